Context: an optimization exercise on an open-source flow, tuned for small area, a short achievable clock period and few clock cycles. The choices shown serve that exercise and are no tape-out recipe. Where RTL was checked, it was by simulation tests only, not by an equivalence proof against the original. The runs stand in the order in which they began. Some may have run side by side, so a run need not build on the results above it, and the first need not be the original design. Not every run is shown, and edits may drop behaviour that the tests do not exercise. For runs 5 to 7, only the layout was checked, not whether the RTL still works. No activity file was given, so power comes from the tool's default toggle rates.

**flow/config.mk**
```make
export PLATFORM = sky130hd
export DESIGN_NAME = divider
export DESIGN_NICKNAME = divider
export VERILOG_FILES = /design/flow/design.v
export SDC_FILE = /design/flow/constraint.sdc
export NUM_CORES = 4
export LEC_CHECK = 0
export CAP_MARGIN = 20
export CORE_MARGIN = 2
export CORE_UTILIZATION = 40
export SLEW_MARGIN = 20
```
**flow/constraint.sdc**
```tcl
create_clock -name core_clock -period 10.0 [get_ports {clk}]
set_input_delay 2.0000 -clock core_clock [delete_from_list [all_inputs] [get_ports {clk}]]
set_output_delay 2.0000 -clock core_clock [all_outputs]
set_load 0.01 [all_outputs]
```
**flow/design.v**
```verilog
module divider
(
	input  wire        clk         ,
	input  wire        rst         ,
	input  wire [63:0] divisor     , 
	input  wire [63:0] dividend    , 
	input  wire [9 :0] inst_op_f3  , 
	input  wire        div_ready   , 
	output wire [63:0] div_rem_data, 
	output wire        div_finish  , 
	output reg         busy_o       
);
	parameter DIV   = 10'b0110011_100;
	parameter DIVU  = 10'b0110011_101;
	parameter REM   = 10'b0110011_110;
	parameter REMU  = 10'b0110011_111;
	parameter DIVW  = 10'b0111011_100;
	parameter DIVUW = 10'b0111011_101;
	parameter REMW  = 10'b0111011_110;
	parameter REMUW = 10'b0111011_111;
	reg [6 :0] counter   ;
	reg        sign      ; 
	reg        sign_y    ; 
	reg [63:0] dividend_t; 
	reg [63:0] divider_t ; 
	reg  [127:0] temp_a   ; 
	reg  [127:0] temp_b   ; 
	reg          finish   ; 
	wire         sign_inst; 
	assign sign_inst = (inst_op_f3 == DIV) || (inst_op_f3 == DIVW) || (inst_op_f3 == REM) || (inst_op_f3 == REMW);
	wire         div_by_zero = inst_op_f3[9:3] == 7'b0111011 ? (divisor[31:0] == 32'd0) : (divisor == 64'd0);
	reg [63:0] yushu;
	reg [63:0] shang;
	always @(posedge clk)
		begin
			if(rst == 1'b1) begin
				counter    = 7'b0  ;
				dividend_t = 64'b0 ;
				divider_t  = 64'b0 ;
				temp_a     = 128'b0;
				temp_b     = 128'b0;
				finish     = 1'b0  ;
				sign       = 1'b0  ;
				sign_y     = 1'b0  ;
				busy_o     = 1'b0  ;
			end
			else begin
				case(counter)
					0:begin
						if(div_ready) begin 
							counter = counter + 1;
							finish  = 1'b0       ;
							busy_o  = 1'b1       ;
                            if((inst_op_f3 == DIV) | (inst_op_f3 == DIVU) | (inst_op_f3 == REM) |(inst_op_f3 == REMU)) begin
    							if(sign_inst && dividend[63] && divisor[63]) begin 
    								dividend_t = ~dividend + 1; 
    								divider_t  = ~divisor + 1 ; 
    								sign       = 1'b0         ; 
    								sign_y     = 1'b1         ; 
    							end
    							else if(sign_inst && dividend[63]) begin 
    								dividend_t = ~dividend + 1; 
    								divider_t  = divisor      ; 
    								sign       = 1'b1         ; 
    								sign_y     = 1'b1         ; 
    							end
    							else if(sign_inst && divisor[63]) begin 
    								divider_t  = ~divisor + 1; 
    								dividend_t = dividend    ; 
    								sign       = 1'b1        ; 
    								sign_y     = 1'b0        ; 
    							end
							    else begin 
							    	divider_t  = divisor ; 
							    	dividend_t = dividend; 
							    	sign       = 1'b0    ; 
							    	sign_y     = 1'b0    ; 
							    end
                            end
                            else begin 
    							if(sign_inst && dividend[31] && divisor[31]) begin 
    								dividend_t = {{32{1'b0}},~dividend[31:0] + 1}; 
    								divider_t  = {{32{1'b0}},~divisor[31:0] + 1}; 
    								sign       = 1'b0         ; 
    								sign_y     = 1'b1         ; 
    							end
    							else if(sign_inst && dividend[31]) begin 
    								dividend_t = {{32{1'b0}},~dividend[31:0] + 1}; 
    								divider_t  = {{32{1'b0}},divisor[31:0]}; 
    								sign       = 1'b1         ; 
    								sign_y     = 1'b1         ; 
    							end
    							else if(sign_inst && divisor[31]) begin 
    								divider_t  = {{32{1'b0}},~divisor[31:0] + 1};; 
    								dividend_t = {{32{1'b0}},dividend[31:0]}; 
    								sign       = 1'b1        ; 
    								sign_y     = 1'b0        ; 
    							end
							    else begin 
							    	divider_t  = {{32{1'b0}},divisor[31:0]} ; 
							    	dividend_t = {{32{1'b0}},dividend[31:0]}; 
							    	sign       = 1'b0    ; 
							    	sign_y     = 1'b0    ; 
							    end
                            end
						end
					end
					1:begin
						temp_a  = {64'b0, dividend_t};
						temp_b  = {divider_t, 64'b0 };
						counter = counter + 1        ;
						busy_o  = 1'b1               ;
					end
					66:begin
						finish  = 1'b1       ;
						counter = counter + 1;
						busy_o  = 1'b0       ;
					end
					67:begin
						counter = 7'b0;
						finish  = 1'b0;
						busy_o  = 1'b0;
					end
					default:begin
						counter = counter + 1;
						temp_a  = {temp_a[126:0], 1'b0};
						if(temp_a >= temp_b) begin
							temp_a = temp_a - temp_b + 1'b1; 
						end
						else begin
							temp_a = temp_a;
						end
					end
				endcase
			end
		end
	always @(*)
		begin
			if(rst == 1'b1) begin
				yushu = 64'b0;
				shang = 64'b0;
			end
			else if(div_by_zero) begin 
				shang = 64'hffff_ffff_ffff_ffff;
				yushu = dividend               ;
			end
			else if(finish) begin
				if(sign && (!sign_y)) begin 
					yushu = temp_a[127:64]     ;
					shang = ~temp_a[63 : 0] + 1;
				end
				else if(sign && sign_y) begin
					yushu = ~temp_a[127:64] + 1;
					shang = ~temp_a[63 : 0] + 1;
				end
				else if((!sign) && (sign_y)) begin
					yushu = ~temp_a[127:64] + 1;
					shang = temp_a[63 : 0]     ;
				end
				else begin
					yushu = temp_a[127:64];
					shang = temp_a[63 : 0];
				end
			end
			else begin
				yushu = temp_a[127:64];
				shang = temp_a[63 : 0];
			end
		end
	assign div_finish = finish;
	assign div_rem_data = ((inst_op_f3 == DIV) || (inst_op_f3 == DIVU)) ? shang :
						  ((inst_op_f3 == DIVUW) || (inst_op_f3 == DIVW)) ? {{32{shang[31]}}, shang[31:0]} :
	                      ((inst_op_f3 == REM) || (inst_op_f3 == REMU)) ? yushu : 
						  ((inst_op_f3 == REMUW) || (inst_op_f3 == REMW)) ? {{32{yushu[31]}}, yushu[31:0]} : 64'b0;
	reg [9 :0] current_instr_type; 
	reg [9 :0] next_instr_type;
	always@(*)begin
		case(current_instr_type)
			DIV:next_instr_type = (inst_op_f3 == DIV)   ? DIV 	: 
							 	  (inst_op_f3 == DIVU)  ? DIVU 	:
							 	  (inst_op_f3 == REM)	? REM	:
							 	  (inst_op_f3 == REMU) 	? REMU  :
							 	  (inst_op_f3 == DIVW)  ? DIVW 	: 
								  (inst_op_f3 == DIVUW) ? DIVUW	:
								  (inst_op_f3 == REMW)	? REMW	:
							 	  (inst_op_f3 == REMUW) ? REMUW :1'b0;
		   DIVU:next_instr_type = (inst_op_f3 == DIV)   ? DIV 	: 
							 	  (inst_op_f3 == DIVU)  ? DIVU 	:
							 	  (inst_op_f3 == REM)	? REM	:
							 	  (inst_op_f3 == REMU) 	? REMU  :
							 	  (inst_op_f3 == DIVW)  ? DIVW 	: 
								  (inst_op_f3 == DIVUW) ? DIVUW	:
								  (inst_op_f3 == REMW)	? REMW	:
							 	  (inst_op_f3 == REMUW) ? REMUW :1'b0;
		    REM:next_instr_type = (inst_op_f3 == DIV)   ? DIV 	: 
							 	  (inst_op_f3 == DIVU)  ? DIVU 	:
							 	  (inst_op_f3 == REM)	? REM	:
							 	  (inst_op_f3 == REMU) 	? REMU  :
							 	  (inst_op_f3 == DIVW)  ? DIVW 	: 
								  (inst_op_f3 == DIVUW) ? DIVUW	:
								  (inst_op_f3 == REMW)	? REMW	:
							 	  (inst_op_f3 == REMUW) ? REMUW :1'b0;
		   REMU:next_instr_type = (inst_op_f3 == DIV)   ? DIV 	: 
							 	  (inst_op_f3 == DIVU)  ? DIVU 	:
							 	  (inst_op_f3 == REM)	? REM	:
							 	  (inst_op_f3 == REMU) 	? REMU  :
							 	  (inst_op_f3 == DIVW)  ? DIVW 	: 
								  (inst_op_f3 == DIVUW) ? DIVUW	:
								  (inst_op_f3 == REMW)	? REMW	:
							 	  (inst_op_f3 == REMUW) ? REMUW :1'b0;
		   DIVW:next_instr_type = (inst_op_f3 == DIV)   ? DIV 	: 
							 	  (inst_op_f3 == DIVU)  ? DIVU 	:
							 	  (inst_op_f3 == REM)	? REM	:
							 	  (inst_op_f3 == REMU) 	? REMU  :
							 	  (inst_op_f3 == DIVW)  ? DIVW 	: 
								  (inst_op_f3 == DIVUW) ? DIVUW	:
								  (inst_op_f3 == REMW)	? REMW	:
							 	  (inst_op_f3 == REMUW) ? REMUW :1'b0;
		  DIVUW:next_instr_type = (inst_op_f3 == DIV)   ? DIV 	: 
							 	  (inst_op_f3 == DIVU)  ? DIVU 	:
							 	  (inst_op_f3 == REM)	? REM	:
							 	  (inst_op_f3 == REMU) 	? REMU  :
							 	  (inst_op_f3 == DIVW)  ? DIVW 	: 
								  (inst_op_f3 == DIVUW) ? DIVUW	:
								  (inst_op_f3 == REMW)	? REMW	:
							 	  (inst_op_f3 == REMUW) ? REMUW :1'b0;
		   REMW:next_instr_type = (inst_op_f3 == DIV)   ? DIV 	: 
							 	  (inst_op_f3 == DIVU)  ? DIVU 	:
							 	  (inst_op_f3 == REM)	? REM	:
							 	  (inst_op_f3 == REMU) 	? REMU  :
							 	  (inst_op_f3 == DIVW)  ? DIVW 	: 
								  (inst_op_f3 == DIVUW) ? DIVUW	:
								  (inst_op_f3 == REMW)	? REMW	:
							 	  (inst_op_f3 == REMUW) ? REMUW :1'b0;
		   REMUW:next_instr_type = (inst_op_f3 == DIV)   ? DIV 	: 
							 	  (inst_op_f3 == DIVU)  ? DIVU 	:
							 	  (inst_op_f3 == REM)	? REM	:
							 	  (inst_op_f3 == REMU) 	? REMU  :
							 	  (inst_op_f3 == DIVW)  ? DIVW 	: 
								  (inst_op_f3 == DIVUW) ? DIVUW	:
								  (inst_op_f3 == REMW)	? REMW	:
							 	  (inst_op_f3 == REMUW) ? REMUW :1'b0;								  
		   1'b0:next_instr_type = (inst_op_f3 == DIV)   ? DIV 	: 
							 	  (inst_op_f3 == DIVU)  ? DIVU 	:
							 	  (inst_op_f3 == REM)	? REM	:
							 	  (inst_op_f3 == REMU) 	? REMU  :
							 	  (inst_op_f3 == DIVW)  ? DIVW 	: 
								  (inst_op_f3 == DIVUW) ? DIVUW	:
								  (inst_op_f3 == REMW)	? REMW	:
							 	  (inst_op_f3 == REMUW) ? REMUW :1'b0;
			default:next_instr_type = 1'b0;
		endcase
	end
	always@(posedge clk)begin
		current_instr_type <= next_instr_type;
	end
endmodule
```
**flow/run.sh**
```bash
#!/bin/bash
# synth_recipe.tcl (not shown) runs the flow's synth.tcl, then flattens the netlist and writes it again
# the make line also repeats each setting of config.mk as NAME=value (left out here)
make -C /OpenROAD-flow-scripts/flow DESIGN_CONFIG=/design/flow/config.mk WORK_HOME=/design/flow/orfs CLKGATE_MAP_FILE= SYNTH_SCRIPT=/design/flow/synth_recipe.tcl finish
```
==> out/results.tsv, run 1 <==
metric	value	unit
status	timing/DRC/antenna clean	
Arrival @ worst endpoint	7.19	ns
Synth Area in Simple Gates	20.41	%
Die X-Extent	282.9	um
most frequent cells in the layout	nand2_1, a21oi_1, nor2_1, dfxtp_1, inv_1	
antenna cells	0	
Synth Flop Type	dfxtp_1	
Yosys warning total	1	
max cap viols	0	
Clock Latency Late Sink	0.62	ns
xor and xnor area share after synthesis	9.823	%
I/O pin cnt	207	
Slew Viols, Final	0	
post-synthesis cell area	0.03112	sq mm
RSZ-0062 raised after global routing	false	
Cell variety after synth	90	
layout cells sized above 1	3.769	%
share of the synthesized area in the top cell type	21.30	%
Pwr Density	318.0	mW/mm^2
Antenna Violating Nets Remaining	0	
Via density	6.034	
Worst-Margin Slew	1.218	ns
vias in the first global route	31290	
WL/cell	24.23	um
peak supply drop	0.0002327	V
Layout area overhead	13.81	%
synthesized flop and latch total	331	
initial core utilization	40.30	%
Fmax	0.1088	GHz
main combinational cell family by area after synthesis	compound AO/OA/AOI/OAI gates	
CTS root buf	clkbuf_16	
largest net degree at the start of global routing	142	
post-CTS setup buffer count	0	
compound-cell area share of the yosys netlist	28.42	%
critical path type	input pin to output port	
Critical Path, Cell by Cell	clkdlybuf4s50_1, or3_1, or4_1, or3_1, nor3_2, nand4_1, o32ai_1, and3_2, nor2_1, o21ai_1, o2111ai_4, o2111ai_1, clkdlybuf4s50_1	
NumNets Final	4803	
die footprint	0.08004	sq mm
post-synthesis adder-cell area fraction	12.45	%
relative slew slack	18.08	%
mux contribution to synthesized area	0.6233	%
Post-Route WL	131.9	mm
min Tclk post-route	9.194	ns
Post-route DRC	0	
via count	32850	
TritonCTS clock tree	yes	
CTS max path bufs	3	
# hold bufs at CTS	0	
First-pass DRT Iterations	6	
Critical Path Fanout Max	32	
critical path's largest stage delay	0.64	ns
CTS resizes	0	
Fillers	8059	
syn avg cell area	7.189	sq um
Crit path required time	8.00	ns
cell taking the most area after synthesis	dfxtp_1	
Placer Congestion	0.9783	
HP Class	register to register	
Post-Syn Nets	4760	
Port Buffer Count	206	
Post-synth ARST share	0	%
core area	0.07721	sq mm
final setup TNS	0	ns
Die Y	282.9	um
DRT iter0 DRCs	3426	
clock transition at the registers of the reported paths	0.06	ns
GRT Total Usage	31.85	%
top area cells in the synthesized netlist	dfxtp_1, ha_1, xnor2_1	
Sink Count	331	
clk_skew	0.03046	ns
most common cell after layout, fill and taps aside	nand2_1	
CP Capture Type	output port	
Worst setup SP type	input pin	
Hold Vio Cnt, Final	0	
design area	0.03541	sq mm
grt total ovfl	0	
Slowest cell on crit path	and3_2	
dpl hpwl	103.6	mm
Gate Count Post-Synth	4328	
cell family with most CP delay	simple AND/OR/NAND/NOR gates	
fin crit share	91.94	%
DP Area	0.03394	sq mm
final setup fails	0	
critical path buffer and inverter count	2	
htree depth	2	
Num CTS Buffers	44	
initial antenna violation count	10	
first-pass GRT wire length	197.8	mm
post-synthesis sequential area ratio	21.30	%
Row Count	102	
Pleak	13.28	nW
EDFF count, synth	0	
[Yosys cell counts, drive strengths merged (37+ instances only)]
cell type,instances
nor2b,39
a211oi,98
a31oi,49
a22oi,38
a21oi,443
o31ai,82
clkbuf,228
o21bai,41
or3,37
nor2,350
nand2,530
nor4,63
ha,260
o21ai,317
nor3,77
inv,313
xnor2,258
xor2,91
nand3,103
a221oi,62
o211ai,80
dfxtp,331
[worst paths after layout]
path | cells after the start | endpoint | startpoint | slack (ns)
setup / recovery | 13 | div_rem_data[61] | divisor[32] | 0.81
hold / removal | 2 | temp_b[118] | divider_t[54] | 0.45
setup reg to reg | 17 | temp_a[27] | temp_a[1] | 3.91
hold reg to reg | 2 | temp_b[118] | divider_t[54] | 0.45
[tightest hold or removal path, cell delays in order (launching register included)]
cell	delay (ns)
dfxtp_1	0.31
nand2_1	0.05
a21oi_1	0.05
[through the flow]
stage	hold slack [ns]	power (mW)	instances	utilization, %	setup WS [ns]
2_1_floorplan	0.4249	7.172	4328	-	3.092
3_5_place_dp	0.4430	9.418	5365	43.96	0.8959
4_1_cts	0.4501	11.09	5444	45.86	0.9018
6_report	0.4514	11.26	5444	45.86	0.8060
3_3_place_gp	0.4376	9.436	5365	43.96	1.000
5_1_grt	0.4607	11.99	5444	45.86	0.5519
[registers in the layout, indices dropped and copies added, names as in the netlist]
register,flops
sign,1
divider_t,64
sign_y,1
temp_a,128
dividend_t,64
finish,1
busy_o,1
temp_b,64
counter,7
[layer usage]
layer | vias to the layer above | track usage [%] | wire length (um)
met5 | - | 0 | 95
met4 | 12 | 12.11 | 5425
met3 | 254 | 5.081 | 10200
met2 | 1312 | 52.59 | 60440
met1 | 15740 | 41.58 | 55730
li1 | 15530 | - | -
[logic make-up after synthesis]
family          count (synthesis)
fa+ha+maj                     291
flops                         331
mux                            19
compound gates               1396
simple gates                 1376
xor+xnor                      349
buf+inv                       566
[area by class of cell]
| type | count | area (sq um) | area share (%) |
|---|---|---|---|
| multi-input combinational | 3431 | 22420 | 63.31 |
| sequential | 331 | 6626 | 18.71 |
| timing repair buffer | 250 | 2416 | 6.823 |
| tap | 1040 | 1301 | 3.675 |
| clock buffer | 59 | 1227 | 3.466 |
| inverter | 313 | 1175 | 3.318 |
| clock inverter | 20 | 246.5 | 0.6960 |
[power by group]
part | internal [mW] | switching [mW]
registers | 1.54 | 0.233
clock network | 0.926 | 0.700
logic | 2.70 | 5.17
total | 5.16 | 6.10
Testbench counts, summed over its fixed seeds: cycles 163,200.
==> run 2, diff against run 1 <==
==> flow/design.v (replaced) <==
module divider
(
	input  wire        clk         ,
	input  wire        rst         ,
	input  wire [63:0] divisor     ,
	input  wire [63:0] dividend    ,
	input  wire [9 :0] inst_op_f3  ,
	input  wire        div_ready   ,
	output wire [63:0] div_rem_data,
	output wire        div_finish  ,
	output wire        busy_o
);
	localparam S_IDLE = 2'd0, S_NORM = 2'd1, S_ITER = 2'd2, S_DONE = 2'd3;
	reg [1:0]  state;
	reg [63:0] rem_r;    
	reg [64:0] dsr_r;    
	reg [63:0] quo_r;    
	reg [4:0]  cnt_r;    
	reg        w_r;      
	reg        rem_op_r; 
	reg        neg_q_r;  
	reg        neg_r_r;  
	reg        dz_r;     
	wire op_w      = inst_op_f3[6];
	wire op_signed = ~inst_op_f3[0];
	wire [63:0] xa = op_w ? {{32{op_signed & dividend[31]}}, dividend[31:0]} : dividend;
	wire [63:0] xb = op_w ? {{32{op_signed & divisor[31]}},  divisor[31:0]}  : divisor;
	wire a_neg = op_signed & xa[63];
	wire b_neg = op_signed & xb[63];
	wire [63:0] abs_a = a_neg ? (~xa + 64'd1) : xa;
	wire [63:0] abs_b = b_neg ? (~xb + 64'd1) : xb;
	wire b_zero = op_w ? (divisor[31:0] == 32'd0) : (divisor == 64'd0);
	function [5:0] lzc64;
		input [63:0] x;
		integer i;
		reg [31:0] v1; reg [31:0] c1;
		reg [15:0] v2; reg [31:0] c2;
		reg [7:0]  v3; reg [23:0] c3;
		reg [3:0]  v4; reg [15:0] c4;
		reg [1:0]  v5; reg [9:0]  c5;
		begin
			for (i = 0; i < 32; i = i + 1) begin
				v1[i] = x[2*i+1] | x[2*i];
				c1[i] = ~x[2*i+1];
			end
			for (i = 0; i < 16; i = i + 1) begin
				v2[i] = v1[2*i+1] | v1[2*i];
				c2[2*i+:2] = v1[2*i+1] ? {1'b0, c1[2*i+1]} : {1'b1, c1[2*i]};
			end
			for (i = 0; i < 8; i = i + 1) begin
				v3[i] = v2[2*i+1] | v2[2*i];
				c3[3*i+:3] = v2[2*i+1] ? {1'b0, c2[2*(2*i+1)+:2]} : {1'b1, c2[2*(2*i)+:2]};
			end
			for (i = 0; i < 4; i = i + 1) begin
				v4[i] = v3[2*i+1] | v3[2*i];
				c4[4*i+:4] = v3[2*i+1] ? {1'b0, c3[3*(2*i+1)+:3]} : {1'b1, c3[3*(2*i)+:3]};
			end
			for (i = 0; i < 2; i = i + 1) begin
				v5[i] = v4[2*i+1] | v4[2*i];
				c5[5*i+:5] = v4[2*i+1] ? {1'b0, c4[4*(2*i+1)+:4]} : {1'b1, c4[4*(2*i)+:4]};
			end
			lzc64 = v5[1] ? {1'b0, c5[9:5]} : {1'b1, c5[4:0]};
		end
	endfunction
	wire [5:0] lz_a = lzc64(rem_r);
	wire [5:0] lz_b = lzc64(dsr_r[63:0]);
	wire [5:0] sh   = lz_b[5:0] - lz_a[5:0];
	wire [64:0] dsr_aligned = {dsr_r[63:0], 1'b0} << {sh[5:1], 1'b0};
	wire zero_quo = dz_r | (rem_r < dsr_r[63:0]);
	wire [65:0] t1 = {2'b0, rem_r} - {1'b0, dsr_r};
	wire        q1 = ~t1[65];
	wire [63:0] r1 = q1 ? t1[63:0] : rem_r;
	wire [64:0] d1 = {1'b0, dsr_r[64:1]};
	wire [65:0] t2 = {2'b0, r1} - {1'b0, d1};
	wire        q2 = ~t2[65];
	wire [63:0] r2 = q2 ? t2[63:0] : r1;
	always @(posedge clk) begin
		if (rst) begin
			state <= S_IDLE;
		end else begin
			case (state)
				S_IDLE: if (div_ready) begin
					state    <= S_NORM;
					rem_r    <= abs_a;
					dsr_r    <= {1'b0, abs_b};
					quo_r    <= {64{b_zero}};
					w_r      <= op_w;
					rem_op_r <= inst_op_f3[1];
					neg_q_r  <= (a_neg ^ b_neg) & ~b_zero;
					neg_r_r  <= a_neg;
					dz_r     <= b_zero;
				end
				S_NORM: begin
					if (zero_quo) begin
						state <= S_IDLE;
					end else begin
						state <= S_ITER;
						dsr_r <= dsr_aligned;
						cnt_r <= sh[5:1];
					end
				end
				S_ITER: begin
					rem_r <= r2;
					dsr_r <= {2'b0, dsr_r[64:2]};
					quo_r <= {quo_r[61:0], q1, q2};
					cnt_r <= cnt_r - 5'd1;
					if (cnt_r == 5'd0)
						state <= S_DONE;
				end
				S_DONE: state <= S_IDLE;
			endcase
		end
	end
	wire [63:0] res_mag = rem_op_r ? rem_r : quo_r;
	wire        res_neg = rem_op_r ? neg_r_r : neg_q_r;
	wire [63:0] res     = res_neg ? (~res_mag + 64'd1) : res_mag;
	assign div_rem_data = w_r ? {{32{res[31]}}, res[31:0]} : res;
	assign div_finish   = (state == S_DONE) | ((state == S_NORM) & zero_quo);
	assign busy_o       = (state == S_ITER);
endmodule
==> out/results.tsv, run 2 <==
metric	value	unit
Slew Viols, Final	0	
TritonCTS clock tree	yes	
First-pass DRT Iterations	6	
Fillers	7020	
I/O pin cnt	207	
layout cells sized above 1	5.766	%
initial antenna violation count	3	
htree depth	1	
grt total ovfl	0	
syn avg cell area	7.693	sq um
count leader, synth	a21oi_1	
FF/Latch Area	0.006136	sq mm
Port Buffer Count	199	
RSZ-0062 raised after global routing	false	
antenna cells	0	
HP Class	register to register	
first-pass GRT wire length	159.2	mm
status	timing/DRC/antenna clean	
Fmax	0.1190	GHz
Worst setup SP type	register	
final setup TNS	0	ns
post-route non-filler standard cell count	4625	
final worst setup slack	1.596	ns
Cell variety after synth	95	
Clock Latency Late Sink	0.58	ns
Pleak	12.24	nW
Post-Syn Nets	3916	
Synth top cells by count	a21oi_1, nor2_1, nand2_1	
Row Count	96	
post-synthesis sequential area ratio	21.97	%
Placer Congestion	0.9467	
Hold Vio Cnt, Final	0	
Synth Flop Type	edfxtp_1	
Die X-Extent	268.3	um
most common cell after layout, fill and taps aside	a21oi_1	
biggest regs	dsr_r x65, quo_r x64, rem_r x64	
CTS max path bufs	3	
min Tclk post-route	8.404	ns
post-CTS setup buffer count	0	
Largest register FFs	65	
dpl hpwl	83.87	mm
vias in the first global route	26580	
EDFF count, synth	203	
clk_skew	0.01989	ns
initial core utilization	40.59	%
NumNets Final	3960	
Critical Path Fanout Max	7	
Yosys warning total	1	
Crit path required time	10.32	ns
most frequent cells in the layout	a21oi_1, nor2_1, nand2_1, o21ai_0, edfxtp_1	
GRT Total Usage	28.39	%
Via density	6.160	
fin crit share	84.04	%
Sink Count	205	
Worst-Margin Slew	1.054	ns
Post-Route WL	105.5	mm
placed insts	4577	
share of the synthesized area in the top cell type	21.82	%
critical path type	register to register	
final setup fails	0	
Layout area overhead	12.76	%
relative slew slack	29.51	%
# hold bufs at CTS	0	
Antenna Violating Nets Remaining	0	
post-synthesis cell area	0.02793	sq mm
die footprint	0.07197	sq mm
WL/cell	22.80	um
cell taking the most area after synthesis	edfxtp_1	
Pwr Density	190.8	mW/mm^2
area of the multi-input gates	0.02053	sq mm
total power	6.011	mW
peak supply drop	0.0001323	V
Num CTS Buffers	26	
synthesized flop and latch total	205	
Gate Count Post-Synth	3631	
CTS resizes	0	
top area cells in the synthesized netlist	edfxtp_1, a21oi_1, ha_1	
core area	0.06883	sq mm
largest net degree at the start of global routing	74	
Post-synth ARST share	0	%
Post-route DRC	0	
worst slack, placed	1.753	ns
Arrival @ worst endpoint	8.72	ns
clock transition at the registers of the reported paths	0.06	ns
DRT iter0 DRCs	3014	
via count	28490	
max cap viols	0	
CTS root buf	clkbuf_16	
CP Capture Type	register	
Die Y	268.3	um
run 2: changes by cell type after synthesis, moves of 107 or more:
cell,previous run,this run
inv_1,313,137
dfxtp_1,331,2
edfxtp_1,0,203
ha_1,260,141
nand2_1,530,294
a21o_1,31,138
mux2i_1,16,171
run 2: worst max-delay path, cell delays in order, from the launching register on:
cell	delay, ns
edfxtp_1	0.49
inv_1	0.15
ha_1	0.36
o211ai_1	0.18
a21oi_1	0.10
a2111oi_0	0.47
buf_4	0.22
o21ai_1	0.07
buf_4	0.17
o211ai_1	0.36
a21oi_1	0.22
nor2_1	0.65
o41a_1	0.53
mux2_2	0.43
ha_1	0.27
nor2b_1	0.14
o31ai_1	0.39
o2bb2ai_1	0.29
o31a_1	0.27
o311ai_0	0.26
a31oi_1	0.49
o31a_1	0.36
o21ai_0	0.21
a311oi_1	0.43
mux2_2	0.39
a211o_1	0.22
run 2: cells by family after synthesis:
| family | Yosys count | share of synthesized area, % |
|---|---|---|
| flops | 205 | 21.97 |
| simple gates | 1102 | 18.74 |
| buf+inv | 360 | 5.048 |
| xor+xnor | 276 | 8.654 |
| compound gates | 1297 | 29.51 |
| fa+ha+maj | 144 | 6.531 |
| mux | 247 | 9.554 |
run 2: worst paths after layout:
check,start,endpoint,slack (ns),depth (start not counted)
min reg2reg,register,register,0.53,2
min,register,register,0.53,2
max reg2reg,dsr_r[2],rem_r[63],1.60,25
max,dsr_r[2],rem_r[63],1.60,25
run 2: cell type report:
type / instances / share of cell area, %
tap: 931 / 3.698
clock buffer: 31 / 2.193
inverter: 138 / 1.644
sequential: 205 / 19.48
clock inverter: 16 / 0.4330
timing repair buffer: 238 / 7.380
multi-input combinational: 3066 / 65.17
run 2: per-stage QoR:
stage          util [%]  hold WS (ns)  instance area (sq um)
5_1_grt           45.77        0.5619                  31500
2_1_floorplan         -        0.4631                  27930
6_report          45.77        0.5306                  31500
3_3_place_gp      44.52        0.5194                  30640
4_1_cts           45.73        0.5413                  31470
3_5_place_dp      44.52        0.5341                  30640
run 2: layer usage:
layer / part of all wire [%] / track usage, % / vias up
met2: 43 / 43.82 / 1191
met5: 0.032 / 0 / -
met1: 46 / 40.79 / 13390
met3: 7.7 / 3.620 / 173
li1: - / - / 13730
met4: 3.5 / 9.361 / 6
run 2: power breakdown:
| group | internal [mW] | switching, mW | total (mW) |
|---|---|---|---|
| logic | 1.46 | 2.39 | 3.85 |
| clock network | 0.542 | 0.403 | 0.946 |
| registers | 1.08 | 0.137 | 1.22 |
| total | 3.08 | 2.93 | 6.01 |
Testbench counts for the RTL of run 2, summed over its fixed seeds: cycles 14,195.
==> run 3, diff against run 2 <==
--- a/flow/config.mk
+++ b/flow/config.mk
@@ -10,2 +10,3 @@
 export CORE_UTILIZATION = 40
+export SETUP_SLACK_MARGIN = 4
 export SLEW_MARGIN = 20
==> out/results.tsv, run 3 <==
metric	value	unit
biggest regs	dsr_r x65, quo_r x64, rem_r x64	
worst hold slack	0.5445	ns
Die X-Extent	268.3	um
Synth top cells by count	a21oi_1, nor2_1, nand2_1	
Die Y	268.3	um
count leader, synth	a21oi_1	
most common cell after layout, fill and taps aside	a21oi_1	
largest net degree at the start of global routing	73	
cell taking the most area after synthesis	edfxtp_1	
initial antenna violation count	5	
RSZ-0062 raised after global routing	true	
EDFF count, synth	203	
first-pass GRT wire length	168.8	mm
cell family with most CP delay	compound AO/OA/AOI/OAI gates	
Via density	6.301	
Largest register FFs	65	
Row Count	96	
max cap viols	0	
Post-Route WL	117.3	mm
Port Buffer Count	199	
Critical Path Fanout Max	7	
Placer Congestion	0.9665	
DRT iter0 DRCs	3257	
post-synthesis sequential area ratio	21.97	%
relative slew slack	14.45	%
via count	30820	
min Tclk post-route	6.458	ns
syn avg cell area	7.693	sq um
HP Class	register to register	
top area cells in the synthesized netlist	edfxtp_1, a21oi_1, ha_1	
vias in the first global route	27970	
CTS max path bufs	3	
critical path's largest stage delay	0.43	ns
grt total ovfl	0	
Cell variety after synth	95	
Fmax	0.1548	GHz
Synth Flop Type	edfxtp_1	
First-pass DRT Iterations	6	
dpl hpwl	82.79	mm
synthesized flop and latch total	205	
Crit path required time	10.28	ns
Num CTS Buffers	27	
Post-route DRC	0	
post-route non-filler standard cell count	4892	
final setup fails	0	
clk_skew	0.01563	ns
Pwr Density	196.3	mW/mm^2
Yosys warning total	1	
Slowest cell on crit path	edfxtp_1	
worst slack, placed	1.652	ns
die footprint	0.07197	sq mm
Fillers	6414	
most frequent cells in the layout	a21oi_1, nor2_1, nand2_1, buf_4, edfxtp_1	
final setup TNS	0	ns
clock transition at the registers of the reported paths	0.07	ns
Antenna Violating Nets Remaining	0	
status	timing/DRC/antenna clean	
GRT Total Usage	30.24	%
Slew Viols, Final	0	
share of the synthesized area in the top cell type	21.82	%
htree depth	1	
critical path type	register to register	
placed insts	4574	
critical path buffer and inverter count	11	
Worst setup SP type	register	
post-layout util	53.72	%
# hold bufs at CTS	0	
CTS root buf	clkbuf_16	
Arrival @ worst endpoint	6.74	ns
I/O pin cnt	207	
Clock Latency Late Sink	0.59	ns
peak supply drop	0.0001688	V
WL/cell	23.98	um
core area	0.06883	sq mm
Post-synth ARST share	0	%
Hold Vio Cnt, Final	0	
initial core utilization	40.59	%
CP Capture Type	register	
Gate Count Post-Synth	3631	
Sink Count	205	
NumNets Final	4223	
Post-Syn Nets	3916	
cell mode on critical path	buf_4	
Pleak	14.18	nW
Layout area overhead	32.36	%
TritonCTS clock tree	yes	
post-synthesis cell area	0.02793	sq mm
fin crit share	64.58	%
final worst setup slack	3.542	ns
Worst-Margin Slew	1.283	ns
layout cells sized above 1	21.95	%
## run 3: changes by cell type in the layout (fill, tap and decap cells not counted), moves of 23 or more
cell,before,now
a21oi_1,437,389
a21oi_2,2,39
buf_4,36,228
buf_6,0,29
clkdlybuf4s50_1,198,172
ha_1,139,48
ha_4,1,77
inv_1,136,101
inv_2,1,27
nand2_1,294,271
nor2_1,367,341
o21ai_0,225,180
o21ai_1,28,52
## run 3: cell type report
| type | count | area, sq um | share of cell area, % |
|---|---|---|---|
| multi-input cells | 3067 | 23330 | 63.11 |
| flip-flops and latches | 205 | 6136 | 16.60 |
| repair buffers | 499 | 4923 | 13.32 |
| well taps | 931 | 1165 | 3.151 |
| clock buffers | 32 | 694.4 | 1.878 |
| inverters | 138 | 545.5 | 1.475 |
| clock inverters | 18 | 170.2 | 0.4602 |
| diodes | 2 | 5.005 | 0.01354 |
## run 3: per-stage QoR
| stage | cell area, sq um | power [mW] |
|---|---|---|
| 6_report | 36970 | 7.259 |
| 3_5_place_dp | 30720 | 4.964 |
| 5_1_grt | 36970 | 7.576 |
| 2_1_floorplan | 28200 | 3.864 |
| 3_3_place_gp | 30720 | 4.965 |
| 4_1_cts | 34240 | 6.496 |
## run 3: final timing paths
kind	startpoint	end	slack [ns]	cells after the start
worst min-delay path	register	register	0.54	2
worst min register to register	register	register	0.54	2
worst max-delay path	rem_r[5]	rem_r[41]	3.54	30
worst max register to register	rem_r[5]	rem_r[41]	3.54	30
## run 3: worst register-to-register path: cells and delay by family (launching register included)
family,cells,cell delay (ns)
flip-flops,1,0.43
multiplexers,1,0.35
buffers and inverters,11,1.80
AO/OA/AOI/OAI,10,1.86
adder cells (fa/ha/maj),2,0.57
AND/OR/NAND/NOR,6,1.14
## run 3: logic make-up (layout without fill, tap and decap cells)
| logic type | count (synthesis) | in the layout | synth area share, % |
|---|---|---|---|
| AOI/OAI and AO/OA | 1297 | 1297 | 29.51 |
| and+or+nand+nor | 1102 | 1103 | 18.74 |
| buffers and inverters | 360 | 687 | 5.048 |
| xor gates and xnor gates | 276 | 276 | 8.654 |
| muxes | 247 | 247 | 9.554 |
| DFF | 205 | 205 | 21.97 |
| adders and majority gates | 144 | 144 | 6.531 |
| other | 0 | 2 | 0 |
## run 3: what timing repair did
action,in CTS,in global routing
buffers inserted,101,142
pin swaps,59,145
cloned,11,11
gates resized for setup,357,370
endpoints found under the setup margin,154,144
## run 3: power breakdown
part / internal, mW / switching [mW] / leakage [nW]
sequential: 1.08 / 0.125 / 1.93
clock: 0.552 / 0.432 / 0.403
combinational: 2.14 / 2.93 / 11.9
total: 3.77 / 3.49 / 14.2
## run 3: routing by layer
metal  up-vias  track usage (%)  wire (um)
li1      14280                -          -
met2      1596            46.23      50450
met1     14640            42.47      49210
met5         -                0         26
met4         4            12.83       6275
met3       309            4.279      11350
==> run 4, diff against run 3 <==
--- a/flow/design.v
+++ b/flow/design.v
@@ -15,5 +15,5 @@
 	reg [63:0] rem_r;    
-	reg [64:0] dsr_r;    
+	reg [63:0] dsr_r;    
 	reg [63:0] quo_r;    
-	reg [4:0]  cnt_r;    
+	reg [5:0]  cnt_r;    
 	reg        w_r;      
@@ -65,13 +65,8 @@
 	wire [5:0] lz_a = lzc64(rem_r);
-	wire [5:0] lz_b = lzc64(dsr_r[63:0]);
-	wire [5:0] sh   = lz_b[5:0] - lz_a[5:0];
-	wire [64:0] dsr_aligned = {dsr_r[63:0], 1'b0} << {sh[5:1], 1'b0};
-	wire zero_quo = dz_r | (rem_r < dsr_r[63:0]);
-	wire [65:0] t1 = {2'b0, rem_r} - {1'b0, dsr_r};
-	wire        q1 = ~t1[65];
+	wire [5:0] lz_b = lzc64(dsr_r);
+	wire [5:0] sh   = lz_b - lz_a;
+	wire [64:0] t1 = {1'b0, rem_r} - {1'b0, dsr_r};
+	wire        q1 = ~t1[64];
 	wire [63:0] r1 = q1 ? t1[63:0] : rem_r;
-	wire [64:0] d1 = {1'b0, dsr_r[64:1]};
-	wire [65:0] t2 = {2'b0, r1} - {1'b0, d1};
-	wire        q2 = ~t2[65];
-	wire [63:0] r2 = q2 ? t2[63:0] : r1;
+	wire zero_quo = dz_r | ~q1;
 	always @(posedge clk) begin
@@ -84,3 +79,3 @@
 					rem_r    <= abs_a;
-					dsr_r    <= {1'b0, abs_b};
+					dsr_r    <= abs_b;
 					quo_r    <= {64{b_zero}};
@@ -97,4 +92,4 @@
 						state <= S_ITER;
-						dsr_r <= dsr_aligned;
-						cnt_r <= sh[5:1];
+						dsr_r <= dsr_r << sh;
+						cnt_r <= sh;
 					end
@@ -102,7 +97,7 @@
 				S_ITER: begin
-					rem_r <= r2;
-					dsr_r <= {2'b0, dsr_r[64:2]};
-					quo_r <= {quo_r[61:0], q1, q2};
-					cnt_r <= cnt_r - 5'd1;
-					if (cnt_r == 5'd0)
+					rem_r <= r1;
+					dsr_r <= {1'b0, dsr_r[63:1]};
+					quo_r <= {quo_r[62:0], q1};
+					cnt_r <= cnt_r - 6'd1;
+					if (cnt_r == 6'd0)
 						state <= S_DONE;
--- a/flow/config.mk
+++ b/flow/config.mk
@@ -10,3 +10,2 @@
 export CORE_UTILIZATION = 40
-export SETUP_SLACK_MARGIN = 4
 export SLEW_MARGIN = 20
==> out/results.tsv, run 4 <==
metric	value	unit
RSZ-0062 raised after global routing	false	
Antenna Violating Nets Remaining	0	
relative slew slack	26.80	%
via count	25620	
syn avg cell area	7.754	sq um
Comb power frac	48.8	%
Arrival @ worst endpoint	5.99	ns
top area cells in the synthesized netlist	edfxtp_1, mux2i_1, nand2_1	
htree depth	1	
final setup TNS	0	ns
final setup fails	0	
Seq pwr share	27.2	%
fin crit share	79.91	%
design area	0.02793	sq mm
HP Start	quo_r[42]	
critical path type	register to output port	
Fillers	5926	
Clock power frac	24.0	%
count leader, synth	nand2_1	
sw frac	43.72	%
CTS max path bufs	3	
Fmax	0.1251	GHz
core area	0.06047	sq mm
worst slack, placed	2.767	ns
TritonCTS clock tree	yes	
max cap viols	0	
Critical Path, Cell by Cell	buf_4, buf_4, mux2i_1, o21ai_0, or2_2, nor2_1, nand2_1, nor2_1, a31oi_1, xor2_1, o21ai_0, clkdlybuf4s50_1	
critical path buffer and inverter count	3	
Hold Vio Cnt, Final	0	
Post-Syn Nets	3378	
area of the multi-input gates	0.01718	sq mm
DRT iter0 DRCs	3172	
Num CTS Buffers	28	
final worst setup slack	2.009	ns
post-layout util	46.19	%
grt total ovfl	0	
Gate Count Post-Synth	3157	
Row Count	90	
Worst setup SP type	register	
first-pass GRT wire length	149.8	mm
cell taking the most area after synthesis	edfxtp_1	
Pleak	10.61	nW
most frequent cells in the layout	nand2_1, nor2_1, a21oi_1, o21ai_0, edfxtp_1	
clock transition at the registers of the reported paths	0.07	ns
largest net degree at the start of global routing	93	
EDFF count, synth	203	
Pwr Density	157.0	mW/mm^2
Slowest cell on crit path	edfxtp_1	
internal power	2.467	mW
initial antenna violation count	0	
antenna cells	0	
crit path from	rem_op_r	
status	timing/DRC/antenna clean	
DP Area	0.02698	sq mm
total power	4.384	mW
Slew Viols, Final	0	
Worst-Margin Slew	1.098	ns
vias in the first global route	23500	
clk_skew	0.03812	ns
Clock Latency Late Sink	0.61	ns
Critical Path Fanout Max	78	
initial core utilization	40.48	%
Post-Route WL	100.4	mm
CP Capture Type	output port	
WL/cell	25.01	um
cell family with most CP delay	buffers and inverters	
post-synthesis cell area	0.02448	sq mm
FF/Latch Area	0.006136	sq mm
CTS resizes	0	
die footprint	0.06319	sq mm
Yosys warning total	1	
NumNets Final	3431	
critical path's largest stage delay	0.97	ns
biggest regs	dsr_r x64, quo_r x64, rem_r x64	
r2r startpoint	dsr_r[50]	
Sink Count	205	
Port Buffer Count	199	
HP Class	register to register	
I/O pin cnt	207	
Placer Congestion	1.003	
most common cell after layout, fill and taps aside	nand2_1	
# hold bufs at CTS	0	
First-pass DRT Iterations	6	
share of the synthesized area in the top cell type	24.90	%
GRT Total Usage	30.79	%
post-synthesis sequential area ratio	25.07	%
peak supply drop	0.0001424	V
sw power	1.917	mW
dpl hpwl	77.52	mm
min Tclk post-route	7.991	ns
Post-route DRC	0	
Via density	6.384	
synthesized flop and latch total	205	
CTS root buf	clkbuf_16	
Die Y	251.4	um
Die X-Extent	251.4	um
Cell variety after synth	86	
Synth Flop Type	edfxtp_1	
layout cells sized above 1	6.685	%
Crit path required time	8.00	ns
Post-synth ARST share	0	%
Synth top cells by count	nand2_1, nor2_1, a21oi_1	
Layout area overhead	14.09	%
post-CTS setup buffer count	0	
[run 4: final cells by class]
cell class	count	area share [%]
tap	782	3.503
sequential	205	21.97
multi-input combinational	2622	61.52
clock inverter	21	0.8467
clock buffer	30	2.536
timing repair buffer	232	8.001
inverter	121	1.626
[run 4: per-stage QoR]
stage / hold slack [ns] / cells
finish: 0.5400 / 4013
global route: 0.5870 / 4013
CTS: 0.5410 / 4013
detailed placement: 0.5332 / 3962
global placement: 0.5126 / 3962
floorplan: 0.4899 / 3157
[run 4: tightest hold or removal path, cell delays in order (launching register included)]
cell and delay (ns):
edfxtp_1 0.34, nand2_1 0.05, nand2_1 0.05
[run 4: cells by family after synthesis]
kind of cell / synth area share [%]
AND/OR/NAND/NOR: 22.41
AO/OA/AOI/OAI: 22.79
buffers and inverters: 5.367
XOR/XNOR: 8.229
multiplexers: 11.99
flip-flops: 25.07
adder cells (fa/ha/maj): 4.150
[run 4: final timing paths]
| kind | end | slack [ns] | depth (start not counted) |
|---|---|---|---|
| worst max register to register | dsr_r[57] | 2.88 | 15 |
| worst max-delay path | div_rem_data[63] | 2.01 | 12 |
| worst min-delay path | quo_r[43] | 0.54 | 2 |
| worst min register to register | quo_r[43] | 0.54 | 2 |
[run 4: routing by layer]
metal	share of wire (%)	track usage [%]	wire length, um	vias up
met5	0	0	0	-
met4	3.1	9.422	3106	0
met3	11	7.238	11470	140
met2	41	44.22	41440	1468
met1	44	45.34	44350	12280
li1	-	-	-	11740
[run 4: power groups by stage]
stage	logic, mW	registers, mW	clock network, mW
6_report	2.14	1.19	1.05
5_1_grt	2.29	1.19	1.10
4_1_cts	2.08	1.18	1.07
3_5_place_dp	2.07	1.20	0
3_3_place_gp	2.06	1.20	0
2_1_floorplan	1.41	1.12	0
Testbench counts for the RTL of run 4, summed over its fixed seeds: cycles 22,072.
==> run 5, diff against run 4 <==
==> flow/design.v (replaced) <==
module divider
(
	input  wire        clk         ,
	input  wire        rst         ,
	input  wire [63:0] divisor     ,
	input  wire [63:0] dividend    ,
	input  wire [9 :0] inst_op_f3  ,
	input  wire        div_ready   ,
	output wire [63:0] div_rem_data,
	output wire        div_finish  ,
	output wire        busy_o
);
	localparam S_IDLE = 3'd0, S_NORM = 3'd1, S_ITER = 3'd2, S_NEG = 3'd3, S_DONE = 3'd4;
	reg [2:0]  state;
	reg [63:0] rem_r;    
	reg [63:0] dsr_r;    
	reg [63:0] res_r;    
	reg [5:0]  cnt_r;    
	reg [6:0]  lza_r;    
	reg [6:0]  lzb_r;    
	reg        w_r;      
	reg        rem_op_r; 
	reg        a_neg_r;  
	reg        b_neg_r;  
	reg        neg_r;    
	reg        dz_r;     
	reg        one_r;    
	reg        fneg_r;   
	function [5:0] lzc64;
		input [63:0] x;
		integer i;
		reg [31:0] v1; reg [31:0] c1;
		reg [15:0] v2; reg [31:0] c2;
		reg [7:0]  v3; reg [23:0] c3;
		reg [3:0]  v4; reg [15:0] c4;
		reg [1:0]  v5; reg [9:0]  c5;
		begin
			for (i = 0; i < 32; i = i + 1) begin
				v1[i] = x[2*i+1] | x[2*i];
				c1[i] = ~x[2*i+1];
			end
			for (i = 0; i < 16; i = i + 1) begin
				v2[i] = v1[2*i+1] | v1[2*i];
				c2[2*i+:2] = v1[2*i+1] ? {1'b0, c1[2*i+1]} : {1'b1, c1[2*i]};
			end
			for (i = 0; i < 8; i = i + 1) begin
				v3[i] = v2[2*i+1] | v2[2*i];
				c3[3*i+:3] = v2[2*i+1] ? {1'b0, c2[2*(2*i+1)+:2]} : {1'b1, c2[2*(2*i)+:2]};
			end
			for (i = 0; i < 4; i = i + 1) begin
				v4[i] = v3[2*i+1] | v3[2*i];
				c4[4*i+:4] = v3[2*i+1] ? {1'b0, c3[3*(2*i+1)+:3]} : {1'b1, c3[3*(2*i)+:3]};
			end
			for (i = 0; i < 2; i = i + 1) begin
				v5[i] = v4[2*i+1] | v4[2*i];
				c5[5*i+:5] = v4[2*i+1] ? {1'b0, c4[4*(2*i+1)+:4]} : {1'b1, c4[4*(2*i)+:4]};
			end
			lzc64 = v5[1] ? {1'b0, c5[9:5]} : {1'b1, c5[4:0]};
		end
	endfunction
	function [6:0] lz_mag;
		input [63:0] x;
		input        sgn;    
		input        w;      
		reg [5:0] c64, c32;
		reg       p64, p32;
		reg [6:0] v64;
		reg [5:0] v32;
		begin
			c64 = lzc64({x[63:1] ^ x[62:0], 1'b1});
			c32 = lzc64({x[31:1] ^ x[30:0], 1'b1, 32'd0});
			p64 = (x[62:0] & ~x[63:1]) == 63'd0;
			p32 = (x[30:0] & ~x[31:1]) == 31'd0;
			v64 = (x[63] & ~sgn) ? 7'd0 : ({1'b0, c64} + {6'd0, ~(x[63] & p64)});
			v32 = (x[31] & ~sgn) ? 6'd0 : ({1'b0, c32[4:0]} + {5'd0, ~(x[31] & p32)});
			lz_mag = w ? {1'b0, v32} + 7'd32 : v64;
		end
	endfunction
	function [63:0] inc64;
		input [63:0] x;
		input cin;
		integer i, l;
		reg [63:0] pp;
		begin
			pp = x;
			for (l = 0; l < 6; l = l + 1)
				for (i = 63; i >= 0; i = i - 1)
					if ((i >> l) & 1)
						pp[i] = pp[i] & pp[((i >> l) << l) - 1];
			inc64[0] = x[0] ^ cin;
			for (i = 1; i < 64; i = i + 1) inc64[i] = x[i] ^ (pp[i-1] & cin);
		end
	endfunction
	function [64:0] add64;
		input [63:0] x, y;
		input cin;
		integer i, l;
		reg [63:0] g, p, gg, pp;
		begin
			g = x & y; p = x ^ y;
			gg = g; pp = p;
			gg[0] = g[0] | (p[0] & cin);
			for (l = 0; l < 6; l = l + 1)
				for (i = 0; i < 64; i = i + 1)
					if ((i >> l) & 1) begin
						gg[i] = gg[i] | (pp[i] & gg[((i >> l) << l) - 1]);
						pp[i] = pp[i] & pp[((i >> l) << l) - 1];
					end
			add64[0] = p[0] ^ cin;
			for (i = 1; i < 64; i = i + 1) add64[i] = p[i] ^ gg[i-1];
			add64[64] = gg[63];
		end
	endfunction
	wire op_w      = inst_op_f3[6];
	wire op_signed = ~inst_op_f3[0];
	wire op_rem    = inst_op_f3[1];
	wire [63:0] xa = op_w ? {{32{op_signed & dividend[31]}}, dividend[31:0]} : dividend;
	wire [63:0] xb = op_w ? {{32{op_signed & divisor[31]}},  divisor[31:0]}  : divisor;
	wire a_neg  = op_signed & (op_w ? dividend[31] : dividend[63]);
	wire b_neg  = op_signed & (op_w ? divisor[31]  : divisor[63]);
	wire b_zero = (divisor[31:0] == 32'd0) & (op_w | (divisor[63:32] == 32'd0));
	wire b_one  = (xb == 64'd1) | (op_signed & (xb == {64{1'b1}}));
	wire [6:0]  sh      = lzb_r - lza_r;
	wire        early   = dz_r | one_r | (lza_r > lzb_r);
	wire [63:0] neg_in  = (state == S_NEG) ? res_r : rem_r;
	wire [63:0] neg_out = inc64(~neg_in, 1'b1);
	wire [63:0] abs_b   = b_neg_r ? inc64(~dsr_r, 1'b1) : dsr_r;
	wire [64:0] t1 = add64(rem_r, ~dsr_r, 1'b1);
	wire        q1 = t1[64];    
	wire [63:0] r1 = q1 ? t1[63:0] : rem_r;
	wire        last = (cnt_r == 6'd0);
	always @(posedge clk) begin
		if (rst) begin
			state <= S_IDLE;
		end else begin
			case (state)
				S_IDLE: if (div_ready) begin
					state    <= S_NORM;
					rem_r    <= xa;
					dsr_r    <= xb;
					res_r    <= op_rem ? (b_one ? 64'd0 : xa) : (b_one ? xa : {64{b_zero}});
					lza_r    <= lz_mag(dividend, op_signed, op_w);
					lzb_r    <= lz_mag(divisor, op_signed, op_w);
					w_r      <= op_w;
					rem_op_r <= op_rem;
					a_neg_r  <= a_neg;
					b_neg_r  <= b_neg;
					neg_r    <= op_rem ? a_neg : (a_neg ^ b_neg);
					dz_r     <= b_zero;
					one_r    <= b_one;
					fneg_r   <= ~op_rem & b_one & b_neg;
				end
				S_NORM: begin
					if (early) begin
						state <= fneg_r ? S_NEG : S_IDLE;
					end else begin
						state <= S_ITER;
						if (a_neg_r)
							rem_r <= neg_out;
						dsr_r <= abs_b << sh[5:0];
						cnt_r <= sh[5:0];
						if (!rem_op_r)
							res_r <= 64'd0;
					end
				end
				S_ITER: begin
					rem_r <= r1;
					dsr_r <= {1'b0, dsr_r[63:1]};
					res_r <= (last & rem_op_r) ? r1 : {res_r[62:0], q1};
					cnt_r <= cnt_r - 6'd1;
					if (last)
						state <= neg_r ? S_NEG : S_DONE;
				end
				S_NEG: begin
					res_r <= neg_out;
					state <= S_DONE;
				end
				default: state <= S_IDLE;
			endcase
		end
	end
	assign div_rem_data = w_r ? {{32{res_r[31]}}, res_r[31:0]} : res_r;
	assign div_finish   = (state == S_DONE) | ((state == S_NORM) & early & ~fneg_r);
	assign busy_o       = (state == S_ITER) | (state == S_NEG);
endmodule
--- a/flow/config.mk
+++ b/flow/config.mk
@@ -10,2 +10,3 @@
 export CORE_UTILIZATION = 40
+export SETUP_SLACK_MARGIN = 4
 export SLEW_MARGIN = 20
==> out/results.tsv, run 5 <==
metric	value	unit
status	timing/DRC/antenna clean	
Post-route DRC	0	
clk_skew	0.08239	ns
via count	34150	
dpl hpwl	101.5	mm
CP Capture Type	output port	
relative slew slack	23.32	%
synthesized flop and latch total	223	
TritonCTS clock tree	yes	
largest net degree at the start of global routing	99	
top area cells in the synthesized netlist	edfxtp_1, o21ai_0, ha_1	
Sink Count	223	
post-route non-filler standard cell count	4961	
worst slack, placed	3.486	ns
biggest regs	dsr_r x64, rem_r x64, res_r x64	
worst hold slack	0.5570	ns
Synth top cells by count	o21ai_0, a21oi_1, nand2_1	
DP Area	0.03256	sq mm
NumNets Final	4263	
Fmax	0.1720	GHz
clock transition at the registers of the reported paths	0.06	ns
Post-Route WL	138.9	mm
first-pass GRT wire length	202.9	mm
core area	0.07432	sq mm
Via density	6.883	
Post-Syn Nets	4279	
Critical Path Fanout Max	6	
Num CTS Buffers	30	
Placer Congestion	0.9757	
post-synthesis cell area	0.02996	sq mm
syn avg cell area	7.525	sq um
final setup fails	0	
Hold Vio Cnt, Final	0	
Row Count	100	
CTS max path bufs	3	
post-layout util	45.11	%
Slew Viols, Final	0	
Gate Count Post-Synth	3982	
I/O pin cnt	207	
peak supply drop	0.0001541	V
Pleak	12.28	nW
First-pass DRT Iterations	7	
Crit path required time	8.00	ns
Pwr Density	164.1	mW/mm^2
Post-synth ARST share	0	%
Port Buffer Count	199	
layout cells sized above 1	6.140	%
FF/Latch Area	0.006669	sq mm
Die X-Extent	277.7	um
Arrival @ worst endpoint	3.81	ns
Layout area overhead	11.90	%
Cell variety after synth	106	
cell taking the most area after synthesis	edfxtp_1	
htree depth	1	
most common cell after layout, fill and taps aside	o21ai_0	
Synth Flop Type	edfxtp_1	
design area	0.03353	sq mm
post-synthesis sequential area ratio	22.25	%
min Tclk post-route	5.814	ns
initial antenna violation count	5	
DRT iter0 DRCs	5489	
area of the multi-input gates	0.02113	sq mm
Worst setup SP type	register	
EDFF count, synth	220	
HP Class	register to register	
count leader, synth	o21ai_0	
most frequent cells in the layout	o21ai_0, a21oi_1, nand2_1, nor2_1, inv_1	
max cap viols	0	
final setup TNS	0	ns
Antenna Violating Nets Remaining	0	
post-CTS setup buffer count	0	
total power	5.501	mW
Yosys warning total	1	
share of the synthesized area in the top cell type	22.05	%
Clock Latency Late Sink	0.66	ns
final worst setup slack	4.186	ns
CTS root buf	clkbuf_16	
Worst-Margin Slew	1.150	ns
placed insts	4902	
grt total ovfl	0	
initial core utilization	40.32	%
Die Y	277.7	um
GRT Total Usage	34.39	%
critical path type	register to output port	
Fillers	7612	
WL/cell	28.00	um
vias in the first global route	30760	
fin crit share	58.14	%
die footprint	0.07711	sq mm
RSZ-0062 raised after global routing	false	
-- run 5: cell types whose count changed after synthesis, sizes merged, moves of 41 or more --
cell	change
a211oi	+44
a21oi	+50
a22oi	+48
clkbuf	+79
ha	+71
inv	+148
mux2i	-94
nand2	-156
nand3	+44
o21ai	+177
o22ai	+68
xor2	-41
-- run 5: cell families after synthesis --
logic type                 count (synthesis)  synth area share (%)
xor gates and xnor gates                 201                 5.875
and+or+nand+nor                         1172                 19.57
adders and majority gates                156                 6.689
buffers and inverters                    593                 7.938
AOI/OAI and AO/OA                       1528                 33.20
DFF                                      223                 22.25
muxes                                    109                 4.476
-- run 5: layout make-up --
class / count / area share, %
multi-input cells: 3166 / 63.03
flip-flops and latches: 223 / 19.89
repair buffers: 274 / 7.605
well taps: 969 / 3.616
inverters: 271 / 3.038
clock buffers: 37 / 2.317
clock inverters: 19 / 0.4851
diodes: 2 / 0.01493
-- run 5: final timing paths --
path	from	end	slack, ns	depth (start not counted)
min	fneg_r	state[0]	0.56	2
max reg2reg	dsr_r[0]	rem_r[55]	4.43	14
max	lzb_r[2]	div_finish	4.19	12
min reg2reg	fneg_r	state[0]	0.56	2
-- run 5: timing repair --
action | in CTS | in global routing
gates resized for setup | 0 | 3
hold buffers | 0 | 0
setup endpoints to repair | 0 | 4
-- run 5: layer usage --
metal  vias up  global-route usage (%)  part of all wire (%)
li1      15100                       -                     -
met5         -                       0                 0.019
met2      2386                   49.96                    41
met4         4                   14.28                   4.7
met3       308                   7.462                    13
met1     16350                   48.90                    41
-- run 5: where the power goes --
part | total, mW | switching, mW | internal [mW]
clock network | 1.10 | 0.497 | 0.601
registers | 1.43 | 0.209 | 1.22
logic | 2.97 | 1.94 | 1.03
-- run 5: worst max-delay path, cell delays in order (launching register included) --
cell and delay, ns:
edfxtp_1 0.40, ha_1 0.52, o21a_1 0.18, o21a_1 0.10
o21a_1 0.09, o21ai_0 0.06, nand2b_1 0.07, a21oi_1 0.09
o21ai_0 0.20, buf_4 0.19, nand3b_1 0.09, a21oi_1 0.49
clkdlybuf4s50_1 0.65
==> run 6, diff against run 5 <==
--- a/flow/config.mk
+++ b/flow/config.mk
@@ -10,3 +10,2 @@
 export CORE_UTILIZATION = 40
-export SETUP_SLACK_MARGIN = 4
 export SLEW_MARGIN = 20
==> out/results.tsv, run 6 <==
metric	value	unit
worst slack, placed	3.542	ns
relative slew slack	15.53	%
WL/cell	27.79	um
most frequent cells in the layout	o21ai_0, a21oi_1, nand2_1, nor2_1, inv_1	
status	timing/DRC/antenna clean	
Gate Count Post-Synth	3982	
antenna cells	0	
Post-Route WL	137.7	mm
Worst-Margin Slew	1.254	ns
HP Class	register to register	
Worst setup SP type	input pin	
Die Y	277.7	um
top area cells in the synthesized netlist	edfxtp_1, o21ai_0, ha_1	
final setup fails	0	
EDFF count, synth	220	
grt total ovfl	0	
Pwr Density	166.2	mW/mm^2
most common cell after layout, fill and taps aside	o21ai_0	
Crit path required time	10.45	ns
Fmax	0.1691	GHz
GRT Total Usage	34.04	%
Num CTS Buffers	30	
Cell variety after synth	106	
cell taking the most area after synthesis	edfxtp_1	
Post-Syn Nets	4279	
critical path type	input pin to register	
first-pass GRT wire length	202.2	mm
Port Buffer Count	199	
Synth Flop Type	edfxtp_1	
largest net degree at the start of global routing	87	
htree depth	1	
final worst setup slack	4.087	ns
NumNets Final	4260	
CTS resizes	0	
initial antenna violation count	0	
First-pass DRT Iterations	8	
syn avg cell area	7.525	sq um
die footprint	0.07711	sq mm
vias in the first global route	30710	
Layout area overhead	12.14	%
peak supply drop	0.0001689	V
TritonCTS clock tree	yes	
Slew Viols, Final	0	
worst hold slack	0.5298	ns
# hold bufs at CTS	0	
CP Capture Type	register	
Clock Latency Late Sink	0.64	ns
post-synthesis cell area	0.02996	sq mm
post-CTS setup buffer count	0	
count leader, synth	o21ai_0	
Arrival @ worst endpoint	6.36	ns
RSZ-0062 raised after global routing	false	
Post-route DRC	0	
Via density	6.854	
via count	33960	
Die X-Extent	277.7	um
Pleak	12.30	nW
Placer Congestion	0.9826	
Synth top cells by count	o21ai_0, a21oi_1, nand2_1	
clock transition at the registers of the reported paths	0.06	ns
clk_skew	0.03801	ns
Sink Count	223	
CTS max path bufs	3	
CTS root buf	clkbuf_16	
initial core utilization	40.32	%
Hold Vio Cnt, Final	0	
synthesized flop and latch total	223	
DRT iter0 DRCs	5252	
share of the synthesized area in the top cell type	22.05	%
post-synthesis sequential area ratio	22.25	%
Post-synth ARST share	0	%
Row Count	100	
final setup TNS	0	ns
core area	0.07432	sq mm
Antenna Violating Nets Remaining	0	
I/O pin cnt	207	
max cap viols	0	
min Tclk post-route	5.913	ns
dpl hpwl	100.8	mm
fin crit share	59.13	%
Critical Path Fanout Max	64	
Yosys warning total	1	
biggest regs	dsr_r x64, rem_r x64, res_r x64	
layout cells sized above 1	6.248	%
run 6: cell counts after synthesis:
Identical to the previous run, type by type.
run 6: routing by layer:
metal / wire length [um] / GRT usage, % / up-vias
met3: 18740 / 9.130 / 367
met2: 56910 / 49.43 / 2404
met5: 0 / 0 / -
met1: 55520 / 47.45 / 16080
li1: - / - / 15100
met4: 6497 / 13.89 / 0
run 6: final timing paths:
path               endpoint  slack, ns  depth (start not counted)   startpoint
hold / removal     state[0]       0.53                          2       fneg_r
setup / recovery  res_r[44]       4.09                         11  divisor[49]
setup reg to reg  res_r[49]       4.34                         14     state[0]
hold reg to reg    state[0]       0.53                          2       fneg_r
run 6: per-stage QoR:
step | cells | area, sq um | power [mW] | utilization [%]
detailed placement | 4899 | 32540 | 4.269 | 43.78
CTS | 4953 | 33570 | 5.460 | 45.17
global route | 4954 | 33600 | 5.800 | 45.21
global placement | 4898 | 32530 | 4.256 | 43.77
finish | 4954 | 33600 | 5.586 | 45.21
floorplan | 3982 | 29960 | 3.259 | -
run 6: power breakdown:
group | switching [mW] | total, mW | internal, mW
Sequential | 0.216 | 1.44 | 1.22
Clock | 0.513 | 1.19 | 0.680
Combinational | 1.93 | 2.95 | 1.02
Total | 2.66 | 5.59 | 2.93
run 6: worst max-delay path, cell delays in order:
cell             delay (ns)
clkdlybuf4s50_1        0.63
inv_1                  0.12
or3_1                  0.42
nor4_1                 0.58
a21boi_0               0.23
o21ai_1                0.75
xor2_4                 0.16
buf_4                  0.70
a21oi_1                0.17
or2_0                  0.24
a211oi_1               0.24
run 6: cell type report:
class	count	area, sq um
Clock buffer	33	762.0
Sequential cell	223	6669
Fill cell	7511	40720
Inverter	271	1018
Clock inverter	21	269.0
Multi-Input combinational cell	3166	21120
Tap cell	969	1212
Timing Repair Buffer	271	2547
run 6: logic make-up after synthesis:
logic type	share of synthesized area [%]
AO/OA/AOI/OAI	33.20
XOR/XNOR	5.875
adder cells (fa/ha/maj)	6.689
buffers and inverters	7.938
flip-flops	22.25
multiplexers	4.476
AND/OR/NAND/NOR	19.57
==> run 7, diff against run 6 <==
--- a/flow/design.v
+++ b/flow/design.v
@@ -15,3 +15,3 @@
 	reg [63:0] rem_r;    
-	reg [63:0] dsr_r;    
+	reg [64:0] dsr_r;    
 	reg [63:0] res_r;    
@@ -21,3 +21,3 @@
 	reg        w_r;      
-	reg        rem_op_r; 
+	reg        out_rem_r; 
 	reg        a_neg_r;  
@@ -28,3 +28,3 @@
 	reg        fneg_r;   
-	function [5:0] lzc64;
+	function [10:0] lzc64;
 		input [63:0] x;
@@ -57,3 +57,3 @@
 			end
-			lzc64 = v5[1] ? {1'b0, c5[9:5]} : {1'b1, c5[4:0]};
+			lzc64 = {c5[4:0], v5[1] ? {1'b0, c5[9:5]} : {1'b1, c5[4:0]}};
 		end
@@ -64,2 +64,3 @@
 		input        w;      
+		reg [10:0] c;
 		reg [5:0] c64, c32;
@@ -69,4 +70,5 @@
 		begin
-			c64 = lzc64({x[63:1] ^ x[62:0], 1'b1});
-			c32 = lzc64({x[31:1] ^ x[30:0], 1'b1, 32'd0});
+			c   = lzc64({x[63:1] ^ x[62:0], 1'b1});
+			c64 = c[5:0];
+			c32 = {1'b0, c[10:6]};
 			p64 = (x[62:0] & ~x[63:1]) == 63'd0;
@@ -93,7 +95,7 @@
 	endfunction
-	function [64:0] add64;
-		input [63:0] x, y;
+	function [65:0] add65;
+		input [64:0] x, y;
 		input cin;
 		integer i, l;
-		reg [63:0] g, p, gg, pp;
+		reg [64:0] g, p, gg, pp;
 		begin
@@ -102,4 +104,4 @@
 			gg[0] = g[0] | (p[0] & cin);
-			for (l = 0; l < 6; l = l + 1)
-				for (i = 0; i < 64; i = i + 1)
+			for (l = 0; l < 7; l = l + 1)
+				for (i = 0; i < 65; i = i + 1)
 					if ((i >> l) & 1) begin
@@ -108,5 +110,5 @@
 					end
-			add64[0] = p[0] ^ cin;
-			for (i = 1; i < 64; i = i + 1) add64[i] = p[i] ^ gg[i-1];
-			add64[64] = gg[63];
+			add65[0] = p[0] ^ cin;
+			for (i = 1; i < 65; i = i + 1) add65[i] = p[i] ^ gg[i-1];
+			add65[65] = gg[64];
 		end
@@ -124,7 +126,7 @@
 	wire        early   = dz_r | one_r | (lza_r > lzb_r);
-	wire [63:0] neg_in  = (state == S_NEG) ? res_r : rem_r;
+	wire [63:0] neg_in  = (state == S_NEG && !out_rem_r) ? res_r : rem_r;
 	wire [63:0] neg_out = inc64(~neg_in, 1'b1);
-	wire [63:0] abs_b   = b_neg_r ? inc64(~dsr_r, 1'b1) : dsr_r;
-	wire [64:0] t1 = add64(rem_r, ~dsr_r, 1'b1);
-	wire        q1 = t1[64];    
+	wire [64:0] dsr_sh  = dsr_r << sh[5:0];
+	wire [65:0] t1 = add65({1'b0, rem_r}, dsr_r, ~b_neg_r);
+	wire        q1 = ~t1[64];   
 	wire [63:0] r1 = q1 ? t1[63:0] : rem_r;
@@ -139,4 +141,4 @@
 					rem_r    <= xa;
-					dsr_r    <= xb;
-					res_r    <= op_rem ? (b_one ? 64'd0 : xa) : (b_one ? xa : {64{b_zero}});
+					dsr_r    <= {b_neg, xb};
+					res_r    <= b_one ? (op_rem ? 64'd0 : xa) : {64{b_zero}};
 					lza_r    <= lz_mag(dividend, op_signed, op_w);
@@ -144,3 +146,3 @@
 					w_r      <= op_w;
-					rem_op_r <= op_rem;
+					out_rem_r <= op_rem & ~b_one;
 					a_neg_r  <= a_neg;
@@ -159,6 +161,5 @@
 							rem_r <= neg_out;
-						dsr_r <= abs_b << sh[5:0];
+						dsr_r <= b_neg_r ? dsr_sh : ~dsr_sh;
 						cnt_r <= sh[5:0];
-						if (!rem_op_r)
-							res_r <= 64'd0;
+						res_r <= 64'd0;
 					end
@@ -167,4 +168,4 @@
 					rem_r <= r1;
-					dsr_r <= {1'b0, dsr_r[63:1]};
-					res_r <= (last & rem_op_r) ? r1 : {res_r[62:0], q1};
+					dsr_r <= {1'b1, dsr_r[64:1]};
+					res_r <= {res_r[62:0], q1};
 					cnt_r <= cnt_r - 6'd1;
@@ -174,3 +175,6 @@
 				S_NEG: begin
-					res_r <= neg_out;
+					if (out_rem_r)
+						rem_r <= neg_out;
+					else
+						res_r <= neg_out;
 					state <= S_DONE;
@@ -181,3 +185,4 @@
 	end
-	assign div_rem_data = w_r ? {{32{res_r[31]}}, res_r[31:0]} : res_r;
+	wire [63:0] res = out_rem_r ? rem_r : res_r;
+	assign div_rem_data = w_r ? {{32{res[31]}}, res[31:0]} : res;
 	assign div_finish   = (state == S_DONE) | ((state == S_NORM) & early & ~fneg_r);
--- a/flow/config.mk
+++ b/flow/config.mk
@@ -10,2 +10,3 @@
 export CORE_UTILIZATION = 40
+export SETUP_SLACK_MARGIN = 5
 export SLEW_MARGIN = 20
==> out/results.tsv, run 7 <==
metric	value	unit
Slew Viols, Final	0	
share of the synthesized area in the top cell type	24.78	%
min Tclk post-route	5.077	ns
final setup fails	0	
Port Buffer Count	199	
Pwr Density	218.1	mW/mm^2
initial core utilization	40.58	%
Seq pwr share	24.8	%
Sink Count	224	
Gate Count Post-Synth	3134	
Synth Flop Type	edfxtp_1	
cell count of the worst reg-to-reg path	11	
dpl hpwl	80.59	mm
Post-synth ARST share	0	%
Row Count	94	
Cell variety after synth	88	
Die X-Extent	262.7	um
r2r startpoint	out_rem_r	
status	timing/DRC/antenna clean	
fin crit share	50.77	%
R2R Setup Slk	5.12	ns
synthesized flop and latch total	224	
layout cells sized above 1	10.54	%
Worst setup SP type	input pin	
Slowest cell on crit path	clkdlybuf4s50_1	
Post-Syn Nets	3426	
CP Capture Type	register	
hold endpoint	state[2]	
clk_skew	0.02984	ns
biggest regs	dsr_r x65, rem_r x64, res_r x64	
Post-route DRC	0	
Synth top cells by count	nand2_1, o21ai_0, mux2i_1	
top area cells in the synthesized netlist	edfxtp_1, mux2i_1, ha_1	
Critical Path Fanout Max	30	
critical path's largest stage delay	0.64	ns
via count	27500	
htree depth	1	
CTS max path bufs	3	
peak supply drop	0.0001467	V
post-synthesis sequential area ratio	25.01	%
antenna cells	0	
Largest register FFs	65	
Pleak	12.32	nW
clock transition at the registers of the reported paths	0.06	ns
CTS root buf	clkbuf_16	
HP Class	register to register	
core area	0.06598	sq mm
Clock Latency Late Sink	0.62	ns
GRT Total Usage	31.13	%
WL/cell	27.55	um
count leader, synth	nand2_1	
worst hold slack	0.5440	ns
internal power	3.625	mW
cell taking the most area after synthesis	edfxtp_1	
Antenna Violating Nets Remaining	0	
first-pass GRT wire length	167.2	mm
Fmax	0.1970	GHz
die footprint	0.06903	sq mm
grt total ovfl	0	
sw power	3.236	mW
Clock power frac	16.6	%
HP Start	neg_r	
Comb power frac	58.6	%
Arrival @ worst endpoint	5.42	ns
I/O pin cnt	207	
Post-Route WL	113.7	mm
initial antenna violation count	0	
EDFF count, synth	221	
largest net degree at the start of global routing	74	
final setup TNS	0	ns
RR Endpoint	res_r[61]	
syn avg cell area	8.544	sq um
most frequent cells in the layout	nand2_1, o21ai_0, mux2i_1, edfxtp_1, a21oi_1	
NumNets Final	3532	
First-pass DRT Iterations	6	
most common cell after layout, fill and taps aside	nand2_1	
DRT iter0 DRCs	3121	
Hold Crit Depth	1	
Hold Vio Cnt, Final	0	
RSZ-0062 raised after global routing	true	
Placer Congestion	0.9579	
Critical Path, Cell by Cell	clkdlybuf4s50_1, nand4_1, nor4_2, a31oi_2, o41ai_1, buf_4, or3_4, o211ai_1, a21oi_1, nand3_1	
Worst-Margin Slew	1.139	ns
post-synthesis cell area	0.02678	sq mm
post-layout util	47.67	%
Die Y	262.7	um
Layout area overhead	17.47	%
critical path type	input pin to register	
sw frac	47.16	%
Num CTS Buffers	30	
Via density	6.664	
Crit path required time	10.34	ns
relative slew slack	23.80	%
Yosys warning total	1	
vias in the first global route	26540	
TritonCTS clock tree	yes	
max cap viols	0	
[run 7: changes by cell type in the layout (fill, tap and decap cells not counted), moves of 61 or more]
| cell | before | now |
|---|---|---|
| mux2i_1 | 71 | 239 |
| inv_1 | 266 | 154 |
| o21ai_0 | 378 | 242 |
| nor2_1 | 271 | 204 |
| clkdlybuf4s50_1 | 198 | 137 |
| a21oi_1 | 366 | 205 |
[run 7: how the worst max path moves through the flow]
stage,startpoint,end,slack (ns),cells past startpoint
6_report,divisor[33],res_r[0],4.92,10
4_1_cts,divisor[53],lzb_r[4],5.00,13
3_3_place_gp,dividend[31],lza_r[4],3.41,13
2_1_floorplan,divisor[63],lzb_r[4],5.00,13
3_5_place_dp,dividend[31],lza_r[4],3.29,13
5_1_grt,divisor[47],lzb_r[4],4.88,13
[run 7: what timing repair did]
action                                  4_1_cts  5_1_grt
hold buffers                                  0        0
pin swaps                                     8       12
cloned                                        3        4
endpoints found under the setup margin      225      139
buffers inserted                             16       10
resized for setup                           100       66
[run 7: area by class of cell]
type                    instances  area (sq um)
clock buffers                  41         852.1
multi-input cells            2550         19240
repair buffers                276          2834
well taps                     864          1081
fillers                      6264         34530
inverters                     158         594.3
clock inverters                14         158.9
flip-flops and latches        224          6698
[run 7: kinds of logic (layout without fill, tap and decap cells)]
group           Yosys count  in the layout  share of synthesized area [%]
fa+ha+maj               151            151                          7.280
compound gates          907            907                          22.11
mux                     351            351                          16.25
buf+inv                 360            489                          5.233
flops                   224            224                          25.01
xor+xnor                218            218                          7.131
simple gates            923            923                          16.99
[run 7: power by group through the flow]
stage	clock network [mW]	logic [mW]	registers (mW)
after CTS	1.15	3.91	1.68
after floorplan	0	2.67	1.53
after detailed placement	0	3.83	1.69
final	1.14	4.02	1.70
after global routing	1.18	4.30	1.71
after global placement	0	3.79	1.69
[run 7: per-stage QoR]
stage / power, mW / std cells / setup slack (ns) / instance area, sq um
6_report: 6.861 / 4127 / 4.923 / 31450
5_1_grt: 7.191 / 4127 / 4.877 / 31450
4_1_cts: 6.735 / 4113 / 5.004 / 31110
3_5_place_dp: 5.529 / 4039 / 3.291 / 29540
3_3_place_gp: 5.473 / 4039 / 3.412 / 29540
2_1_floorplan: 4.195 / 3134 / 5.000 / 26810
[run 7: per-layer routing]
layer  global-route usage [%]  wire, um  vias up
met5                        0         0        -
met4                    15.52      5960        0
met3                    4.723     10520      305
met2                    48.61     50520     1664
met1                    41.91     46680    13410
li1                         -         -    12120
[run 7: critical path: cells and delay by family]
| family | cells | cell delay, ns |
|---|---|---|
| simple gates | 4 | 1.36 |
| buf+inv | 2 | 0.88 |
| compound gates | 4 | 1.15 |
==> run 8, diff against run 7 <==
--- a/flow/design.v
+++ b/flow/design.v
@@ -156,3 +156,5 @@
 					if (early) begin
-						state <= fneg_r ? S_NEG : S_IDLE;
+						if (fneg_r)
+							res_r <= neg_out;
+						state <= fneg_r ? S_DONE : S_IDLE;
 					end else begin
==> out/results.tsv, run 8 <==
metric	value	unit
Die Y	261.3	um
Num CTS Buffers	30	
Hold Vio Cnt, Final	0	
RSZ-0062 raised after global routing	false	
initial core utilization	40.34	%
critical path's largest stage delay	0.63	ns
syn avg cell area	8.240	sq um
Layout area overhead	16.13	%
peak supply drop	0.0001380	V
final setup fails	0	
TritonCTS clock tree	yes	
Largest register FFs	65	
Clock Latency Late Sink	0.62	ns
Crit path required time	8.00	ns
Post-synth ARST share	0	%
critical path type	register to output port	
Critical Path Fanout Max	38	
Row Count	94	
grt total ovfl	0	
max cap viols	0	
post-synthesis sequential area ratio	25.29	%
via count	27310	
dpl hpwl	78.94	mm
CTS max path bufs	3	
die footprint	0.06826	sq mm
layout cells sized above 1	9.928	%
Critical Path, Cell by Cell	buf_6, buf_8, mux2i_1, a21oi_1, clkdlybuf4s50_1	
NumNets Final	3582	
first-pass GRT wire length	161.3	mm
cell family with most CP delay	buffers and inverters	
DRT iter0 DRCs	4019	
Slew Viols, Final	0	
total power	5.448	mW
vias in the first global route	24660	
htree depth	1	
relative slew slack	14.55	%
share of the synthesized area in the top cell type	25.07	%
Via density	6.533	
I/O pin cnt	207	
count leader, synth	o21ai_0	
clk_skew	0.03136	ns
Antenna Violating Nets Remaining	0	
Die X-Extent	261.3	um
WL/cell	26.69	um
sw power	2.424	mW
Post-Route WL	111.6	mm
Yosys warning total	1	
min Tclk post-route	5.028	ns
Post-Syn Nets	3505	
CTS root buf	clkbuf_16	
Slowest cell on crit path	mux2i_1	
Fmax	0.1989	GHz
# hold bufs at CTS	0	
Seq pwr share	27.3	%
EDFF count, synth	221	
most common cell after layout, fill and taps aside	o21ai_0	
Placer Congestion	0.9472	
post-layout util	46.84	%
Worst-Margin Slew	1.268	ns
Synth Flop Type	edfxtp_1	
final setup TNS	0	ns
largest net degree at the start of global routing	74	
most frequent cells in the layout	o21ai_0, a21oi_1, nand2_1, edfxtp_1, nor2_1	
critical path buffer and inverter count	3	
post-synthesis cell area	0.02647	sq mm
core area	0.06563	sq mm
Post-route DRC	0	
sw frac	44.49	%
Cell variety after synth	95	
status	timing/DRC/antenna clean	
Clock power frac	21.4	%
Port Buffer Count	199	
HP Class	register to register	
Worst setup SP type	register	
Comb power frac	51.4	%
Sink Count	224	
CP Capture Type	output port	
internal power	3.024	mW
initial antenna violation count	9	
synthesized flop and latch total	224	
cell taking the most area after synthesis	edfxtp_1	
top area cells in the synthesized netlist	edfxtp_1, ha_1, mux2i_1	
fin crit share	50.28	%
Gate Count Post-Synth	3213	
Pwr Density	177.2	mW/mm^2
biggest regs	dsr_r x65, rem_r x64, res_r x64	
GRT Total Usage	31.26	%
First-pass DRT Iterations	6	
Arrival @ worst endpoint	3.03	ns
Pleak	11.87	nW
clock transition at the registers of the reported paths	0.07	ns
Synth top cells by count	o21ai_0, a21oi_1, nand2_1	
run 8: cell types whose count changed after synthesis, moves of 14 or more:
cell / change
nor3_1: +19
mux2i_1: -71
o21ai_0: +91
a22oi_1: +19
a221oi_1: -20
clkbuf_1: +16
nand3_1: -33
o221ai_1: -17
o211ai_1: -14
a21oi_1: +94
inv_1: +15
o22ai_1: +21
run 8: final timing paths:
check             from          endpoint  slack, ns  depth (start not counted)
max reg2reg    b_neg_r         rem_r[45]       5.20                         14
max          out_rem_r  div_rem_data[62]       4.97                          5
min reg2reg      neg_r          state[0]       0.56                          2
min              neg_r          state[0]       0.56                          2
run 8: repair_timing:
| item | CTS | global route |
|---|---|---|
| buffers inserted | 2 | 13 |
| gates resized for setup | 80 | 117 |
| cloned | 2 | 4 |
| setup endpoints to repair | 178 | 103 |
| pin swaps | 3 | 10 |
run 8: worst reg2reg max path, delay by kind of cell (launching register included):
family	cells	cell delay [ns]
flip-flops	1	0.39
buffers and inverters	2	0.56
AND/OR/NAND/NOR	3	0.77
AO/OA/AOI/OAI	7	1.83
adder cells (fa/ha/maj)	2	0.87
run 8: stage by stage:
stage	hold WS (ns)	cells	cell area, sq um	setup slack, ns
after floorplan	0.5010	3213	26530	5.037
after global placement	0.5410	4098	29240	3.674
after detailed placement	0.5392	4098	29240	3.653
after CTS	0.5522	4158	30390	4.990
after global routing	0.6027	4180	30740	4.962
final	0.5555	4180	30740	4.972
run 8: layout make-up:
cell class                 instances  area [sq um]
multi-input combinational       2602         18770
sequential                       224          6698
inverter                         173         661.9
clock inverter                    25         274.0
clock buffer                      31         754.5
fill                            6501         34880
timing repair buffer             259          2496
tap                              864          1081
antenna                            2         5.005
run 8: cells by family (layout without fill, tap and decap cells):
logic type	after synthesis	in the layout	share of synthesized area [%]
AND/OR/NAND/NOR	892	896	16.57
flip-flops	224	224	25.29
adder cells (fa/ha/maj)	151	151	7.363
other	0	2	0
XOR/XNOR	207	207	6.848
multiplexers	271	271	13.24
AO/OA/AOI/OAI	1077	1077	24.95
buffers and inverters	391	488	5.737
run 8: power by group through the flow:
stage          sequential [mW]  combinational (mW)  clock [mW]
5_1_grt                   1.49                3.00        1.20
2_1_floorplan             1.37                1.86           0
4_1_cts                   1.47                2.69        1.17
3_3_place_gp              1.49                2.65           0
6_report                  1.48                2.80        1.16
3_5_place_dp              1.49                2.67           0
run 8: per-layer routing:
layer  track usage [%]  up-vias  wire length, um
li1                  -    12270                -
met1             44.39    13160            46140
met2             44.97     1632            46830
met3             7.269      249            13270
met4             13.83        2             5300
met5                 0        -               18
Testbench counts for the RTL of run 8, summed over its fixed seeds: cycles 13,401.
==> run 9, diff against run 8 <==
--- a/flow/config.mk
+++ b/flow/config.mk
@@ -9,3 +9,3 @@
 export CORE_MARGIN = 2
-export CORE_UTILIZATION = 40
+export CORE_UTILIZATION = 65
 export SETUP_SLACK_MARGIN = 5
==> out/results.tsv, run 9 <==
metric	value	unit
clk_skew	0.03563	ns
cell taking the most area after synthesis	edfxtp_1	
Hold Vio Cnt, Final	0	
RSZ-0062 raised after global routing	true	
DRT iter0 DRCs	5772	
Pwr Density	176.2	mW/mm^2
max cap viols	0	
peak supply drop	0.0001307	V
core area	0.04001	sq mm
Crit path required time	10.27	ns
Arrival @ worst endpoint	5.38	ns
Cell variety after synth	95	
htree depth	1	
Placer Congestion	1.026	
sw power	2.425	mW
CP Capture Type	register	
largest net degree at the start of global routing	91	
share of the synthesized area in the top cell type	25.07	%
layout cells sized above 1	10.56	%
Die Y	205.8	um
final setup fails	0	
internal power	2.927	mW
clock transition at the registers of the reported paths	0.06	ns
final worst setup slack	4.885	ns
Pleak	11.86	nW
EDFF count, synth	221	
biggest regs	dsr_r x65, rem_r x64, res_r x64	
Synth Flop Type	edfxtp_1	
Antenna Violating Nets Remaining	0	
GRT Total Usage	48.09	%
vias in the first global route	26960	
Port Buffer Count	199	
CTS max path bufs	3	
Post-synth ARST share	0	%
count leader, synth	o21ai_0	
I/O pin cnt	207	
First-pass DRT Iterations	9	
status	timing/DRC/antenna clean	
Largest register FFs	65	
# hold bufs at CTS	0	
Worst setup SP type	register	
sw frac	45.32	%
Num CTS Buffers	27	
Clock power frac	19.2	%
via count	29030	
Post-route DRC	0	
critical path type	register to register	
final setup TNS	0	ns
NumNets Final	3577	
CTS root buf	clkbuf_16	
WL/cell	27.66	um
Seq pwr share	27.7	%
Via density	7.578	
relative slew slack	21.25	%
dpl hpwl	73.94	mm
TritonCTS clock tree	yes	
Critical Path Fanout Max	54	
Fmax	0.1955	GHz
die footprint	0.04236	sq mm
syn avg cell area	8.240	sq um
Yosys warning total	1	
Fillers	2831	
initial antenna violation count	1	
Post-Syn Nets	3505	
min Tclk post-route	5.115	ns
HP Class	register to register	
grt total ovfl	0	
Clock Latency Late Sink	0.60	ns
first-pass GRT wire length	156.6	mm
Worst-Margin Slew	1.169	ns
Sink Count	224	
post-synthesis sequential area ratio	25.29	%
Comb power frac	53.1	%
Gate Count Post-Synth	3213	
most frequent cells in the layout	o21ai_0, a21oi_1, nand2_1, edfxtp_1, nor2_1	
Die X-Extent	205.8	um
Synth top cells by count	o21ai_0, a21oi_1, nand2_1	
most common cell after layout, fill and taps aside	o21ai_0	
Layout area overhead	14.71	%
Slew Viols, Final	0	
Row Count	73	
Post-Route WL	106.0	mm
fin crit share	51.15	%
post-synthesis cell area	0.02647	sq mm
synthesized flop and latch total	224	
top area cells in the synthesized netlist	edfxtp_1, ha_1, mux2i_1	
initial core utilization	66.18	%
antenna cells	0	
worst slack, placed	3.136	ns
-- run 9: cell counts after synthesis --
No cell type changed its count.
-- run 9: cell families after synthesis --
| family | share of synthesized area (%) |
|---|---|
| AND/OR/NAND/NOR | 16.57 |
| flip-flops | 25.29 |
| multiplexers | 13.24 |
| adder cells (fa/ha/maj) | 7.363 |
| buffers and inverters | 5.737 |
| XOR/XNOR | 6.848 |
| AO/OA/AOI/OAI | 24.95 |
-- run 9: layout make-up --
type,instances,area [sq um],share of cell area [%]
repair buffers,259,2524,8.310
inverters,173,663.1,2.184
well taps,525,656.9,2.163
flip-flops and latches,224,6701,22.07
multi-input cells,2600,18960,62.42
clock inverters,15,161.4,0.5315
clock buffers,35,705.7,2.324
-- run 9: final timing paths --
check,from,to,slack [ns],cells past startpoint
worst max-delay path,b_neg_r,rem_r[52],4.89,14
worst min-delay path,neg_r,state[0],0.58,2
worst max register to register,b_neg_r,rem_r[52],4.89,14
worst min register to register,neg_r,state[0],0.58,2
-- run 9: power by group through the flow --
stage                     clock, mW  combinational (mW)  sequential, mW
after floorplan                   0                1.86            1.37
after global placement            0                2.55            1.47
after detailed placement          0                2.63            1.47
after CTS                      1.01                2.68            1.46
after global routing           1.04                3.00            1.48
final                          1.03                2.84            1.48
-- run 9: critical path, cell delays in order, from the launching register on --
cell and delay [ns]:
edfxtp_1 0.38, buf_8 0.44, fa_1 0.31, fa_1 0.23, nand2b_1 0.16, a21oi_1 0.13, o21a_1 0.26, a211oi_4 0.61
o21ai_2 0.23, o2111ai_1 0.50, o21ai_4 0.17, a211oi_2 0.49, nor4b_2 0.13, nor3_4 0.31, buf_8 0.36
-- run 9: through the flow --
stage               util [%]  power, mW  hold WS (ns)  instances  instance area (sq um)
floorplan                  -      3.239        0.5010       3213                  26530
global placement       72.00      4.016        0.5367       3757                  28800
detailed placement     72.00      4.106        0.5579       3757                  28810
CTS                    74.96      5.137        0.5707       3815                  29990
global route           75.91      5.521        0.6088       3831                  30370
finish                 75.91      5.352        0.5839       3831                  30370
-- run 9: timing repair --
action / 4_1_cts / 5_1_grt
setup endpoints to repair: 203 / 164
pin swaps: 6 / 10
setup buffers: 7 / 13
gates resized for setup: 139 / 111
cloned: 1 / 2
-- run 9: metal layers --
layer / wire length [um] / vias up / global-route usage (%)
met5: 14 / - / 0
met4: 8575 / 2 / 29.21
met3: 17270 / 726 / 18.29
met2: 44410 / 2747 / 72.08
met1: 35720 / 13300 / 58.55
li1: - / 12250 / -
==> run 10, diff against run 9 <==
--- a/flow/design.v
+++ b/flow/design.v
@@ -12,4 +12,7 @@
 );
-	localparam S_IDLE = 3'd0, S_NORM = 3'd1, S_ITER = 3'd2, S_NEG = 3'd3, S_DONE = 3'd4;
-	reg [2:0]  state;
+	reg        st_idle;  
+	reg        st_norm;  
+	reg        st_iter;  
+	reg        st_neg;   
+	reg        st_done;  
 	reg [63:0] rem_r;    
@@ -25,4 +28,3 @@
 	reg        neg_r;    
-	reg        dz_r;     
-	reg        one_r;    
+	reg        fast_r;   
 	reg        fneg_r;   
@@ -125,4 +127,4 @@
 	wire [6:0]  sh      = lzb_r - lza_r;
-	wire        early   = dz_r | one_r | (lza_r > lzb_r);
-	wire [63:0] neg_in  = (state == S_NEG && !out_rem_r) ? res_r : rem_r;
+	wire        early   = fast_r | (lza_r > lzb_r);
+	wire [63:0] neg_in  = (st_neg & ~out_rem_r) ? res_r : rem_r;
 	wire [63:0] neg_out = inc64(~neg_in, 1'b1);
@@ -134,54 +136,43 @@
 	always @(posedge clk) begin
-		if (rst) begin
-			state <= S_IDLE;
-		end else begin
-			case (state)
-				S_IDLE: if (div_ready) begin
-					state    <= S_NORM;
-					rem_r    <= xa;
-					dsr_r    <= {b_neg, xb};
-					res_r    <= b_one ? (op_rem ? 64'd0 : xa) : {64{b_zero}};
-					lza_r    <= lz_mag(dividend, op_signed, op_w);
-					lzb_r    <= lz_mag(divisor, op_signed, op_w);
-					w_r      <= op_w;
-					out_rem_r <= op_rem & ~b_one;
-					a_neg_r  <= a_neg;
-					b_neg_r  <= b_neg;
-					neg_r    <= op_rem ? a_neg : (a_neg ^ b_neg);
-					dz_r     <= b_zero;
-					one_r    <= b_one;
-					fneg_r   <= ~op_rem & b_one & b_neg;
-				end
-				S_NORM: begin
-					if (early) begin
-						if (fneg_r)
-							res_r <= neg_out;
-						state <= fneg_r ? S_DONE : S_IDLE;
-					end else begin
-						state <= S_ITER;
-						if (a_neg_r)
-							rem_r <= neg_out;
-						dsr_r <= b_neg_r ? dsr_sh : ~dsr_sh;
-						cnt_r <= sh[5:0];
-						res_r <= 64'd0;
-					end
-				end
-				S_ITER: begin
-					rem_r <= r1;
-					dsr_r <= {1'b1, dsr_r[64:1]};
-					res_r <= {res_r[62:0], q1};
-					cnt_r <= cnt_r - 6'd1;
-					if (last)
-						state <= neg_r ? S_NEG : S_DONE;
-				end
-				S_NEG: begin
-					if (out_rem_r)
-						rem_r <= neg_out;
-					else
-						res_r <= neg_out;
-					state <= S_DONE;
-				end
-				default: state <= S_IDLE;
-			endcase
+		lza_r   <= lz_mag(dividend, op_signed, op_w);
+		lzb_r   <= lz_mag(divisor, op_signed, op_w);
+		a_neg_r <= a_neg;
+		fast_r  <= b_zero | b_one;
+		fneg_r  <= ~op_rem & b_one & b_neg;
+		dsr_r   <= st_idle ? {b_neg, xb} :
+		           st_norm ? (b_neg_r ? dsr_sh : ~dsr_sh) :
+		                     {1'b1, dsr_r[64:1]};
+		cnt_r   <= st_norm ? sh[5:0] : cnt_r - 6'd1;
+	end
+	always @(posedge clk) begin
+		if (st_idle) begin
+			rem_r     <= xa;
+			res_r     <= {64{b_zero}};
+			w_r       <= op_w;
+			out_rem_r <= op_rem ? ~b_one : (b_one & ~b_neg);
+			b_neg_r   <= b_neg;
+			neg_r     <= op_rem ? a_neg : (a_neg ^ b_neg);
 		end
+		if (st_norm) begin
+			if (a_neg_r)
+				rem_r <= neg_out;
+			res_r <= fneg_r ? neg_out : 64'd0;
+		end
+		if (st_iter) begin
+			rem_r <= r1;
+			res_r <= {res_r[62:0], q1};
+		end
+		if (st_neg) begin
+			if (out_rem_r)
+				rem_r <= neg_out;
+			else
+				res_r <= neg_out;
+		end
+	end
+	always @(posedge clk) begin
+		st_idle <= rst | (st_idle & ~div_ready) | (st_norm & early & ~fneg_r) | st_done;
+		st_norm <= ~rst & st_idle & div_ready;
+		st_iter <= ~rst & ((st_norm & ~early) | (st_iter & ~last));
+		st_neg  <= ~rst & st_iter & last & neg_r;
+		st_done <= ~rst & ((st_norm & early & fneg_r) | (st_iter & last & ~neg_r) | st_neg);
 	end
@@ -189,4 +180,4 @@
 	assign div_rem_data = w_r ? {{32{res[31]}}, res[31:0]} : res;
-	assign div_finish   = (state == S_DONE) | ((state == S_NORM) & early & ~fneg_r);
-	assign busy_o       = (state == S_ITER) | (state == S_NEG);
+	assign div_finish   = st_done | (st_norm & early & ~fneg_r);
+	assign busy_o       = st_iter | st_neg;
 endmodule
==> flow/flow/run.sh (new file) <==
#!/bin/bash
set -euo pipefail
bash standard.sh "BUFFER_PORTS_ARGS=-buffer_cell sky130_fd_sc_hd__buf_2" finish > standard.log 2>&1
==> flow/standard.sh (new file) <==
#!/bin/bash
# synth_recipe.tcl (not shown) runs the flow's synth.tcl, then flattens the netlist and writes it again
# the make line also repeats each setting of config.mk as NAME=value (left out here)
make -C /OpenROAD-flow-scripts/flow DESIGN_CONFIG=/design/flow/config.mk WORK_HOME=/design/flow/orfs CLKGATE_MAP_FILE= SYNTH_SCRIPT=/design/flow/synth_recipe.tcl "${@:-finish}"
--- a/flow/config.mk
+++ b/flow/config.mk
@@ -9,3 +9,3 @@
 export CORE_MARGIN = 2
-export CORE_UTILIZATION = 65
+export CORE_UTILIZATION = 40
 export SETUP_SLACK_MARGIN = 5
removed: flow/run.sh
==> out/results.tsv, run 10 <==
metric	value	unit
status	timing/DRC/antenna clean	
initial core utilization	40.39	%
Post-synth ARST share	0	%
NumNets Final	3833	
max layer used	met4	
htree depth	1	
Sink Count	225	
RSZ-0062 raised after global routing	false	
Slowest cell on crit path	mux2_2	
M1 WL	45.63	mm
antenna cells	0	
layout cells sized above 1	13.03	%
Post-Syn Nets	3812	
via count	28190	
biggest regs	dsr_r x65, rem_r x64, res_r x64	
Port Buffer Count	199	
Slew Viols, Final	0	
initial antenna violation count	3	
core area	0.06563	sq mm
Critical Path, Cell by Cell	buf_4, buf_12, mux2_2, nor2_4, a21oi_1, buf_2	
post-synthesis cell area	0.02651	sq mm
cell count of the worst reg-to-reg path	13	
first-pass GRT wire length	158.7	mm
TritonCTS clock tree	yes	
Row Count	94	
final worst setup slack	5.139	ns
EDFF count, synth	4	
crit path from	out_rem_r	
synthesized flop and latch total	225	
worst hold slack	0.4914	ns
HP Class	register to register	
DP Area	0.02806	sq mm
final setup TNS	0	ns
Die X-Extent	261.4	um
crit path capture	div_rem_data[61]	
Post-Route WL	106.2	mm
Worst setup SP type	register	
Fillers	6746	
worst slack, placed	3.922	ns
Worst-Margin Slew	1.222	ns
CTS root buf	clkbuf_16	
top area cells in the synthesized netlist	dfxtp_1, mux2i_1, ha_1	
First-pass DRT Iterations	5	
design area	0.02921	sq mm
min Tclk post-route	4.861	ns
count leader, synth	a21oi_1	
die footprint	0.06834	sq mm
max cap viols	0	
Layout area overhead	10.21	%
Critical Path Fanout Max	53	
share of the synthesized area in the top cell type	16.69	%
Pleak	12.44	nW
peak supply drop	0.0001610	V
critical path's largest stage delay	0.48	ns
Hold Vio Cnt, Final	0	
Antenna Violating Nets Remaining	0	
Synth Flop Type	dfxtp_1	
WL/cell	24.00	um
most frequent cells in the layout	a21oi_1, mux2i_1, nand2_1, nor2_1, o21ai_0	
Placer Congestion	0.9862	
DRT iter0 DRCs	3474	
clock transition at the registers of the reported paths	0.06	ns
RR Endpoint	res_r[46]	
clk_skew	0.02164	ns
GRT Total Usage	29.73	%
cell taking the most area after synthesis	dfxtp_1	
Arrival @ worst endpoint	2.86	ns
Pwr Density	226.1	mW/mm^2
critical path type	register to output port	
Cell variety after synth	88	
Fmax	0.2057	GHz
vias in the first global route	25600	
Largest register FFs	65	
r2r startpoint	out_rem_r	
relative slew slack	18.52	%
dpl hpwl	78.13	mm
final setup fails	0	
Post-route DRC	0	
Synth top cells by count	a21oi_1, mux2i_1, nand2_1	
Clock Latency Late Sink	0.61	ns
grt total ovfl	0	
syn avg cell area	7.530	sq um
Via density	6.369	
post-synthesis sequential area ratio	17.15	%
Crit path required time	8.00	ns
most common cell after layout, fill and taps aside	a21oi_1	
CP Capture Type	output port	
CTS max path bufs	3	
met3 WL post-DR	9.768	mm
R2R Setup Slk	5.21	ns
largest net degree at the start of global routing	115	
Gate Count Post-Synth	3520	
Die Y	261.4	um
Num CTS Buffers	30	
Yosys warning total	1	
Met2 Wirelength	46.57	mm
I/O pin cnt	207	
fin crit share	48.61	%
[run 10: cell types whose count changed after synthesis, moves of 26 or more]
| cell | change |
|---|---|
| edfxtp_1 | -217 |
| a22oi_1 | -51 |
| mux2i_1 | +129 |
| a21oi_1 | +31 |
| xnor2_1 | +40 |
| or3_1 | +26 |
| a211oi_1 | +40 |
| dfxtp_1 | +218 |
| xor2_1 | -30 |
| nor2b_1 | +35 |
| clkbuf_1 | +42 |
| nor2_1 | +57 |
| o22ai_1 | +29 |
| o21ai_0 | -106 |
[run 10: per-layer routing]
metal	up-vias	GRT usage [%]
met3	193	4.578
met5	-	0
li1	13170	-
met1	13410	41.44
met4	0	11.17
met2	1416	46.08
[run 10: final cells by class]
cell class	count	area [sq um]	share of cell area [%]
Inverter	157	593.1	2.030
Timing Repair Buffer	248	1436	4.917
Multi-Input combinational cell	2879	20580	70.44
Clock inverter	6	45.04	0.1542
Tap cell	864	1081	3.701
Clock buffer	47	924.6	3.165
Sequential cell	225	4556	15.60
[run 10: logic make-up after synthesis]
logic type / share of synthesized area, %
muxes: 16.82
buffers and inverters: 5.976
xor gates and xnor gates: 7.232
adders and majority gates: 7.355
AOI/OAI and AO/OA: 27.04
and+or+nand+nor: 18.42
DFF: 17.15
[run 10: critical path: cells and delay by family (launching register included)]
family / cells / cell delay [ns]
mux: 1 / 0.48
flops: 1 / 0.34
simple gates: 1 / 0.40
buf+inv: 3 / 0.89
compound gates: 1 / 0.11
[run 10: worst min-delay path by stage]
stage          startpoint  endpoint  cells past startpoint
2_1_floorplan    cnt_r[0]  cnt_r[0]                      1
3_3_place_gp     cnt_r[0]  cnt_r[0]                      1
3_5_place_dp     cnt_r[0]  cnt_r[0]                      1
4_1_cts          cnt_r[0]  cnt_r[0]                      1
5_1_grt          cnt_r[0]  cnt_r[0]                      1
6_report         cnt_r[0]  cnt_r[0]                      1
[run 10: per-stage QoR]
stage	power [mW]	utilization, %	cells
2_1_floorplan	4.248	-	3520
3_3_place_gp	5.374	42.75	4367
3_5_place_dp	5.392	42.75	4367
4_1_cts	6.490	44.29	4422
5_1_grt	6.991	44.51	4426
6_report	6.606	44.51	4426
[run 10: timing repair]
action,CTS,global route
setup buffers,1,2
pin swaps,1,3
hold buffers,0,0
cloned,1,0
setup endpoints to repair,45,40
gates resized for setup,7,18
[run 10: where the power goes]
part           leakage (nW)  switching (mW)  internal (mW)
sequential             1.88           0.339           1.05
combinational          10.1            2.47           1.66
clock                 0.483           0.460          0.628
Testbench counts for the RTL of run 10, summed over its fixed seeds: cycles 13,401.
==> run 11, diff against run 10 <==
--- a/flow/config.mk
+++ b/flow/config.mk
@@ -10,2 +10,4 @@
 export CORE_UTILIZATION = 40
+export CTS_CLUSTER_DIAMETER = 100
+export CTS_CLUSTER_SIZE = 24
 export SETUP_SLACK_MARGIN = 5
==> out/results.tsv, run 11 <==
metric	value	unit
DRT iter0 DRCs	3567	
fin crit share	49.01	%
antenna cells	0	
CTS root buf	clkbuf_16	
critical path type	input pin to register	
Synth Flop Type	dfxtp_1	
Worst-Margin Slew	1.141	ns
biggest regs	dsr_r x65, rem_r x64, res_r x64	
Post-synth ARST share	0	%
Layout area overhead	8.686	%
min Tclk post-route	4.901	ns
total power	6.330	mW
htree depth	1	
Row Count	94	
# hold bufs at CTS	0	
Num CTS Buffers	17	
Die X-Extent	261.4	um
Port Buffer Count	199	
share of the synthesized area in the top cell type	16.69	%
vias in the first global route	25370	
Fmax	0.2041	GHz
Via density	6.341	
count leader, synth	a21oi_1	
post-layout util	43.90	%
Gate Count Post-Synth	3520	
first-pass GRT wire length	158.2	mm
design area	0.02881	sq mm
grt total ovfl	0	
synthesized flop and latch total	225	
top area cells in the synthesized netlist	dfxtp_1, mux2i_1, ha_1	
most common cell after layout, fill and taps aside	a21oi_1	
Placer Congestion	0.9862	
Pwr Density	219.7	mW/mm^2
Post-Route WL	105.7	mm
relative slew slack	23.76	%
WL/cell	24.01	um
RSZ-0062 raised after global routing	true	
clk_skew	0.03763	ns
Crit path required time	10.46	ns
EDFF count, synth	4	
largest net degree at the start of global routing	115	
Sink Count	225	
Synth top cells by count	a21oi_1, mux2i_1, nand2_1	
status	timing/DRC/antenna clean	
post-synthesis sequential area ratio	17.15	%
final setup TNS	0	ns
Fillers	6785	
area of the multi-input gates	0.02057	sq mm
Slew Viols, Final	0	
initial antenna violation count	4	
Antenna Violating Nets Remaining	0	
Arrival @ worst endpoint	5.36	ns
dpl hpwl	78.13	mm
post-synthesis cell area	0.02651	sq mm
First-pass DRT Iterations	6	
initial core utilization	40.39	%
FF/Latch Area	0.004554	sq mm
CP Capture Type	register	
clock transition at the registers of the reported paths	0.10	ns
layout cells sized above 1	12.44	%
via count	27910	
most frequent cells in the layout	a21oi_1, mux2i_1, nand2_1, nor2_1, o21ai_0	
peak supply drop	0.0001091	V
Hold Vio Cnt, Final	0	
core area	0.06563	sq mm
Clock Latency Late Sink	0.56	ns
NumNets Final	3820	
die footprint	0.06834	sq mm
cell taking the most area after synthesis	dfxtp_1	
Largest register FFs	65	
Critical Path Fanout Max	13	
GRT Total Usage	29.66	%
Cell variety after synth	88	
Worst setup SP type	input pin	
Die Y	261.4	um
syn avg cell area	7.530	sq um
final setup fails	0	
Pleak	12.25	nW
Post-Syn Nets	3812	
HP Class	register to register	
Post-route DRC	0	
Yosys warning total	1	
TritonCTS clock tree	yes	
DP Area	0.02806	sq mm
max cap viols	0	
I/O pin cnt	207	
CTS max path bufs	3	
-- run 11: repair_timing --
action                                  4_1_cts  5_1_grt
pin swaps                                     1        3
endpoints found under the setup margin       46       27
setup buffers                                 1        3
resized for setup                             8       12
cloned                                        1        0
-- run 11: kinds of logic after synthesis --
kind of cell / Yosys count / synth area share, %
AOI/OAI and AO/OA: 1112 / 27.04
and+or+nand+nor: 1003 / 18.42
buffers and inverters: 417 / 5.976
muxes: 394 / 16.82
DFF: 225 / 17.15
xor gates and xnor gates: 218 / 7.232
adders and majority gates: 151 / 7.355
-- run 11: per-stage QoR --
stage                     worst slack, ns  instances  hold WS [ns]
after floorplan                     5.036       3520        0.4353
after global placement              3.982       4367        0.4598
after detailed placement            3.922       4367        0.4802
after CTS                           5.012       4398        0.5033
after global routing                4.903       4402        0.5340
final                               5.099       4402        0.5072
-- run 11: layer usage --
metal  vias to the layer above  global-route usage (%)  part of all wire, %
met1                     13220                   41.71                   43
li1                      13120                       -                    -
met4                         0                   10.50                  3.9
met5                         -                       0                    0
met2                      1394                   45.91                   43
met3                       183                   4.491                  9.7
-- run 11: final timing paths --
check / cells past startpoint / endpoint / slack (ns) / startpoint
worst max register to register: 14 / rem_r[29] / 5.29 / b_neg_r
worst max-delay path: 12 / lza_r[5] / 5.10 / dividend[31]
worst min register to register: 1 / cnt_r[0] / 0.51 / cnt_r[0]
worst min-delay path: 1 / cnt_r[0] / 0.51 / cnt_r[0]
-- run 11: report_power, final --
| group | switching (mW) | total, mW | internal (mW) |
|---|---|---|---|
| logic | 2.48 | 4.13 | 1.66 |
| registers | 0.337 | 1.38 | 1.05 |
| clock network | 0.433 | 0.816 | 0.383 |
-- run 11: layout make-up --
cell class,count,share of cell area (%)
multi-input combinational,2879,71.40
sequential,225,15.81
timing repair buffer,248,4.943
tap,864,3.753
inverter,157,2.059
clock buffer,17,1.477
clock inverter,12,0.5646
-- run 11: worst max-delay path, cell delays in order --
cell,delay [ns]
buf_2,0.26
inv_1,0.22
ha_1,0.47
o21ai_0,0.24
nand2b_1,0.23
a311o_1,0.34
a22oi_2,0.54
and2_1,0.25
o211a_1,0.20
nand3b_1,0.11
xor2_1,0.16
a221oi_1,0.33
==> run 12, diff against run 11 <==
==> flow/flow/run.sh (replaced) <==
#!/bin/bash
set -euo pipefail
bash standard.sh "BUFFER_PORTS_ARGS=-buffer_cell sky130_fd_sc_hd__buf_2" SETUP_SLACK_MARGIN=5.6 finish > standard.log 2>&1
==> out/results.tsv, run 12 <==
metric	value	unit
Crit path required time	8.00	ns
final setup fails	0	
Arrival @ worst endpoint	2.66	ns
htree depth	1	
min Tclk post-route	4.660	ns
Layout area overhead	12.28	%
peak supply drop	0.0001375	V
CTS max path bufs	3	
Cell variety after synth	88	
CTS root buf	clkbuf_16	
Num CTS Buffers	16	
Slowest cell on crit path	dfxtp_2	
Worst-Margin Slew	1.226	ns
clk_skew	0.02437	ns
count leader, synth	a21oi_1	
Row Count	94	
Worst setup SP type	register	
DRT iter0 DRCs	3656	
first-pass GRT wire length	160.6	mm
Via density	6.363	
Port Buffer Count	199	
Post-Route WL	108.5	mm
Synth Flop Type	dfxtp_1	
r2r startpoint	out_rem_r	
fin crit share	46.60	%
final worst setup slack	5.340	ns
largest net degree at the start of global routing	73	
placed insts	4373	
# hold bufs at CTS	0	
HP Class	register to register	
Pwr Density	215.4	mW/mm^2
Critical Path, Cell by Cell	ha_4, nor2b_1, o21a_1, o21a_1, o21a_1, o21a_1, o21a_1, o22a_1, nor2_2, o21bai_2, buf_2	
Post-synth ARST share	0	%
via count	28360	
initial core utilization	40.39	%
worst hold slack	0.4724	ns
NumNets Final	3873	
max cap viols	0	
First-pass DRT Iterations	8	
post-layout util	45.35	%
grt total ovfl	0	
syn avg cell area	7.530	sq um
EDFF count, synth	4	
RSZ-0062 raised after global routing	true	
WL/cell	24.34	um
most frequent cells in the layout	a21oi_1, mux2i_1, nand2_1, nor2_1, o21ai_0	
Antenna Violating Nets Remaining	0	
Clock Latency Late Sink	0.54	ns
core area	0.06563	sq mm
Critical Path Fanout Max	3	
crit path capture	div_finish	
share of the synthesized area in the top cell type	16.69	%
dpl hpwl	78.77	mm
Placer Congestion	0.9580	
crit path from	lzb_r[1]	
Pleak	12.58	nW
biggest regs	dsr_r x65, rem_r x64, res_r x64	
cell count of the worst reg-to-reg path	12	
top area cells in the synthesized netlist	dfxtp_1, mux2i_1, ha_1	
most common cell after layout, fill and taps aside	a21oi_1	
Fmax	0.2146	GHz
RR Endpoint	res_r[57]	
I/O pin cnt	207	
R2R Setup Slk	5.66	ns
critical path type	register to output port	
initial antenna violation count	2	
Slew Viols, Final	0	
layout cells sized above 1	15.54	%
vias in the first global route	25640	
relative slew slack	17.54	%
die footprint	0.06834	sq mm
critical path's largest stage delay	0.41	ns
Fillers	6737	
Synth top cells by count	a21oi_1, mux2i_1, nand2_1	
cell taking the most area after synthesis	dfxtp_1	
area of the multi-input gates	0.02095	sq mm
Die Y	261.4	um
GRT Total Usage	30.22	%
synthesized flop and latch total	225	
status	timing/DRC/antenna clean	
CP Capture Type	output port	
post-synthesis cell area	0.02651	sq mm
worst slack, placed	4.285	ns
Gate Count Post-Synth	3520	
Sink Count	225	
FF/Latch Area	0.004556	sq mm
Die X-Extent	261.4	um
post-route non-filler standard cell count	4456	
TritonCTS clock tree	yes	
Post-Syn Nets	3812	
Hold Vio Cnt, Final	0	
post-synthesis sequential area ratio	17.15	%
cell mode on critical path	o21a_1	
Post-route DRC	0	
clock transition at the registers of the reported paths	0.10	ns
Yosys warning total	1	
Largest register FFs	65	
final setup TNS	0	ns
-- run 12: routing by layer --
metal  vias up  GRT usage, %  part of all wire (%)
met4         2         11.27                   4.2
met5         -             0                 0.011
met1     13520         42.53                    43
li1      13220             -                     -
met3       193         3.436                   8.6
met2      1416         47.30                    44
-- run 12: timing repair --
action | 4_1_cts | 5_1_grt
buffers inserted | 30 | 17
pin swaps | 24 | 16
cloned | 6 | 1
resized for setup | 75 | 37
setup endpoints to repair | 212 | 111
-- run 12: final cells by class --
type	count	area share [%]
clock inverter	10	0.3616
sequential	225	15.31
inverter	157	2.073
multi-input combinational	2882	70.40
timing repair buffer	299	6.773
tap	864	3.633
clock buffer	18	1.442
antenna	1	0.008409
-- run 12: cell families (layout without fill, tap and decap cells) --
group	after synthesis	in the layout	share of synthesized area [%]
AO/OA/AOI/OAI	1112	1112	27.04
adder cells (fa/ha/maj)	151	151	7.355
buffers and inverters	417	484	5.976
XOR/XNOR	218	218	7.232
AND/OR/NAND/NOR	1003	1007	18.42
multiplexers	394	394	16.82
flip-flops	225	225	17.15
other	0	1	0
-- run 12: worst min path at each step --
stage,start,to,slack (ns),cells past startpoint
finish,cnt_r[0],cnt_r[0],0.47,1
global route,cnt_r[0],cnt_r[0],0.50,1
CTS,cnt_r[0],cnt_r[0],0.48,1
detailed placement,cnt_r[0],cnt_r[0],0.46,1
global placement,cnt_r[0],cnt_r[0],0.46,1
floorplan,cnt_r[0],cnt_r[0],0.44,1
-- run 12: metrics by stage --
step	cell area (sq um)	power (mW)
detailed placement	28250	5.396
floorplan	26700	4.256
finish	29760	6.410
CTS	29470	6.253
global route	29760	6.791
global placement	28250	5.377
-- run 12: where the power goes --
part           internal (mW)  switching, mW
Sequential              1.05          0.341
Clock                  0.330          0.417
Combinational           1.74           2.54
Total                   3.12           3.29
-- run 12: worst max-delay path, delay by kind of cell, from the launching register on --
family	cells	cell delay, ns
AOI/OAI and AO/OA	7	1.10
DFF	1	0.41
and+or+nand+nor	2	0.25
adders and majority gates	1	0.22
buffers and inverters	1	0.15
==> run 13, diff against run 12 <==
==> flow/flow/run.sh (replaced) <==
#!/bin/bash
set -euo pipefail
bash standard.sh "BUFFER_PORTS_ARGS=-buffer_cell sky130_fd_sc_hd__buf_2" SETUP_SLACK_MARGIN=6.0 finish > standard.log 2>&1
==> out/results.tsv, run 13 <==
metric	value	unit
Yosys warning total	1	
GRT Total Usage	31.13	%
cell count of the worst reg-to-reg path	18	
Critical Path Fanout Max	2	
Post-Syn Nets	3812	
die footprint	0.06834	sq mm
Fmax	0.2136	GHz
layout cells sized above 1	21.66	%
Gate Count Post-Synth	3520	
Post-route DRC	0	
RSZ-0062 raised after global routing	true	
via count	29610	
Synth Flop Type	dfxtp_1	
core area	0.06563	sq mm
cell taking the most area after synthesis	dfxtp_1	
Via density	6.467	
Slew Viols, Final	0	
Fillers	6470	
Worst-Margin Slew	1.129	ns
Num CTS Buffers	17	
DRT iter0 DRCs	4020	
Hold Crit Depth	1	
post-synthesis sequential area ratio	17.15	%
final setup TNS	0	ns
syn avg cell area	7.530	sq um
post-synthesis cell area	0.02651	sq mm
Hold Vio Cnt, Final	0	
Sink Count	225	
Largest register FFs	65	
EDFF count, synth	4	
min Tclk post-route	4.683	ns
Clock Latency Late Sink	0.55	ns
Die X-Extent	261.4	um
Post-synth ARST share	0	%
Cell variety after synth	88	
most common cell after layout, fill and taps aside	a21oi_1	
Die Y	261.4	um
clk_skew	0.02891	ns
final setup fails	0	
Pleak	13.74	nW
peak supply drop	0.0001572	V
WL/cell	25.27	um
initial antenna violation count	3	
Arrival @ worst endpoint	2.68	ns
Post-Route WL	115.7	mm
clock transition at the registers of the reported paths	0.10	ns
Row Count	94	
max cap viols	0	
share of the synthesized area in the top cell type	16.69	%
# hold bufs at CTS	0	
relative slew slack	24.58	%
CTS max path bufs	3	
vias in the first global route	26380	
Worst setup SP type	register	
fin crit share	46.83	%
status	timing/DRC/antenna clean	
most frequent cells in the layout	a21oi_1, mux2i_1, nand2_1, nor2_1, dfxtp_1	
grt total ovfl	0	
htree depth	1	
First-pass DRT Iterations	6	
post-route non-filler standard cell count	4579	
TritonCTS clock tree	yes	
Synth top cells by count	a21oi_1, mux2i_1, nand2_1	
largest net degree at the start of global routing	77	
Placer Congestion	0.9835	
first-pass GRT wire length	164.7	mm
dpl hpwl	78.56	mm
placed insts	4374	
synthesized flop and latch total	225	
HP Class	register to register	
I/O pin cnt	207	
initial core utilization	40.39	%
Pwr Density	212.1	mW/mm^2
biggest regs	dsr_r x65, rem_r x64, res_r x64	
CP Capture Type	output port	
Antenna Violating Nets Remaining	0	
Port Buffer Count	199	
critical path type	register to output port	
Crit path required time	8.00	ns
top area cells in the synthesized netlist	dfxtp_1, mux2i_1, ha_1	
CTS root buf	clkbuf_16	
count leader, synth	a21oi_1	
NumNets Final	3994	
Layout area overhead	22.96	%
[run 13: timing repair]
item,CTS,global route
buffers inserted,68,76
endpoints found under the setup margin,244,207
pin swaps,68,104
gates resized for setup,213,222
cloned,14,15
[run 13: logic make-up (layout without fill, tap and decap cells)]
family | after synthesis | count (layout) | share of synthesized area (%)
AND/OR/NAND/NOR | 1003 | 1008 | 18.42
other | 0 | 3 | 0
AO/OA/AOI/OAI | 1112 | 1112 | 27.04
buffers and inverters | 417 | 604 | 5.976
multiplexers | 394 | 394 | 16.82
XOR/XNOR | 218 | 218 | 7.232
flip-flops | 225 | 225 | 17.15
adder cells (fa/ha/maj) | 151 | 151 | 7.355
[run 13: metal layers]
layer | wire [um] | share of wire (%) | vias up | global-route usage, %
met5 | 0 | 0 | - | 0
met4 | 5597 | 4.8 | 0 | 12.77
met3 | 11510 | 10 | 279 | 4.472
met2 | 51100 | 44 | 1707 | 47.92
met1 | 47500 | 41 | 14130 | 43.48
li1 | - | - | 13500 | -
[run 13: layout make-up]
cell class                 count  area (sq um)  share of cell area, %
inverter                     157         639.4                  1.962
sequential                   225          4557                  13.98
clock buffer                  19         454.2                  1.394
clock inverter                10         110.1                 0.3378
timing repair buffer         418          3801                  11.66
antenna                        3         7.507                0.02303
tap                          864          1081                  3.317
multi-input combinational   2883         21940                  67.32
[run 13: through the flow]
step	area (sq um)	setup WS [ns]	util (%)	total power, mW	hold slack [ns]
floorplan	26780	5.364	-	4.262	0.4353
global placement	28280	4.293	43.09	5.379	0.4612
detailed placement	28280	4.318	43.09	5.396	0.4792
CTS	30610	5.299	46.64	6.403	0.5006
global route	32590	5.166	49.66	7.264	0.5316
finish	32590	5.317	49.66	6.912	0.4997
[run 13: worst paths after layout]
kind | start | end | slack, ns
worst max-delay path | lza_r[1] | div_finish | 5.32
worst min-delay path | cnt_r[0] | cnt_r[0] | 0.50
worst min register to register | cnt_r[0] | cnt_r[0] | 0.50
worst max register to register | b_neg_r | rem_r[62] | 6.05
[run 13: worst max-delay path: stages, from the launching register on]
cell and delay (ns):
dfxtp_2 0.37, inv_2 0.06, ha_4 0.21, nor2b_4 0.12
o21a_1 0.15, o21a_1 0.16, o21a_1 0.16, o21a_1 0.16
o21a_1 0.16, o22a_1 0.21, nor2_2 0.13, o21bai_2 0.09
buf_2 0.15
[run 13: where the power goes]
group	switching [mW]	leakage (nW)	internal, mW
registers	0.356	1.88	1.05
logic	2.73	11.6	2.00
clock network	0.426	0.273	0.351
==> run 14, diff against run 13 <==
==> flow/flow/run.sh (replaced) <==
#!/bin/bash
set -euo pipefail
bash standard.sh "BUFFER_PORTS_ARGS=-buffer_cell sky130_fd_sc_hd__buf_2" finish > standard.log 2>&1
--- a/flow/config.mk
+++ b/flow/config.mk
@@ -12,2 +12,3 @@
 export CTS_CLUSTER_SIZE = 24
+export PLACE_DENSITY = 0.8
 export SETUP_SLACK_MARGIN = 5
==> out/results.tsv, run 14 <==
metric	value	unit
status	timing/DRC/antenna clean	
Synth top cells by count	a21oi_1, mux2i_1, nand2_1	
Num CTS Buffers	14	
I/O pin cnt	207	
First-pass DRT Iterations	6	
EDFF count, synth	4	
initial core utilization	40.39	%
core area	0.06563	sq mm
syn avg cell area	7.530	sq um
Via density	6.558	
Slowest cell on crit path	nor3_2	
fin crit share	49.34	%
HP Class	register to register	
vias in the first global route	25930	
Post-route DRC	0	
synthesized flop and latch total	225	
Sink Count	225	
grt total ovfl	0	
most frequent cells in the layout	a21oi_1, mux2i_1, nand2_1, nor2_1, o21ai_0	
FF/Latch Area	0.004556	sq mm
die footprint	0.06834	sq mm
Largest register FFs	65	
most common cell after layout, fill and taps aside	a21oi_1	
Pleak	12.13	nW
GRT Total Usage	28.68	%
cell taking the most area after synthesis	dfxtp_1	
Yosys warning total	1	
dpl hpwl	76.06	mm
largest net degree at the start of global routing	96	
Critical Path Fanout Max	13	
share of the synthesized area in the top cell type	16.69	%
critical path type	input pin to register	
# hold bufs at CTS	0	
CTS max path bufs	3	
critical path's largest stage delay	0.64	ns
Cell variety after synth	88	
Pwr Density	217.1	mW/mm^2
relative slew slack	24.43	%
min Tclk post-route	4.934	ns
Clock Latency Late Sink	0.56	ns
RSZ-0062 raised after global routing	true	
NumNets Final	3814	
Critical Path, Cell by Cell	buf_2, inv_1, ha_1, o21ai_0, nand4b_1, a21oi_1, nor3_2, o41ai_1, nor3_1, ha_1, o211a_1, nand3b_1, xor2_1, a221oi_1	
Worst-Margin Slew	1.134	ns
Fmax	0.2027	GHz
Worst setup SP type	input pin	
Synth Flop Type	dfxtp_1	
WL/cell	23.48	um
post-synthesis sequential area ratio	17.15	%
Fillers	6612	
max cap viols	0	
area of the multi-input gates	0.02055	sq mm
peak supply drop	0.0001947	V
TritonCTS clock tree	yes	
Hold Vio Cnt, Final	0	
cell mode on critical path	ha_1	
top area cells in the synthesized netlist	dfxtp_1, mux2i_1, ha_1	
Antenna Violating Nets Remaining	0	
Placer Congestion	1.024	
CP Capture Type	register	
biggest regs	dsr_r x65, rem_r x64, res_r x64	
final setup fails	0	
Die Y	261.4	um
critical path buffer and inverter count	2	
Layout area overhead	7.850	%
cell family with most CP delay	simple AND/OR/NAND/NOR gates	
Gate Count Post-Synth	3520	
layout cells sized above 1	12.10	%
Arrival @ worst endpoint	5.36	ns
final setup TNS	0	ns
post-route non-filler standard cell count	4394	
htree depth	1	
post-synthesis cell area	0.02651	sq mm
CTS root buf	clkbuf_16	
Port Buffer Count	199	
initial antenna violation count	0	
Die X-Extent	261.4	um
antenna cells	0	
post-layout util	43.56	%
placed insts	4367	
first-pass GRT wire length	154.5	mm
via count	28820	
DRT iter0 DRCs	4414	
Slew Viols, Final	0	
Row Count	94	
Post-Route WL	103.2	mm
Post-Syn Nets	3812	
Crit path required time	10.43	ns
clock transition at the registers of the reported paths	0.12	ns
clk_skew	0.05115	ns
count leader, synth	a21oi_1	
Post-synth ARST share	0	%
==> run 14: worst paths after layout <==
kind / slack [ns] / endpoint / start / cells after the start
max: 5.07 / lza_r[5] / dividend[31] / 14
min: 0.48 / cnt_r[0] / cnt_r[0] / 1
max reg2reg: 5.13 / rem_r[51] / out_rem_r / 12
min reg2reg: 0.48 / cnt_r[0] / cnt_r[0] / 1
==> run 14: worst reg2reg max path: cells and delay by family (launching register included) <==
| kind | cells | cell delay, ns |
|---|---|---|
| compound gates | 2 | 0.64 |
| simple gates | 6 | 2.50 |
| mux | 1 | 0.38 |
| xor+xnor | 1 | 0.08 |
| buf+inv | 2 | 0.77 |
| flops | 1 | 0.34 |
==> run 14: area by class of cell <==
type                       instances  area share, %
clock buffer                      19          1.396
clock inverter                     5         0.2013
sequential                       225          15.94
multi-input combinational       2880          71.87
inverter                         157          2.066
timing repair buffer             244          4.745
tap                              864          3.782
==> run 14: kinds of logic (layout without fill, tap and decap cells) <==
| group | Yosys count | count (layout) | synth area share (%) |
|---|---|---|---|
| compound gates | 1112 | 1112 | 27.04 |
| xor+xnor | 218 | 218 | 7.232 |
| fa+ha+maj | 151 | 151 | 7.355 |
| buf+inv | 417 | 425 | 5.976 |
| flops | 225 | 225 | 17.15 |
| mux | 394 | 394 | 16.82 |
| simple gates | 1003 | 1005 | 18.42 |
==> run 14: timing repair <==
| action | in CTS | in global routing |
|---|---|---|
| gates cloned | 1 | 1 |
| buffers inserted | 1 | 0 |
| resized for setup | 5 | 13 |
| pin swaps | 1 | 1 |
| endpoints found under the setup margin | 46 | 64 |
==> run 14: per-layer routing <==
layer / global-route usage, % / up-vias / routed length [um]
li1: - / 13080 / -
met1: 39.05 / 13470 / 40870
met2: 43.83 / 1984 / 44570
met3: 5.120 / 286 / 12340
met4: 13.46 / 0 / 5367
met5: 0 / - / 0
==> run 14: report_power, final <==
group          switching, mW  leakage [nW]  internal (mW)
registers              0.323          1.88           1.04
logic                   2.52          10.0           1.65
clock network          0.377         0.225          0.295
==> run 14: through the flow <==
step	hold WS, ns	power, mW	setup WS [ns]	area, sq um
finish	0.4826	6.206	5.066	28590
global route	0.5099	6.550	4.929	28590
CTS	0.4798	6.035	4.956	28530
detailed placement	0.4581	5.361	3.957	28040
global placement	0.4517	5.289	4.068	28040
floorplan	0.4353	4.248	5.036	26510
==> run 15, diff against run 14 <==
==> flow/flow/run.sh (replaced) <==
#!/bin/bash
set -euo pipefail
bash standard.sh "BUFFER_PORTS_ARGS=-buffer_cell sky130_fd_sc_hd__buf_2" SETUP_SLACK_MARGIN=5.6 finish > standard.log 2>&1
--- a/flow/config.mk
+++ b/flow/config.mk
@@ -11,3 +11,3 @@
 export CTS_CLUSTER_DIAMETER = 100
-export CTS_CLUSTER_SIZE = 24
+export CTS_CLUSTER_SIZE = 20
 export PLACE_DENSITY = 0.8
==> out/results.tsv, run 15 <==
metric	value	unit
status	timing/DRC/antenna clean	
I/O pin cnt	207	
Post-Route WL	105.8	mm
Yosys warning total	1	
Gate Count Post-Synth	3520	
Die X-Extent	261.4	um
Row Count	94	
initial core utilization	40.39	%
CTS root buf	clkbuf_16	
dpl hpwl	76.07	mm
die footprint	0.06834	sq mm
cell family with most CP delay	compound AO/OA/AOI/OAI gates	
max cap viols	0	
layout cells sized above 1	14.98	%
relative slew slack	20.79	%
Critical Path Fanout Max	2	
HP Class	register to register	
syn avg cell area	7.530	sq um
R2R Setup Slk	5.68	ns
CTS max path bufs	3	
DRT iter0 DRCs	4315	
TritonCTS clock tree	yes	
Post-Syn Nets	3812	
post-layout util	45.05	%
post-synthesis adder-cell area fraction	7.355	%
Hold Vio Cnt, Final	0	
clk_skew	0.02405	ns
critical path type	register to output port	
cell mode on critical path	o21a_1	
htree depth	1	
share of the synthesized area in the top cell type	16.69	%
GRT Total Usage	29.20	%
Synth Area in Simple Gates	18.42	%
CP Capture Type	output port	
biggest regs	dsr_r x65, rem_r x64, res_r x64	
initial antenna violation count	3	
via count	29340	
cell taking the most area after synthesis	dfxtp_1	
most common cell after layout, fill and taps aside	a21oi_1	
RSZ-0062 raised after global routing	true	
Die Y	261.4	um
Fmax	0.2164	GHz
min Tclk post-route	4.620	ns
FF/Latch Area	0.004558	sq mm
Post-route DRC	0	
Placer Congestion	1.008	
NumNets Final	3857	
Arrival @ worst endpoint	2.62	ns
EDFF count, synth	4	
HP Start	cnt_r[0]	
Pleak	12.50	nW
synthesized flop and latch total	225	
vias in the first global route	26360	
Worst setup SP type	register	
grt total ovfl	0	
core area	0.06563	sq mm
main combinational cell family by area after synthesis	compound AO/OA/AOI/OAI gates	
critical path's largest stage delay	0.37	ns
Critical Path, Cell by Cell	inv_2, ha_4, nor2b_4, o21a_1, o21a_1, o21a_1, o21a_1, o21a_1, o22a_1, nor2_2, o21bai_2, buf_6	
Layout area overhead	11.53	%
most frequent cells in the layout	a21oi_1, mux2i_1, nand2_1, nor2_1, o21ai_0	
r2r startpoint	out_rem_r	
critical path buffer and inverter count	2	
Hold Crit Depth	1	
xor and xnor area share after synthesis	7.232	%
count leader, synth	a21oi_1	
Sink Count	225	
compound-cell area share of the yosys netlist	27.04	%
first-pass GRT wire length	157.6	mm
area of the multi-input gates	0.02100	sq mm
Post-synth ARST share	0	%
largest net degree at the start of global routing	73	
post-synthesis cell area	0.02651	sq mm
RR Endpoint	res_r[46]	
Antenna Violating Nets Remaining	0	
WL/cell	23.84	um
First-pass DRT Iterations	17	
clock transition at the registers of the reported paths	0.08	ns
Worst-Margin Slew	1.188	ns
peak supply drop	0.0001465	V
Largest register FFs	65	
final setup fails	0	
cell count of the worst reg-to-reg path	12	
Fillers	6455	
Synth top cells by count	a21oi_1, mux2i_1, nand2_1	
hold endpoint	cnt_r[0]	
post-synthesis sequential area ratio	17.15	%
Via density	6.611	
Num CTS Buffers	15	
final setup TNS	0	ns
Slowest cell on crit path	dfxtp_2	
Slew Viols, Final	0	
Pwr Density	212.8	mW/mm^2
top area cells in the synthesized netlist	dfxtp_1, mux2i_1, ha_1	
fin crit share	46.20	%
Clock Latency Late Sink	0.53	ns
Crit path required time	8.00	ns
mux contribution to synthesized area	16.82	%
Synth Flop Type	dfxtp_1	
Port Buffer Count	199	
Cell variety after synth	88	
-- run 15: cell types whose count changed in the layout (fill, tap and decap cells not counted), sizes merged --
cell and delta:
nand2b +1, and3 +2, inv -3, buf +36, bufbuf +3, clkinvlp +2, clkbuf +1, clkinv -1
diode +2
-- run 15: cells by family after synthesis --
kind of cell	after synthesis
buf+inv	417
simple gates	1003
compound gates	1112
flops	225
xor+xnor	218
mux	394
fa+ha+maj	151
-- run 15: how the worst max path moves through the flow --
stage | slack (ns) | cells after the start | from | to
6_report | 5.38 | 12 | lza_r[1] | div_finish
5_1_grt | 5.28 | 12 | lza_r[1] | div_finish
4_1_cts | 5.34 | 12 | lza_r[1] | div_finish
3_5_place_dp | 4.03 | 14 | dividend[31] | lza_r[5]
3_3_place_gp | 4.13 | 14 | dividend[31] | lza_r[5]
2_1_floorplan | 5.36 | 16 | divisor[5] | lzb_r[4]
-- run 15: cell type report --
cell class / count / area share [%]
timing repair buffer: 283 / 6.357
antenna: 2 / 0.01693
clock inverter: 3 / 0.08888
sequential: 225 / 15.42
multi-input combinational: 2883 / 71.02
tap: 864 / 3.657
clock buffer: 20 / 1.333
inverter: 157 / 2.108
-- run 15: per-layer routing --
layer | vias to the layer above | part of all wire (%) | global-route usage (%)
met3 | 363 | 13 | 6.156
met4 | 2 | 5.4 | 14.05
met5 | - | 0.012 | 0
met2 | 2110 | 43 | 44.85
met1 | 13650 | 39 | 38.86
li1 | 13210 | - | -
-- run 15: stage by stage --
step	hold WS [ns]	setup WS, ns	area [sq um]	total power, mW	cells
finish	0.4813	5.380	29560	6.291	4437
detailed placement	0.4694	4.033	28220	5.341	4369
global placement	0.4569	4.133	28220	5.275	4369
floorplan	0.4353	5.364	26700	4.256	3520
global route	0.5037	5.279	29560	6.611	4437
CTS	0.4832	5.341	29210	6.070	4420
-- run 15: what timing repair did --
item | in CTS | in global routing
pin swaps | 20 | 17
setup buffers | 21 | 14
resized for setup | 65 | 55
hold buffers | 0 | 0
cloned | 7 | 1
endpoints found under the setup margin | 170 | 85
-- run 15: power breakdown --
group	switching [mW]	internal (mW)
registers	0.326	1.05
clock network	0.360	0.283
logic	2.56	1.72
total	3.25	3.04
==> run 16, diff against run 15 <==
==> flow/flow/run.sh (replaced) <==
#!/bin/bash
set -euo pipefail
bash standard.sh "BUFFER_PORTS_ARGS=-buffer_cell sky130_fd_sc_hd__buf_2" SETUP_SLACK_MARGIN=5.8 finish > standard.log 2>&1
==> out/results.tsv, run 16 <==
metric	value	unit
Clock power frac	11.0	%
Via density	6.593	
crit path capture	div_finish	
initial antenna violation count	2	
critical path type	register to output port	
CP Capture Type	output port	
EDFF count, synth	4	
Worst-Margin Slew	1.072	ns
critical path buffer and inverter count	2	
Critical Path Fanout Max	2	
layout cells sized above 1	18.35	%
internal power	3.154	mW
Seq pwr share	21.4	%
GR Util met2	44.65	%
final setup fails	0	
DRT iter0 DRCs	4256	
htree depth	1	
clk_skew	0.02433	ns
Yosys warning total	1	
Post-route DRC	0	
sw frac	51.33	%
Arrival @ worst endpoint	2.64	ns
Pleak	12.88	nW
post-layout util	46.84	%
fin crit share	46.42	%
r2r startpoint	out_rem_r	
largest net degree at the start of global routing	81	
First-pass DRT Iterations	8	
Fmax	0.2154	GHz
Synth Flop Type	dfxtp_1	
top area cells in the synthesized netlist	dfxtp_1, mux2i_1, ha_1	
synthesized flop and latch total	225	
biggest regs	dsr_r x65, rem_r x64, res_r x64	
CTS root buf	clkbuf_16	
most frequent cells in the layout	a21oi_1, mux2i_1, nand2_1, nor2_1, dfxtp_1	
min Tclk post-route	4.642	ns
grt total ovfl	0	
peak supply drop	0.0002006	V
final setup TNS	0	ns
Die Y	261.4	um
RR Endpoint	res_r[46]	
Comb power frac	67.6	%
RSZ-0062 raised after global routing	true	
worst hold slack	0.5263	ns
Layout area overhead	15.96	%
Hold Vio Cnt, Final	0	
GRT Total Usage	29.35	%
post-synthesis cell area	0.02651	sq mm
cell family with most CP delay	compound AO/OA/AOI/OAI gates	
Post-synth ARST share	0	%
crit path from	lza_r[1]	
WL/cell	23.98	um
cell count of the worst reg-to-reg path	15	
post-synthesis sequential area ratio	17.15	%
HP Class	register to register	
Sink Count	225	
Crit path required time	8.00	ns
Post-Syn Nets	3812	
via count	29490	
initial core utilization	40.39	%
Largest register FFs	65	
critical path's largest stage delay	0.37	ns
most common cell after layout, fill and taps aside	a21oi_1	
Slew Viols, Final	0	
Synth top cells by count	a21oi_1, mux2i_1, nand2_1	
count leader, synth	a21oi_1	
Worst setup SP type	register	
Num CTS Buffers	16	
cell taking the most area after synthesis	dfxtp_1	
TritonCTS clock tree	yes	
dpl hpwl	76.20	mm
status	timing/DRC/antenna clean	
Crit path depth	12	
Die X-Extent	261.4	um
sw power	3.326	mW
Clock Latency Late Sink	0.54	ns
Row Count	94	
syn avg cell area	7.530	sq um
max cap viols	0	
cell mode on critical path	o21a_1	
Antenna Violating Nets Remaining	0	
Post-Route WL	107.2	mm
core area	0.06563	sq mm
NumNets Final	3892	
first-pass GRT wire length	157.7	mm
Port Buffer Count	199	
total power	6.480	mW
I/O pin cnt	207	
die footprint	0.06834	sq mm
Placer Congestion	1.048	
share of the synthesized area in the top cell type	16.69	%
CTS max path bufs	3	
routing usage on met3	5.894	%
Gate Count Post-Synth	3520	
grt met1 use	39.16	%
vias in the first global route	26550	
R2R Setup Slk	5.73	ns
Critical Path, Cell by Cell	inv_4, ha_4, nor2b_4, o21a_1, o21a_1, o21a_1, o21a_1, o21a_1, o22a_1, nor2_2, o21bai_2, buf_4	
Pwr Density	210.8	mW/mm^2
global routing's busiest layer	met2	
clock transition at the registers of the reported paths	0.10	ns
relative slew slack	28.39	%
Cell variety after synth	88	
Slowest cell on crit path	dfxtp_4	
## run 16: cell count changes in the layout (fill, tap and decap cells not counted), sizes merged
cell / before / now
clkinv: 3 / 4
diode: 2 / 1
and3: 21 / 20
or3: 47 / 48
bufbuf: 3 / 1
buf: 279 / 312
inv: 155 / 157
nand2b: 21 / 20
clkbuf: 21 / 25
clkinvlp: 2 / 1
## run 16: per-layer routing
metal / up-vias / share of wire (%)
li1: 13240 / -
met1: 13760 / 38
met2: 2103 / 43
met3: 378 / 13
met4: 2 / 5.8
met5: - / 0.0084
## run 16: power groups by stage
| stage | clock network, mW | logic, mW | registers, mW |
|---|---|---|---|
| 3_5_place_dp | 0 | 3.99 | 1.37 |
| 5_1_grt | 0.737 | 4.67 | 1.39 |
| 2_1_floorplan | 0 | 3.05 | 1.21 |
| 3_3_place_gp | 0 | 3.93 | 1.36 |
| 4_1_cts | 0.712 | 4.14 | 1.35 |
| 6_report | 0.714 | 4.38 | 1.38 |
## run 16: area by class of cell
class                      instances  area [sq um]
multi-input combinational       2882         21590
antenna                            1         2.502
fill                            6326         34890
sequential                       225          4562
clock inverter                     5         41.29
tap                              864          1081
clock buffer                      20         446.7
inverter                         157         621.8
timing repair buffer             318          2396
## run 16: how the worst min path moves through the flow
| stage | slack (ns) | end | cells after the start | from |
|---|---|---|---|---|
| CTS | 0.49 | cnt_r[0] | 1 | cnt_r[0] |
| global placement | 0.46 | cnt_r[0] | 1 | cnt_r[0] |
| finish | 0.53 | res_r[0] | 2 | res_r[0] |
| global route | 0.56 | res_r[0] | 2 | res_r[0] |
| floorplan | 0.44 | cnt_r[0] | 1 | cnt_r[0] |
| detailed placement | 0.48 | cnt_r[0] | 1 | cnt_r[0] |
## run 16: stage by stage
| stage | instances | worst slack, ns | area, sq um |
|---|---|---|---|
| floorplan | 3520 | 5.364 | 26730 |
| global placement | 4364 | 3.926 | 28190 |
| detailed placement | 4366 | 3.849 | 28210 |
| CTS | 4430 | 5.329 | 29680 |
| global route | 4472 | 5.274 | 30740 |
| finish | 4472 | 5.358 | 30740 |
## run 16: worst register-to-register path, cell delays in order (launching register included)
cell      delay [ns]
edfxtp_1        0.44
buf_12          0.17
buf_8           0.13
buf_4           0.14
buf_12          0.16
buf_16          0.20
or4b_1          0.53
o31ai_1         0.13
o2111a_1        0.31
nand4_1         0.25
or3_4           0.53
or2_2           0.37
nor2_2          0.15
xnor2_2         0.20
o22ai_1         0.17
a221o_1         0.32
## run 16: kinds of logic (layout without fill, tap and decap cells)
kind of cell / count (synthesis) / after routing / synth area share (%)
compound gates: 1112 / 1112 / 27.04
xor+xnor: 218 / 218 / 7.232
fa+ha+maj: 151 / 151 / 7.355
buf+inv: 417 / 500 / 5.976
flops: 225 / 225 / 17.15
mux: 394 / 394 / 16.82
other cells: 0 / 1 / 0
simple gates: 1003 / 1007 / 18.42
## run 16: repair_timing
item                       CTS  global route
pin swaps                   28            59
resized for setup          145           154
buffers inserted            30            38
setup endpoints to repair  215           180
hold buffers                 0             0
gates cloned                 9             3
==> run 17, diff against run 16 <==
==> flow/flow/run.sh (replaced) <==
#!/bin/bash
set -euo pipefail
bash standard.sh "BUFFER_PORTS_ARGS=-buffer_cell sky130_fd_sc_hd__buf_2" SETUP_SLACK_MARGIN=5.6 finish > standard.log 2>&1
--- a/flow/config.mk
+++ b/flow/config.mk
@@ -12,3 +12,3 @@
 export CTS_CLUSTER_SIZE = 20
-export PLACE_DENSITY = 0.8
+export PLACE_DENSITY = 0.9
 export SETUP_SLACK_MARGIN = 5
==> out/results.tsv, run 17 <==
metric	value	unit
layout cells sized above 1	15.25	%
I/O pin cnt	207	
r2r startpoint	out_rem_r	
Num CTS Buffers	15	
Antenna Violating Nets Remaining	0	
Post-Syn Nets	3812	
CTS max path bufs	3	
cell mode on critical path	o21a_1	
synthesized flop and latch total	225	
final setup fails	0	
syn avg cell area	7.530	sq um
Slew Viols, Final	0	
cell taking the most area after synthesis	dfxtp_1	
Fmax	0.2143	GHz
critical path type	register to output port	
HP Class	register to register	
Worst-Margin Slew	1.018	ns
Largest register FFs	65	
EDFF count, synth	4	
# hold bufs at CTS	0	
Layout area overhead	11.68	%
Post-Route WL	106.2	mm
crit path capture	div_finish	
Synth Flop Type	dfxtp_1	
post-route non-filler standard cell count	4434	
biggest regs	dsr_r x65, rem_r x64, res_r x64	
Pleak	12.49	nW
status	timing/DRC/antenna clean	
max layer used	met5	
Cell variety after synth	88	
Fillers	6353	
Crit path required time	8.00	ns
Critical Path, Cell by Cell	inv_2, ha_4, nor2b_1, o21a_1, o21a_1, o21a_1, o21a_1, o21a_1, o22a_1, nor2_4, o21bai_4, buf_6	
min Tclk post-route	4.666	ns
peak supply drop	0.0001355	V
area of the multi-input gates	0.02108	sq mm
post-layout util	45.11	%
core area	0.06563	sq mm
Worst setup SP type	register	
crit path from	lza_r[1]	
post-synthesis sequential area ratio	17.15	%
Placer Congestion	1.012	
Critical Path Fanout Max	2	
count leader, synth	a21oi_1	
first-pass GRT wire length	159.9	mm
placed insts	4366	
clk_skew	0.02431	ns
Sink Count	225	
Slowest cell on crit path	dfxtp_2	
total power	6.349	mW
initial antenna violation count	4	
via count	29950	
WL/cell	23.96	um
relative slew slack	32.00	%
dpl hpwl	76.34	mm
Synth top cells by count	a21oi_1, mux2i_1, nand2_1	
First-pass DRT Iterations	9	
max cap viols	0	
Post-route DRC	0	
met3 WL post-DR	15.49	mm
critical path's largest stage delay	0.36	ns
Arrival @ worst endpoint	2.67	ns
RSZ-0062 raised after global routing	true	
NumNets Final	3854	
Die Y	261.4	um
post-synthesis cell area	0.02651	sq mm
cell count of the worst reg-to-reg path	14	
M1 WL	38.72	mm
clock transition at the registers of the reported paths	0.10	ns
CP Capture Type	output port	
fin crit share	46.66	%
initial core utilization	40.39	%
htree depth	1	
most common cell after layout, fill and taps aside	a21oi_1	
FF/Latch Area	0.004557	sq mm
Gate Count Post-Synth	3520	
top area cells in the synthesized netlist	dfxtp_1, mux2i_1, ha_1	
grt total ovfl	0	
RR Endpoint	res_r[57]	
Pwr Density	214.5	mW/mm^2
Hold Vio Cnt, Final	0	
Met2 Wirelength	45.70	mm
share of the synthesized area in the top cell type	16.69	%
most frequent cells in the layout	a21oi_1, mux2i_1, nand2_1, nor2_1, o21ai_0	
die footprint	0.06834	sq mm
Port Buffer Count	199	
Yosys warning total	1	
largest net degree at the start of global routing	76	
DRT iter0 DRCs	5435	
GRT Total Usage	29.48	%
vias in the first global route	27490	
CTS root buf	clkbuf_16	
final setup TNS	0	ns
Die X-Extent	261.4	um
TritonCTS clock tree	yes	
Clock Latency Late Sink	0.52	ns
Post-synth ARST share	0	%
R2R Setup Slk	5.72	ns
Via density	6.755	
Row Count	94	
[run 17: cell counts after synthesis]
Identical to the previous run, type by type.
[run 17: worst max-delay path, delay by kind of cell (launching register included)]
kind	cells	cell delay, ns
and+or+nand+nor	2	0.26
adders and majority gates	1	0.21
AOI/OAI and AO/OA	7	1.13
buffers and inverters	2	0.19
DFF	1	0.36
[run 17: how the worst min path moves through the flow]
stage / from / to / cells past startpoint
floorplan: cnt_r[0] / cnt_r[0] / 1
CTS: cnt_r[0] / cnt_r[0] / 1
global route: cnt_r[0] / cnt_r[0] / 1
finish: cnt_r[0] / cnt_r[0] / 1
detailed placement: cnt_r[0] / cnt_r[0] / 1
global placement: cnt_r[0] / cnt_r[0] / 1
[run 17: per-stage QoR]
stage | hold slack [ns] | setup WS (ns) | cell area [sq um]
6_report | 0.4902 | 5.334 | 29600
3_5_place_dp | 0.4697 | 3.917 | 28200
2_1_floorplan | 0.4353 | 5.364 | 26700
3_3_place_gp | 0.4566 | 4.085 | 28200
4_1_cts | 0.4873 | 5.294 | 29290
5_1_grt | 0.5096 | 5.212 | 29600
[run 17: area by class of cell]
| type | instances | area share, % |
|---|---|---|
| diodes | 3 | 0.02536 |
| clock buffers | 19 | 1.319 |
| clock inverters | 3 | 0.08876 |
| inverters | 157 | 2.101 |
| multi-input cells | 2881 | 71.22 |
| flip-flops and latches | 225 | 15.39 |
| well taps | 864 | 3.652 |
| repair buffers | 281 | 6.184 |
| repair inverters | 1 | 0.01691 |
[run 17: cells by family after synthesis]
family                   synth area share [%]
buffers and inverters                   5.976
adder cells (fa/ha/maj)                 7.355
AND/OR/NAND/NOR                         18.42
multiplexers                            16.82
XOR/XNOR                                7.232
AO/OA/AOI/OAI                           27.04
flip-flops                              17.15
[run 17: metal layers]
| metal | vias up | track usage, % |
|---|---|---|
| li1 | 13190 | - |
| met1 | 13860 | 38.57 |
| met2 | 2405 | 44.52 |
| met3 | 494 | 7.182 |
| met4 | 2 | 16.04 |
| met5 | - | 0 |
[run 17: power breakdown]
part           leakage (nW)  total [mW]  switching (mW)  internal (mW)
sequential             1.88        1.39           0.340           1.05
clock                 0.203       0.643           0.361          0.282
combinational          10.4        4.32            2.59           1.73
total                  12.5        6.35            3.29           3.06
[run 17: timing repair]
item	4_1_cts	5_1_grt
pin swaps	27	27
gates cloned	5	0
buffers inserted	34	4
setup endpoints to repair	187	135
gates resized for setup	76	57

[re-timing with driven ports]
No port has a modelled driver above. Below, the same layouts with a new extraction and two added sets of constraints.
Step 1: set_driving_cell puts a clkbuf_16 on clk and a buf_2 on each other input, an assumption about the parent block.
Step 2 also shifts input and output timing later by t, the mid clock arrival at the registers, as if the neighbouring blocks saw the same clock.
Three values: no drivers, after step 1, after step 2; two values: the first two.
| run | t (ns) | setup slack, ns | hold slack, ns | worst setup path at the end | worst slew at a driven data input, ns |
|---|---|---|---|---|---|
| run 1 | 0.672 | 0.806 / 0.786 / 0.786 | 0.451 / 0.451 / 0.451 | input to output | 0.10 |
| run 2 | 0.622 | 1.596 / 1.596 / 1.596 | 0.531 / 0.531 / 0.531 | register to register | 0.11 |
| run 3 | 0.641 | 3.542 / 3.542 / 3.209 | 0.544 / 0.544 / 0.544 | input to register | 0.12 |
| run 4 | 0.653 | 2.009 / 1.945 / 2.598 | 0.540 / 0.540 / 0.540 | register to output | 0.07 |
| run 5 | 0.685 | 4.186 / 4.118 / 3.647 | 0.557 / 0.557 / 0.557 | input to register | 0.10 |
| run 6 | 0.678 | 4.087 / 4.123 / 3.445 | 0.530 / 0.530 / 0.530 | input to register | 0.07 |
| run 7 | 0.664 | 4.923 / 4.962 / 4.298 | 0.544 / 0.544 / 0.544 | input to register | 0.08 |
| run 8 | 0.671 | 4.972 / 4.904 / 4.408 | 0.556 / 0.556 / 0.556 | input to register | 0.09 |
| run 9 | 0.649 | 4.885 / 4.885 / 4.406 | 0.584 / 0.584 / 0.584 | input to register | 0.05 |
| run 10 | 0.657 | 5.139 / 5.081 / 4.488 | 0.491 / 0.491 / 0.491 | input to register | 0.06 |
| run 11 | 0.599 | 5.099 / 5.074 / 4.502 | 0.507 / 0.507 / 0.507 | input to register | 0.07 |
| run 12 | 0.593 | 5.340 / 5.279 / 4.874 | 0.472 / 0.472 / 0.472 | input to register | 0.07 |
| run 13 | 0.593 | 5.317 / 5.255 / 4.887 | 0.500 / 0.500 / 0.500 | input to register | 0.08 |
| run 14 | 0.590 | 5.066 / 5.085 / 4.514 | 0.483 / 0.483 / 0.483 | input to register | 0.06 |
| run 15 | 0.578 | 5.380 / 5.319 / 4.949 | 0.481 / 0.481 / 0.481 | input to register | 0.08 |
| run 16 | 0.591 | 5.358 / 5.300 / 4.936 | 0.526 / 0.526 / 0.526 | input to register | 0.08 |
| run 17 | 0.574 | 5.334 / 5.271 / 4.891 | 0.490 / 0.490 / 0.490 | input to register | 0.08 |
After both steps every run listed still meets setup and hold. For run 10, which loses most, drivers alone change the setup slack by -0.058 ns; drivers and shift together by -0.651 ns.
